Context: an optimization exercise on an open-source flow, tuned for small area and a short achievable clock period. The choices shown serve that exercise and are no tape-out recipe.
At most, simulation tests tie the RTL to the original design; equivalence was not proved.
Order is by start time. A run may have started before the one above it ended, and the first run may already hold edits.
The series may have gaps, and a smaller design here may also do less where the tests do not look.
The RTL of runs 3 to 7, 11, 16 to 18, 28 and 29 was laid out without a check of its function.

File: design/flow/constraint.sdc
create_clock -name core_clock -period 120.0 [get_ports {clk}]
set_input_delay 24.0000 -clock core_clock [delete_from_list [all_inputs] [get_ports {clk}]]
set_output_delay 24.0000 -clock core_clock [all_outputs]
set_load 0.01 [all_outputs]
File: design/flow/design.v
`timescale 1ns / 1ps
module crc #(
	parameter DATA_WIDTH = 32,				 
	parameter CRC_WIDTH = 32				   
)
(
	input wire clk,							           
	input wire resetn,						         
	input wire clear,						           
	input wire [CRC_WIDTH-1:0]init_in,	   
	input wire [CRC_WIDTH:0]poly_in,		   
	input wire data_reverse,				       
	input wire crc_reverse,					       
	input wire [CRC_WIDTH-1:0]xorout_in,	 
	input wire [DATA_WIDTH-1:0]data_in,		 
	input wire data_in_valid,				       
	output wire [CRC_WIDTH-1:0]crc_out		 
);
reg [CRC_WIDTH-1:0]state;
reg [CRC_WIDTH-1:0]crc, crc_next;
wire [CRC_WIDTH-1:0]state_out;
reg [DATA_WIDTH-1:0]data;
integer i;
assign crc_out = crc;
always @(posedge clk or negedge resetn) begin
	if (resetn == 1'b0) begin
		state <= 'd0;
		crc <= 'd0;
	end else begin
		if (clear == 1'b1) begin
			state <= init_in;
			crc <= 'd0;
		end else begin
			if (data_in_valid) begin
				state <= state_out;
				crc <= crc_next;
			end
		end
	end
end
always @(*) begin
	data = data_in;
	if (data_reverse == 1'b1) begin
		for (i = 0; i < DATA_WIDTH; i = i + 1) begin
			data[i] = data_in[DATA_WIDTH-1-i];
		end
	end
end
always @(*) begin
	crc_next = state_out;
	if (crc_reverse == 1'b1) begin
		for (i = 0; i < CRC_WIDTH; i = i + 1) begin
			crc_next[i] = state_out[CRC_WIDTH-1-i];
		end
	end
	crc_next = crc_next ^ xorout_in;
end
crc_lfsr #(
	.DATA_WIDTH(DATA_WIDTH),
	.POLY_WIDTH(CRC_WIDTH)
) crc_lfsr_inst (
	.state_in(state),
	.data_in(data),
	.poly_in(poly_in),
	.state_out(state_out)
);
endmodule
module crc_lfsr #(
	parameter DATA_WIDTH = 4,		 
	parameter POLY_WIDTH = 4		 
)
(
	input wire [POLY_WIDTH-1:0]state_in,	 
	input wire [DATA_WIDTH-1:0]data_in,		 
	input wire [POLY_WIDTH  :0]poly_in,		 
	output wire [POLY_WIDTH-1:0]state_out	 
);
reg [POLY_WIDTH-1:0]c_state[DATA_WIDTH  :0];
reg [POLY_WIDTH-1:0]r_state[DATA_WIDTH-1:0];
reg [POLY_WIDTH  :0]t_state[DATA_WIDTH-1:0];
reg [$clog2(POLY_WIDTH+1)-1:0]deg_p;
reg [POLY_WIDTH-1:0]r_mask;
integer i, j;
assign state_out = c_state[DATA_WIDTH] & r_mask;
always @(*) begin
	deg_p = 'd0;
	for (i = 0; i < POLY_WIDTH+1; i = i + 1)begin
		if (poly_in[i] & 1'b1) begin
			deg_p = i;
		end	 
	end
	for (i = 0; i < POLY_WIDTH; i = i + 1) begin
		r_mask[i] = 1'b0;
		if (i < deg_p) begin
			r_mask[i] = 1'b1;
		end
	end
end
always @(*) begin
	c_state[0] = state_in;
	for (i = 0; i < DATA_WIDTH; i = i + 1) begin
		t_state[i][0] = 1'b0; 
		for (j = 1; j < POLY_WIDTH+1; j = j + 1) begin
			t_state[i][j] = c_state[i][j-1];
		end
		for (j = 0; j < POLY_WIDTH; j = j + 1) begin
			r_state[i][j] = t_state[i][j] ^ (poly_in[j] & (t_state[i][deg_p] ^ data_in[DATA_WIDTH-1-i]));
		end
		c_state[i+1] = r_state[i];
	end
end
endmodule
File: design/flow/run.sh
#!/bin/bash
# synth_recipe.tcl (not shown) runs the flow's synth.tcl, then flattens the netlist and writes it again
# the make line also repeats each setting of config.mk as NAME=value (left out here)
make -C /OpenROAD-flow-scripts/flow DESIGN_CONFIG=/design/flow/config.mk WORK_HOME=/design/flow/orfs CLKGATE_MAP_FILE= SYNTH_SCRIPT=/design/flow/synth_recipe.tcl finish
File: design/flow/config.mk
export PLATFORM = sky130hd
export DESIGN_NAME = crc
export DESIGN_NICKNAME = crc
export VERILOG_FILES = /design/flow/design.v
export SDC_FILE = /design/flow/constraint.sdc
export NUM_CORES = 4
export LEC_CHECK = 0
export CAP_MARGIN = 20
export CORE_MARGIN = 2
export CORE_UTILIZATION = 25
export GPL_ROUTABILITY_DRIVEN = 1
export PLACE_DENSITY = 0.35
export SLEW_MARGIN = 20
==> reports/metrics.yaml, run 1 <==
layout_commonest_cell: "nand2_1"
root_buffer: "clkbuf_16"
cp-end-kind: "register"
num_rows: 189
clkLatencyLatePin_ps: 350
rsz0062_at_grt: "no"
numClockSinks: 64
synth-main-ff-cell: "dfrtp_1"
hold_buffers: 0
wl_per_cell_um: 49.5
rr_worst_depth: 172
worst_path_most_repeated_cell: "buf_4"
first_pass_iters: 10
fill_cells: 29640
syn_to_final_growth_pct: 5.17
reg2reg_slack_ps: 45380
r2r_start: "state[25]"
drc: 0
grt_pass1_vias: 82534
synthArstFlopShare: 1.00
gp_congestion: 1.11
cts-htree-levels: 3
arrival_ps: 101040
syn_inst: 9447
grt_pass1_wl_mm: 820
hold_violations: 0
vias_per_cell: 7.42
cts_setup_buffers: 0
grt_usage: 0.444
final_cell_mix: "nand2_1 (1106), nor2_1 (737), xnor2_1 (560)"
grt_max_degree: 74
slew_headroom: 0.0709
io_pins: 167
drive_gt1_frac: 0.167
syn_area_mm2: 0.0663
yosysSeqAreaShare: 0.0241
die_height_um: 519
worstPathMaxFanout: 46
setup_viol: 0
worstSetupStartpoint: "poly_in[20]"
crit_required_ps: 120270
synth_edf_count: 0
io_buffers: 166
coreArea_mm2: 0.265
routed-via-count: 95361
criticalPathCategory: "input pin to register"
fin_tns_setup_ps: 0
antenna_left: 0
syn_avg_cell_area_um2: 7.02
slowest_stage: "a21oi_4"
min_path_cells: 2
fin_crit_sh: 0.840
grt_overflow: 0
synth_nets: 9582
fin_nets: 9298
hpwl_mm: 448
slowest_delay_ps: 1070
worst_slew_pin_slew_ps: 1390
slew_viol_final: 0
first_iter_violations: 18768
dieWidth_um: 519
fp.dieArea_mm2: 0.269
antenna_found_initial: 132
period_needed_ps: 100770
status: "no timing/DRC/antenna violations"
hp-class: "register to register"
cts_tree: "done"
fin_skew_ps: 10.5
routed_wirelength_mm: 636
synth_seq_cells: 64
cts_resized: 0
max_freq_ghz: 0.00992
ys_warn_count: 5
clk_pin_slew_ps: 60
initial_utilization: 0.251
critPathLaunchType: "input pin"
timing.rr.end: "state[23]"
clockBufferDepth: 2
ys_types: 189
maxCapViolCount: 0
cts_buffers: 9
critPathCapture: "state[23]"
-- through the flow --
step | worst slack, ps | instances | area (um^2) | hold WS [ps] | util
after CTS | 22340 | 12698 | 69300 | 535 | 0.262
after global placement | 22850 | 12681 | 68900 | 523 | 0.260
after global routing | 17470 | 12720 | 69400 | 551 | 0.262
after floorplan | 46970 | 9447 | 66300 | 539 | -
after detailed placement | 22240 | 12682 | 69000 | 527 | 0.261
final | 19230 | 12849 | 69800 | 529 | 0.264
-- cell families (layout without fill, tap and decap cells) --
kind of cell	Yosys count	in the layout	share of synthesized area
compound gates	3214	3214	0.368
xor+xnor	895	895	0.126
buf+inv	1063	784	0.129
flops	64	64	0.0241
mux	327	327	0.0520
other cells	0	148	0
simple gates	3884	3884	0.302
-- routing by layer --
layer / vias up / GRT usage / wire, um
met5: - / 0.00231 / 230
met4: 32 / 0.385 / 65100
met3: 2966 / 0.186 / 86800
met2: 9825 / 0.599 / 245000
met1: 46630 / 0.534 / 238000
li1: 35908 / - / -
-- synthesized netlist by cell type (all sizes together) (233+ instances only) --
cell type     n  area (um^2)
a21oi       547         3080
a31oi       233         1580
buf         570         4880
clkbuf      360         2730
mux2i       246         2500
nand2      1166         4530
nand3       414         2180
nor2        808         3170
nor3        413         2260
o21ai       534         2940
xnor2       619         5770
xor2        274         2520
-- sequential cells by signal, summed over array words and instances (netlist names) --
signal  count
crc        32
state      32
-- critical path, delay by kind of cell --
kind / cells / cell delay (ps)
xor+xnor: 15 / 8760
buf+inv: 14 / 4610
compound gates: 82 / 31130
simple gates: 58 / 28420
mux: 10 / 3480
-- final cells by class --
class,count,area [um^2],area share
timing repair buffer,697,5610,0.0804
sequential,64,1600,0.0230
clock inverter,7,71.3,0.00102
clock buffer,9,225,0.00323
antenna,148,370,0.00531
multi-input combinational,8320,57200,0.819
tap,3533,4420,0.0634
inverter,71,304,0.00436
-- how the worst min path moves through the flow --
stage	startpoint	to	slack [ps]
finish	crc[13]	crc[13]	530
detailed placement	crc[14]	crc[14]	530
global route	crc[19]	crc[19]	550
CTS	crc[7]	crc[7]	540
floorplan	state[31]	state[31]	540
global placement	crc[13]	crc[13]	520
Power of run 1 is not shown: default switching activity piles up to over one toggle a cycle in this logic, so the estimate is an artifact.
==> run 2, diff against run 1 <==
==> design/flow/design.v (replaced) <==
`timescale 1ns / 1ps
module crc #(
	parameter DATA_WIDTH = 32,
	parameter CRC_WIDTH = 32
)
(
	input wire clk,
	input wire resetn,
	input wire clear,
	input wire [CRC_WIDTH-1:0]init_in,
	input wire [CRC_WIDTH:0]poly_in,
	input wire data_reverse,
	input wire crc_reverse,
	input wire [CRC_WIDTH-1:0]xorout_in,
	input wire [DATA_WIDTH-1:0]data_in,
	input wire data_in_valid,
	output wire [CRC_WIDTH-1:0]crc_out
);
reg [31:0] state;
reg [31:0] crc;
assign crc_out = crc;
integer i;
wire s4 = ~|poly_in[32:17];
wire [32:0] p4 = s4 ? {poly_in[16:0], 16'd0} : poly_in;
wire s3 = ~|p4[32:25];
wire [32:0] p3 = s3 ? {p4[24:0], 8'd0} : p4;
wire s2 = ~|p3[32:29];
wire [32:0] p2 = s2 ? {p3[28:0], 4'd0} : p3;
wire s1 = ~|p2[32:31];
wire [32:0] p1 = s1 ? {p2[30:0], 2'd0} : p2;
wire s0 = ~p1[32];
wire [31:0] pn = s0 ? {p1[30:0], 1'b0} : p1[31:0];
wire [31:0] t4 = s4 ? {state[15:0], 16'd0} : state;
wire [31:0] t3 = s3 ? {t4[23:0], 8'd0} : t4;
wire [31:0] t2 = s2 ? {t3[27:0], 4'd0} : t3;
wire [31:0] t1 = s1 ? {t2[29:0], 2'd0} : t2;
wire [31:0] sl = s0 ? {t1[30:0], 1'b0} : t1;
reg [31:0] mask;
always @(*) begin
	for (i = 0; i < 32; i = i + 1)
		mask[i] = |(poly_in >> (i + 1));
end
reg [31:0] data;
always @(*) begin
	for (i = 0; i < 32; i = i + 1)
		data[i] = data_reverse ? data_in[31-i] : data_in[i];
end
reg [31:0] e;
reg [31:0] q;
always @(*) begin
	e = sl ^ data;
	for (i = 0; i < 32; i = i + 1) begin
		q[i] = e[31];
		e = {e[30:0], 1'b0} ^ (pn & {32{q[i]}});
	end
end
reg [31:0] prod;
always @(*) begin
	prod = 32'd0;
	for (i = 0; i < 32; i = i + 1)
		prod = prod ^ ((poly_in[31:0] << (31 - i)) & {32{q[i]}});
end
wire [31:0] n = prod & mask;
reg [31:0] nr;
always @(*) begin
	for (i = 0; i < 32; i = i + 1)
		nr[i] = crc_reverse ? n[31-i] : n[i];
end
always @(posedge clk) begin
	if (clear)
		state <= init_in;
	else if (data_in_valid)
		state <= n;
end
always @(posedge clk or negedge resetn) begin
	if (!resetn)
		crc <= 32'd0;
	else if (clear)
		crc <= 32'd0;
	else if (data_in_valid)
		crc <= nr ^ xorout_in;
end
endmodule
==> run 2 against run 1 <==
  * Still clean on timing, DRC and antenna
  * Critical path depth is 116 lower
  * Core utilization is 2.0 points higher
  * Worst hold slack worse by 43 ps
  * Cell area shrank 55%
  * Register-to-register slack improved by 55000 ps
  * Area after synthesis decreased by 58%
  * Setup slack gained 54000 ps
  * Clock-buffer cell count unchanged
  * Via count is 68% lower
  * Critical path type unchanged
==> reports/metrics.yaml, run 2 <==
syn_inst: 4305  # -54%
fp.dieArea_mm2: 0.114  # -58%
vias_per_cell: 5.34  # -28%
layout_commonest_cell: "nand2_1"
ys_warn_count: 1  # -4
cts_buffers: 9  # unchanged
grt_max_degree: 81  # +9.5%
worst_path_most_repeated_cell: "buf_4"
hold_buffers: 0  # unchanged
ys_top_cells_by_area: "xnor2_1 (25%), nand2_1 (14%), mux2i_1 (6.4%)"
reg2reg_slack_ps: 100010  # +54630 ps
syn_avg_cell_area_um2: 6.48  # -7.7%
routed-via-count: 30571  # -68%
synthArstFlopShare: 0.500  # -0.500
slew_headroom: 0.259  # +0.188
yosysTopAreaCell: "xnor2_1"
io_buffers: 166  # unchanged
cts_setup_buffers: 0  # unchanged
synth_nets: 4440  # -54%
rr_worst_depth: 55  # -68%
cts_tree: "done"
wl_per_cell_um: 25.2  # -49%
critPathLaunchType: "input pin"
period_needed_ps: 46730  # -54040 ps
slew_viol_final: 0  # unchanged
numClockSinks: 64  # unchanged
die_height_um: 338  # -35%
critPathCapture: "crc[30]"
fin_tns_setup_ps: 0  # unchanged
worstPathMaxFanout: 46  # unchanged
criticalPathCategory: "input pin to register"
ys_types: 125  # -34%
synth-main-ff-cell: "edfxtp_1"
grt_usage: 0.245  # -0.199
hold_violations: 0  # unchanged
antenna_found_initial: 2  # -98%
fin_nets: 4363  # -53%
slowest_stage: "or2_1"
yosysMostFrequentCell: "nand2_1"
cp-end-kind: "register"
hold_path_startpoint: "crc[0]"
syn_area_mm2: 0.0279  # -58%
io_pins: 167  # unchanged
grt_pass1_vias: 29187  # -65%
drc: 0  # unchanged
cts_resized: 0  # unchanged
clkLatencyLatePin_ps: 360  # about the same
setup_viol: 0  # unchanged
drive_gt1_frac: 0.0754  # -0.0916
root_buffer: "clkbuf_16"
fill_cells: 12212  # -59%
timing.rr.end: "crc[30]"
first_pass_iters: 5  # -5
routed_wirelength_mm: 144  # -77%
fin_skew_ps: 10.4  # -0.0567 ps
hp-class: "register to register"
r2r_start: "state[4]"
fin_crit_sh: 0.389  # -0.450
initial_utilization: 0.252  # +0.00132
dieWidth_um: 338  # -35%
cts-htree-levels: 3  # unchanged
rsz0062_at_grt: "no"
reg_top3: "crc x32, state x32"
coreArea_mm2: 0.111  # -58%
crit_required_ps: 120240  # -30 ps
yosys.area.top_type_share: 0.249  # +0.174
antenna_cells: 0  # -100%
maxCapViolCount: 0  # unchanged
worst_slew_pin_slew_ps: 1110  # -283 ps
antenna_left: 0  # unchanged
grt_overflow: 0  # unchanged
grt_pass1_wl_mm: 211  # -74%
yosys-top-cells-count: "nand2_1 (1056), xnor2_1 (793), a21oi_1 (256), clkbuf_1 (256), o21ai_0 (232)"
worstSetupStartpoint: "poly_in[29]"
max_freq_ghz: 0.0214  # +120%
final_cell_mix: "nand2_1 (1055), xnor2_1 (784), a21oi_1 (254)"
status: "no timing/DRC/antenna violations"
clk_pin_slew_ps: 60  # about the same
yosysSeqAreaShare: 0.0632  # +0.0390
clockBufferDepth: 2  # unchanged
arrival_ps: 46970  # -54070 ps
num_rows: 122  # -35%
syn_to_final_growth_pct: 12.5
hpwl_mm: 105  # -77%
synth_seq_cells: 64  # unchanged
first_iter_violations: 2629  # -86%
gp_congestion: 0.863  # -22%
synth_edf_count: 32  # +32
slowest_delay_ps: 830  # -240 ps
[run 2: cell types whose count changed after synthesis, moves of 191 or more]
cell     previous run  this run
a21oi_1           483       256
buf_6             197         6
nand3_1           397       118
nor2_1            774       210
nor3_1            381       103
xnor2_1           572       793
xor2_1            258        35
[run 2: worst min-delay path by stage]
stage,to,slack [ps],cells past startpoint
final,crc[0],490,2
after CTS,crc[0],500,2
after detailed placement,crc[0],470,2
after floorplan,crc[0],520,2
after global placement,crc[24],480,2
after global routing,crc[0],510,2
[run 2: stage by stage]
| stage | utilization | std cells | cell area (um^2) | setup WS, ps | hold WS [ps] |
|---|---|---|---|---|---|
| 2_1_floorplan | - | 4305 | 27900 | 81350 | 517 |
| 3_3_place_gp | 0.281 | 5705 | 31100 | 73030 | 481 |
| 3_5_place_dp | 0.281 | 5705 | 31100 | 73060 | 473 |
| 4_1_cts | 0.283 | 5721 | 31400 | 73390 | 496 |
| 5_1_grt | 0.283 | 5721 | 31400 | 71640 | 512 |
| 6_report | 0.283 | 5721 | 31400 | 73270 | 486 |
[run 2: cell type report]
cell class | count | area [um^2] | share of cell area
Clock buffer | 9 | 225 | 0.00718
Clock inverter | 7 | 46.3 | 0.00148
Inverter | 35 | 131 | 0.00419
Multi-Input combinational cell | 3809 | 24600 | 0.786
Sequential cell | 64 | 1760 | 0.0562
Tap cell | 1488 | 1860 | 0.0593
Timing Repair Buffer | 309 | 2700 | 0.0860
[run 2: logic make-up (layout without fill, tap and decap cells)]
group,count (synthesis),after routing,synth area share
xor gates and xnor gates,860,860,0.284
and+or+nand+nor,1762,1762,0.283
AOI/OAI and AO/OA,997,997,0.238
muxes,190,190,0.0691
buffers and inverters,432,360,0.0630
DFF,64,64,0.0632
[run 2: worst max-delay path: cells and delay by family]
family                 cells  cell delay [ps]
multiplexers               3             1180
AND/OR/NAND/NOR           21             8940
buffers and inverters     10             4390
AO/OA/AOI/OAI             20             5440
XOR/XNOR                   9             2850
[run 2: layer usage]
layer / routed length [um] / global-route usage / part of all wire / vias up
met5: 0 / 0 / 0 / -
met4: 4180 / 0.0651 / 0.029 / 0
met3: 5200 / 0.0161 / 0.036 / 146
met2: 68600 / 0.419 / 0.48 / 915
met1: 66100 / 0.331 / 0.46 / 14741
li1: - / - / - / 14769
Power of run 2 is left out for the same reason.
==> run 3, diff against run 2 <==
==> design/flow/design.v (replaced) <==
`timescale 1ns / 1ps
module crc #(
	parameter DATA_WIDTH = 32,
	parameter CRC_WIDTH = 32
)
(
	input wire clk,
	input wire resetn,
	input wire clear,
	input wire [CRC_WIDTH-1:0]init_in,
	input wire [CRC_WIDTH:0]poly_in,
	input wire data_reverse,
	input wire crc_reverse,
	input wire [CRC_WIDTH-1:0]xorout_in,
	input wire [DATA_WIDTH-1:0]data_in,
	input wire data_in_valid,
	output wire [CRC_WIDTH-1:0]crc_out
);
localparam M = 19;
reg [31:0] r;        
reg raw;             
reg [32:0] pl;       
reg [31:0] xo;
reg rv;
integer i;
wire a4 = ~|poly_in[32:17];
wire [32:0] b4 = a4 ? {poly_in[16:0], 16'd0} : poly_in;
wire a3 = ~|b4[32:25];
wire [32:0] b3 = a3 ? {b4[24:0], 8'd0} : b4;
wire a2 = ~|b3[32:29];
wire [32:0] b2 = a2 ? {b3[28:0], 4'd0} : b3;
wire a1 = ~|b2[32:31];
wire [32:0] b1 = a1 ? {b2[30:0], 2'd0} : b2;
wire a0 = ~b1[32];
wire [31:0] bn = a0 ? {b1[30:0], 1'b0} : b1[31:0];
reg s4, s3, s2, s1, s0;
reg [31:0] pn;
reg [31:0] mask;
always @(*) begin
	for (i = 0; i < 32; i = i + 1)
		mask[i] = |(pl >> (i + 1));
end
wire [31:0] q;
wire [31:0] e2 [M:32];
assign e2[M] = {r[31:M], {M{1'b0}}};
genvar gi, gj;
generate
	for (gi = 0; gi < M; gi = gi + 1) begin : g_qlo
		assign q[gi] = r[M-1-gi];
	end
	for (gi = M; gi < 32; gi = gi + 1) begin : g_q2
		assign q[gi] = e2[gi][31];
		for (gj = 0; gj <= gi; gj = gj + 1) begin : g_lo
			assign e2[gi+1][gj] = 1'b0;
		end
		for (gj = gi + 1; gj < 32; gj = gj + 1) begin : g_hi
			crc_axo u (.a(e2[gi][gj-1]), .b(pn[gj]), .c(q[gi]), .y(e2[gi+1][gj]));
		end
	end
	for (gj = 0; gj < 32; gj = gj + 1) begin : g_prod
		wire [31:0] acc;
		assign acc[31-gj] = q[31-gj] & pl[0];
		for (gi = 32 - gj; gi < 32; gi = gi + 1) begin : g_t
			crc_axo u (.a(acc[gi-1]), .b(pl[gj-31+gi]), .c(q[gi]), .y(acc[gi]));
		end
	end
endgenerate
wire [31:0] prod;
generate
	for (gj = 0; gj < 32; gj = gj + 1) begin : g_pb
		assign prod[gj] = g_prod[gj].acc[31];
	end
endgenerate
wire [31:0] n = prod & mask;
reg [31:0] nr;
always @(*) begin
	for (i = 0; i < 32; i = i + 1)
		nr[i] = rv ? n[31-i] : n[i];
end
assign crc_out = (nr ^ xo) & {32{~raw}};
wire [31:0] s = raw ? r : n;
wire [31:0] t4 = s4 ? {s[15:0], 16'd0} : s;
wire [31:0] t3 = s3 ? {t4[23:0], 8'd0} : t4;
wire [31:0] t2 = s2 ? {t3[27:0], 4'd0} : t3;
wire [31:0] t1 = s1 ? {t2[29:0], 2'd0} : t2;
wire [31:0] sl = s0 ? {t1[30:0], 1'b0} : t1;
reg [31:0] data;
always @(*) begin
	for (i = 0; i < 32; i = i + 1)
		data[i] = data_reverse ? data_in[31-i] : data_in[i];
end
wire [31:0] e1 [0:M];
assign e1[0] = sl ^ data;
wire [31:0] r_next;
generate
	for (gi = 0; gi < M; gi = gi + 1) begin : g_q1
		assign r_next[M-1-gi] = e1[gi][31];
		for (gj = 0; gj <= gi; gj = gj + 1) begin : g_lo
			assign e1[gi+1][gj] = 1'b0;
		end
		for (gj = gi + 1; gj < 32; gj = gj + 1) begin : g_hi
			crc_axo u (.a(e1[gi][gj-1]), .b(pn[gj]), .c(e1[gi][31]), .y(e1[gi+1][gj]));
		end
	end
endgenerate
assign r_next[31:M] = e1[M][31:M];
always @(posedge clk) begin
	pl <= poly_in;
	pn <= bn;
	{s4, s3, s2, s1, s0} <= {a4, a3, a2, a1, a0};
	xo <= xorout_in;
	rv <= crc_reverse;
	if (clear)
		r <= init_in;
	else if (data_in_valid)
		r <= r_next;
end
always @(posedge clk or negedge resetn) begin
	if (!resetn)
		raw <= 1'b1;
	else if (clear)
		raw <= 1'b1;
	else if (data_in_valid)
		raw <= 1'b0;
end
endmodule
module crc_axo (
	input wire a,
	input wire b,
	input wire c,
	output wire y
);
assign y = a ^ (b & c);
endmodule
--- a/design/flow/config.mk
+++ b/design/flow/config.mk
@@ -8,6 +8,7 @@
 export CAP_MARGIN = 20
 export CORE_MARGIN = 2
-export CORE_UTILIZATION = 25
+export CORE_UTILIZATION = 55
 export GPL_ROUTABILITY_DRIVEN = 1
-export PLACE_DENSITY = 0.35
+export PLACE_DENSITY = 0.65
 export SLEW_MARGIN = 20
+export SYNTH_HIERARCHICAL = 1
==> run 3 against run 2 <==
  * Still clean on timing, DRC and antenna
  * Clock skew up 1.7 ps
  * Non-clock buffer count down 69
  * Worst hold slack better by 520 ps
  * Register-to-register slack worse by 3100 ps
  * Critical path type unchanged
  * Critical endpoint is now r[29]
  * Largest cell class unchanged
==> reports/metrics.yaml, run 3 <==
hold_buffers: 0  # unchanged
path_buf_inv: 14  # +4
antenna_found_initial: 2  # unchanged
synth_mux_area_frac: 0.0885  # +0.0193
period_needed_ps: 36640  # -10090 ps
routed-via-count: 23021  # -25%
hold_violations: 0  # unchanged
criticalPathCategory: "input pin to register"
synth_seq_cells: 135  # +110%
timing.rr.end: "r[29]"
syn_to_final_growth_pct: 14.5
cp-end-kind: "register"
slew_headroom: 0.257  # -0.00212
final_cell_mix: "nand2_1 (1091), xnor2_1 (1009), clkdlybuf4s50_1 (165)"
critPathLaunchType: "input pin"
ys_top_cells_by_area: "xnor2_1 (40%), nand2_1 (18%), dfxtp_1 (9.1%)"
slew_viol_final: 0  # unchanged
maxCapViolCount: 0  # unchanged
routed_wirelength_mm: 83.5  # -42%
regMostFlops: "pl"
rsz0062_at_grt: "no"
arrival_ps: 36830  # -10140 ps
hp-class: "register to register"
wl_per_cell_um: 21.6  # -14%
grt_pass1_vias: 21558  # -26%
wl_met2_mm: 38.0  # -45%
rr_worst_depth: 98  # +78%
ys_warn_count: 7  # +6
worstPathMaxFanout: 32  # -30%
synth_nets: 3286  # -26%
io_pins: 167  # unchanged
fp.dieArea_mm2: 0.0426  # -63%
yosysMostFrequentCell: "nand2_1"
status: "no timing/DRC/antenna violations"
clkLatencyLatePin_ps: 440  # +80 ps
io_buffers: 166  # unchanged
synth-simple-area-share: 0.243  # -0.0400
drc: 0  # unchanged
drive_gt1_frac: 0.0674  # -0.00795
syn_inst: 3151  # -27%
largest_register_ffs: 33
cts-htree-levels: 4  # +1
max_freq_ghz: 0.0273  # +28%
yosysSeqAreaShare: 0.134  # +0.0712
yosys-top-cells-count: "nand2_1 (1091), xnor2_1 (1032), mux2i_1 (116), dfxtp_1 (102), nor2_1 (85)"
vias_per_cell: 5.95  # +11%
wirelength_met1_mm: 34.7  # -47%
yosys.area_share.xor_xnor: 0.410  # +0.126
synth_edf_count: 32  # unchanged
first_pass_iters: 5  # unchanged
root_buffer: "clkbuf_16"
cts_setup_buffers: 0  # unchanged
cts_buffers: 17  # +8
reg2reg_slack_ps: 96890  # -3120 ps
slowest_delay_ps: 880  # +50 ps
num_rows: 74  # -39%
grt_overflow: 0  # unchanged
syn_avg_cell_area_um2: 7.15  # +10%
min_path_cells: 4  # +2
worst_slew_pin_slew_ps: 1110  # +1.81 ps
cts_tree: "done"
grt_usage: 0.388  # +0.143
first_iter_violations: 2586  # -1.6%
cts_resized: 0  # unchanged
die_height_um: 206  # -39%
post_dp_cell_area_mm2: 0.0252  # -19%
clk_pin_slew_ps: 60  # about the same
synthAdderAreaFrac: 0  # unchanged
dr_wl_met3_mm: 6.82  # +31%
yosys.area.top_type_share: 0.401  # +0.152
yosysTopAreaCell: "xnor2_1"
fin_crit_sh: 0.305  # -0.0841
synthArstFlopShare: 0.00741  # -0.493
setup_viol: 0  # unchanged
utilization: 0.635  # +0.351
reg_top3: "pl x33, r x32, xo x32"
hpwl_mm: 62.0  # -41%
layout_setup_ws_ps: 83360  # +10090 ps
gp_congestion: 1.05  # +21%
ys_types: 82  # -34%
slowest_stage: "xnor2_1"
critPathTopFamily: "XOR/XNOR gates"
hold_path_startpoint: "pn[20]"
r2r_start: "r[31]"
numClockSinks: 135  # +110%
fin_nets: 3462  # -21%
crit_required_ps: 120190  # -50 ps
fin_tns_setup_ps: 0  # unchanged
synth-main-ff-cell: "dfxtp_1"
fin_area_mm2: 0.0258  # -18%
routed.top_layer: "met4"
dieWidth_um: 206  # -39%
place_ws_ps: 82490  # +9420 ps
fin_skew_ps: 12.1  # +1.72 ps
grt_pass1_wl_mm: 127  # -40%
syn_area_mm2: 0.0225  # -19%
antenna_left: 0  # unchanged
synth-compound-area-share: 0.105  # -0.133
worst_path_most_repeated_cell: "nand2_1"
grt_max_degree: 55  # -32%
coreArea_mm2: 0.0406  # -63%
clockBufferDepth: 2  # unchanged
initial_utilization: 0.555  # +0.303
synth_top_family_by_area: "XOR/XNOR gates"
layout_commonest_cell: "nand2_1"
hold_end: "r[20]"
[run 3: layout make-up]
cell class,instances,area [um^2]
clock buffer,17,425
fill,3677,14800
inverter,22,82.6
sequential,135,3030
clock inverter,13,121
timing repair buffer,240,2210
antenna,2,5.00
tap,532,666
multi-input combinational,2911,19300
[run 3: worst min-delay path: stages, from the launching register on]
cell and delay (ps):
dfxtp_1 290, buf_4 220, nand2_1 120, xnor2_1 110, mux2_2 130
[run 3: kinds of logic after synthesis]
| kind of cell | after synthesis |
|---|---|
| AND/OR/NAND/NOR | 1343 |
| XOR/XNOR | 1055 |
| AO/OA/AOI/OAI | 334 |
| multiplexers | 179 |
| flip-flops | 135 |
| buffers and inverters | 105 |
[run 3: Yosys stat by module (local to each module, per instance)]
| module | cells inside | times used | flip-flops and latches | area (um^2) |
|---|---|---|---|---|
| crc | 1167 | 1 | 135 | 10100 |
| crc_axo | 2 | 992 | 0 | 12.5 |
[run 3: metrics by stage]
stage / std cells / hold slack [ps]
CTS: 3870 / 990
global route: 3871 / 1030
floorplan: 3151 / 892
detailed placement: 3840 / 975
global placement: 3840 / 968
finish: 3872 / 1000
[run 3: metal layers]
layer	vias to the layer above	GRT usage
met2	1134	0.627
met1	10887	0.509
met5	-	0
met3	240	0.0591
met4	0	0.174
li1	10760	-
[run 3: worst max path at each step]
stage | slack, ps | from | to | cells past startpoint
3_5_place_dp | 82490 | data_reverse | r[22] | 56
5_1_grt | 82110 | data_reverse | r[29] | 55
4_1_cts | 82810 | data_reverse | r[29] | 56
6_report | 83360 | data_reverse | r[29] | 56
3_3_place_gp | 83050 | data_reverse | r[31] | 56
2_1_floorplan | 74760 | data_reverse | r[19] | 43
Power of run 3 is left out for the same reason.
==> run 4, diff against run 3 <==
--- a/design/flow/config.mk
+++ b/design/flow/config.mk
@@ -8,7 +8,7 @@
 export CAP_MARGIN = 20
 export CORE_MARGIN = 2
-export CORE_UTILIZATION = 55
+export CORE_UTILIZATION = 25
 export GPL_ROUTABILITY_DRIVEN = 1
-export PLACE_DENSITY = 0.65
+export PLACE_DENSITY = 0.35
 export SLEW_MARGIN = 20
 export SYNTH_HIERARCHICAL = 1
==> run 4 against run 3 <==
  * Clock-buffer cell count grew 1
  * Die area grew 120%
  * Clock skew rose by 1.7 ps
  * Flip-flop and latch count unchanged
  * Via count decreased by 4.4%
  * Non-clock buffer count is 3 higher
  * Area after synthesis unchanged
  * Synthesized cell count unchanged
  * Core utilization decreased by 34 points
  * Critical endpoint is now r[21]
==> reports/metrics.yaml, run 4 <==
clockBufferDepth: 2  # unchanged
fin_tns_setup_ps: 0  # unchanged
worst_slew_pin_slew_ps: 1100  # -8.87 ps
fp.dieArea_mm2: 0.0926  # +120%
hold_path_startpoint: "pn[20]"
worstPathMaxFanout: 32  # unchanged
gp_congestion: 0.894  # -14%
slew_headroom: 0.267  # +0.00955
synth_edf_count: 32  # unchanged
coreArea_mm2: 0.0897  # +120%
regMostFlops: "pl"
clk_pin_slew_ps: 70  # about the same
syn_inst: 3151  # unchanged
root_buffer: "clkbuf_16"
slew_viol_final: 0  # unchanged
first_iter_violations: 1676  # -35%
syn_to_final_growth_pct: 18.5
initial_utilization: 0.251  # -0.303
worstSetupStartpoint: "data_reverse"
fin_nets: 3465  # +0.087%
routed_wirelength_mm: 102  # +22%
grt_pass1_vias: 22067  # +2.4%
dieWidth_um: 304  # +47%
cts_buffers: 17  # unchanged
layout_commonest_cell: "nand2_1"
yosysSeqAreaShare: 0.134  # unchanged
vias_per_cell: 4.87  # -18%
antenna_left: 0  # unchanged
grt_overflow: 0  # unchanged
critPathLaunchType: "input pin"
ys_types: 82  # unchanged
wl_per_cell_um: 22.5  # +4.3%
critPathTopFamily: "XOR/XNOR gates"
arrival_ps: 37460  # +630 ps
worst_path_most_repeated_cell: "nand2_1"
die_height_um: 304  # +47%
fin_crit_sh: 0.310  # +0.00503
io_pins: 167  # unchanged
max_freq_ghz: 0.0268  # -1.6%
path_buf_inv: 13  # -1
dp_cells: 4486  # +17%
num_rows: 110  # +49%
grt_max_degree: 60  # +9.1%
status: "no timing/DRC/antenna violations"
cts_setup_buffers: 0  # unchanged
yosysMostFrequentCell: "nand2_1"
syn_area_mm2: 0.0225  # unchanged
fin_skew_ps: 13.8  # +1.68 ps
crit_required_ps: 120210  # +20 ps
drc: 0  # unchanged
cts-htree-levels: 4  # unchanged
ys_top_cells_by_area: "xnor2_1 (40%), nand2_1 (18%), dfxtp_1 (9.1%)"
hp-class: "register to register"
cp-end-kind: "register"
r2r_start: "r[31]"
numClockSinks: 135  # unchanged
io_buffers: 166  # unchanged
setup_viol: 0  # unchanged
slowest_delay_ps: 830  # -50 ps
cts_tree: "done"
criticalPathCategory: "input pin to register"
ys_warn_count: 7  # unchanged
slowest_stage: "xnor2_2"
drive_gt1_frac: 0.0697  # +0.00229
hold_violations: 0  # unchanged
reg_top3: "pl x33, r x32, xo x32"
largest_register_ffs: 33  # unchanged
yosysTopAreaCell: "xnor2_1"
first_pass_iters: 5  # unchanged
antenna_cells: 0  # -2
synth_seq_cells: 135  # unchanged
synth-main-ff-cell: "dfxtp_1"
stdcell_count: 4519  # +17%
hold_buffers: 0  # unchanged
antenna_found_initial: 1  # -1
rsz0062_at_grt: "no"
grt_pass1_wl_mm: 153  # +20%
final_cell_mix: "nand2_1 (1091), xnor2_1 (1006), clkdlybuf4s50_1 (165)"
routed-via-count: 22008  # -4.4%
clkLatencyLatePin_ps: 470  # +30 ps
synth_nets: 3286  # unchanged
yosys.area.top_type_share: 0.401  # unchanged
syn_avg_cell_area_um2: 7.15  # unchanged
period_needed_ps: 37250  # +603 ps
maxCapViolCount: 0  # unchanged
synthArstFlopShare: 0.00741  # unchanged
hpwl_mm: 75.9  # +22%
yosys-top-cells-count: "nand2_1 (1091), xnor2_1 (1032), mux2i_1 (116), dfxtp_1 (102), nor2_1 (85)"
cts_resized: 0  # unchanged
grt_usage: 0.216  # -0.172
-- run 4: cell counts after synthesis --
No cell type changed its count.
-- run 4: per-layer routing --
metal	vias to the layer above	wire length [um]	global-route usage
met2	552	48600	0.368
li1	10767	-	-
met3	110	3610	0.0172
met1	10579	46800	0.292
met5	-	0	0
met4	0	2580	0.0598
-- run 4: worst min-delay path, delay by kind of cell, from the launching register on --
kind	cells	cell delay [ps]
xor gates and xnor gates	1	110
buffers and inverters	1	230
DFF	1	300
muxes	1	130
and+or+nand+nor	1	130
-- run 4: layout make-up --
type | count | area, um^2
Multi-Input combinational cell | 2911 | 19300
Clock inverter | 14 | 153
Sequential cell | 135 | 3040
Clock buffer | 18 | 429
Timing Repair Buffer | 243 | 2240
Inverter | 22 | 82.6
Tap cell | 1176 | 1470
Fill cell | 9679 | 63000
-- run 4: stage by stage --
| stage | hold WS, ps | util | cell area, um^2 | worst slack (ps) |
|---|---|---|---|---|
| 3_5_place_dp | 1010 | 0.291 | 26100 | 81510 |
| 5_1_grt | 1070 | 0.298 | 26700 | 81350 |
| 3_3_place_gp | 1010 | 0.290 | 26100 | 80890 |
| 2_1_floorplan | 892 | - | 22500 | 74760 |
| 4_1_cts | 1030 | 0.297 | 26700 | 82010 |
| 6_report | 1030 | 0.298 | 26700 | 82750 |
-- run 4: path summary, 6_finish.rpt --
kind | to | slack [ps] | cells after the start
worst max register to register | r[21] | 95880 | 97
worst min register to register | r[20] | 1030 | 4
min in group asynchronous | raw | 23960 | 1
max in group asynchronous | raw | 96030 | 1
worst min-delay path | r[20] | 1030 | 4
worst max-delay path | r[21] | 82750 | 55
-- run 4: cells by family (layout without fill, tap and decap cells) --
family                 Yosys count  after routing  synth area share
multiplexers                   179            179            0.0885
XOR/XNOR                      1055           1055             0.410
buffers and inverters          105            297            0.0190
flip-flops                     135            135             0.134
AO/OA/AOI/OAI                  334            334             0.105
AND/OR/NAND/NOR               1343           1343             0.243
-- run 4: Yosys stat by module (local to each module, per instance) --
module   area [um^2]  cells  flip-flops and latches
crc            10100   1167                     135
crc_axo         12.5      2                       0
Power of run 4 is left out for the same reason.
## Run 5: large edit since run 4, in outline
design/flow/design.v: 134 -> 2833 lines; modules unchanged: 1
  crc: edited, 125 -> 2808 lines, shown in part
  crc_ax2: new, 9 lines
  crc_x2: new, 7 lines
==> module crc, changes in run 5, first 44 of 2807 lines <==
@@ -20,6 +20,8 @@
 reg raw;             
 reg [32:0] pl;       
+reg [31:0] pn;       
+reg s4, s3, s2, s1, s0;   
 reg [31:0] xo;
-reg rv;
+reg rv, dr;
 integer i;
 wire a4 = ~|poly_in[32:17];
@@ -33,6 +35,4 @@
 wire a0 = ~b1[32];
 wire [31:0] bn = a0 ? {b1[30:0], 1'b0} : b1[31:0];
-reg s4, s3, s2, s1, s0;
-reg [31:0] pn;
 reg [31:0] mask;
 always @(*) begin
@@ -40,35 +40,1686 @@
 		mask[i] = |(pl >> (i + 1));
 end
+wire [31:0] c0 = pn;
+wire [31:0] c1;
+assign c1[0] = c0[31] & pn[0];
+crc_axo u1 (.a(c0[0]), .b(c0[31]), .c(pn[1]), .y(c1[1]));
+crc_axo u2 (.a(c0[1]), .b(c0[31]), .c(pn[2]), .y(c1[2]));
+crc_axo u3 (.a(c0[2]), .b(c0[31]), .c(pn[3]), .y(c1[3]));
+crc_axo u4 (.a(c0[3]), .b(c0[31]), .c(pn[4]), .y(c1[4]));
+crc_axo u5 (.a(c0[4]), .b(c0[31]), .c(pn[5]), .y(c1[5]));
+crc_axo u6 (.a(c0[5]), .b(c0[31]), .c(pn[6]), .y(c1[6]));
+crc_axo u7 (.a(c0[6]), .b(c0[31]), .c(pn[7]), .y(c1[7]));
+crc_axo u8 (.a(c0[7]), .b(c0[31]), .c(pn[8]), .y(c1[8]));
+crc_axo u9 (.a(c0[8]), .b(c0[31]), .c(pn[9]), .y(c1[9]));
+crc_axo u10 (.a(c0[9]), .b(c0[31]), .c(pn[10]), .y(c1[10]));
+crc_axo u11 (.a(c0[10]), .b(c0[31]), .c(pn[11]), .y(c1[11]));
+crc_axo u12 (.a(c0[11]), .b(c0[31]), .c(pn[12]), .y(c1[12]));
+crc_axo u13 (.a(c0[12]), .b(c0[31]), .c(pn[13]), .y(c1[13]));
+crc_axo u14 (.a(c0[13]), .b(c0[31]), .c(pn[14]), .y(c1[14]));
+crc_axo u15 (.a(c0[14]), .b(c0[31]), .c(pn[15]), .y(c1[15]));
+crc_axo u16 (.a(c0[15]), .b(c0[31]), .c(pn[16]), .y(c1[16]));
+crc_axo u17 (.a(c0[16]), .b(c0[31]), .c(pn[17]), .y(c1[17]));
+crc_axo u18 (.a(c0[17]), .b(c0[31]), .c(pn[18]), .y(c1[18]));
+crc_axo u19 (.a(c0[18]), .b(c0[31]), .c(pn[19]), .y(c1[19]));
+crc_axo u20 (.a(c0[19]), .b(c0[31]), .c(pn[20]), .y(c1[20]));
+crc_axo u21 (.a(c0[20]), .b(c0[31]), .c(pn[21]), .y(c1[21]));
==> module crc_ax2 as of run 5 <==
module crc_ax2 (
	input wire a,
	input wire b,
	input wire c,
	input wire d,
	output wire y
);
assign y = (a & b) ^ (c & d);
endmodule
==> module crc_x2 as of run 5 <==
module crc_x2 (
	input wire a,
	input wire b,
	output wire y
);
assign y = a ^ b;
endmodule
--- a/design/flow/config.mk
+++ b/design/flow/config.mk
@@ -8,7 +8,7 @@
 export CAP_MARGIN = 20
 export CORE_MARGIN = 2
-export CORE_UTILIZATION = 25
+export CORE_UTILIZATION = 55
 export GPL_ROUTABILITY_DRIVEN = 1
-export PLACE_DENSITY = 0.35
+export PLACE_DENSITY = 0.65
 export SLEW_MARGIN = 20
 export SYNTH_HIERARCHICAL = 1
==> run 5 against run 4 <==
  * Die area fell by 53%
  * Sequential share of layout area rose by 0.13 points
  * Non-clock buffer count rose by 10
  * Global-route usage rose by 20 points
  * Cell count fell by 12%
  * Flip-flop and latch count rose by 1
  * Via count rose by 9.6%
  * Maximum frequency rose by 15%
  * Critical path type is now register to primary output
==> reports/metrics.yaml, run 5 <==
status: "no timing/DRC/antenna violations"
crit_required_ps: 96000  # -24210 ps
slowest_delay_ps: 850  # +20 ps
dp_cells: 3965  # -12%
syn_avg_cell_area_um2: 7.09  # -0.88%
rsz0062_at_grt: "no"
clk_pin_slew_ps: 70  # about the same
fin_area_mm2: 0.0266  # -0.54%
worstSetupStartpoint: "r[31]"
antenna_cells: 0  # unchanged
regMostFlops: "pl"
yosysMostFrequentCell: "nand2_1"
yosysTopAreaCell: "xor2_1"
dieWidth_um: 209  # -31%
vias_per_cell: 6.04  # +24%
slowest_stage: "xnor2_1"
hold_buffers: 0  # unchanged
regArea_mm2: 0.00305  # +0.58%
grt_overflow: 0  # unchanged
fin_tns_setup_ps: 0  # unchanged
critPathTopFamily: "XOR/XNOR gates"
fp.dieArea_mm2: 0.0436  # -53%
cts_buffers: 17  # unchanged
worstPathMaxFanout: 33  # +3.1%
multi_input_area_mm2: 0.0199  # +3.0%
cts_tree: "done"
slew_viol_final: 0  # unchanged
hold_path_startpoint: "pn[30]"
die_height_um: 209  # -31%
hpwl_mm: 65.9  # -13%
antenna_left: 0  # unchanged
root_buffer: "clkbuf_16"
grt_pass1_vias: 23050  # +4.5%
synth_seq_cells: 136  # +0.74%
clkLatencyLatePin_ps: 480  # about the same
cts_setup_buffers: 0  # unchanged
ys_types: 86  # +4.9%
r2r_start: "r[31]"
num_rows: 75  # -32%
routed_wirelength_mm: 91.5  # -9.9%
post_dp_cell_area_mm2: 0.0259  # -0.55%
syn_inst: 3255  # +3.3%
synth-main-ff-cell: "dfxtp_1"
worst_path_most_repeated_cell: "nand2_1"
coreArea_mm2: 0.0417  # -54%
layout_setup_ws_ps: 87620  # +4860 ps
reg_top3: "pl x33, r x32, xo x32"
routed-via-count: 24130  # +9.6%
clockBufferDepth: 2  # unchanged
cts_resized: 0  # unchanged
hold_end: "r[30]"
fin_crit_sh: 0.270  # -0.0405
first_pass_iters: 6  # +1
synth_nets: 3390  # +3.2%
fin_skew_ps: 19.6  # +5.74 ps
place_ws_ps: 87850  # +6340 ps
syn_to_final_growth_pct: 15.1
critPathLaunchType: "register"
synth_edf_count: 32  # unchanged
drc: 0  # unchanged
cts-htree-levels: 4  # unchanged
gp_congestion: 1.03  # +15%
fill_cells: 3789  # -61%
period_needed_ps: 32380  # -4860 ps
syn_area_mm2: 0.0231  # +2.4%
largest_register_ffs: 33  # unchanged
cp-end-kind: "primary output"
hp-class: "register to register"
io_pins: 167  # unchanged
layout_commonest_cell: "nand2_1"
fin_nets: 3580  # +3.3%
max_freq_ghz: 0.0309  # +15%
hold_violations: 0  # unchanged
stdcell_count: 3996  # -12%
initial_utilization: 0.554  # +0.303
min_path_cells: 4  # unchanged
grt_pass1_wl_mm: 139  # -9.2%
maxCapViolCount: 0  # unchanged
slew_headroom: 0.242  # -0.0244
yosys.area.top_type_share: 0.272  # -0.129
ys_top_cells_by_area: "xor2_1 (27%), nand2_1 (19%), xnor2_1 (15%)"
synthArstFlopShare: 0.00735  # -0.0000545
reg2reg_slack_ps: 104450  # +8570 ps
rr_worst_depth: 53  # -45%
antenna_found_initial: 1  # unchanged
first_iter_violations: 2991  # +78%
grt_usage: 0.414  # +0.198
drive_gt1_frac: 0.0836  # +0.0139
final_cell_mix: "nand2_1 (1167), xor2_1 (698), xnor2_1 (390)"
path_buf_inv: 4  # -9
grt_max_degree: 60  # unchanged
setup_viol: 0  # unchanged
timing.rr.end: "r[28]"
arrival_ps: 8380  # -29080 ps
yosysSeqAreaShare: 0.132  # -0.00227
criticalPathCategory: "register to primary output"
numClockSinks: 136  # +0.74%
worst_slew_pin_slew_ps: 1130  # +32.7 ps
wl_per_cell_um: 22.9  # +1.9%
yosys-top-cells-count: "nand2_1 (1167), xor2_1 (716), xnor2_1 (398), dfxtp_1 (103), mux2_2 (98)"
io_buffers: 166  # unchanged
ys_warn_count: 7  # unchanged
-- run 5: cell types whose count changed after synthesis, moves of 12 or more --
cell / delta
o311ai_0: -12
mux2i_1: -38
nand2_1: +76
mux2_2: +46
o211ai_1: -12
buf_2: -12
xnor2_1: -634
and2_1: -27
a21oi_1: +16
xor2_1: +693
-- run 5: cell families after synthesis --
kind of cell,count (synthesis),synth area share
and+or+nand+nor,1401,0.246
DFF,136,0.132
xor gates and xnor gates,1114,0.423
muxes,179,0.0846
buffers and inverters,98,0.0171
AOI/OAI and AO/OA,327,0.0979
-- run 5: final cells by class --
cell class	count	share of cell area
Sequential cell	136	0.115
Inverter	16	0.00226
Tap cell	539	0.0254
Timing Repair Buffer	253	0.0873
Clock buffer	17	0.0160
Multi-Input combinational cell	3021	0.748
Clock inverter	14	0.00617
-- run 5: per-stage QoR --
stage | util | hold slack (ps)
3_5_place_dp | 0.623 | 930
2_1_floorplan | - | 790
5_1_grt | 0.638 | 989
4_1_cts | 0.637 | 957
6_report | 0.638 | 965
3_3_place_gp | 0.622 | 913
-- run 5: tightest hold or removal path, delay by kind of cell (launching register included) --
kind	cells	cell delay [ps]
flip-flops	1	300
buffers and inverters	1	200
multiplexers	1	130
XOR/XNOR	1	110
AND/OR/NAND/NOR	1	100
-- run 5: worst max-delay path by stage --
stage	end	slack [ps]	depth (start not counted)
6_report	crc_out[11]	87620	25
5_1_grt	crc_out[11]	87180	25
4_1_cts	crc_out[11]	87750	25
3_5_place_dp	r[28]	87850	28
3_3_place_gp	r[31]	88030	28
2_1_floorplan	crc_out[27]	85260	22
-- run 5: routing by layer --
metal	routed length [um]	global-route usage	vias to the layer above
met2	41400	0.657	1407
met5	0	0	-
met1	36400	0.531	11354
met4	5250	0.229	0
met3	8440	0.0748	362
li1	-	-	11007
-- run 5: modules after synthesis, one instance, submodules excluded --
| module | flops+latches | cells inside |
|---|---|---|
| crc_ax2 | 0 | 3 |
| crc_x2 | 0 | 1 |
| crc_axo | 0 | 2 |
| crc | 136 | 1096 |
Power of run 5 is left out for the same reason.
==> run 6, diff against run 5 <==
--- a/design/flow/config.mk
+++ b/design/flow/config.mk
@@ -6,9 +6,9 @@
 export NUM_CORES = 4
 export LEC_CHECK = 0
-export CAP_MARGIN = 20
+export CAP_MARGIN = 75
 export CORE_MARGIN = 2
 export CORE_UTILIZATION = 55
 export GPL_ROUTABILITY_DRIVEN = 1
 export PLACE_DENSITY = 0.65
-export SLEW_MARGIN = 20
+export SLEW_MARGIN = 75
 export SYNTH_HIERARCHICAL = 1
==> run 6 against run 5 <==
  * First-iteration DRC count shrank 2.8%
  * Maximum frequency increased by 4.2%
  * Critical path depth rose by 3
  * Die area is the same
  * Non-clock buffer count rose by 112
  * Register-to-register slack improved by 2300 ps
  * Worst hold slack got worse by 100 ps
  * Flip-flop and latch count did not move
  * Cell area is 8.0% higher
  * Clock skew up 1.5 ps
  * Core utilization grew 5.1 points
==> reports/metrics.yaml, run 6 <==
fin_crit_sh: 0.259  # -0.0110
setup_viol: 0  # unchanged
io_buffers: 166  # unchanged
regArea_mm2: 0.00312  # +2.3%
fin_skew_ps: 21.0  # +1.49 ps
synthArstFlopShare: 0.00735  # unchanged
drc: 0  # unchanged
dieWidth_um: 209  # unchanged
yosysSeqAreaShare: 0.132  # unchanged
io_pins: 167  # unchanged
coreArea_mm2: 0.0417  # unchanged
fin_nets: 3692  # +3.1%
slew_viol_final: 0  # unchanged
antenna_found_initial: 1  # unchanged
routed_wirelength_mm: 93.3  # +2.0%
reg2reg_slack_ps: 106760  # +2310 ps
gp_congestion: 1.03  # unchanged
final_cell_mix: "nand2_1 (1164), xor2_1 (674), xnor2_1 (335)"
syn_avg_cell_area_um2: 7.09  # unchanged
numClockSinks: 136  # unchanged
layout_commonest_cell: "nand2_1"
fp.dieArea_mm2: 0.0436  # unchanged
slew_headroom: 0.721  # +0.479
synth_nets: 3390  # unchanged
cts_buffers: 17  # unchanged
die_height_um: 209  # unchanged
cts-htree-levels: 4  # unchanged
synth_seq_cells: 136  # unchanged
yosysMostFrequentCell: "nand2_1"
path_buf_inv: 6  # +2
yosysTopAreaCell: "xor2_1"
hpwl_mm: 68.8  # +4.4%
routed-via-count: 24784  # +2.7%
grt_pass1_wl_mm: 142  # +2.1%
multi_input_area_mm2: 0.0210  # +5.9%
fill_cells: 3565  # -5.9%
hold_violations: 0  # unchanged
grt_pass1_vias: 24195  # +5.0%
ys_types: 86  # unchanged
hold_buffers: 0  # unchanged
worst_slew_pin_slew_ps: 415  # -717 ps
ys_top_cells_by_area: "xor2_1 (27%), nand2_1 (19%), xnor2_1 (15%)"
first_iter_violations: 2907  # -2.8%
slowest_stage: "clkdlybuf4s50_1"
grt_max_degree: 52  # -13%
syn_to_final_growth_pct: 24.3
cts_setup_buffers: 0  # unchanged
clkLatencyLatePin_ps: 480  # about the same
largest_register_ffs: 33  # unchanged
syn_inst: 3255  # unchanged
cts_tree: "done"
period_needed_ps: 31060  # -1320 ps
yosys-top-cells-count: "nand2_1 (1167), xor2_1 (716), xnor2_1 (398), dfxtp_1 (103), mux2_2 (98)"
clockBufferDepth: 2  # unchanged
hp-class: "register to register"
num_rows: 75  # unchanged
yosys.area.top_type_share: 0.272  # unchanged
rsz0062_at_grt: "no"
synth_edf_count: 32  # unchanged
grt_usage: 0.422  # +0.00753
drive_gt1_frac: 0.160  # +0.0761
max_freq_ghz: 0.0322  # +4.2%
antenna_cells: 0  # unchanged
critPathTopFamily: "XOR/XNOR gates"
grt_overflow: 0  # unchanged
regMostFlops: "pl"
crit_required_ps: 96000  # about the same
worst_path_most_repeated_cell: "nand2_1"
clk_pin_slew_ps: 70  # about the same
arrival_ps: 7060  # -1320 ps
criticalPathCategory: "register to primary output"
maxCapViolCount: 0  # unchanged
cts_resized: 0  # unchanged
ys_warn_count: 7  # unchanged
reg_top3: "pl x33, r x32, xo x32"
first_pass_iters: 6  # unchanged
initial_utilization: 0.554  # unchanged
status: "no timing/DRC/antenna violations"
antenna_left: 0  # unchanged
syn_area_mm2: 0.0231  # unchanged
slowest_delay_ps: 580  # -270 ps
vias_per_cell: 6.03  # -0.11%
wl_per_cell_um: 22.7  # -0.84%
worstPathMaxFanout: 33  # unchanged
synth-main-ff-cell: "dfxtp_1"
root_buffer: "clkbuf_16"
critPathLaunchType: "register"
fin_tns_setup_ps: 0  # unchanged
cp-end-kind: "primary output"
## run 6: worst paths after layout
path | depth (start not counted) | startpoint | to
min in group asynchronous | 1 | resetn | raw
setup / recovery | 28 | r[31] | crc_out[11]
setup reg to reg | 59 | r[31] | r[19]
max in group asynchronous | 1 | resetn | raw
hold reg to reg | 3 | pn[20] | r[20]
hold / removal | 3 | pn[20] | r[20]
## run 6: logic make-up (layout without fill, tap and decap cells)
kind of cell,after synthesis,count (layout),share of synthesized area
xor gates and xnor gates,1114,1114,0.423
buffers and inverters,98,413,0.0171
AOI/OAI and AO/OA,327,327,0.0979
DFF,136,136,0.132
muxes,179,179,0.0846
and+or+nand+nor,1401,1401,0.246
## run 6: worst min-delay path, delay by kind of cell (launching register included)
| kind | cells | cell delay (ps) |
|---|---|---|
| muxes | 1 | 140 |
| and+or+nand+nor | 1 | 100 |
| DFF | 1 | 410 |
| xor gates and xnor gates | 1 | 110 |
## run 6: modules after synthesis (local to each module, per instance)
| module | cell area (um^2) | flip-flops and latches |
|---|---|---|
| crc | 9560 | 136 |
| crc_ax2 | 16.3 | 0 |
| crc_axo | 12.5 | 0 |
| crc_x2 | 8.76 | 0 |
## run 6: final cells by class
cell class / count / share of cell area
inverters: 16 / 0.00270
repair buffers: 365 / 0.111
clock buffers: 20 / 0.0167
clock inverters: 12 / 0.00358
flip-flops and latches: 136 / 0.109
well taps: 539 / 0.0235
multi-input cells: 3021 / 0.734
## run 6: stage by stage
step / cells / hold slack (ps) / area (um^2) / setup WS (ps) / util
floorplan: 3255 / 790 / 23100 / 85260 / -
global placement: 3964 / 913 / 25900 / 88030 / 0.622
detailed placement: 4067 / 854 / 27700 / 89000 / 0.664
CTS: 4099 / 868 / 28300 / 88840 / 0.678
global route: 4109 / 884 / 28700 / 88620 / 0.688
finish: 4109 / 862 / 28700 / 88940 / 0.688
## run 6: per-layer routing
metal  track usage  vias up  wire length, um  share of wire
met2         0.662     1487            42000           0.45
met4         0.256        0             5990          0.064
met5             0        -                0              0
li1              -    11222                -              -
met1         0.533    11678            36300           0.39
met3        0.0858      397             8990          0.096
Power of run 6 is left out for the same reason.
==> run 7, diff against run 6 <==
--- a/design/flow/config.mk
+++ b/design/flow/config.mk
@@ -6,9 +6,9 @@
 export NUM_CORES = 4
 export LEC_CHECK = 0
-export CAP_MARGIN = 75
+export CAP_MARGIN = 50
 export CORE_MARGIN = 2
 export CORE_UTILIZATION = 55
 export GPL_ROUTABILITY_DRIVEN = 1
 export PLACE_DENSITY = 0.65
-export SLEW_MARGIN = 75
+export SLEW_MARGIN = 50
 export SYNTH_HIERARCHICAL = 1
==> run 7 against run 6 <==
  * Via count is 2.1% lower
  * Highest routed layer unchanged
  * Still clean on timing, DRC and antenna
  * Register-to-register slack got worse by 1200 ps
  * Setup slack got worse by 640 ps
  * Sequential share of layout area rose by 0.51 points
  * Clock skew shrank 2.0 ps
  * Area after synthesis is the same
  * Cell count decreased by 2.5%
  * Die area is the same
  * Core utilization shrank 4.4 points
  * Synthesized cell count unchanged
  * First-iteration DRC count up 0.89%
==> reports/metrics.yaml, run 7 <==
crit_required_ps: 96000  # about the same
coreArea_mm2: 0.0417  # unchanged
rr_worst_depth: 55  # -6.8%
first_iter_violations: 2933  # +0.89%
yosys.area.top_type_share: 0.272  # unchanged
syn_area_mm2: 0.0231  # unchanged
worst_path_most_repeated_cell: "nand2_1"
hold_buffers: 0  # unchanged
fin_crit_sh: 0.264  # +0.00537
num_rows: 75  # unchanged
antenna_cells: 0  # unchanged
routed_wirelength_mm: 91.4  # -2.0%
slew_viol_final: 0  # unchanged
grt_pass1_wl_mm: 138  # -2.8%
place_ws_ps: 88590  # -408 ps
wl_per_cell_um: 22.8  # +0.47%
ys_warn_count: 7  # unchanged
critPathTopFamily: "XOR/XNOR gates"
antenna_left: 0  # unchanged
grt_overflow: 0  # unchanged
cts_resized: 0  # unchanged
syn_avg_cell_area_um2: 7.09  # unchanged
root_buffer: "clkbuf_16"
slew_headroom: 0.473  # -0.248
r2r_start: "r[31]"
regMostFlops: "pl"
layout_setup_ws_ps: 88290  # -644 ps
die_height_um: 209  # unchanged
numClockSinks: 136  # unchanged
routed-via-count: 24275  # -2.1%
grt_pass1_vias: 23146  # -4.3%
min_path_cells: 3  # unchanged
path_buf_inv: 5  # -1
hold_path_startpoint: "pn[27]"
reg2reg_slack_ps: 105550  # -1210 ps
setup_viol: 0  # unchanged
cts-htree-levels: 4  # unchanged
synth_nets: 3390  # unchanged
initial_utilization: 0.554  # unchanged
worstPathMaxFanout: 33  # unchanged
grt_max_degree: 60  # +15%
dieWidth_um: 209  # unchanged
synth_seq_cells: 136  # unchanged
hp-class: "register to register"
yosysSeqAreaShare: 0.132  # unchanged
yosysTopAreaCell: "xor2_1"
final_cell_mix: "nand2_1 (1167), xor2_1 (695), xnor2_1 (378)"
timing.rr.end: "r[24]"
antenna_found_initial: 1  # unchanged
status: "no timing/DRC/antenna violations"
first_pass_iters: 8  # +2
grt_usage: 0.410  # -0.0112
clk_pin_slew_ps: 60  # about the same
syn_inst: 3255  # unchanged
synth_edf_count: 32  # unchanged
cp-end-kind: "primary output"
cts_setup_buffers: 0  # unchanged
drive_gt1_frac: 0.0940  # -0.0657
fill_cells: 3821  # +7.2%
clkLatencyLatePin_ps: 480  # about the same
reg_top3: "pl x33, r x32, xo x32"
period_needed_ps: 31710  # +644 ps
hold_end: "r[27]"
largest_register_ffs: 33  # unchanged
ys_types: 86  # unchanged
hpwl_mm: 66.3  # -3.7%
fin_nets: 3591  # -2.7%
synthArstFlopShare: 0.00735  # unchanged
vias_per_cell: 6.06  # +0.41%
layout_commonest_cell: "nand2_1"
gp_congestion: 1.03  # unchanged
yosys-top-cells-count: "nand2_1 (1167), xor2_1 (716), xnor2_1 (398), dfxtp_1 (103), mux2_2 (98)"
syn_to_final_growth_pct: 16.3
fin_tns_setup_ps: 0  # unchanged
io_pins: 167  # unchanged
drc: 0  # unchanged
maxCapViolCount: 0  # unchanged
cts_buffers: 17  # unchanged
criticalPathCategory: "register to primary output"
slowest_delay_ps: 580  # about the same
fp.dieArea_mm2: 0.0436  # unchanged
worst_slew_pin_slew_ps: 782  # +366 ps
cts_tree: "done"
io_buffers: 166  # unchanged
arrival_ps: 7710  # +650 ps
max_freq_ghz: 0.0315  # -2.0%
rsz0062_at_grt: "no"
slowest_stage: "clkdlybuf4s50_1"
yosysMostFrequentCell: "nand2_1"
ys_top_cells_by_area: "xor2_1 (27%), nand2_1 (19%), xnor2_1 (15%)"
hold_violations: 0  # unchanged
synth-main-ff-cell: "dfxtp_1"
fin_skew_ps: 19.1  # -1.97 ps
critPathLaunchType: "register"
clockBufferDepth: 2  # unchanged
run 7: cell counts after synthesis:
Identical to the previous run, type by type.
run 7: area by class of cell:
type / instances / area (um^2) / area share
repair buffers: 264 / 2450 / 0.0913
flip-flops and latches: 136 / 3060 / 0.114
well taps: 539 / 674 / 0.0251
clock inverters: 13 / 111 / 0.00415
inverters: 16 / 61.3 / 0.00228
clock buffers: 19 / 443 / 0.0165
multi-input cells: 3021 / 20000 / 0.747
run 7: worst reg2reg max path, delay by kind of cell, from the launching register on:
family                    cells  cell delay [ps]
buffers and inverters         9             2750
xor gates and xnor gates     26             7240
and+or+nand+nor              14             1990
muxes                         3              900
DFF                           1              330
AOI/OAI and AO/OA             3             1010
run 7: cell families after synthesis:
kind of cell           count (synthesis)  share of synthesized area
buffers and inverters                 98                     0.0171
AO/OA/AOI/OAI                        327                     0.0979
AND/OR/NAND/NOR                     1401                      0.246
flip-flops                           136                      0.132
multiplexers                         179                     0.0846
XOR/XNOR                            1114                      0.423
run 7: Yosys stat by module (local to each module, per instance):
module | cells | area, um^2 | times used | flip-flops and latches
crc | 1096 | 9560 | 1 | 136
crc_ax2 | 3 | 16.3 | 352 | 0
crc_axo | 2 | 12.5 | 372 | 0
crc_x2 | 1 | 8.76 | 359 | 0
run 7: per-stage QoR:
stage               area (um^2)  std cells  hold WS [ps]   util
floorplan                 23100       3255           790      -
global placement          25900       3964           913  0.622
detailed placement        26200       3971           936  0.628
CTS                       26700       4003           962  0.641
global route              26800       4008           974  0.644
finish                    26800       4008           950  0.644
run 7: how the worst max path moves through the flow:
stage / start / end / slack [ps] / cells after the start
5_1_grt: r[31] / crc_out[11] / 87900 / 26
2_1_floorplan: pn[31] / crc_out[27] / 85260 / 22
3_5_place_dp: data_in[30] / r[24] / 88590 / 28
3_3_place_gp: data_in[1] / r[31] / 88030 / 28
6_report: r[31] / crc_out[11] / 88290 / 27
4_1_cts: r[31] / crc_out[11] / 88240 / 27
run 7: metal layers:
metal | vias to the layer above | wire length [um] | global-route usage
li1 | 11024 | - | -
met2 | 1381 | 41100 | 0.651
met4 | 0 | 5660 | 0.245
met3 | 379 | 8760 | 0.0736
met5 | - | 0 | 0
met1 | 11491 | 35900 | 0.520
Power of run 7 is left out for the same reason.
==> run 8, diff against run 7 <==
--- a/design/flow/design.v
+++ b/design/flow/design.v
@@ -1723,12 +1723,134 @@
 assign pa31_6 = pa31_6_t_0;
 assign prod[31] = pa31_6;
-wire [31:0] n = prod & mask;
-reg [31:0] nr;
-always @(*) begin
-	for (i = 0; i < 32; i = i + 1)
-		nr[i] = rv ? n[31-i] : n[i];
-end
-assign crc_out = (nr ^ xo) & {32{~raw}};
-wire [31:0] s = raw ? r : n;
+wire [31:0] ma, mb, xz;
+assign ma[0] = ~rv & mask[0] & ~raw;
+assign mb[0] = rv & mask[31] & ~raw;
+assign xz[0] = xo[0] & ~raw;
+crc_ob uo0 (.a(prod[0]), .b(ma[0]), .c(prod[31]), .d(mb[0]), .e(xz[0]), .y(crc_out[0]));
+assign ma[1] = ~rv & mask[1] & ~raw;
+assign mb[1] = rv & mask[30] & ~raw;
+assign xz[1] = xo[1] & ~raw;
+crc_ob uo1 (.a(prod[1]), .b(ma[1]), .c(prod[30]), .d(mb[1]), .e(xz[1]), .y(crc_out[1]));
+assign ma[2] = ~rv & mask[2] & ~raw;
+assign mb[2] = rv & mask[29] & ~raw;
+assign xz[2] = xo[2] & ~raw;
+crc_ob uo2 (.a(prod[2]), .b(ma[2]), .c(prod[29]), .d(mb[2]), .e(xz[2]), .y(crc_out[2]));
+assign ma[3] = ~rv & mask[3] & ~raw;
+assign mb[3] = rv & mask[28] & ~raw;
+assign xz[3] = xo[3] & ~raw;
+crc_ob uo3 (.a(prod[3]), .b(ma[3]), .c(prod[28]), .d(mb[3]), .e(xz[3]), .y(crc_out[3]));
+assign ma[4] = ~rv & mask[4] & ~raw;
+assign mb[4] = rv & mask[27] & ~raw;
+assign xz[4] = xo[4] & ~raw;
+crc_ob uo4 (.a(prod[4]), .b(ma[4]), .c(prod[27]), .d(mb[4]), .e(xz[4]), .y(crc_out[4]));
+assign ma[5] = ~rv & mask[5] & ~raw;
+assign mb[5] = rv & mask[26] & ~raw;
+assign xz[5] = xo[5] & ~raw;
+crc_ob uo5 (.a(prod[5]), .b(ma[5]), .c(prod[26]), .d(mb[5]), .e(xz[5]), .y(crc_out[5]));
+assign ma[6] = ~rv & mask[6] & ~raw;
+assign mb[6] = rv & mask[25] & ~raw;
+assign xz[6] = xo[6] & ~raw;
+crc_ob uo6 (.a(prod[6]), .b(ma[6]), .c(prod[25]), .d(mb[6]), .e(xz[6]), .y(crc_out[6]));
+assign ma[7] = ~rv & mask[7] & ~raw;
+assign mb[7] = rv & mask[24] & ~raw;
+assign xz[7] = xo[7] & ~raw;
+crc_ob uo7 (.a(prod[7]), .b(ma[7]), .c(prod[24]), .d(mb[7]), .e(xz[7]), .y(crc_out[7]));
+assign ma[8] = ~rv & mask[8] & ~raw;
+assign mb[8] = rv & mask[23] & ~raw;
+assign xz[8] = xo[8] & ~raw;
+crc_ob uo8 (.a(prod[8]), .b(ma[8]), .c(prod[23]), .d(mb[8]), .e(xz[8]), .y(crc_out[8]));
+assign ma[9] = ~rv & mask[9] & ~raw;
+assign mb[9] = rv & mask[22] & ~raw;
+assign xz[9] = xo[9] & ~raw;
+crc_ob uo9 (.a(prod[9]), .b(ma[9]), .c(prod[22]), .d(mb[9]), .e(xz[9]), .y(crc_out[9]));
+assign ma[10] = ~rv & mask[10] & ~raw;
+assign mb[10] = rv & mask[21] & ~raw;
+assign xz[10] = xo[10] & ~raw;
+crc_ob uo10 (.a(prod[10]), .b(ma[10]), .c(prod[21]), .d(mb[10]), .e(xz[10]), .y(crc_out[10]));
+assign ma[11] = ~rv & mask[11] & ~raw;
+assign mb[11] = rv & mask[20] & ~raw;
+assign xz[11] = xo[11] & ~raw;
+crc_ob uo11 (.a(prod[11]), .b(ma[11]), .c(prod[20]), .d(mb[11]), .e(xz[11]), .y(crc_out[11]));
+assign ma[12] = ~rv & mask[12] & ~raw;
+assign mb[12] = rv & mask[19] & ~raw;
+assign xz[12] = xo[12] & ~raw;
+crc_ob uo12 (.a(prod[12]), .b(ma[12]), .c(prod[19]), .d(mb[12]), .e(xz[12]), .y(crc_out[12]));
+assign ma[13] = ~rv & mask[13] & ~raw;
+assign mb[13] = rv & mask[18] & ~raw;
+assign xz[13] = xo[13] & ~raw;
+crc_ob uo13 (.a(prod[13]), .b(ma[13]), .c(prod[18]), .d(mb[13]), .e(xz[13]), .y(crc_out[13]));
+assign ma[14] = ~rv & mask[14] & ~raw;
+assign mb[14] = rv & mask[17] & ~raw;
+assign xz[14] = xo[14] & ~raw;
+crc_ob uo14 (.a(prod[14]), .b(ma[14]), .c(prod[17]), .d(mb[14]), .e(xz[14]), .y(crc_out[14]));
+assign ma[15] = ~rv & mask[15] & ~raw;
+assign mb[15] = rv & mask[16] & ~raw;
+assign xz[15] = xo[15] & ~raw;
+crc_ob uo15 (.a(prod[15]), .b(ma[15]), .c(prod[16]), .d(mb[15]), .e(xz[15]), .y(crc_out[15]));
+assign ma[16] = ~rv & mask[16] & ~raw;
+assign mb[16] = rv & mask[15] & ~raw;
+assign xz[16] = xo[16] & ~raw;
+crc_ob uo16 (.a(prod[16]), .b(ma[16]), .c(prod[15]), .d(mb[16]), .e(xz[16]), .y(crc_out[16]));
+assign ma[17] = ~rv & mask[17] & ~raw;
+assign mb[17] = rv & mask[14] & ~raw;
+assign xz[17] = xo[17] & ~raw;
+crc_ob uo17 (.a(prod[17]), .b(ma[17]), .c(prod[14]), .d(mb[17]), .e(xz[17]), .y(crc_out[17]));
+assign ma[18] = ~rv & mask[18] & ~raw;
+assign mb[18] = rv & mask[13] & ~raw;
+assign xz[18] = xo[18] & ~raw;
+crc_ob uo18 (.a(prod[18]), .b(ma[18]), .c(prod[13]), .d(mb[18]), .e(xz[18]), .y(crc_out[18]));
+assign ma[19] = ~rv & mask[19] & ~raw;
+assign mb[19] = rv & mask[12] & ~raw;
+assign xz[19] = xo[19] & ~raw;
+crc_ob uo19 (.a(prod[19]), .b(ma[19]), .c(prod[12]), .d(mb[19]), .e(xz[19]), .y(crc_out[19]));
+assign ma[20] = ~rv & mask[20] & ~raw;
+assign mb[20] = rv & mask[11] & ~raw;
+assign xz[20] = xo[20] & ~raw;
+crc_ob uo20 (.a(prod[20]), .b(ma[20]), .c(prod[11]), .d(mb[20]), .e(xz[20]), .y(crc_out[20]));
+assign ma[21] = ~rv & mask[21] & ~raw;
+assign mb[21] = rv & mask[10] & ~raw;
+assign xz[21] = xo[21] & ~raw;
+crc_ob uo21 (.a(prod[21]), .b(ma[21]), .c(prod[10]), .d(mb[21]), .e(xz[21]), .y(crc_out[21]));
+assign ma[22] = ~rv & mask[22] & ~raw;
+assign mb[22] = rv & mask[9] & ~raw;
+assign xz[22] = xo[22] & ~raw;
+crc_ob uo22 (.a(prod[22]), .b(ma[22]), .c(prod[9]), .d(mb[22]), .e(xz[22]), .y(crc_out[22]));
+assign ma[23] = ~rv & mask[23] & ~raw;
+assign mb[23] = rv & mask[8] & ~raw;
+assign xz[23] = xo[23] & ~raw;
+crc_ob uo23 (.a(prod[23]), .b(ma[23]), .c(prod[8]), .d(mb[23]), .e(xz[23]), .y(crc_out[23]));
+assign ma[24] = ~rv & mask[24] & ~raw;
+assign mb[24] = rv & mask[7] & ~raw;
+assign xz[24] = xo[24] & ~raw;
+crc_ob uo24 (.a(prod[24]), .b(ma[24]), .c(prod[7]), .d(mb[24]), .e(xz[24]), .y(crc_out[24]));
+assign ma[25] = ~rv & mask[25] & ~raw;
+assign mb[25] = rv & mask[6] & ~raw;
+assign xz[25] = xo[25] & ~raw;
+crc_ob uo25 (.a(prod[25]), .b(ma[25]), .c(prod[6]), .d(mb[25]), .e(xz[25]), .y(crc_out[25]));
+assign ma[26] = ~rv & mask[26] & ~raw;
+assign mb[26] = rv & mask[5] & ~raw;
+assign xz[26] = xo[26] & ~raw;
+crc_ob uo26 (.a(prod[26]), .b(ma[26]), .c(prod[5]), .d(mb[26]), .e(xz[26]), .y(crc_out[26]));
+assign ma[27] = ~rv & mask[27] & ~raw;
+assign mb[27] = rv & mask[4] & ~raw;
+assign xz[27] = xo[27] & ~raw;
+crc_ob uo27 (.a(prod[27]), .b(ma[27]), .c(prod[4]), .d(mb[27]), .e(xz[27]), .y(crc_out[27]));
+assign ma[28] = ~rv & mask[28] & ~raw;
+assign mb[28] = rv & mask[3] & ~raw;
+assign xz[28] = xo[28] & ~raw;
+crc_ob uo28 (.a(prod[28]), .b(ma[28]), .c(prod[3]), .d(mb[28]), .e(xz[28]), .y(crc_out[28]));
+assign ma[29] = ~rv & mask[29] & ~raw;
+assign mb[29] = rv & mask[2] & ~raw;
+assign xz[29] = xo[29] & ~raw;
+crc_ob uo29 (.a(prod[29]), .b(ma[29]), .c(prod[2]), .d(mb[29]), .e(xz[29]), .y(crc_out[29]));
+assign ma[30] = ~rv & mask[30] & ~raw;
+assign mb[30] = rv & mask[1] & ~raw;
+assign xz[30] = xo[30] & ~raw;
+crc_ob uo30 (.a(prod[30]), .b(ma[30]), .c(prod[1]), .d(mb[30]), .e(xz[30]), .y(crc_out[30]));
+assign ma[31] = ~rv & mask[31] & ~raw;
+assign mb[31] = rv & mask[0] & ~raw;
+assign xz[31] = xo[31] & ~raw;
+crc_ob uo31 (.a(prod[31]), .b(ma[31]), .c(prod[0]), .d(mb[31]), .e(xz[31]), .y(crc_out[31]));
+wire [31:0] s = raw ? r : prod;
 wire [31:0] t4 = s4 ? {s[15:0], 16'd0} : s;
 wire [31:0] t3 = s3 ? {t4[23:0], 8'd0} : t4;
@@ -2825,4 +2947,14 @@
 assign y = (a & b) ^ (c & d);
 endmodule
+module crc_ob (
+	input wire a,
+	input wire b,
+	input wire c,
+	input wire d,
+	input wire e,
+	output wire y
+);
+assign y = ((a & b) | (c & d)) ^ e;
+endmodule
 module crc_x2 (
 	input wire a,
==> run 8 against run 7 <==
  * Via count is 6.2% lower
  * Clock skew is 1.1 ps lower
  * Setup slack worse by 390 ps
  * Clock-buffer cell count is 2 lower
==> reports/metrics.yaml, run 8 <==
status: "no timing/DRC/antenna violations"
critPathCapture: "crc_out[26]"
cts_setup_buffers: 0  # unchanged
cts-htree-levels: 4  # unchanged
max_freq_ghz: 0.0312  # -1.2%
setup_viol: 0  # unchanged
num_rows: 74  # -1.3%
hpwl_mm: 61.6  # -7.0%
synth-main-ff-cell: "dfxtp_1"
final_cell_mix: "nand2_1 (1116), xor2_1 (691), xnor2_1 (383)"
worstSetupStartpoint: "pn[31]"
slowest_stage: "xnor2_1"
arrival_ps: 8100  # +390 ps
io_pins: 167  # unchanged
grt_usage: 0.384  # -0.0259
syn_avg_cell_area_um2: 7.21  # +1.7%
hp-class: "register to register"
hold_violations: 0  # unchanged
largest_register_ffs: 33  # unchanged
antenna_found_initial: 4  # +3
vias_per_cell: 5.84  # -3.6%
ys_warn_count: 7  # unchanged
numClockSinks: 136  # unchanged
regMostFlops: "pl"
synth_seq_cells: 136  # unchanged
dieWidth_um: 207  # -0.85%
gp_congestion: 0.956  # -6.8%
fp.dieArea_mm2: 0.0429  # -1.7%
first_pass_iters: 9  # +1
reg2reg_slack_ps: 105100  # -450 ps
cts_resized: 0  # unchanged
routed_wirelength_mm: 85.0  # -7.1%
layout_commonest_cell: "nand2_1"
cp-end-kind: "primary output"
routed-via-count: 22766  # -6.2%
r2r_start: "pn[31]"
rr_worst_depth: 60  # +9.1%
slowest_delay_ps: 590  # about the same
initial_utilization: 0.557  # +0.00285
cts_buffers: 17  # unchanged
grt_pass1_vias: 21797  # -5.8%
cts_tree: "done"
yosysMostFrequentCell: "nand2_1"
hold_buffers: 0  # unchanged
timing.rr.end: "r[21]"
clkLatencyLatePin_ps: 460  # -20 ps
synth_edf_count: 32  # unchanged
grt_max_degree: 75  # +25%
yosys.area.top_type_share: 0.275  # +0.00282
grt_overflow: 0  # unchanged
worst_slew_pin_slew_ps: 763  # -18.3 ps
reg_top3: "pl x33, r x32, xo x32"
syn_to_final_growth_pct: 16.5
clk_pin_slew_ps: 70  # about the same
drive_gt1_frac: 0.0991  # +0.00516
criticalPathCategory: "register to primary output"
ys_types: 75  # -13%
antenna_left: 0  # unchanged
antenna_cells: 0  # unchanged
maxCapViolCount: 0  # unchanged
wl_per_cell_um: 21.8  # -4.5%
coreArea_mm2: 0.0407  # -2.2%
ys_top_cells_by_area: "xor2_1 (27%), nand2_1 (18%), xnor2_1 (16%)"
clockBufferDepth: 2  # unchanged
syn_area_mm2: 0.0227  # -1.7%
worstPathMaxFanout: 43  # +30%
grt_pass1_wl_mm: 129  # -6.4%
yosysSeqAreaShare: 0.134  # +0.00231
fin_nets: 3491  # -2.8%
syn_inst: 3145  # -3.4%
rsz0062_at_grt: "no"
root_buffer: "clkbuf_16"
drc: 0  # unchanged
die_height_um: 207  # -0.85%
io_buffers: 166  # unchanged
fin_crit_sh: 0.267  # +0.00325
fin_tns_setup_ps: 0  # unchanged
synthArstFlopShare: 0.00735  # unchanged
slew_viol_final: 0  # unchanged
crit_required_ps: 96000  # about the same
fin_skew_ps: 18.0  # -1.08 ps
critPathLaunchType: "register"
yosys-top-cells-count: "nand2_1 (1116), xor2_1 (711), xnor2_1 (404), nor2_1 (139), mux2i_1 (115)"
utilization: 0.649  # +0.00462
period_needed_ps: 32100  # +390 ps
first_iter_violations: 2795  # -4.7%
worst_path_most_repeated_cell: "buf_4"
slew_headroom: 0.491  # +0.0179
synth_nets: 3280  # -3.2%
yosysTopAreaCell: "xor2_1"
[run 8: cell count changes in the layout (fill, tap and decap cells not counted), sizes merged, moves of 7 or more]
cell	before	now
nand2	1167	1118
nor2	96	141
mux2i	78	115
nor2b	2	37
a22oi	8	38
o21ai	71	45
nand3	34	10
a31oi	15	2
o31ai	13	1
o22ai	17	7
a211oi	19	10
and3	9	2
o211ai	13	6
[run 8: worst min path at each step]
| stage | start | end | slack (ps) | depth (start not counted) |
|---|---|---|---|---|
| 6_report | raw | raw | 930 | 2 |
| 5_1_grt | pn[19] | r[19] | 940 | 3 |
| 4_1_cts | pn[19] | r[19] | 920 | 3 |
| 3_5_place_dp | pn[19] | r[19] | 910 | 3 |
| 3_3_place_gp | pn[27] | r[27] | 920 | 4 |
| 2_1_floorplan | pn[19] | r[19] | 790 | 3 |
[run 8: layout make-up]
class                      count  area, um^2
tap                          532         666
timing repair buffer         257        2370
inverter                      14        58.8
sequential                   136        3060
clock buffer                  17         425
clock inverter                15         199
multi-input combinational   2930       19700
fill                        3676       14300
[run 8: cell families after synthesis]
family          share of synthesized area
mux                                 0.103
xor+xnor                            0.431
buf+inv                            0.0153
flops                               0.134
compound gates                     0.0712
simple gates                        0.246
[run 8: modules after synthesis (local to each module, per instance)]
module	cells inside	cell area [um^2]	times used	flip-flops and latches
crc_x2	1	8.76	359	0
crc	922	8480	1	136
crc_axo	2	12.5	372	0
crc_ob	2	21.3	32	0
crc_ax2	3	16.3	352	0
[run 8: per-layer routing]
layer  GRT usage  vias up  wire [um]
met4       0.188        0       4230
met3      0.0579      252       7440
met5           0        -          0
met2       0.603     1216      38100
li1            -    10494          -
met1       0.515    10804      35100
[run 8: critical path: cells and delay by family, from the launching register on]
kind            cells  cell delay [ps]
buf+inv             8             3180
xor+xnor           13             3110
simple gates        6              770
flops               1              310
compound gates      1              210
[run 8: per-stage QoR]
step	hold WS [ps]	cells	instance area [um^2]	setup slack, ps
2_1_floorplan	790	3145	22700	85420
3_3_place_gp	920	3860	25500	88070
3_5_place_dp	908	3866	25700	88480
4_1_cts	920	3898	26300	87940
5_1_grt	939	3901	26400	87380
6_report	927	3901	26400	87900
Power of run 8 is left out for the same reason.
==> run 9, diff against run 8 <==
==> design/flow/flow/run.sh (new file) <==
#!/bin/bash
# The standard layout, with two changes: timing repair aims for a larger
# setup slack than the 120 ns clock needs (so that it shortens the paths
# that set the achieved period), and the port buffers are buf_2 cells.
set -euo pipefail
bash standard.sh synth > synth.log 2>&1
bash standard.sh SETUP_SLACK_MARGIN=90 \
  BUFFER_PORTS_ARGS="-buffer_cell sky130_fd_sc_hd__buf_2" finish > layout.log 2>&1
==> design/flow/standard.sh (new file) <==
#!/bin/bash
# synth_recipe.tcl (not shown) runs the flow's synth.tcl, then flattens the netlist and writes it again
# the make line also repeats each setting of config.mk as NAME=value (left out here)
make -C /OpenROAD-flow-scripts/flow DESIGN_CONFIG=/design/flow/config.mk WORK_HOME=/design/flow/orfs CLKGATE_MAP_FILE= SYNTH_SCRIPT=/design/flow/synth_recipe.tcl "${@:-finish}"
removed: design/flow/run.sh
==> run 9 against run 8 <==
  * Setup slack better by 2300 ps
  * Sequential share of layout area shrank 0.47 points
  * Synthesized cell count did not move
  * Flip-flop and latch count is the same
  * Clock-buffer cell count unchanged
  * Via count rose by 3.5%
  * Critical endpoint is now crc_out[11]
==> reports/metrics.yaml, run 9 <==
status: "no timing/DRC/antenna violations"
clockBufferDepth: 2  # unchanged
antenna_left: 0  # unchanged
routed-via-count: 23556  # +3.5%
wl_per_cell_um: 22.5  # +3.4%
ys_types: 75  # unchanged
worst_slew_pin_slew_ps: 768  # +4.15 ps
synth_edf_count: 32  # unchanged
yosysTopAreaCell: "xor2_1"
rsz0062_at_grt: "no"
fp.dieArea_mm2: 0.0429  # unchanged
num_rows: 74  # unchanged
cts_buffers: 17  # unchanged
clk_pin_slew_ps: 80  # about the same
initial_utilization: 0.557  # unchanged
grt_overflow: 0  # unchanged
hp-class: "register to register"
regMostFlops: "pl"
cp-end-kind: "primary output"
ys_warn_count: 7  # unchanged
cts-htree-levels: 4  # unchanged
numClockSinks: 136  # unchanged
grt_max_degree: 45  # -40%
slew_headroom: 0.488  # -0.00277
syn_to_final_growth_pct: 21.5
grt_pass1_wl_mm: 135  # +4.8%
io_buffers: 166  # unchanged
ys_top_cells_by_area: "xor2_1 (27%), nand2_1 (18%), xnor2_1 (16%)"
fin_tns_setup_ps: 0  # unchanged
yosysMostFrequentCell: "nand2_1"
crit_required_ps: 96000  # about the same
arrival_ps: 5850  # -2250 ps
syn_inst: 3145  # unchanged
synth_seq_cells: 136  # unchanged
io_pins: 167  # unchanged
clkLatencyLatePin_ps: 470  # about the same
max_freq_ghz: 0.0335  # +7.5%
worstPathMaxFanout: 31  # -28%
hpwl_mm: 63.9  # +3.7%
place_ws_ps: 88330  # -154 ps
criticalPathCategory: "register to primary output"
synth-main-ff-cell: "dfxtp_1"
die_height_um: 207  # unchanged
antenna_found_initial: 1  # -3
coreArea_mm2: 0.0407  # unchanged
dieWidth_um: 207  # unchanged
routed_wirelength_mm: 89.4  # +5.2%
yosys-top-cells-count: "nand2_1 (1116), xor2_1 (711), xnor2_1 (404), nor2_1 (139), mux2i_1 (115)"
fin_skew_ps: 15.0  # -3.01 ps
period_needed_ps: 29850  # -2250 ps
cts_tree: "done"
drc: 0  # unchanged
setup_viol: 0  # unchanged
vias_per_cell: 5.93  # +1.7%
syn_avg_cell_area_um2: 7.21  # unchanged
gp_congestion: 1.03  # +7.6%
synth_nets: 3280  # unchanged
largest_register_ffs: 33  # unchanged
first_iter_violations: 3075  # +10%
first_pass_iters: 8  # -1
maxCapViolCount: 0  # unchanged
hold_violations: 0  # unchanged
layout_setup_ws_ps: 90150  # +2250 ps
layout_commonest_cell: "nand2_1"
fin_nets: 3557  # +1.9%
critPathLaunchType: "register"
reg_top3: "pl x33, r x32, xo x32"
final_cell_mix: "nand2_1 (1090), xor2_1 (651), xnor2_1 (347)"
fin_crit_sh: 0.249  # -0.0188
grt_pass1_vias: 22333  # +2.5%
drive_gt1_frac: 0.195  # +0.0956
grt_usage: 0.405  # +0.0207
yosys.area.top_type_share: 0.275  # unchanged
root_buffer: "clkbuf_16"
syn_area_mm2: 0.0227  # unchanged
slew_viol_final: 0  # unchanged
yosysSeqAreaShare: 0.134  # unchanged
synthArstFlopShare: 0.00735  # unchanged
## run 9: cell counts after synthesis
Identical to the previous run, type by type.
## run 9: stage by stage
stage                     hold WS [ps]  utilization  cells  instance area (um^2)
after floorplan                    797            -   3145                 23600
after global placement             902        0.623   3840                 25400
after detailed placement           910        0.634   3861                 25800
after CTS                          922        0.667   3942                 27200
after global routing               968        0.676   3967                 27600
final                              926        0.677   3969                 27600
## run 9: per-layer routing
layer / share of wire / GRT usage / wire (um) / up-vias
li1: - / - / - / 10611
met1: 0.40 / 0.547 / 35900 / 11168
met2: 0.43 / 0.615 / 38800 / 1482
met3: 0.11 / 0.0907 / 10200 / 295
met4: 0.049 / 0.183 / 4410 / 0
met5: 0 / 0 / 0 / -
## run 9: cell families (layout without fill, tap and decap cells)
family	count (synthesis)	count (layout)	synth area share
AO/OA/AOI/OAI	222	222	0.0712
XOR/XNOR	1115	1119	0.431
buffers and inverters	79	365	0.0153
flip-flops	136	136	0.134
multiplexers	213	213	0.103
other	0	2	0
AND/OR/NAND/NOR	1380	1380	0.246
## run 9: Yosys stat by module, one instance, submodules excluded
module / flip-flops and latches / cells inside / times used
crc: 136 / 922 / 1
crc_ob: 0 / 2 / 32
crc_x2: 0 / 1 / 359
crc_ax2: 0 / 3 / 352
crc_axo: 0 / 2 / 372
## run 9: area by class of cell
type | count | area (um^2)
Sequential cell | 136 | 3060
Clock inverter | 15 | 196
Clock buffer | 17 | 425
Inverter | 14 | 58.8
Timing Repair Buffer | 319 | 2230
Tap cell | 532 | 666
Multi-Input combinational cell | 2934 | 20900
Antenna cell | 2 | 5.00
Fill cell | 3476 | 13200
## run 9: timing repair
item                       4_1_cts  5_1_grt
pin swaps                       26        9
cloned                           4        1
resized for setup               42       19
buffers inserted                45       16
hold buffers                     0        0
setup endpoints to repair       48       46
## run 9: critical path: stages, from the launching register on
cell	delay, ps
dfxtp_4	400
buf_12	210
nand2_2	120
xnor2_4	190
buf_8	230
nand2_1	130
xor2_2	270
xor2_4	220
buf_4	160
nand2_1	80
xor2_2	180
xor2_2	220
buf_4	150
buf_4	140
nand2_1	90
xor2_2	200
xor2_2	210
buf_12	200
nand2_1	80
xnor2_1	240
xor2_1	430
xnor2_1	190
xor2_1	260
xnor2_2	180
a22oi_2	270
xnor2_1	140
buf_2	150
## run 9: worst paths after layout
path | cells past startpoint | start | slack (ps) | to
max | 26 | pn[31] | 90150 | crc_out[11]
min | 4 | pn[23] | 930 | r[23]
max reg2reg | 56 | pn[31] | 107670 | r[23]
min reg2reg | 4 | pn[23] | 930 | r[23]
max in group asynchronous | 1 | resetn | 96530 | raw
min in group asynchronous | 1 | resetn | 23450 | raw
Power of run 9 is left out for the same reason.
==> run 10, diff against run 9 <==
==> design/flow/flow/run.sh (replaced) <==
#!/bin/bash
# The standard layout, with two changes: timing repair aims for a larger
# setup slack than the 120 ns clock needs (so that it shortens the paths
# that set the achieved period), and the port buffers are buf_1 cells.
set -euo pipefail
bash standard.sh synth > synth.log 2>&1
bash standard.sh SETUP_SLACK_MARGIN=94 \
  BUFFER_PORTS_ARGS="-buffer_cell sky130_fd_sc_hd__buf_1" finish > layout.log 2>&1
==> run 10 against run 9 <==
  * Sequential share of layout area decreased by 1.9 points
  * Cell area increased by 20%
  * Cell count increased by 7.1%
  * Critical path depth increased by 4
  * Still clean on timing, DRC and antenna
  * First-iteration DRC count increased by 46%
  * Area after synthesis unchanged
  * Non-clock buffer count increased by 269
  * Highest routed layer is now met5
  * Global-route usage increased by 5.4 points
==> reports/metrics.yaml, run 10 <==
status: "no timing/DRC/antenna violations"
synth-main-ff-cell: "dfxtp_1"
drive_gt1_frac: 0.304  # +0.109
hp-class: "register to register"
antenna_found_initial: 4  # +3
worst_path_most_repeated_cell: "xor2_4"
fin_skew_ps: 18.8  # +3.81 ps
yosysTopAreaCell: "xor2_1"
crit_required_ps: 120250  # +24250 ps
syn_area_mm2: 0.0227  # unchanged
drc: 0  # unchanged
ys_top_cells_by_area: "xor2_1 (27%), nand2_1 (18%), xnor2_1 (16%)"
worstSetupStartpoint: "data_in[29]"
grt_pass1_vias: 24789  # +11%
critPathCapture: "r[31]"
grt_overflow: 0  # unchanged
synth_edf_count: 32  # unchanged
dieWidth_um: 207  # unchanged
r2r_start: "pn[31]"
regMostFlops: "pl"
worstPathMaxFanout: 7  # -77%
fin_crit_sh: 0.254  # +0.00569
syn_to_final_growth_pct: 46.2
syn_avg_cell_area_um2: 7.21  # unchanged
yosysSeqAreaShare: 0.134  # unchanged
vias_per_cell: 6.41  # +8.0%
cts_tree: "done"
io_pins: 167  # unchanged
grt_pass1_wl_mm: 152  # +13%
final_cell_mix: "nand2_1 (1012), xor2_1 (592), xnor2_1 (282)"
yosys.area.top_type_share: 0.275  # unchanged
worst_slew_pin_slew_ps: 1050  # +278 ps
root_buffer: "clkbuf_16"
cp-end-kind: "register"
synth_seq_cells: 136  # unchanged
hpwl_mm: 62.9  # -1.6%
criticalPathCategory: "input pin to register"
numClockSinks: 136  # unchanged
synthArstFlopShare: 0.00735  # unchanged
slowest_delay_ps: 850  # +420 ps
synth_nets: 3280  # unchanged
wl_per_cell_um: 27.3  # +21%
slew_headroom: 0.302  # -0.186
arrival_ps: 30780  # +24930 ps
reg2reg_slack_ps: 106340  # -1330 ps
io_buffers: 166  # unchanged
routed_wirelength_mm: 116  # +30%
syn_inst: 3145  # unchanged
slowest_stage: "xor2_2"
fin_nets: 3835  # +7.8%
layout_commonest_cell: "nand2_1"
die_height_um: 207  # unchanged
layout_setup_ws_ps: 89470  # -683 ps
grt_usage: 0.459  # +0.0543
reg_top3: "pl x33, r x32, xo x32"
yosysMostFrequentCell: "nand2_1"
timing.rr.end: "r[31]"
cts_buffers: 17  # unchanged
initial_utilization: 0.557  # unchanged
rr_worst_depth: 62  # +11%
largest_register_ffs: 33  # unchanged
maxCapViolCount: 0  # unchanged
first_pass_iters: 9  # +1
coreArea_mm2: 0.0407  # unchanged
period_needed_ps: 30530  # +683 ps
setup_viol: 0  # unchanged
place_ws_ps: 88290  # -44.4 ps
clockBufferDepth: 2  # unchanged
cts-htree-levels: 4  # unchanged
num_rows: 74  # unchanged
first_iter_violations: 4490  # +46%
ys_warn_count: 7  # unchanged
grt_max_degree: 45  # unchanged
ys_types: 75  # unchanged
antenna_left: 0  # unchanged
clk_pin_slew_ps: 80  # about the same
rsz0062_at_grt: "yes"
gp_congestion: 0.979  # -4.8%
routed-via-count: 27230  # +16%
critPathLaunchType: "input pin"
slew_viol_final: 0  # unchanged
fin_tns_setup_ps: 0  # unchanged
hold_violations: 0  # unchanged
fp.dieArea_mm2: 0.0429  # unchanged
max_freq_ghz: 0.0328  # -2.2%
clkLatencyLatePin_ps: 490  # +20 ps
yosys-top-cells-count: "nand2_1 (1116), xor2_1 (711), xnor2_1 (404), nor2_1 (139), mux2i_1 (115)"
## run 10: kinds of logic (layout without fill, tap and decap cells)
| logic type | count (synthesis) | count (layout) | share of synthesized area |
|---|---|---|---|
| simple gates | 1380 | 1381 | 0.246 |
| xor+xnor | 1115 | 1119 | 0.431 |
| compound gates | 222 | 225 | 0.0712 |
| mux | 213 | 213 | 0.103 |
| flops | 136 | 136 | 0.134 |
| buf+inv | 79 | 639 | 0.0153 |
| other cells | 0 | 5 | 0 |
## run 10: worst min path at each step
stage	cells after the start	slack, ps	startpoint	endpoint
6_report	3	960	pn[19]	r[19]
3_5_place_dp	3	900	pn[31]	r[31]
3_3_place_gp	3	900	pn[31]	r[31]
4_1_cts	3	930	pn[26]	r[26]
5_1_grt	3	970	pn[19]	r[19]
2_1_floorplan	3	800	pn[19]	r[19]
## run 10: final cells by class
cell class,instances,area (um^2)
clock inverters,14,149
repair inverters,5,56.3
fillers,2454,7570
flip-flops and latches,136,3070
inverters,14,124
well taps,532,666
repair buffers,588,5280
clock buffers,18,439
multi-input cells,2938,23400
diodes,5,12.5
## run 10: metrics by stage
step / util / instances / area (um^2) / hold WS, ps
6_report: 0.814 / 4250 / 33200 / 964
5_1_grt: 0.814 / 4245 / 33200 / 975
4_1_cts: 0.759 / 4160 / 30900 / 929
3_5_place_dp: 0.629 / 3860 / 25600 / 898
3_3_place_gp: 0.618 / 3836 / 25200 / 899
2_1_floorplan: - / 3145 / 23800 / 797
## run 10: metal layers
metal	track usage	wire length [um]	vias up
li1	-	-	11144
met1	0.591	39600	12654
met2	0.692	47800	2545
met3	0.134	18200	885
met4	0.250	10400	2
met5	0	97	-
## run 10: worst max-delay path: cells and delay by family
kind	cells	cell delay, ps
buffers and inverters	7	970
XOR/XNOR	14	4350
AND/OR/NAND/NOR	7	830
multiplexers	2	580
## run 10: repair_timing
| item | CTS | global route |
|---|---|---|
| setup buffers | 241 | 82 |
| cloned | 27 | 1 |
| hold endpoints to repair | 0 | 0 |
| resized for setup | 457 | 292 |
| hold buffers | 0 | 0 |
| endpoints found under the setup margin | 94 | 91 |
| pin swaps | 194 | 194 |
## run 10: Yosys stat by module (local to each module, per instance)
module   copies in the design  cells inside
crc_axo                   372             2
crc                         1           922
crc_ax2                   352             3
crc_x2                    359             1
crc_ob                     32             2
Power of run 10 is left out for the same reason.
## Run 11: large edit since run 10, in outline
design/flow/design.v: 2965 -> 2891 lines; modules unchanged: 4
  crc: edited, 2930 -> 2856 lines, shown in part
==> module crc, changes in run 11, first 30 of 4421 lines <==
@@ -107,4 +107,37 @@
 crc_axo u61 (.a(c1[29]), .b(c1[31]), .c(pn[30]), .y(c2[30]));
 crc_axo u62 (.a(c1[30]), .b(c1[31]), .c(pn[31]), .y(c2[31]));
+wire [31:0] c3;
+assign c3[0] = c2[31] & pn[0];
+crc_axo u63 (.a(c2[0]), .b(c2[31]), .c(pn[1]), .y(c3[1]));
+crc_axo u64 (.a(c2[1]), .b(c2[31]), .c(pn[2]), .y(c3[2]));
+crc_axo u65 (.a(c2[2]), .b(c2[31]), .c(pn[3]), .y(c3[3]));
+crc_axo u66 (.a(c2[3]), .b(c2[31]), .c(pn[4]), .y(c3[4]));
+crc_axo u67 (.a(c2[4]), .b(c2[31]), .c(pn[5]), .y(c3[5]));
+crc_axo u68 (.a(c2[5]), .b(c2[31]), .c(pn[6]), .y(c3[6]));
+crc_axo u69 (.a(c2[6]), .b(c2[31]), .c(pn[7]), .y(c3[7]));
+crc_axo u70 (.a(c2[7]), .b(c2[31]), .c(pn[8]), .y(c3[8]));
+crc_axo u71 (.a(c2[8]), .b(c2[31]), .c(pn[9]), .y(c3[9]));
+crc_axo u72 (.a(c2[9]), .b(c2[31]), .c(pn[10]), .y(c3[10]));
+crc_axo u73 (.a(c2[10]), .b(c2[31]), .c(pn[11]), .y(c3[11]));
+crc_axo u74 (.a(c2[11]), .b(c2[31]), .c(pn[12]), .y(c3[12]));
+crc_axo u75 (.a(c2[12]), .b(c2[31]), .c(pn[13]), .y(c3[13]));
+crc_axo u76 (.a(c2[13]), .b(c2[31]), .c(pn[14]), .y(c3[14]));
+crc_axo u77 (.a(c2[14]), .b(c2[31]), .c(pn[15]), .y(c3[15]));
+crc_axo u78 (.a(c2[15]), .b(c2[31]), .c(pn[16]), .y(c3[16]));
+crc_axo u79 (.a(c2[16]), .b(c2[31]), .c(pn[17]), .y(c3[17]));
+crc_axo u80 (.a(c2[17]), .b(c2[31]), .c(pn[18]), .y(c3[18]));
+crc_axo u81 (.a(c2[18]), .b(c2[31]), .c(pn[19]), .y(c3[19]));
+crc_axo u82 (.a(c2[19]), .b(c2[31]), .c(pn[20]), .y(c3[20]));
+crc_axo u83 (.a(c2[20]), .b(c2[31]), .c(pn[21]), .y(c3[21]));
+crc_axo u84 (.a(c2[21]), .b(c2[31]), .c(pn[22]), .y(c3[22]));
+crc_axo u85 (.a(c2[22]), .b(c2[31]), .c(pn[23]), .y(c3[23]));
+crc_axo u86 (.a(c2[23]), .b(c2[31]), .c(pn[24]), .y(c3[24]));
+crc_axo u87 (.a(c2[24]), .b(c2[31]), .c(pn[25]), .y(c3[25]));
--- a/design/flow/flow/run.sh
+++ b/design/flow/flow/run.sh
@@ -5,4 +5,4 @@
 set -euo pipefail
 bash standard.sh synth > synth.log 2>&1
-bash standard.sh SETUP_SLACK_MARGIN=94 \
+bash standard.sh SETUP_SLACK_MARGIN=88 \
   BUFFER_PORTS_ARGS="-buffer_cell sky130_fd_sc_hd__buf_1" finish > layout.log 2>&1
==> run 11 against run 10 <==
  * Synthesized cell count grew 1.8%
  * Largest cell class unchanged
  * Flip-flop and latch count did not move
  * Wire length shrank 25%
  * Register-to-register slack worse by 280 ps
  * Area after synthesis is 1.7% higher
  * Critical path depth down 4
  * Cell count down 6.7%
  * Clock-buffer cell count fell by 1
  * Sequential share of layout area rose by 2.6 points
  * Worst hold slack gained 34 ps
  * Setup slack got worse by 760 ps
  * Core utilization fell by 20 points
==> reports/metrics.yaml, run 11 <==
yosysTopAreaCell: "xor2_1"
status: "no timing/DRC/antenna violations"
ys_types: 75  # unchanged
synth_nets: 3336  # +1.7%
maxCapViolCount: 0  # unchanged
num_rows: 75  # +1.4%
wl_per_cell_um: 22.0  # -20%
slowest_delay_ps: 590  # -260 ps
cp-end-kind: "primary output"
reg_top3: "pl x33, r x32, xo x32"
root_buffer: "clkbuf_16"
vias_per_cell: 5.83  # -9.0%
grt_max_degree: 75  # +67%
path_buf_inv: 6  # -1
yosysSeqAreaShare: 0.132  # -0.00229
gp_congestion: 0.999  # +2.1%
yosys.area.top_type_share: 0.362  # +0.0876
antenna_cells: 0  # -5
critPathLaunchType: "register"
fin_skew_ps: 23.0  # +4.26 ps
fin_nets: 3547  # -7.5%
max_freq_ghz: 0.0320  # -2.4%
slowest_stage: "buf_4"
final_cell_mix: "nand2_1 (1156), xor2_1 (931), xnor2_1 (177)"
dp_cells: 3931  # +1.8%
layout_setup_ws_ps: 88710  # -755 ps
fp.dieArea_mm2: 0.0436  # +1.7%
dieWidth_um: 209  # +0.85%
cts_setup_buffers: 0  # -100%
antenna_left: 0  # unchanged
syn_avg_cell_area_um2: 7.21  # about the same
criticalPathCategory: "register to primary output"
clockBufferDepth: 2  # unchanged
place_ws_ps: 89330  # +1040 ps
ys_warn_count: 7  # unchanged
hold_violations: 0  # unchanged
die_height_um: 209  # +0.85%
stdcell_count: 3964  # -6.7%
hold_path_startpoint: "raw"
yosysMostFrequentCell: "nand2_1"
hold_buffers: 0  # unchanged
rsz0062_at_grt: "no"
clkLatencyLatePin_ps: 470  # -20 ps
syn_area_mm2: 0.0231  # +1.7%
period_needed_ps: 31290  # +755 ps
io_buffers: 166  # unchanged
routed-via-count: 23100  # -15%
r2r_start: "pn[31]"
routed_wirelength_mm: 87.1  # -25%
worstSetupStartpoint: "pn[31]"
slew_viol_final: 0  # unchanged
hp-class: "register to register"
grt_pass1_wl_mm: 132  # -14%
synth-main-ff-cell: "dfxtp_1"
utilization: 0.619  # -0.196
coreArea_mm2: 0.0417  # +2.3%
ys_top_cells_by_area: "xor2_1 (36%), nand2_1 (19%), dfxtp_1 (8.9%)"
numClockSinks: 136  # unchanged
regMostFlops: "pl"
hpwl_mm: 64.2  # +2.0%
worstPathMaxFanout: 49  # +42
io_pins: 167  # unchanged
syn_to_final_growth_pct: 11.7
yosys-top-cells-count: "nand2_1 (1156), xor2_1 (954), xnor2_1 (189), nor2_1 (137), dfxtp_1 (103)"
clk_pin_slew_ps: 80  # about the same
first_iter_violations: 2626  # -42%
initial_utilization: 0.554  # -0.00294
drc: 0  # unchanged
grt_pass1_vias: 21641  # -13%
drive_gt1_frac: 0.0984  # -0.205
largest_register_ffs: 33  # unchanged
arrival_ps: 7290  # -23490 ps
synth_edf_count: 32  # unchanged
synth_seq_cells: 136  # unchanged
fin_crit_sh: 0.261  # +0.00630
critPathTopFamily: "XOR/XNOR gates"
cts_resized: 0  # -100%
fin_tns_setup_ps: 0  # unchanged
setup_viol: 0  # unchanged
grt_usage: 0.392  # -0.0674
worst_path_most_repeated_cell: "xor2_1"
antenna_found_initial: 0  # -4
syn_inst: 3201  # +1.8%
worst_slew_pin_slew_ps: 779  # -267 ps
cts_buffers: 17  # unchanged
first_pass_iters: 6  # -3
grt_overflow: 0  # unchanged
layout_commonest_cell: "nand2_1"
cts-htree-levels: 4  # unchanged
cts_tree: "done"
fill_cells: 3919  # +60%
slew_headroom: 0.481  # +0.178
crit_required_ps: 96000  # -24250 ps
synthArstFlopShare: 0.00735  # unchanged
[run 11: path summary, 6_finish.rpt]
| path | end | slack, ps | cells past startpoint |
|---|---|---|---|
| max | crc_out[29] | 88710 | 26 |
| min | raw | 1000 | 2 |
| max reg2reg | r[0] | 106060 | 55 |
| min reg2reg | raw | 1000 | 2 |
| max in group asynchronous | raw | 96510 | 1 |
| min in group asynchronous | raw | 23470 | 1 |
[run 11: through the flow]
step                      hold slack (ps)  cell area (um^2)
after CTS                             958             25700
after detailed placement              949             25100
after global routing                 1020             25800
after floorplan                       887             23100
after global placement               1020             24900
final                                 998             25800
[run 11: kinds of logic after synthesis]
| logic type | share of synthesized area |
|---|---|
| xor+xnor | 0.434 |
| compound gates | 0.0731 |
| flops | 0.132 |
| buf+inv | 0.0158 |
| simple gates | 0.245 |
| mux | 0.100 |
[run 11: layout make-up]
type,instances,area (um^2),area share
Sequential cell,136,3060,0.119
Timing Repair Buffer,257,1340,0.0519
Clock buffer,17,425,0.0165
Multi-Input combinational cell,2987,20000,0.777
Inverter,13,53.8,0.00209
Clock inverter,15,191,0.00743
Tap cell,539,674,0.0262
[run 11: metal layers]
metal / vias up / track usage / wire length [um]
met2: 1233 / 0.607 / 38200
met3: 235 / 0.0515 / 7610
met5: - / 0 / 0
met1: 10946 / 0.533 / 36500
met4: 0 / 0.205 / 4790
li1: 10686 / - / -
[run 11: worst reg2reg max path, delay by kind of cell (launching register included)]
family	cells	cell delay, ps
xor+xnor	27	6690
buf+inv	9	3240
simple gates	12	1430
mux	4	1240
compound gates	3	570
flops	1	500
[run 11: per-module statistics from Yosys (local to each module, per instance)]
module	times used	cells inside	flip-flops and latches	area, um^2
crc	1	921	136	8520
crc_ax2	474	3	0	16.3
crc_axo	157	2	0	12.5
crc_ob	32	2	0	21.3
crc_x2	480	1	0	8.76
Power of run 11 is left out for the same reason.
==> run 12, diff against run 11 <==
==> design/flow/design.v: back to that of run 8 <==
--- a/design/flow/config.mk
+++ b/design/flow/config.mk
@@ -10,4 +10,5 @@
 export CORE_UTILIZATION = 55
 export GPL_ROUTABILITY_DRIVEN = 1
+export GPL_TIMING_DRIVEN = 1
 export PLACE_DENSITY = 0.65
 export SLEW_MARGIN = 50
==> run 12 against run 11 <==
  * Cell count decreased by 1.3%
  * First-iteration DRC count up 7.0%
  * Setup slack got worse by 51 ps
  * Sequential share of layout area grew 0.092 points
  * Maximum frequency shrank 0.16%
  * Non-clock buffer count grew 11
  * Clock-buffer cell count stayed put
  * Cell area shrank 0.77%
==> reports/metrics.yaml, run 12 <==
status: "no timing/DRC/antenna violations"
numClockSinks: 136  # unchanged
cts_buffers: 17  # unchanged
fill_cells: 3731  # -4.8%
clk_pin_slew_ps: 80  # about the same
layout_commonest_cell: "nand2_1"
cts-htree-levels: 4  # unchanged
synth_nets: 3280  # -1.7%
io_buffers: 166  # unchanged
yosysSeqAreaShare: 0.134  # +0.00229
clockBufferDepth: 2  # unchanged
maxCapViolCount: 0  # unchanged
first_iter_violations: 2809  # +7.0%
synth-main-ff-cell: "dfxtp_1"
largest_register_ffs: 33  # unchanged
clkLatencyLatePin_ps: 460  # about the same
ys_top_cells_by_area: "xor2_1 (27%), nand2_1 (18%), xnor2_1 (16%)"
grt_usage: 0.382  # -0.0103
synth_seq_cells: 136  # unchanged
criticalPathCategory: "register to primary output"
yosys-top-cells-count: "nand2_1 (1116), xor2_1 (711), xnor2_1 (404), nor2_1 (139), mux2i_1 (115)"
final_cell_mix: "nand2_1 (1116), xor2_1 (688), xnor2_1 (381)"
syn_inst: 3145  # -1.7%
syn_to_final_growth_pct: 12.8
syn_avg_cell_area_um2: 7.21  # about the same
rsz0062_at_grt: "no"
ys_types: 75  # unchanged
period_needed_ps: 31340  # +50.8 ps
worst_slew_pin_slew_ps: 817  # +37.9 ps
fp.dieArea_mm2: 0.0429  # -1.7%
grt_max_degree: 76  # +1.3%
hpwl_mm: 61.8  # -3.7%
fin_tns_setup_ps: 0  # unchanged
synth_edf_count: 32  # unchanged
worst_path_most_repeated_cell: "nand2_1"
gp_congestion: 0.934  # -6.6%
setup_viol: 0  # unchanged
hold_violations: 0  # unchanged
fin_skew_ps: 18.5  # -4.53 ps
syn_area_mm2: 0.0227  # -1.7%
yosysMostFrequentCell: "nand2_1"
max_freq_ghz: 0.0319  # -0.16%
slowest_delay_ps: 630  # +40 ps
fin_crit_sh: 0.261  # +0.000423
fin_nets: 3502  # -1.3%
grt_overflow: 0  # unchanged
worstPathMaxFanout: 41  # -16%
antenna_left: 0  # unchanged
initial_utilization: 0.557  # +0.00294
hp-class: "register to register"
dieWidth_um: 207  # -0.84%
drc: 0  # unchanged
routed-via-count: 22705  # -1.7%
hold_buffers: 0  # unchanged
first_pass_iters: 8  # +2
die_height_um: 207  # -0.84%
slew_viol_final: 0  # unchanged
wl_per_cell_um: 21.5  # -2.0%
grt_pass1_vias: 21370  # -1.3%
synthArstFlopShare: 0.00735  # unchanged
regMostFlops: "pl"
multi_input_area_mm2: 0.0198  # -1.4%
vias_per_cell: 5.80  # -0.40%
slowest_stage: "xnor2_1"
regArea_mm2: 0.00306  # unchanged
yosys.area.top_type_share: 0.275  # -0.0876
cp-end-kind: "primary output"
crit_required_ps: 96000  # about the same
critPathLaunchType: "register"
io_pins: 167  # unchanged
grt_pass1_wl_mm: 128  # -2.5%
cts_setup_buffers: 0  # unchanged
ys_warn_count: 7  # unchanged
root_buffer: "clkbuf_16"
coreArea_mm2: 0.0407  # -2.2%
yosysTopAreaCell: "xor2_1"
arrival_ps: 7340  # +50 ps
antenna_found_initial: 0  # unchanged
cts_tree: "done"
cts_resized: 0  # unchanged
drive_gt1_frac: 0.103  # +0.00456
slew_headroom: 0.451  # -0.0292
routed_wirelength_mm: 84.3  # -3.3%
reg_top3: "pl x33, r x32, xo x32"
num_rows: 74  # -1.3%
antenna_cells: 0  # unchanged
[run 12: layout make-up]
| cell class | count | area share |
|---|---|---|
| inverters | 14 | 0.00230 |
| flip-flops and latches | 136 | 0.120 |
| clock buffers | 17 | 0.0166 |
| multi-input cells | 2930 | 0.772 |
| repair buffers | 268 | 0.0555 |
| well taps | 532 | 0.0260 |
| clock inverters | 15 | 0.00778 |
[run 12: worst paths after layout]
check | cells after the start | slack [ps] | end | from
min in group asynchronous | 1 | 23470 | raw | resetn
worst min-delay path | 2 | 900 | raw | raw
worst max register to register | 57 | 105260 | r[30] | pn[31]
worst max-delay path | 26 | 88660 | crc_out[26] | pn[31]
max in group asynchronous | 1 | 96510 | raw | resetn
worst min register to register | 2 | 900 | raw | raw
[run 12: modules after synthesis, one instance, submodules excluded]
module / area (um^2) / copies in the design / flip-flops and latches / cells inside
crc: 8480 / 1 / 136 / 922
crc_ax2: 16.3 / 352 / 0 / 3
crc_axo: 12.5 / 372 / 0 / 2
crc_ob: 21.3 / 32 / 0 / 2
crc_x2: 8.76 / 359 / 0 / 1
[run 12: metrics by stage]
step	worst slack [ps]	instances	hold WS, ps	instance area, um^2	utilization
CTS	88770	3908	901	25400	0.625
global placement	87810	3867	919	24600	0.603
floorplan	88050	3145	790	22800	-
detailed placement	88410	3876	891	24800	0.609
finish	88660	3912	901	25600	0.628
global route	88400	3912	957	25600	0.628
[run 12: kinds of logic (layout without fill, tap and decap cells)]
family / after synthesis / in the layout / share of synthesized area
XOR/XNOR: 1115 / 1115 / 0.431
AND/OR/NAND/NOR: 1380 / 1380 / 0.246
buffers and inverters: 79 / 314 / 0.0153
flip-flops: 136 / 136 / 0.134
multiplexers: 213 / 213 / 0.103
AO/OA/AOI/OAI: 222 / 222 / 0.0712
[run 12: critical path, delay by kind of cell, from the launching register on]
| kind | cells | cell delay [ps] |
|---|---|---|
| flops | 1 | 330 |
| compound gates | 1 | 200 |
| xor+xnor | 12 | 3200 |
| simple gates | 6 | 810 |
| buf+inv | 7 | 2260 |
[run 12: layer usage]
| metal | GRT usage | vias to the layer above | share of wire |
|---|---|---|---|
| li1 | - | 10515 | - |
| met5 | 0 | - | 0 |
| met1 | 0.534 | 10739 | 0.42 |
| met4 | 0.153 | 0 | 0.041 |
| met3 | 0.0487 | 226 | 0.090 |
| met2 | 0.595 | 1225 | 0.44 |
Power of run 12 is left out for the same reason.
==> run 13, diff against run 12 <==
--- a/design/flow/config.mk
+++ b/design/flow/config.mk
@@ -8,8 +8,7 @@
 export CAP_MARGIN = 50
 export CORE_MARGIN = 2
-export CORE_UTILIZATION = 55
+export CORE_UTILIZATION = 70
 export GPL_ROUTABILITY_DRIVEN = 1
-export GPL_TIMING_DRIVEN = 1
-export PLACE_DENSITY = 0.65
+export PLACE_DENSITY = 0.8
 export SLEW_MARGIN = 50
 export SYNTH_HIERARCHICAL = 1
==> run 13 against run 12 <==
  * Still clean on timing, DRC and antenna
  * Worst hold slack better by 40 ps
  * Highest routed layer is now met5
  * Synthesized cell count did not move
  * Sequential share of layout area increased by 0.16 points
==> reports/metrics.yaml, run 13 <==
io_pins: 167  # unchanged
ys_top_cells_by_area: "xor2_1 (27%), nand2_1 (18%), xnor2_1 (16%)"
fin_crit_sh: 0.265  # +0.00354
hold_buffers: 0  # unchanged
clkLatencyLatePin_ps: 460  # about the same
yosysMostFrequentCell: "nand2_1"
fp.dieArea_mm2: 0.0339  # -21%
routed-via-count: 24301  # +7.0%
clockBufferDepth: 2  # unchanged
cp-end-kind: "primary output"
critPathLaunchType: "register"
slew_viol_final: 0  # unchanged
grt_pass1_vias: 22850  # +6.9%
initial_utilization: 0.715  # +0.158
worst_path_most_repeated_cell: "nand2_1"
final_cell_mix: "nand2_1 (1116), xor2_1 (686), xnor2_1 (381)"
grt_usage: 0.494  # +0.113
maxCapViolCount: 0  # unchanged
yosysSeqAreaShare: 0.134  # unchanged
routed_wirelength_mm: 85.9  # +2.0%
grt_max_degree: 75  # -1.3%
ys_warn_count: 7  # unchanged
num_rows: 65  # -12%
fin_tns_setup_ps: 0  # unchanged
wl_per_cell_um: 22.8  # +5.6%
dp_cells: 3742  # -3.5%
antenna_found_initial: 3  # +3
grt_pass1_wl_mm: 129  # +0.27%
hp-class: "register to register"
synth_seq_cells: 136  # unchanged
coreArea_mm2: 0.0317  # -22%
arrival_ps: 7760  # +420 ps
slowest_stage: "xnor2_1"
cts-htree-levels: 4  # unchanged
criticalPathCategory: "register to primary output"
die_height_um: 184  # -11%
yosysTopAreaCell: "xor2_1"
largest_register_ffs: 33  # unchanged
hpwl_mm: 60.8  # -1.6%
cts_tree: "done"
stdcell_count: 3777  # -3.5%
io_buffers: 166  # unchanged
synth_edf_count: 32  # unchanged
drive_gt1_frac: 0.102  # -0.000676
first_iter_violations: 4386  # +56%
fill_cells: 2115  # -43%
reg_top3: "pl x33, r x32, xo x32"
syn_inst: 3145  # unchanged
hold_violations: 0  # unchanged
syn_to_final_growth_pct: 11.5
cts_setup_buffers: 0  # unchanged
regMostFlops: "pl"
gp_congestion: 0.992  # +6.2%
antenna_left: 0  # unchanged
vias_per_cell: 6.43  # +11%
ys_types: 75  # unchanged
grt_overflow: 0  # unchanged
fin_area_mm2: 0.0253  # -1.2%
worstPathMaxFanout: 36  # -12%
synth_nets: 3280  # unchanged
crit_required_ps: 96000  # about the same
cts_buffers: 17  # unchanged
layout_commonest_cell: "nand2_1"
fin_nets: 3495  # -0.20%
setup_viol: 0  # unchanged
worst_slew_pin_slew_ps: 823  # +5.52 ps
drc: 0  # unchanged
cts_resized: 0  # unchanged
clk_pin_slew_ps: 70  # about the same
period_needed_ps: 31760  # +425 ps
fin_skew_ps: 27.9  # +9.36 ps
rsz0062_at_grt: "no"
slew_headroom: 0.448  # -0.00371
status: "no timing/DRC/antenna violations"
numClockSinks: 136  # unchanged
root_buffer: "clkbuf_16"
post_dp_cell_area_mm2: 0.0246  # -1.1%
dieWidth_um: 184  # -11%
critPathTopFamily: "XOR/XNOR gates"
slowest_delay_ps: 680  # +50 ps
path_buf_inv: 5  # -2
max_freq_ghz: 0.0315  # -1.3%
yosys-top-cells-count: "nand2_1 (1116), xor2_1 (711), xnor2_1 (404), nor2_1 (139), mux2i_1 (115)"
first_pass_iters: 7  # -1
synth-main-ff-cell: "dfxtp_1"
syn_avg_cell_area_um2: 7.21  # unchanged
syn_area_mm2: 0.0227  # unchanged
yosys.area.top_type_share: 0.275  # unchanged
synthArstFlopShare: 0.00735  # unchanged
-- run 13: cell types whose count changed in the layout (fill, tap and decap cells not counted), sizes merged --
cell	previous run	this run
bufinv	2	1
inv	21	19
diode	0	2
clkinv	6	8
clkinvlp	0	1
buf	267	260
-- run 13: Yosys stat by module (local to each module, per instance) --
module,cells,times used,flops+latches,area [um^2]
crc,922,1,136,8480
crc_axo,2,372,0,12.5
crc_x2,1,359,0,8.76
crc_ob,2,32,0,21.3
crc_ax2,3,352,0,16.3
-- run 13: per-layer routing --
metal / track usage / part of all wire / routed length [um]
met1: 0.644 / 0.36 / 31000
met2: 0.736 / 0.41 / 35100
met3: 0.150 / 0.16 / 13900
met4: 0.254 / 0.069 / 5940
met5: 0.00444 / 0.00033 / 28
-- run 13: layout make-up --
cell class | count | area, um^2 | share of cell area
Clock buffer | 17 | 425 | 0.0168
Inverter | 14 | 58.8 | 0.00233
Timing Repair Buffer | 261 | 1350 | 0.0532
Clock inverter | 15 | 160 | 0.00633
Tap cell | 402 | 503 | 0.0199
Multi-Input combinational cell | 2930 | 19700 | 0.780
Antenna cell | 2 | 5.00 | 0.000198
Sequential cell | 136 | 3070 | 0.121
-- run 13: path summary, 6_finish.rpt --
check                        from          to  slack [ps]  cells past startpoint
max reg2reg                pn[31]       r[30]      104410                     56
max in group asynchronous  resetn         raw       96450                      1
max                        pn[31]  crc_out[4]       88240                     25
min reg2reg                pn[25]       r[25]         940                      3
min                        pn[25]       r[25]         940                      3
min in group asynchronous  resetn         raw       23530                      1
-- run 13: stage by stage --
stage	util	hold slack [ps]	setup WS (ps)
global route	0.797	965	88070
detailed placement	0.774	924	88450
CTS	0.793	939	88340
floorplan	-	790	88050
global placement	0.769	900	87820
finish	0.797	941	88240
-- run 13: cells by family (layout without fill, tap and decap cells) --
| group | after synthesis | after routing | share of synthesized area |
|---|---|---|---|
| simple gates | 1380 | 1380 | 0.246 |
| xor+xnor | 1115 | 1115 | 0.431 |
| compound gates | 222 | 222 | 0.0712 |
| mux | 213 | 213 | 0.103 |
| flops | 136 | 136 | 0.134 |
| buf+inv | 79 | 307 | 0.0153 |
| other cells | 0 | 2 | 0 |
-- run 13: worst min-delay path, cell delays in order (launching register included) --
cell and delay (ps):
dfxtp_2 460, nand2_1 130, xnor2_1 120, mux2_2 130
Power of run 13 is left out for the same reason.
==> run 14, diff against run 13 <==
--- a/design/flow/config.mk
+++ b/design/flow/config.mk
@@ -8,7 +8,7 @@
 export CAP_MARGIN = 50
 export CORE_MARGIN = 2
-export CORE_UTILIZATION = 70
+export CORE_UTILIZATION = 55
 export GPL_ROUTABILITY_DRIVEN = 1
-export PLACE_DENSITY = 0.8
+export PLACE_DENSITY = 0.65
 export SLEW_MARGIN = 50
 export SYNTH_HIERARCHICAL = 1
==> run 14 against run 13 <==
  * Still clean
  * Area after synthesis unchanged
  * Maximum frequency is 1.4% higher
  * Cell count grew 3.6%
  * Critical endpoint is now crc_out[26]
  * Largest cell class unchanged
==> reports/metrics.yaml, run 14 <==
status: "no timing/DRC/antenna violations"
criticalPathCategory: "register to primary output"
layout_commonest_cell: "nand2_1"
vias_per_cell: 5.80  # -9.8%
max_freq_ghz: 0.0319  # +1.4%
syn_to_final_growth_pct: 12.8
stdcell_count: 3912  # +3.6%
fin_area_mm2: 0.0256  # +1.2%
worst_slew_pin_slew_ps: 817  # -5.52 ps
utilization: 0.628  # -0.169
yosysMostFrequentCell: "nand2_1"
worstPathMaxFanout: 41  # +14%
synth_nets: 3280  # unchanged
largest_register_ffs: 33  # unchanged
hold_end: "raw"
hp-class: "register to register"
regMostFlops: "pl"
grt_pass1_vias: 21370  # -6.5%
cp-end-kind: "primary output"
clk_pin_slew_ps: 80  # about the same
grt_overflow: 0  # unchanged
gp_congestion: 0.934  # -5.9%
slew_viol_final: 0  # unchanged
num_rows: 74  # +14%
syn_inst: 3145  # unchanged
slew_headroom: 0.451  # +0.00371
fin_crit_sh: 0.261  # -0.00354
dp_cells: 3876  # +3.6%
hpwl_mm: 61.8  # +1.7%
reg2reg_slack_ps: 105260  # +850 ps
routed-via-count: 22705  # -6.6%
cts_tree: "done"
grt_pass1_wl_mm: 128  # -0.27%
syn_avg_cell_area_um2: 7.21  # unchanged
initial_utilization: 0.557  # -0.158
r2r_start: "pn[31]"
post_dp_cell_area_mm2: 0.0248  # +1.1%
final_cell_mix: "nand2_1 (1116), xor2_1 (688), xnor2_1 (381)"
crit_required_ps: 96000  # about the same
drive_gt1_frac: 0.103  # +0.000676
fin_tns_setup_ps: 0  # unchanged
antenna_left: 0  # unchanged
setup_viol: 0  # unchanged
hold_path_startpoint: "raw"
yosys-top-cells-count: "nand2_1 (1116), xor2_1 (711), xnor2_1 (404), nor2_1 (139), mux2i_1 (115)"
routed_wirelength_mm: 84.3  # -2.0%
grt_usage: 0.382  # -0.113
cts_buffers: 17  # unchanged
first_pass_iters: 8  # +1
first_iter_violations: 2809  # -36%
cts_setup_buffers: 0  # unchanged
timing.rr.end: "r[30]"
hold_buffers: 0  # unchanged
critPathLaunchType: "register"
wl_per_cell_um: 21.5  # -5.3%
min_path_cells: 2  # -1
worstSetupStartpoint: "pn[31]"
reg_top3: "pl x33, r x32, xo x32"
coreArea_mm2: 0.0407  # +28%
ys_warn_count: 7  # unchanged
root_buffer: "clkbuf_16"
multi_input_area_mm2: 0.0198  # +0.15%
period_needed_ps: 31340  # -425 ps
synth-main-ff-cell: "dfxtp_1"
yosys.area.top_type_share: 0.275  # unchanged
io_buffers: 166  # unchanged
syn_area_mm2: 0.0227  # unchanged
numClockSinks: 136  # unchanged
fp.dieArea_mm2: 0.0429  # +27%
fin_skew_ps: 18.5  # -9.36 ps
rr_worst_depth: 57  # +1.8%
io_pins: 167  # unchanged
dieWidth_um: 207  # +13%
clockBufferDepth: 2  # unchanged
regArea_mm2: 0.00306  # -0.16%
synth_seq_cells: 136  # unchanged
fin_nets: 3502  # +0.20%
maxCapViolCount: 0  # unchanged
drc: 0  # unchanged
antenna_found_initial: 0  # -3
hold_violations: 0  # unchanged
synth_edf_count: 32  # unchanged
antenna_cells: 0  # -2
ys_top_cells_by_area: "xor2_1 (27%), nand2_1 (18%), xnor2_1 (16%)"
synthArstFlopShare: 0.00735  # unchanged
fill_cells: 3731  # +76%
rsz0062_at_grt: "no"
cts-htree-levels: 4  # unchanged
arrival_ps: 7340  # -420 ps
ys_types: 75  # unchanged
cts_resized: 0  # unchanged
clkLatencyLatePin_ps: 460  # about the same
yosysTopAreaCell: "xor2_1"
yosysSeqAreaShare: 0.134  # unchanged
grt_max_degree: 76  # +1.3%
die_height_um: 207  # +13%
run 14: Yosys stat by module, one instance, submodules excluded:
module   flops+latches  cell area (um^2)  copies in the design
crc_ob               0              21.3                    32
crc                136              8480                     1
crc_x2               0              8.76                   359
crc_ax2              0              16.3                   352
crc_axo              0              12.5                   372
run 14: worst max-delay path: stages, from the launching register on:
cell and delay, ps:
dfxtp_2 330, buf_4 360, nand2_1 220, xnor2_4 290
buf_4 540, nand2_1 140, xnor2_1 450, nand2_1 120
xor2_1 240, xor2_2 150, buf_4 390, nand2_1 120
xor2_1 230, xor2_2 140, buf_4 370, nand2_1 120
xor2_1 330, xor2_4 170, buf_6 200, buf_6 220
nand2_1 90, xnor2_1 150, xor2_1 180, xnor2_1 630
a22oi_2 200, xnor2_1 240, buf_1 180
run 14: cells by family after synthesis:
logic type,after synthesis,synth area share
flip-flops,136,0.134
buffers and inverters,79,0.0153
AO/OA/AOI/OAI,222,0.0712
XOR/XNOR,1115,0.431
AND/OR/NAND/NOR,1380,0.246
multiplexers,213,0.103
run 14: stage by stage:
stage / setup slack, ps / hold slack, ps
after floorplan: 88050 / 790
after global placement: 87810 / 919
after detailed placement: 88410 / 891
after CTS: 88770 / 901
after global routing: 88400 / 957
final: 88660 / 901
run 14: worst max-delay path by stage:
stage                       end  slack (ps)  cells past startpoint
floorplan            crc_out[4]       88050                     20
global placement          r[25]       87810                     27
detailed placement        r[19]       88410                     27
CTS                 crc_out[30]       88770                     26
global route        crc_out[26]       88400                     26
finish              crc_out[26]       88660                     26
run 14: routing by layer:
layer	up-vias	share of wire	routed length, um	GRT usage
li1	10515	-	-	-
met1	10739	0.42	35800	0.534
met2	1225	0.44	37500	0.595
met3	226	0.090	7570	0.0487
met4	0	0.041	3440	0.153
met5	-	0	0	0
run 14: cell type report:
class	count	share of cell area
clock buffers	17	0.0166
clock inverters	15	0.00778
flip-flops and latches	136	0.120
well taps	532	0.0260
inverters	14	0.00230
multi-input cells	2930	0.772
repair buffers	268	0.0555
Power of run 14 is left out for the same reason.
==> run 15, diff against run 14 <==
--- a/design/flow/config.mk
+++ b/design/flow/config.mk
@@ -6,9 +6,9 @@
 export NUM_CORES = 4
 export LEC_CHECK = 0
-export CAP_MARGIN = 50
+export CAP_MARGIN = 20
 export CORE_MARGIN = 2
 export CORE_UTILIZATION = 55
 export GPL_ROUTABILITY_DRIVEN = 1
 export PLACE_DENSITY = 0.65
-export SLEW_MARGIN = 50
+export SLEW_MARGIN = 20
 export SYNTH_HIERARCHICAL = 1
==> run 15 against run 14 <==
  * Cell area is 1.0% lower
  * Flip-flop and latch count stayed put
  * Core utilization is 0.64 points lower
  * Critical path type unchanged
==> reports/metrics.yaml, run 15 <==
multi_input_area_mm2: 0.0196  # -0.66%
crit_required_ps: 96000  # about the same
hold_buffers: 0  # unchanged
worst_path_most_repeated_cell: "nand2_1"
yosysTopAreaCell: "xor2_1"
routed_wirelength_mm: 84.4  # +0.17%
first_pass_iters: 6  # -2
final_cell_mix: "nand2_1 (1116), xor2_1 (687), xnor2_1 (395)"
grt_pass1_wl_mm: 128  # -0.43%
critPathTopFamily: "XOR/XNOR gates"
hp-class: "register to register"
synth-compound-area-share: 0.0712  # unchanged
synth_seq_cells: 136  # unchanged
antenna_left: 0  # unchanged
yosys-top-cells-count: "nand2_1 (1116), xor2_1 (711), xnor2_1 (404), nor2_1 (139), mux2i_1 (115)"
fp.dieArea_mm2: 0.0429  # unchanged
clk_pin_slew_ps: 90  # about the same
period_needed_ps: 31780  # +442 ps
numClockSinks: 136  # unchanged
worstPathMaxFanout: 41  # unchanged
grt_overflow: 0  # unchanged
coreArea_mm2: 0.0407  # unchanged
grt_max_degree: 76  # unchanged
critPathLaunchType: "register"
cts_resized: 0  # unchanged
first_iter_violations: 2611  # -7.0%
initial_utilization: 0.557  # unchanged
fin_skew_ps: 23.6  # +5.11 ps
layout_commonest_cell: "nand2_1"
status: "no timing/DRC/antenna violations"
gp_congestion: 0.934  # unchanged
max_freq_ghz: 0.0315  # -1.4%
clkLatencyLatePin_ps: 460  # about the same
slowest_delay_ps: 710  # +80 ps
yosys.area_share.xor_xnor: 0.431  # unchanged
ys_top_cells_by_area: "xor2_1 (27%), nand2_1 (18%), xnor2_1 (16%)"
cp-end-kind: "primary output"
synthAdderAreaFrac: 0  # unchanged
wl_per_cell_um: 21.6  # +0.43%
antenna_found_initial: 2  # +2
dieWidth_um: 207  # unchanged
ys_types: 75  # unchanged
synthArstFlopShare: 0.00735  # unchanged
drive_gt1_frac: 0.0938  # -0.00913
num_rows: 74  # unchanged
fin_tns_setup_ps: 0  # unchanged
cts-htree-levels: 4  # unchanged
cts_setup_buffers: 0  # unchanged
clockBufferDepth: 2  # unchanged
synth-main-ff-cell: "dfxtp_1"
synth_mux_area_frac: 0.103  # unchanged
cts_tree: "done"
syn_avg_cell_area_um2: 7.21  # unchanged
syn_inst: 3145  # unchanged
cts_buffers: 17  # unchanged
setup_viol: 0  # unchanged
rsz0062_at_grt: "no"
regArea_mm2: 0.00305  # -0.29%
vias_per_cell: 5.81  # +0.14%
hold_violations: 0  # unchanged
ys_warn_count: 7  # unchanged
synth_top_family_by_area: "XOR/XNOR gates"
largest_register_ffs: 33  # unchanged
syn_area_mm2: 0.0227  # unchanged
die_height_um: 207  # unchanged
hpwl_mm: 61.2  # -0.85%
path_buf_inv: 4  # -3
io_buffers: 166  # unchanged
fill_cells: 3731  # unchanged
reg_top3: "pl x33, r x32, xo x32"
fin_crit_sh: 0.265  # +0.00369
slew_headroom: 0.242  # -0.209
arrival_ps: 7780  # +440 ps
root_buffer: "clkbuf_16"
worst_slew_pin_slew_ps: 1130  # +316 ps
io_pins: 167  # unchanged
slew_viol_final: 0  # unchanged
synth_nets: 3280  # unchanged
yosysSeqAreaShare: 0.134  # unchanged
yosysMostFrequentCell: "nand2_1"
regMostFlops: "pl"
maxCapViolCount: 0  # unchanged
routed-via-count: 22678  # -0.12%
criticalPathCategory: "register to primary output"
grt_pass1_vias: 21152  # -1.0%
slowest_stage: "xnor2_1"
drc: 0  # unchanged
fin_nets: 3490  # -0.34%
synth-simple-area-share: 0.246  # unchanged
grt_usage: 0.380  # -0.00160
synth_edf_count: 32  # unchanged
syn_to_final_growth_pct: 11.6
yosys.area.top_type_share: 0.275  # unchanged
crit_chain: "buf_4 -> nand2_1 -> xnor2_4 -> buf_4 -> nand2_1 -> xnor2_1 -> nand2_1 -> xor2_1 -> xor2_2 -> buf_4 -> nand2_1 -> xor2_1 -> xor2_1 -> nand2_1 -> xor2_2 -> xor2_4 -> nand2_1 -> xnor2_1 -> xor2_1 -> xnor2_1 -> a22oi_2 -> xnor2_1 -> buf_1"
==> run 15: cell count changes in the layout (fill, tap and decap cells not counted), moves of 4 or more <==
cell / delta
dfxtp_2: -4
buf_6: -8
xnor2_2: -14
buf_4: -5
dfxtp_1: +5
xor2_2: +4
xnor2_1: +14
==> run 15: final timing paths <==
path / startpoint / end / slack [ps] / cells past startpoint
max in group asynchronous: resetn / raw / 96510 / 1
min in group asynchronous: resetn / raw / 23470 / 1
hold reg to reg: pn[22] / r[22] / 960 / 4
setup / recovery: pn[31] / crc_out[22] / 88220 / 23
hold / removal: pn[22] / r[22] / 960 / 4
setup reg to reg: pn[31] / r[19] / 104320 / 52
==> run 15: kinds of logic after synthesis <==
kind of cell    Yosys count
simple gates           1380
xor+xnor               1115
compound gates          222
mux                     213
flops                   136
buf+inv                  79
==> run 15: area by class of cell <==
type / count / area share
tap: 532 / 0.0263
timing repair buffer: 255 / 0.0510
sequential: 136 / 0.121
clock buffer: 17 / 0.0168
clock inverter: 15 / 0.00796
inverter: 14 / 0.00232
multi-input combinational: 2931 / 0.775
antenna: 2 / 0.000198
==> run 15: layer usage <==
layer / routed length [um] / share of wire / track usage
met5: 11 / 0.00013 / 0
met1: 35600 / 0.42 / 0.532
met3: 8070 / 0.096 / 0.0593
met2: 37200 / 0.44 / 0.585
met4: 3440 / 0.041 / 0.147
==> run 15: per-stage QoR <==
| stage | utilization | worst slack, ps | area [um^2] | std cells | hold slack (ps) |
|---|---|---|---|---|---|
| 2_1_floorplan | - | 88050 | 22800 | 3145 | 790 |
| 3_3_place_gp | 0.603 | 87810 | 24600 | 3867 | 919 |
| 3_5_place_dp | 0.603 | 87570 | 24600 | 3867 | 938 |
| 4_1_cts | 0.619 | 88040 | 25200 | 3899 | 944 |
| 5_1_grt | 0.621 | 87990 | 25300 | 3900 | 977 |
| 6_report | 0.622 | 88220 | 25300 | 3902 | 957 |
==> run 15: Yosys stat by module (local to each module, per instance) <==
module,cells inside,times used,cell area (um^2)
crc_ob,2,32,21.3
crc,922,1,8480
crc_ax2,3,352,16.3
crc_axo,2,372,12.5
crc_x2,1,359,8.76
==> run 15: worst reg2reg max path: cells and delay by family (launching register included) <==
family                 cells  cell delay (ps)
XOR/XNOR                  25             9130
buffers and inverters      6             2220
AND/OR/NAND/NOR           15             2180
AO/OA/AOI/OAI              3              800
multiplexers               3              780
flip-flops                 1              330
Power of run 15 is left out for the same reason.
## Run 16: large edit since run 15, in outline
design/flow/design.v: 2965 -> 2958 lines; modules unchanged: 4
  crc: edited, 2930 -> 2923 lines, shown in part
==> module crc, changes in run 16, first 46 of 1766 lines <==
@@ -167,400 +167,393 @@
 assign g20[31] = g20_b31_0;
 assign q[19] = g19[31];
-wire [31:0] g22;
-assign g22[21:0] = 22'd0;
-wire g22_b22_0;
-crc_ax2 u75 (.a(g20[31]), .b(c1[22]), .c(g20[30]), .d(c0[22]), .y(g22_b22_0));
-wire g22_b22_1;
-crc_x2 u76 (.a(g22_b22_0), .b(g20[20]), .y(g22_b22_1));
-assign g22[22] = g22_b22_1;
-wire g22_b23_0;
-crc_ax2 u77 (.a(g20[31]), .b(c1[23]), .c(g20[30]), .d(c0[23]), .y(g22_b23_0));
-wire g22_b23_1;
-crc_x2 u78 (.a(g22_b23_0), .b(g20[21]), .y(g22_b23_1));
-assign g22[23] = g22_b23_1;
-wire g22_b24_0;
-crc_ax2 u79 (.a(g20[31]), .b(c1[24]), .c(g20[30]), .d(c0[24]), .y(g22_b24_0));
-wire g22_b24_1;
-crc_x2 u80 (.a(g22_b24_0), .b(g20[22]), .y(g22_b24_1));
-assign g22[24] = g22_b24_1;
-wire g22_b25_0;
-crc_ax2 u81 (.a(g20[31]), .b(c1[25]), .c(g20[30]), .d(c0[25]), .y(g22_b25_0));
-wire g22_b25_1;
-crc_x2 u82 (.a(g22_b25_0), .b(g20[23]), .y(g22_b25_1));
-assign g22[25] = g22_b25_1;
-wire g22_b26_0;
-crc_ax2 u83 (.a(g20[31]), .b(c1[26]), .c(g20[30]), .d(c0[26]), .y(g22_b26_0));
-wire g22_b26_1;
-crc_x2 u84 (.a(g22_b26_0), .b(g20[24]), .y(g22_b26_1));
-assign g22[26] = g22_b26_1;
-wire g22_b27_0;
-crc_ax2 u85 (.a(g20[31]), .b(c1[27]), .c(g20[30]), .d(c0[27]), .y(g22_b27_0));
-wire g22_b27_1;
-crc_x2 u86 (.a(g22_b27_0), .b(g20[25]), .y(g22_b27_1));
-assign g22[27] = g22_b27_1;
-wire g22_b28_0;
-crc_ax2 u87 (.a(g20[31]), .b(c1[28]), .c(g20[30]), .d(c0[28]), .y(g22_b28_0));
-wire g22_b28_1;
-crc_x2 u88 (.a(g22_b28_0), .b(g20[26]), .y(g22_b28_1));
-assign g22[28] = g22_b28_1;
-wire g22_b29_0;
-crc_ax2 u89 (.a(g20[31]), .b(c1[29]), .c(g20[30]), .d(c0[29]), .y(g22_b29_0));
-wire g22_b29_1;
-crc_x2 u90 (.a(g22_b29_0), .b(g20[27]), .y(g22_b29_1));
-assign g22[29] = g22_b29_1;
-wire g22_b30_0;
--- a/design/flow/config.mk
+++ b/design/flow/config.mk
@@ -6,9 +6,9 @@
 export NUM_CORES = 4
 export LEC_CHECK = 0
-export CAP_MARGIN = 20
+export CAP_MARGIN = 50
 export CORE_MARGIN = 2
 export CORE_UTILIZATION = 55
 export GPL_ROUTABILITY_DRIVEN = 1
 export PLACE_DENSITY = 0.65
-export SLEW_MARGIN = 20
+export SLEW_MARGIN = 50
 export SYNTH_HIERARCHICAL = 1
==> run 16 against run 15 <==
  * Global-route usage grew 1.2 points
  * Cell count is essentially flat
  * Via count is 0.17% higher
  * Maximum frequency grew 1.1%
  * Sequential share of layout area barely moved
  * Area after synthesis unchanged
  * Core utilization up 0.12 points
  * First-iteration DRC count up 8.3%
  * Non-clock buffer count grew 6
  * Critical endpoint is now crc_out[30]
  * Worst hold slack lost 25 ps
  * Clock skew down 7.4 ps
==> reports/metrics.yaml, run 16 <==
synth_seq_cells: 136  # unchanged
grt_usage: 0.392  # +0.0116
cts_buffers: 17  # unchanged
clk_pin_slew_ps: 70  # -20 ps
ys_warn_count: 7  # unchanged
routed_wirelength_mm: 86.6  # +2.6%
dieWidth_um: 207  # unchanged
arrival_ps: 7440  # -340 ps
largest_register_ffs: 33  # unchanged
max_freq_ghz: 0.0318  # +1.1%
syn_to_final_growth_pct: 11.8
critPathLaunchType: "register"
hold_violations: 0  # unchanged
drive_gt1_frac: 0.0976  # +0.00374
criticalPathCategory: "register to primary output"
hold_buffers: 0  # unchanged
place_ws_ps: 88650  # +1080 ps
fin_crit_sh: 0.262  # -0.00283
slew_viol_final: 0  # unchanged
yosysSeqAreaShare: 0.134  # unchanged
layout_commonest_cell: "nand2_1"
slew_headroom: 0.514  # +0.272
syn_inst: 3145  # unchanged
yosys-top-cells-count: "nand2_1 (1116), xor2_1 (711), xnor2_1 (404), nor2_1 (139), mux2i_1 (115)"
fin_nets: 3495  # +0.14%
final_cell_mix: "nand2_1 (1116), xor2_1 (692), xnor2_1 (394)"
coreArea_mm2: 0.0407  # unchanged
regMostFlops: "pl"
period_needed_ps: 31440  # -340 ps
layout_setup_ws_ps: 88560  # +340 ps
ys_types: 75  # unchanged
cp-end-kind: "primary output"
initial_utilization: 0.557  # unchanged
hpwl_mm: 63.1  # +3.0%
worstPathMaxFanout: 32  # -22%
hp-class: "register to register"
die_height_um: 207  # unchanged
setup_viol: 0  # unchanged
num_rows: 74  # unchanged
synthArstFlopShare: 0.00735  # unchanged
io_buffers: 166  # unchanged
first_pass_iters: 7  # +1
syn_avg_cell_area_um2: 7.21  # unchanged
first_iter_violations: 2829  # +8.3%
maxCapViolCount: 0  # unchanged
grt_max_degree: 46  # -39%
crit_required_ps: 96000  # about the same
vias_per_cell: 5.82  # +0.12%
antenna_found_initial: 2  # unchanged
routed-via-count: 22716  # +0.17%
root_buffer: "clkbuf_16"
io_pins: 167  # unchanged
cts_setup_buffers: 0  # unchanged
yosysTopAreaCell: "xor2_1"
antenna_left: 0  # unchanged
synth_nets: 3280  # unchanged
clockBufferDepth: 2  # unchanged
antenna_cells: 0  # -2
fin_tns_setup_ps: 0  # unchanged
grt_pass1_vias: 21787  # +3.0%
drc: 0  # unchanged
slowest_delay_ps: 580  # -130 ps
grt_overflow: 0  # unchanged
yosysMostFrequentCell: "nand2_1"
ys_top_cells_by_area: "xor2_1 (27%), nand2_1 (18%), xnor2_1 (16%)"
fp.dieArea_mm2: 0.0429  # unchanged
worst_slew_pin_slew_ps: 709  # -424 ps
status: "no timing/DRC/antenna violations"
slowest_stage: "xor2_1"
cts-htree-levels: 4  # unchanged
reg_top3: "pl x33, r x32, xo x32"
fin_skew_ps: 16.2  # -7.43 ps
rsz0062_at_grt: "no"
synth_edf_count: 32  # unchanged
grt_pass1_wl_mm: 131  # +2.7%
fill_cells: 3763  # +0.86%
wl_per_cell_um: 22.2  # +2.6%
clkLatencyLatePin_ps: 470  # about the same
synth-main-ff-cell: "dfxtp_1"
cts_tree: "done"
numClockSinks: 136  # unchanged
cts_resized: 0  # unchanged
gp_congestion: 0.976  # +4.5%
syn_area_mm2: 0.0227  # unchanged
yosys.area.top_type_share: 0.275  # unchanged
==> run 16: cell count changes in the layout (fill, tap and decap cells not counted), sizes merged <==
cell	previous run	this run
diode	2	0
buf	254	260
inv	23	21
bufinv	2	3
xor2	712	711
==> run 16: metrics by stage <==
stage	util	std cells	instance area [um^2]	hold WS [ps]
final	0.623	3904	25400	932
after global routing	0.623	3904	25400	990
after CTS	0.622	3902	25300	950
after detailed placement	0.606	3871	24700	931
after global placement	0.603	3863	24600	944
after floorplan	-	3145	22900	790
==> run 16: layer usage <==
layer,share of wire,track usage,vias to the layer above
met3,0.091,0.0622,256
met2,0.45,0.619,1190
met1,0.41,0.521,10760
met4,0.051,0.188,4
met5,0.00029,0,-
li1,-,-,10506
==> run 16: area by class of cell <==
class                           count  area (um^2)  area share
Timing Repair Buffer              261         1360      0.0535
Multi-Input combinational cell   2930        19600       0.773
Sequential cell                   136         3060       0.121
Inverter                           14         58.8     0.00232
Tap cell                          532          666      0.0262
Clock buffer                       17          425      0.0168
Clock inverter                     14          201     0.00794
==> run 16: worst max-delay path: cells and delay by family, from the launching register on <==
family | cells | cell delay [ps]
AO/OA/AOI/OAI | 1 | 190
flip-flops | 1 | 310
AND/OR/NAND/NOR | 7 | 970
buffers and inverters | 5 | 1370
XOR/XNOR | 13 | 4080
==> run 16: path summary, 6_finish.rpt <==
| check | startpoint | to | slack, ps | cells past startpoint |
|---|---|---|---|---|
| setup / recovery | pn[31] | crc_out[30] | 88560 | 26 |
| hold / removal | pn[25] | r[25] | 930 | 3 |
| setup reg to reg | pn[31] | r[20] | 105090 | 58 |
| hold reg to reg | pn[25] | r[25] | 930 | 3 |
| max in group asynchronous | resetn | raw | 96520 | 1 |
| min in group asynchronous | resetn | raw | 23460 | 1 |
==> run 16: cell families after synthesis <==
family,count (synthesis),synth area share
AND/OR/NAND/NOR,1380,0.246
buffers and inverters,79,0.0153
XOR/XNOR,1115,0.431
AO/OA/AOI/OAI,222,0.0712
multiplexers,213,0.103
flip-flops,136,0.134
==> run 16: per-module statistics from Yosys (local to each module, per instance) <==
| module | flops+latches | cells | copies in the design | area, um^2 |
|---|---|---|---|---|
| crc_x2 | 0 | 1 | 359 | 8.76 |
| crc_ax2 | 0 | 3 | 352 | 16.3 |
| crc_axo | 0 | 2 | 372 | 12.5 |
| crc_ob | 0 | 2 | 32 | 21.3 |
| crc | 136 | 922 | 1 | 8480 |
Power of run 16 is left out for the same reason.
## Run 17: large edit since run 16, in outline
design/flow/design.v: 2958 -> 2942 lines; modules unchanged: 4
  crc: edited, 2923 -> 2907 lines, shown in part
==> module crc as of run 17, first 56 of 2907 lines <==
module crc #(
	parameter DATA_WIDTH = 32,
	parameter CRC_WIDTH = 32
)
(
	input wire clk,
	input wire resetn,
	input wire clear,
	input wire [CRC_WIDTH-1:0]init_in,
	input wire [CRC_WIDTH:0]poly_in,
	input wire data_reverse,
	input wire crc_reverse,
	input wire [CRC_WIDTH-1:0]xorout_in,
	input wire [DATA_WIDTH-1:0]data_in,
	input wire data_in_valid,
	output wire [CRC_WIDTH-1:0]crc_out
);
localparam M = 18;
reg [31:0] r;        
reg raw;             
reg [32:0] pl;       
reg [31:0] pn;       
reg s4, s3, s2, s1, s0;   
reg [31:0] xo;
reg rv, dr;
integer i;
wire a4 = ~|poly_in[32:17];
wire [32:0] b4 = a4 ? {poly_in[16:0], 16'd0} : poly_in;
wire a3 = ~|b4[32:25];
wire [32:0] b3 = a3 ? {b4[24:0], 8'd0} : b4;
wire a2 = ~|b3[32:29];
wire [32:0] b2 = a2 ? {b3[28:0], 4'd0} : b3;
wire a1 = ~|b2[32:31];
wire [32:0] b1 = a1 ? {b2[30:0], 2'd0} : b2;
wire a0 = ~b1[32];
wire [31:0] bn = a0 ? {b1[30:0], 1'b0} : b1[31:0];
reg [31:0] mask;
always @(*) begin
	for (i = 0; i < 32; i = i + 1)
		mask[i] = |(pl >> (i + 1));
end
wire [31:0] c0 = pn;
wire [31:0] c1;
assign c1[0] = c0[31] & pn[0];
crc_axo u1 (.a(c0[0]), .b(c0[31]), .c(pn[1]), .y(c1[1]));
crc_axo u2 (.a(c0[1]), .b(c0[31]), .c(pn[2]), .y(c1[2]));
crc_axo u3 (.a(c0[2]), .b(c0[31]), .c(pn[3]), .y(c1[3]));
crc_axo u4 (.a(c0[3]), .b(c0[31]), .c(pn[4]), .y(c1[4]));
crc_axo u5 (.a(c0[4]), .b(c0[31]), .c(pn[5]), .y(c1[5]));
crc_axo u6 (.a(c0[5]), .b(c0[31]), .c(pn[6]), .y(c1[6]));
crc_axo u7 (.a(c0[6]), .b(c0[31]), .c(pn[7]), .y(c1[7]));
crc_axo u8 (.a(c0[7]), .b(c0[31]), .c(pn[8]), .y(c1[8]));
crc_axo u9 (.a(c0[8]), .b(c0[31]), .c(pn[9]), .y(c1[9]));
crc_axo u10 (.a(c0[9]), .b(c0[31]), .c(pn[10]), .y(c1[10]));
crc_axo u11 (.a(c0[10]), .b(c0[31]), .c(pn[11]), .y(c1[11]));
crc_axo u12 (.a(c0[11]), .b(c0[31]), .c(pn[12]), .y(c1[12]));
==> run 17 against run 16 <==
  * Still clean on timing, DRC and antenna
  * Clock-buffer cell count grew 1
  * Non-clock buffer count is 4 lower
  * Via count decreased by 0.36%
  * Die area stayed put
  * Clock skew shrank 4.6 ps
  * Flip-flop and latch count is the same
  * Critical path depth grew 2
  * Critical endpoint is now crc_out[5]
==> reports/metrics.yaml, run 17 <==
io_pins: 167  # unchanged
r2r_start: "pn[31]"
cts-htree-levels: 4  # unchanged
routed-via-count: 22634  # -0.36%
syn_avg_cell_area_um2: 7.21  # unchanged
critPathTopFamily: "XOR/XNOR gates"
hold_violations: 0  # unchanged
die_height_um: 207  # unchanged
hpwl_mm: 61.4  # -2.7%
regArea_mm2: 0.00306  # -0.12%
critPathLaunchType: "register"
drc: 0  # unchanged
reg_top3: "pl x33, r x32, xo x32"
antenna_left: 0  # unchanged
num_rows: 74  # unchanged
cts_buffers: 17  # unchanged
rsz0062_at_grt: "no"
clk_pin_slew_ps: 70  # about the same
slowest_delay_ps: 520  # -60 ps
max_freq_ghz: 0.0318  # about the same
coreArea_mm2: 0.0407  # unchanged
yosysSeqAreaShare: 0.134  # unchanged
criticalPathCategory: "register to primary output"
syn_to_final_growth_pct: 12.3
multi_input_area_mm2: 0.0197  # +0.54%
period_needed_ps: 31430  # -5.50 ps
root_buffer: "clkbuf_16"
status: "no timing/DRC/antenna violations"
syn_inst: 3145  # unchanged
grt_overflow: 0  # unchanged
grt_pass1_vias: 21120  # -3.1%
dieWidth_um: 207  # unchanged
first_iter_violations: 2283  # -19%
hold_path_startpoint: "pn[30]"
layout_setup_ws_ps: 88570  # +5.50 ps
wl_per_cell_um: 21.9  # -1.1%
grt_max_degree: 64  # +39%
fin_tns_setup_ps: 0  # unchanged
layout_commonest_cell: "nand2_1"
cts_setup_buffers: 0  # unchanged
routed_wirelength_mm: 85.6  # -1.2%
ys_top_cells_by_area: "xor2_1 (29%), nand2_1 (18%), xnor2_1 (14%)"
synthArstFlopShare: 0.00735  # unchanged
place_ws_ps: 88830  # +185 ps
clockBufferDepth: 2  # unchanged
slowest_stage: "xor2_1"
slew_viol_final: 0  # unchanged
synth_nets: 3280  # unchanged
grt_pass1_wl_mm: 130  # -1.2%
reg2reg_slack_ps: 105230  # +140 ps
cp-end-kind: "primary output"
setup_viol: 0  # unchanged
vias_per_cell: 5.80  # -0.28%
fill_cells: 3793  # +0.80%
ys_types: 75  # unchanged
worst_slew_pin_slew_ps: 827  # +118 ps
whs_ps: 1040  # +109 ps
cts_tree: "done"
worstSetupStartpoint: "pn[31]"
gp_congestion: 0.986  # +1.0%
syn_area_mm2: 0.0227  # unchanged
yosysTopAreaCell: "xor2_1"
grt_usage: 0.387  # -0.00457
path_buf_inv: 7  # +2
ys_warn_count: 7  # unchanged
fin_skew_ps: 11.6  # -4.58 ps
yosys-top-cells-count: "nand2_1 (1116), xor2_1 (755), xnor2_1 (360), nor2_1 (139), mux2i_1 (115)"
synth-main-ff-cell: "dfxtp_1"
fp.dieArea_mm2: 0.0429  # unchanged
largest_register_ffs: 33  # unchanged
final_cell_mix: "nand2_1 (1116), xor2_1 (732), xnor2_1 (347)"
hp-class: "register to register"
synth_seq_cells: 136  # unchanged
drive_gt1_frac: 0.0980  # +0.000384
fin_crit_sh: 0.262  # about the same
yosysMostFrequentCell: "nand2_1"
antenna_cells: 0  # unchanged
crit_required_ps: 96000  # about the same
fin_nets: 3491  # -0.11%
maxCapViolCount: 0  # unchanged
clkLatencyLatePin_ps: 470  # about the same
first_pass_iters: 5  # -2
slew_headroom: 0.448  # -0.0659
worstPathMaxFanout: 44  # +38%
worst_path_most_repeated_cell: "nand2_1"
io_buffers: 166  # unchanged
numClockSinks: 136  # unchanged
yosys.area.top_type_share: 0.292  # +0.0170
antenna_found_initial: 6  # +4
utilization: 0.625  # +0.00276
arrival_ps: 7430  # about the same
synth_edf_count: 32  # unchanged
regMostFlops: "pl"
initial_utilization: 0.557  # unchanged
==> run 17: changes by cell type after synthesis, sizes merged <==
cell   delta
xor2     +44
xnor2    -44
==> run 17: per-module statistics from Yosys (local to each module, per instance) <==
| module | flops+latches | area (um^2) | times used |
|---|---|---|---|
| crc_ob | 0 | 21.3 | 32 |
| crc_axo | 0 | 12.5 | 328 |
| crc_ax2 | 0 | 16.3 | 374 |
| crc_x2 | 0 | 8.76 | 381 |
| crc | 136 | 8480 | 1 |
==> run 17: cells by family (layout without fill, tap and decap cells) <==
family          after synthesis  in the layout  share of synthesized area
simple gates               1380           1380                      0.246
xor+xnor                   1115           1115                      0.431
mux                         213            213                      0.103
compound gates              222            222                     0.0712
flops                       136            136                      0.134
buf+inv                      79            303                     0.0153
==> run 17: path summary, 6_finish.rpt <==
path	end	cells past startpoint
worst max-delay path	crc_out[5]	28
worst min-delay path	r[30]	4
worst max register to register	r[29]	57
worst min register to register	r[30]	4
max in group asynchronous	raw	1
min in group asynchronous	raw	1
==> run 17: layout make-up <==
class,count,share of cell area
Inverter,14,0.00231
Multi-Input combinational cell,2930,0.773
Clock buffer,18,0.0177
Timing Repair Buffer,257,0.0547
Clock inverter,14,0.00589
Tap cell,532,0.0261
Sequential cell,136,0.120
==> run 17: worst reg2reg max path: cells and delay by family (launching register included) <==
family | cells | cell delay (ps)
xor gates and xnor gates | 25 | 6930
buffers and inverters | 11 | 3500
AOI/OAI and AO/OA | 3 | 660
muxes | 4 | 1150
and+or+nand+nor | 14 | 1760
DFF | 1 | 510
==> run 17: timing repair <==
item | CTS | global route
setup endpoints to repair | 0 | 28
endpoints found under the hold margin | 0 | 0
hold buffers | 0 | 0
resized for setup | 0 | 4
==> run 17: routing by layer <==
layer  share of wire  GRT usage  vias up
met3           0.093     0.0572      220
met5         0.00060          0        -
li1                -          -    10500
met2            0.45      0.611     1209
met4           0.043      0.167        8
met1            0.41      0.526    10697
==> run 17: metrics by stage <==
stage / instances / area, um^2
after detailed placement: 3865 / 24800
after CTS: 3897 / 25400
after floorplan: 3145 / 22800
after global routing: 3901 / 25500
after global placement: 3848 / 24500
final: 3901 / 25500
Power of run 17 is left out for the same reason.
## Run 18: large edit since run 17, in outline
design/flow/design.v: 2942 -> 2975 lines; modules unchanged: 4
  crc: edited, 2907 -> 2940 lines, shown in part
==> module crc, changes in run 18, first 35 of 4097 lines <==
@@ -16,5 +16,5 @@
 	output wire [CRC_WIDTH-1:0]crc_out
 );
-localparam M = 18;
+localparam M = 19;
 reg [31:0] r;        
 reg raw;             
@@ -107,271 +107,280 @@
 crc_axo u61 (.a(c1[29]), .b(c1[31]), .c(pn[30]), .y(c2[30]));
 crc_axo u62 (.a(c1[30]), .b(c1[31]), .c(pn[31]), .y(c2[31]));
+wire [31:0] c3;
+assign c3[0] = c2[31] & pn[0];
+crc_axo u63 (.a(c2[0]), .b(c2[31]), .c(pn[1]), .y(c3[1]));
+crc_axo u64 (.a(c2[1]), .b(c2[31]), .c(pn[2]), .y(c3[2]));
+crc_axo u65 (.a(c2[2]), .b(c2[31]), .c(pn[3]), .y(c3[3]));
+crc_axo u66 (.a(c2[3]), .b(c2[31]), .c(pn[4]), .y(c3[4]));
+crc_axo u67 (.a(c2[4]), .b(c2[31]), .c(pn[5]), .y(c3[5]));
+crc_axo u68 (.a(c2[5]), .b(c2[31]), .c(pn[6]), .y(c3[6]));
+crc_axo u69 (.a(c2[6]), .b(c2[31]), .c(pn[7]), .y(c3[7]));
+crc_axo u70 (.a(c2[7]), .b(c2[31]), .c(pn[8]), .y(c3[8]));
+crc_axo u71 (.a(c2[8]), .b(c2[31]), .c(pn[9]), .y(c3[9]));
+crc_axo u72 (.a(c2[9]), .b(c2[31]), .c(pn[10]), .y(c3[10]));
+crc_axo u73 (.a(c2[10]), .b(c2[31]), .c(pn[11]), .y(c3[11]));
+crc_axo u74 (.a(c2[11]), .b(c2[31]), .c(pn[12]), .y(c3[12]));
+crc_axo u75 (.a(c2[12]), .b(c2[31]), .c(pn[13]), .y(c3[13]));
+crc_axo u76 (.a(c2[13]), .b(c2[31]), .c(pn[14]), .y(c3[14]));
+crc_axo u77 (.a(c2[14]), .b(c2[31]), .c(pn[15]), .y(c3[15]));
+crc_axo u78 (.a(c2[15]), .b(c2[31]), .c(pn[16]), .y(c3[16]));
+crc_axo u79 (.a(c2[16]), .b(c2[31]), .c(pn[17]), .y(c3[17]));
+crc_axo u80 (.a(c2[17]), .b(c2[31]), .c(pn[18]), .y(c3[18]));
+crc_axo u81 (.a(c2[18]), .b(c2[31]), .c(pn[19]), .y(c3[19]));
+crc_axo u82 (.a(c2[19]), .b(c2[31]), .c(pn[20]), .y(c3[20]));
+crc_axo u83 (.a(c2[20]), .b(c2[31]), .c(pn[21]), .y(c3[21]));
+crc_axo u84 (.a(c2[21]), .b(c2[31]), .c(pn[22]), .y(c3[22]));
+crc_axo u85 (.a(c2[22]), .b(c2[31]), .c(pn[23]), .y(c3[23]));
==> run 18 against run 17 <==
  * Still clean
  * First-iteration DRC count shrank 5.5%
  * Die area grew 0.70%
  * Cell count increased by 0.74%
  * Register-to-register slack better by 240 ps
  * Flip-flop and latch count unchanged
  * Area after synthesis up 0.72%
  * Via count is 0.22% higher
  * Maximum frequency fell by 0.28%
  * Setup slack got worse by 88 ps
  * Worst hold slack worse by 130 ps
  * Largest cell class unchanged
  * Highest routed layer is now met4
==> reports/metrics.yaml, run 18 <==
synthAdderAreaFrac: 0  # unchanged
synth_top_family_by_area: "XOR/XNOR gates"
routed-via-count: 22684  # +0.22%
synth_seq_cells: 136  # unchanged
routed_wirelength_mm: 83.4  # -2.6%
die_height_um: 208  # +0.35%
multi_input_area_mm2: 0.0198  # +0.48%
final_cell_mix: "nand2_1 (1129), xor2_1 (719), xnor2_1 (379)"
ys_types: 75  # unchanged
fin_tns_setup_ps: 0  # unchanged
fin_nets: 3518  # +0.77%
grt_usage: 0.377  # -0.0100
vias_per_cell: 5.77  # -0.52%
grt_overflow: 0  # unchanged
initial_utilization: 0.558  # +0.00146
period_needed_ps: 31520  # +87.7 ps
worstPathMaxFanout: 33  # -25%
ys_warn_count: 7  # unchanged
yosysTopAreaCell: "xor2_1"
synth_mux_area_frac: 0.102  # -0.000732
syn_to_final_growth_pct: 11.5
drc: 0  # unchanged
worst_slew_pin_slew_ps: 783  # -44.0 ps
syn_area_mm2: 0.0228  # +0.72%
antenna_found_initial: 2  # -4
critPathLaunchType: "register"
hold_violations: 0  # unchanged
yosys.area.top_type_share: 0.283  # -0.00898
yosysMostFrequentCell: "nand2_1"
grt_pass1_vias: 21577  # +2.2%
whs_ps: 915  # -126 ps
cts_buffers: 17  # unchanged
fin_area_mm2: 0.0255  # about the same
fill_cells: 3780  # -0.34%
worstSetupStartpoint: "r[31]"
slew_headroom: 0.478  # +0.0301
clockBufferDepth: 2  # unchanged
fp.dieArea_mm2: 0.0432  # +0.70%
reg_top3: "pl x33, r x32, xo x32"
dieWidth_um: 208  # +0.35%
regMostFlops: "pl"
numClockSinks: 136  # unchanged
max_freq_ghz: 0.0317  # -0.28%
crit_required_ps: 96000  # about the same
num_rows: 74  # unchanged
ys_top_cells_by_area: "xor2_1 (28%), nand2_1 (19%), xnor2_1 (15%)"
io_buffers: 166  # unchanged
cts_tree: "done"
hp-class: "register to register"
hpwl_mm: 60.9  # -0.90%
fin_crit_sh: 0.263  # +0.000731
setup_viol: 0  # unchanged
drive_gt1_frac: 0.0957  # -0.00225
criticalPathCategory: "register to primary output"
hold_path_startpoint: "raw"
fin_skew_ps: 18.5  # +6.88 ps
synthArstFlopShare: 0.00735  # unchanged
regArea_mm2: 0.00306  # about the same
yosysSeqAreaShare: 0.133  # -0.000957
largest_register_ffs: 33  # unchanged
yosys-top-cells-count: "nand2_1 (1129), xor2_1 (737), xnor2_1 (391), nor2_1 (139), mux2i_1 (115)"
clkLatencyLatePin_ps: 470  # about the same
layout_commonest_cell: "nand2_1"
coreArea_mm2: 0.0409  # +0.45%
r2r_start: "r[31]"
status: "no timing/DRC/antenna violations"
cts-htree-levels: 4  # unchanged
synth-simple-area-share: 0.246  # +0.000387
root_buffer: "clkbuf_16"
slew_viol_final: 0  # unchanged
gp_congestion: 0.982  # -0.47%
post_dp_cell_area_mm2: 0.0248  # +0.22%
syn_inst: 3171  # +0.83%
maxCapViolCount: 0  # unchanged
antenna_left: 0  # unchanged
grt_pass1_wl_mm: 128  # -1.6%
synth_edf_count: 32  # unchanged
first_iter_violations: 2157  # -5.5%
arrival_ps: 7520  # +90 ps
clk_pin_slew_ps: 60  # about the same
grt_max_degree: 75  # +17%
synth-main-ff-cell: "dfxtp_1"
yosys.area_share.xor_xnor: 0.432  # +0.00192
rsz0062_at_grt: "no"
syn_avg_cell_area_um2: 7.20  # -0.11%
io_pins: 167  # unchanged
synth_nets: 3306  # +0.79%
synth-compound-area-share: 0.0707  # -0.000507
first_pass_iters: 8  # +3
cp-end-kind: "primary output"
wl_per_cell_um: 21.2  # -3.3%
-- run 18: cell types whose count changed after synthesis, sizes merged --
cell and change:
xnor2 +31, xor2 -18, nand2 +13
-- run 18: timing repair --
item	CTS	global route
gates resized for setup	0	1
setup endpoints to repair	0	1
buffers inserted	0	0
hold buffers	0	0
-- run 18: cell families (layout without fill, tap and decap cells) --
logic type,after synthesis,in the layout
mux,213,213
compound gates,222,222
xor+xnor,1128,1128
buf+inv,79,304
flops,136,136
simple gates,1393,1393
other cells,0,2
-- run 18: through the flow --
| stage | util | worst slack (ps) | std cells |
|---|---|---|---|
| finish | 0.623 | 88480 | 3930 |
| global route | 0.622 | 88010 | 3928 |
| CTS | 0.621 | 88500 | 3927 |
| detailed placement | 0.607 | 89050 | 3895 |
| global placement | 0.602 | 87880 | 3882 |
| floorplan | - | 88040 | 3171 |
-- run 18: path summary, 6_finish.rpt --
check | endpoint | slack [ps] | cells past startpoint
max | crc_out[31] | 88480 | 27
min | raw | 910 | 2
max reg2reg | r[31] | 105470 | 57
min reg2reg | raw | 910 | 2
max in group asynchronous | raw | 96510 | 1
min in group asynchronous | raw | 23470 | 1
-- run 18: layer usage --
layer / global-route usage / share of wire / vias to the layer above
met1: 0.478 / 0.40 / 10719
met4: 0.203 / 0.054 / 0
met2: 0.616 / 0.46 / 1147
met3: 0.0587 / 0.080 / 235
met5: 0 / 0 / -
li1: - / - / 10583
-- run 18: cell type report --
| cell class | count | area share |
|---|---|---|
| Tap cell | 532 | 0.0261 |
| Sequential cell | 136 | 0.120 |
| Clock buffer | 19 | 0.0174 |
| Multi-Input combinational cell | 2956 | 0.777 |
| Clock inverter | 13 | 0.00417 |
| Inverter | 14 | 0.00231 |
| Antenna cell | 2 | 0.000196 |
| Timing Repair Buffer | 258 | 0.0526 |
-- run 18: Yosys stat by module, one instance, submodules excluded --
| module | flops+latches | area (um^2) | times used | cells inside |
|---|---|---|---|---|
| crc | 136 | 8480 | 1 | 922 |
| crc_ob | 0 | 21.3 | 32 | 2 |
| crc_ax2 | 0 | 16.3 | 365 | 3 |
| crc_axo | 0 | 12.5 | 359 | 2 |
| crc_x2 | 0 | 8.76 | 372 | 1 |
-- run 18: critical path, cell delays in order, from the launching register on --
cell and delay (ps):
edfxtp_1 320, buf_4 360, nand2_1 210, xnor2_4 380, buf_6 210, nand2_1 90, xnor2_2 550, nand2_1 150
xor2_1 200, xor2_1 550, nand2_1 140, xor2_1 290, xor2_2 160, buf_4 340, nand2_1 110, xor2_1 220
xor2_2 140, buf_4 350, nand2_1 110, xor2_1 240, xor2_2 140, buf_4 360, nand2_1 120, xnor2_1 180
xor2_1 560, a22oi_2 180, xnor2_1 180, buf_1 170
Power of run 18 is left out for the same reason.
--- run 19: outline of the changes from run 18 ---
design/flow/design.v: 2975 -> 2982 lines; modules unchanged: 4
  crc: edited, 2940 -> 2947 lines, shown in part
==> module crc, changes in run 19, first 48 of 1766 lines <==
@@ -200,393 +200,400 @@
 assign g20[31] = g20_b31_0;
 assign q[19] = g19[31];
-wire [31:0] g21;
-assign g21[20:0] = 21'd0;
-wire g21_b21_0;
-crc_axo u106 (.a(g20[20]), .b(g20[31]), .c(c0[21]), .y(g21_b21_0));
-assign g21[21] = g21_b21_0;
-wire g21_b22_0;
-crc_axo u107 (.a(g20[21]), .b(g20[31]), .c(c0[22]), .y(g21_b22_0));
-assign g21[22] = g21_b22_0;
-wire g21_b23_0;
-crc_axo u108 (.a(g20[22]), .b(g20[31]), .c(c0[23]), .y(g21_b23_0));
-assign g21[23] = g21_b23_0;
-wire g21_b24_0;
-crc_axo u109 (.a(g20[23]), .b(g20[31]), .c(c0[24]), .y(g21_b24_0));
-assign g21[24] = g21_b24_0;
-wire g21_b25_0;
-crc_axo u110 (.a(g20[24]), .b(g20[31]), .c(c0[25]), .y(g21_b25_0));
-assign g21[25] = g21_b25_0;
-wire g21_b26_0;
-crc_axo u111 (.a(g20[25]), .b(g20[31]), .c(c0[26]), .y(g21_b26_0));
-assign g21[26] = g21_b26_0;
-wire g21_b27_0;
-crc_axo u112 (.a(g20[26]), .b(g20[31]), .c(c0[27]), .y(g21_b27_0));
-assign g21[27] = g21_b27_0;
-wire g21_b28_0;
-crc_axo u113 (.a(g20[27]), .b(g20[31]), .c(c0[28]), .y(g21_b28_0));
-assign g21[28] = g21_b28_0;
-wire g21_b29_0;
-crc_axo u114 (.a(g20[28]), .b(g20[31]), .c(c0[29]), .y(g21_b29_0));
-assign g21[29] = g21_b29_0;
-wire g21_b30_0;
-crc_axo u115 (.a(g20[29]), .b(g20[31]), .c(c0[30]), .y(g21_b30_0));
-assign g21[30] = g21_b30_0;
-wire g21_b31_0;
-crc_axo u116 (.a(g20[30]), .b(g20[31]), .c(c0[31]), .y(g21_b31_0));
-assign g21[31] = g21_b31_0;
+wire [31:0] g22;
+assign g22[21:0] = 22'd0;
+wire g22_b22_0;
+crc_ax2 u106 (.a(g20[31]), .b(c1[22]), .c(g20[30]), .d(c0[22]), .y(g22_b22_0));
+wire g22_b22_1;
+crc_x2 u107 (.a(g22_b22_0), .b(g20[20]), .y(g22_b22_1));
+assign g22[22] = g22_b22_1;
+wire g22_b23_0;
+crc_ax2 u108 (.a(g20[31]), .b(c1[23]), .c(g20[30]), .d(c0[23]), .y(g22_b23_0));
+wire g22_b23_1;
--- a/design/flow/config.mk
+++ b/design/flow/config.mk
@@ -9,4 +9,6 @@
 export CORE_MARGIN = 2
 export CORE_UTILIZATION = 55
+export CTS_BUF_LIST = sky130_fd_sc_hd__clkbuf_8
+export CTS_CLUSTER_SIZE = 30
 export GPL_ROUTABILITY_DRIVEN = 1
 export PLACE_DENSITY = 0.65
==> run 19 against run 18 <==
  * Global-route usage increased by 0.12 points
  * Clock-buffer cell count down 1
  * Synthesized cell count unchanged
  * Critical path depth fell by 1
  * Still clean
  * Wire length rose by 0.94%
  * Cell count about the same
  * Via count up 0.63%
  * Worst hold slack gained 170 ps
  * Clock skew increased by 15 ps
  * Core utilization shrank 0.47 points
  * Cell area is 0.76% lower
  * Register-to-register slack improved by 440 ps
==> reports/metrics.yaml, run 19 <==
cts_setup_buffers: 0  # unchanged
maxCapViolCount: 0  # unchanged
yosysTopAreaCell: "xor2_1"
hp-class: "register to register"
synthArstFlopShare: 0.00735  # unchanged
fin_nets: 3519  # +0.028%
clk_pin_slew_ps: 110  # +50 ps
yosysSeqAreaShare: 0.133  # unchanged
yosys.area.top_type_share: 0.283  # unchanged
vias_per_cell: 5.81  # +0.60%
rr_worst_depth: 57  # unchanged
regMostFlops: "pl"
hold_end: "r[2]"
routed-via-count: 22827  # +0.63%
first_iter_violations: 2153  # -0.19%
syn_avg_cell_area_um2: 7.20  # unchanged
clockBufferDepth: 2  # unchanged
synth_seq_cells: 136  # unchanged
grt_max_degree: 49  # -35%
ys_warn_count: 7  # unchanged
syn_to_final_growth_pct: 10.7
slowest_stage: "xnor2_1"
io_buffers: 166  # unchanged
io_pins: 167  # unchanged
grt_pass1_wl_mm: 128  # +0.20%
reg2reg_slack_ps: 105910  # +440 ps
routed_wirelength_mm: 84.1  # +0.94%
yosysMostFrequentCell: "nand2_1"
cts_resized: 0  # unchanged
syn_area_mm2: 0.0228  # unchanged
worstPathMaxFanout: 33  # unchanged
hold_violations: 0  # unchanged
synth-main-ff-cell: "dfxtp_1"
hpwl_mm: 60.8  # -0.11%
critPathLaunchType: "register"
root_buffer: "clkbuf_8"
cp-end-kind: "primary output"
cts_tree: "done"
largest_register_ffs: 33  # unchanged
reg_top3: "pl x33, r x32, xo x32"
antenna_found_initial: 3  # +1
fill_cells: 3890  # +2.9%
fin_tns_setup_ps: 0  # unchanged
setup_viol: 0  # unchanged
hold_path_startpoint: "pn[31]"
period_needed_ps: 31160  # -363 ps
rsz0062_at_grt: "no"
final_cell_mix: "nand2_1 (1129), xor2_1 (716), xnor2_1 (375)"
dieWidth_um: 208  # unchanged
ys_top_cells_by_area: "xor2_1 (28%), nand2_1 (19%), xnor2_1 (15%)"
hold_buffers: 0  # unchanged
min_path_cells: 4  # +2
clkLatencyLatePin_ps: 530  # +60 ps
synth_nets: 3306  # unchanged
path_buf_inv: 6  # unchanged
drive_gt1_frac: 0.0980  # +0.00233
synth_edf_count: 32  # unchanged
fp.dieArea_mm2: 0.0432  # unchanged
slowest_delay_ps: 670  # +110 ps
status: "no timing/DRC/antenna violations"
worst_slew_pin_slew_ps: 817  # +34.1 ps
drc: 0  # unchanged
regArea_mm2: 0.00306  # +0.16%
cts_buffers: 17  # unchanged
fin_skew_ps: 33.5  # +15.0 ps
critPathTopFamily: "XOR/XNOR gates"
arrival_ps: 7160  # -360 ps
timing.rr.end: "r[19]"
slew_viol_final: 0  # unchanged
syn_inst: 3171  # unchanged
num_rows: 74  # unchanged
wl_per_cell_um: 21.4  # +0.91%
slew_headroom: 0.451  # -0.0266
fin_crit_sh: 0.260  # -0.00303
grt_usage: 0.378  # +0.00116
coreArea_mm2: 0.0409  # unchanged
ys_types: 75  # unchanged
r2r_start: "r[31]"
crit_required_ps: 96000  # about the same
multi_input_area_mm2: 0.0198  # about the same
first_pass_iters: 5  # -3
antenna_left: 0  # unchanged
yosys-top-cells-count: "nand2_1 (1129), xor2_1 (737), xnor2_1 (391), nor2_1 (139), mux2i_1 (115)"
max_freq_ghz: 0.0321  # +1.2%
gp_congestion: 0.941  # -4.1%
die_height_um: 208  # unchanged
initial_utilization: 0.558  # unchanged
worst_path_most_repeated_cell: "nand2_1"
grt_pass1_vias: 21672  # +0.44%
grt_overflow: 0  # unchanged
numClockSinks: 136  # unchanged
cts-htree-levels: 4  # unchanged
criticalPathCategory: "register to primary output"
layout_commonest_cell: "nand2_1"
run 19: cell count changes in the layout (fill, tap and decap cells not counted), moves of 2 or more:
cell       previous run  this run
clkbuf_8              1        19
clkbuf_16            17         0
xnor2_2               8        15
buf_4                85        90
buf_6                 7         2
xor2_2               15        20
xnor2_1             379       375
inv_8                 0         3
xnor2_4               4         1
xor2_1              719       716
dfxtp_1              96        94
xor2_4                3         1
run 19: tightest hold or removal path, delay by kind of cell (launching register included):
kind / cells / cell delay (ps)
flip-flops: 1 / 330
buffers and inverters: 1 / 230
multiplexers: 1 / 150
XOR/XNOR: 1 / 130
AND/OR/NAND/NOR: 1 / 120
run 19: cells by family after synthesis:
family / after synthesis / synth area share
flops: 136 / 0.133
simple gates: 1393 / 0.246
xor+xnor: 1128 / 0.432
mux: 213 / 0.102
compound gates: 222 / 0.0707
buf+inv: 79 / 0.0152
run 19: area by class of cell:
type / instances / share of cell area
Antenna cell: 2 / 0.000198
Sequential cell: 136 / 0.121
Clock buffer: 18 / 0.00980
Tap cell: 532 / 0.0263
Clock inverter: 14 / 0.00490
Inverter: 14 / 0.00233
Multi-Input combinational cell: 2956 / 0.782
Timing Repair Buffer: 259 / 0.0529
run 19: metrics by stage:
stage | hold WS [ps] | instances | setup slack [ps] | cell area, um^2 | utilization
6_report | 1090 | 3931 | 88840 | 25300 | 0.618
2_1_floorplan | 1000 | 3171 | 88100 | 23000 | -
3_3_place_gp | 1020 | 3888 | 88900 | 24700 | 0.603
3_5_place_dp | 1030 | 3893 | 89260 | 24800 | 0.606
4_1_cts | 1080 | 3925 | 88790 | 25200 | 0.615
5_1_grt | 1130 | 3929 | 88460 | 25300 | 0.618
run 19: per-layer routing:
layer	GRT usage	part of all wire
met4	0.165	0.042
met2	0.605	0.46
met5	0	0
met1	0.510	0.42
met3	0.0498	0.078
run 19: worst max path at each step:
stage / cells past startpoint / endpoint / from
final: 26 / crc_out[28] / r[31]
after global routing: 25 / crc_out[30] / r[31]
after CTS: 26 / crc_out[10] / r[31]
after detailed placement: 28 / r[19] / data_in[30]
after global placement: 28 / r[31] / data_in[1]
after floorplan: 22 / r[31] / data_in[1]
run 19: modules after synthesis, one instance, submodules excluded:
module / flops+latches / cells inside
crc: 136 / 922
crc_x2: 0 / 1
crc_ob: 0 / 2
crc_ax2: 0 / 3
crc_axo: 0 / 2
Power of run 19 is left out for the same reason.
==> run 20, diff against run 19 <==
--- a/design/flow/flow/run.sh
+++ b/design/flow/flow/run.sh
@@ -5,4 +5,4 @@
 set -euo pipefail
 bash standard.sh synth > synth.log 2>&1
-bash standard.sh SETUP_SLACK_MARGIN=88 \
+bash standard.sh SETUP_SLACK_MARGIN=89 \
   BUFFER_PORTS_ARGS="-buffer_cell sky130_fd_sc_hd__buf_1" finish > layout.log 2>&1
==> run 20 against run 19 <==
  * First-iteration DRC count up 27%
  * Setup slack better by 510 ps
  * Register-to-register slack better by 290 ps
  * Via count about the same
  * Clock-buffer cell count down 1
  * Cell count up 0.20%
  * Clock skew up 0.68 ps
  * Non-clock buffer count up 7
  * Largest cell class unchanged
==> reports/metrics.yaml, run 20 <==
clkLatencyLatePin_ps: 540  # about the same
num_rows: 74  # unchanged
fill_cells: 3718  # -4.4%
crit_required_ps: 96000  # about the same
io_buffers: 166  # unchanged
synth_seq_cells: 136  # unchanged
numClockSinks: 136  # unchanged
worst_path_most_repeated_cell: "nand2_1"
worst_slew_pin_slew_ps: 745  # -72.6 ps
critPathTopFamily: "XOR/XNOR gates"
yosys-top-cells-count: "nand2_1 (1129), xor2_1 (737), xnor2_1 (391), nor2_1 (139), mux2i_1 (115)"
grt_max_degree: 75  # +53%
slew_headroom: 0.500  # +0.0488
arrival_ps: 6650  # -510 ps
grt_pass1_vias: 21462  # -0.97%
dieWidth_um: 208  # unchanged
synth_edf_count: 32  # unchanged
initial_utilization: 0.558  # unchanged
synthArstFlopShare: 0.00735  # unchanged
routed-via-count: 22842  # +0.066%
routed_wirelength_mm: 85.0  # +1.1%
fin_skew_ps: 34.2  # +0.677 ps
largest_register_ffs: 33  # unchanged
fin_crit_sh: 0.255  # -0.00423
setup_viol: 0  # unchanged
ys_types: 75  # unchanged
regMostFlops: "pl"
grt_overflow: 0  # unchanged
syn_to_final_growth_pct: 13.0
clockBufferDepth: 2  # unchanged
yosysSeqAreaShare: 0.133  # unchanged
gp_congestion: 0.932  # -1.0%
slowest_stage: "xnor2_1"
drive_gt1_frac: 0.107  # +0.00940
die_height_um: 208  # unchanged
io_pins: 167  # unchanged
grt_pass1_wl_mm: 128  # about the same
hold_violations: 0  # unchanged
yosysMostFrequentCell: "nand2_1"
yosysTopAreaCell: "xor2_1"
antenna_found_initial: 1  # -2
syn_area_mm2: 0.0228  # unchanged
ys_warn_count: 7  # unchanged
path_buf_inv: 4  # -2
syn_inst: 3171  # unchanged
maxCapViolCount: 0  # unchanged
multi_input_area_mm2: 0.0202  # +2.4%
reg_top3: "pl x33, r x32, xo x32"
final_cell_mix: "nand2_1 (1129), xor2_1 (706), xnor2_1 (356)"
fin_tns_setup_ps: 0  # unchanged
critPathLaunchType: "register"
fin_nets: 3529  # +0.28%
grt_usage: 0.379  # +0.000981
coreArea_mm2: 0.0409  # unchanged
slew_viol_final: 0  # unchanged
cp-end-kind: "primary output"
synth-main-ff-cell: "dfxtp_1"
hp-class: "register to register"
antenna_left: 0  # unchanged
fp.dieArea_mm2: 0.0432  # unchanged
ys_top_cells_by_area: "xor2_1 (28%), nand2_1 (19%), xnor2_1 (15%)"
status: "no timing/DRC/antenna violations"
layout_commonest_cell: "nand2_1"
wl_per_cell_um: 21.6  # +0.85%
crit_chain: "buf_4 -> nand2_1 -> xnor2_4 -> nand2_1 -> xor2_1 -> xor2_4 -> nand2_1 -> xor2_1 -> xor2_2 -> nand2_1 -> xnor2_1 -> xor2_4 -> buf_6 -> nand2_1 -> xor2_1 -> xor2_2 -> buf_4 -> nand2_1 -> xnor2_1 -> xor2_1 -> xnor2_1 -> a22oi_2 -> xnor2_1 -> buf_1"
first_iter_violations: 2725  # +27%
drc: 0  # unchanged
max_freq_ghz: 0.0326  # +1.7%
regArea_mm2: 0.00306  # -0.12%
worstPathMaxFanout: 33  # unchanged
syn_avg_cell_area_um2: 7.20  # unchanged
cts_tree: "done"
rsz0062_at_grt: "no"
cts_buffers: 17  # unchanged
period_needed_ps: 30650  # -507 ps
hpwl_mm: 61.9  # +1.9%
first_pass_iters: 8  # +3
slowest_delay_ps: 540  # -130 ps
cts-htree-levels: 4  # unchanged
criticalPathCategory: "register to primary output"
clk_pin_slew_ps: 90  # -20 ps
synth_nets: 3306  # unchanged
vias_per_cell: 5.80  # -0.14%
yosys.area.top_type_share: 0.283  # unchanged
root_buffer: "clkbuf_8"
antenna_cells: 0  # -2
-- run 20: area by class of cell --
cell class,instances,share of cell area
Clock buffer,17,0.00906
Clock inverter,15,0.00465
Inverter,14,0.00228
Multi-Input combinational cell,2959,0.784
Sequential cell,136,0.118
Tap cell,532,0.0258
Timing Repair Buffer,266,0.0554
-- run 20: cells by family (layout without fill, tap and decap cells) --
family | after synthesis | in the layout | synth area share
compound gates | 222 | 222 | 0.0707
xor+xnor | 1128 | 1131 | 0.432
buf+inv | 79 | 312 | 0.0152
flops | 136 | 136 | 0.133
mux | 213 | 213 | 0.102
simple gates | 1393 | 1393 | 0.246
-- run 20: per-module statistics from Yosys (local to each module, per instance) --
module   cell area (um^2)  cells
crc                  8480    922
crc_x2               8.76      1
crc_axo              12.5      2
crc_ob               21.3      2
crc_ax2              16.3      3
-- run 20: final timing paths --
kind	from	to	slack, ps	depth (start not counted)
worst max-delay path	r[31]	crc_out[25]	89350	24
min in group asynchronous	resetn	raw	23400	1
worst min-delay path	raw	raw	890	2
max in group asynchronous	resetn	raw	96580	1
worst min register to register	raw	raw	890	2
worst max register to register	r[31]	r[24]	106200	50
-- run 20: layer usage --
layer / vias to the layer above / global-route usage / wire, um
met3: 234 / 0.0635 / 7490
met5: - / 0 / 0
met1: 10863 / 0.513 / 35700
li1: 10601 / - / -
met2: 1144 / 0.594 / 38100
met4: 0 / 0.163 / 3800
-- run 20: stage by stage --
step                      hold slack (ps)  instances   util  worst slack [ps]  instance area [um^2]
final                                 888       3939  0.631             89350                 25800
after floorplan                      1000       3171      -             89020                 23100
after global routing                  937       3939  0.631             89000                 25800
after global placement               1030       3877  0.603             87890                 24700
after CTS                             924       3919  0.621             89030                 25400
after detailed placement              907       3887  0.611             88710                 25000
-- run 20: worst min-delay path, stage by stage (launching register included) --
cell,delay [ps]
dfstp_2,380
buf_6,270
a21o_1,240
-- run 20: what timing repair did --
item	CTS	global route
pin swaps	0	5
hold buffers	0	0
gates cloned	0	3
setup endpoints to repair	32	46
resized for setup	8	18
setup buffers	0	13
hold endpoints to repair	0	0
Power of run 20 is left out for the same reason.
==> run 21, diff against run 20 <==
--- a/design/flow/flow/run.sh
+++ b/design/flow/flow/run.sh
@@ -5,4 +5,4 @@
 set -euo pipefail
 bash standard.sh synth > synth.log 2>&1
-bash standard.sh SETUP_SLACK_MARGIN=89 \
+bash standard.sh SETUP_SLACK_MARGIN=88 \
   BUFFER_PORTS_ARGS="-buffer_cell sky130_fd_sc_hd__buf_1" finish > layout.log 2>&1
--- a/design/flow/config.mk
+++ b/design/flow/config.mk
@@ -9,6 +9,4 @@
 export CORE_MARGIN = 2
 export CORE_UTILIZATION = 55
-export CTS_BUF_LIST = sky130_fd_sc_hd__clkbuf_8
-export CTS_CLUSTER_SIZE = 30
 export GPL_ROUTABILITY_DRIVEN = 1
 export PLACE_DENSITY = 0.65
==> run 21 against run 20 <==
  * Non-clock buffer count down 7
  * Wire length down 0.91%
  * Die area unchanged
  * Still clean on timing, DRC and antenna
  * First-iteration DRC count down 21%
  * Core utilization down 0.87 points
  * Critical path depth up 2
  * Clock skew down 14 ps
  * Largest cell class unchanged
  * Setup slack worse by 460 ps
==> reports/metrics.yaml, run 21 <==
status: "no timing/DRC/antenna violations"
hold_path_startpoint: "pn[31]"
yosys-top-cells-count: "nand2_1 (1129), xor2_1 (737), xnor2_1 (391), nor2_1 (139), mux2i_1 (115)"
syn_inst: 3171  # unchanged
period_needed_ps: 31110  # +463 ps
reg_top3: "pl x33, r x32, xo x32"
hold_buffers: 0  # unchanged
synth_nets: 3306  # unchanged
clk_pin_slew_ps: 70  # -20 ps
grt_usage: 0.380  # about the same
yosysMostFrequentCell: "nand2_1"
ys_top_cells_by_area: "xor2_1 (28%), nand2_1 (19%), xnor2_1 (15%)"
max_freq_ghz: 0.0321  # -1.5%
criticalPathCategory: "register to primary output"
routed_wirelength_mm: 84.3  # -0.91%
io_pins: 167  # unchanged
drive_gt1_frac: 0.0980  # -0.00940
setup_viol: 0  # unchanged
grt_pass1_vias: 21684  # +1.0%
arrival_ps: 7110  # +460 ps
root_buffer: "clkbuf_16"
routed-via-count: 22716  # -0.55%
cts-htree-levels: 4  # unchanged
synthArstFlopShare: 0.00735  # unchanged
vias_per_cell: 5.78  # -0.30%
yosys.area.top_type_share: 0.283  # unchanged
synth_seq_cells: 136  # unchanged
hpwl_mm: 60.8  # -1.8%
maxCapViolCount: 0  # unchanged
regArea_mm2: 0.00306  # +0.12%
hold_end: "r[2]"
numClockSinks: 136  # unchanged
ys_types: 75  # unchanged
final_cell_mix: "nand2_1 (1129), xor2_1 (716), xnor2_1 (375)"
crit_required_ps: 96000  # about the same
worst_slew_pin_slew_ps: 792  # +47.0 ps
regMostFlops: "pl"
die_height_um: 208  # unchanged
coreArea_mm2: 0.0409  # unchanged
clockBufferDepth: 2  # unchanged
ys_warn_count: 7  # unchanged
r2r_start: "r[31]"
antenna_found_initial: 2  # +1
initial_utilization: 0.558  # unchanged
grt_max_degree: 49  # -35%
fin_nets: 3519  # -0.28%
fin_tns_setup_ps: 0  # unchanged
grt_overflow: 0  # unchanged
drc: 0  # unchanged
fin_skew_ps: 20.0  # -14.2 ps
io_buffers: 166  # unchanged
syn_avg_cell_area_um2: 7.20  # unchanged
timing.rr.end: "r[19]"
grt_pass1_wl_mm: 128  # +0.20%
slew_headroom: 0.468  # -0.0316
multi_input_area_mm2: 0.0198  # -2.3%
cts_buffers: 17  # unchanged
first_iter_violations: 2151  # -21%
rr_worst_depth: 57  # +14%
synth_edf_count: 32  # unchanged
fp.dieArea_mm2: 0.0432  # unchanged
reg2reg_slack_ps: 105910  # -290 ps
worstPathMaxFanout: 33  # unchanged
antenna_left: 0  # unchanged
wl_per_cell_um: 21.4  # -0.66%
layout_commonest_cell: "nand2_1"
synth-main-ff-cell: "dfxtp_1"
yosysTopAreaCell: "xor2_1"
syn_area_mm2: 0.0228  # unchanged
gp_congestion: 0.941  # +1.0%
cts_setup_buffers: 0  # unchanged
first_pass_iters: 6  # -2
largest_register_ffs: 33  # unchanged
yosysSeqAreaShare: 0.133  # unchanged
rsz0062_at_grt: "no"
antenna_cells: 0  # unchanged
cts_resized: 0  # -8
hp-class: "register to register"
min_path_cells: 4  # +2
num_rows: 74  # unchanged
clkLatencyLatePin_ps: 470  # -70 ps
critPathLaunchType: "register"
hold_violations: 0  # unchanged
slew_viol_final: 0  # unchanged
fill_cells: 3866  # +4.0%
cp-end-kind: "primary output"
fin_crit_sh: 0.259  # +0.00386
cts_tree: "done"
syn_to_final_growth_pct: 11.4
dieWidth_um: 208  # unchanged
run 21: cell types whose count changed in the layout (fill, tap and decap cells not counted), sizes merged:
cell / delta
inv: +3
clkbuf: +2
clkinvlp: -3
buf: -8
clkinv: -1
xor2: -3
run 21: critical path, cell delays in order, from the launching register on:
cell,delay (ps)
edfxtp_1,320
buf_4,370
nand2_1,170
xnor2_2,530
nand2_1,170
xor2_1,250
xor2_2,150
buf_4,360
nand2_1,120
xor2_1,220
xor2_2,140
buf_4,350
nand2_1,120
xor2_1,230
xor2_2,150
buf_4,360
nand2_1,120
xor2_1,250
xor2_2,150
buf_4,380
nand2_1,130
xnor2_1,240
xor2_1,140
xnor2_1,640
a22oi_2,180
xnor2_1,190
buf_1,170
run 21: cell type report:
| class | count | share of cell area |
|---|---|---|
| Inverter | 14 | 0.00231 |
| Timing Repair Buffer | 259 | 0.0525 |
| Sequential cell | 136 | 0.120 |
| Clock inverter | 14 | 0.00487 |
| Multi-Input combinational cell | 2956 | 0.777 |
| Tap cell | 532 | 0.0261 |
| Clock buffer | 18 | 0.0172 |
run 21: kinds of logic after synthesis:
group / after synthesis / synth area share
flops: 136 / 0.133
compound gates: 222 / 0.0707
mux: 213 / 0.102
xor+xnor: 1128 / 0.432
buf+inv: 79 / 0.0152
simple gates: 1393 / 0.246
run 21: per-module statistics from Yosys (local to each module, per instance):
module	copies in the design	cell area, um^2	flops+latches	cells inside
crc_axo	359	12.5	0	2
crc	1	8480	136	922
crc_ax2	365	16.3	0	3
crc_ob	32	21.3	0	2
crc_x2	372	8.76	0	1
run 21: per-stage QoR:
stage                     setup WS, ps  cell area (um^2)  hold slack (ps)  utilization  instances
after floorplan                  88100             23000             1000            -       3171
after global placement           88900             24700             1020        0.603       3888
after detailed placement         89260             24800             1030        0.606       3893
after CTS                        88860             25400             1070        0.620       3925
after global routing             88520             25500             1120        0.622       3929
final                            88890             25500             1080        0.622       3929
run 21: worst max path at each step:
stage / from / to / slack [ps] / depth (start not counted)
after floorplan: data_in[1] / r[31] / 88100 / 22
after global placement: data_in[1] / r[31] / 88900 / 28
after detailed placement: data_in[30] / r[19] / 89260 / 28
after CTS: r[31] / crc_out[10] / 88860 / 26
after global routing: r[31] / crc_out[30] / 88520 / 25
final: r[31] / crc_out[8] / 88890 / 26
run 21: layer usage:
metal  wire (um)  vias to the layer above  track usage
met3        6490                      225       0.0533
li1            -                    10573            -
met2       38500                     1047        0.609
met5           0                        -            0
met1       35600                    10871        0.508
met4        3700                        0        0.165
Power of run 21 is left out for the same reason.
==> run 22, diff against run 21 <==
--- a/design/flow/config.mk
+++ b/design/flow/config.mk
@@ -10,5 +10,5 @@
 export CORE_UTILIZATION = 55
 export GPL_ROUTABILITY_DRIVEN = 1
-export PLACE_DENSITY = 0.65
+export PLACE_DENSITY = 0.75
 export SLEW_MARGIN = 50
 export SYNTH_HIERARCHICAL = 1
==> run 22 against run 21 <==
  * First-iteration DRC count is 23% higher
  * Setup slack lost 310 ps
  * Cell area up 0.36%
  * Clock skew increased by 0.99 ps
  * Non-clock buffer count increased by 3
  * Via count down 0.15%
  * Critical path depth up 1
  * Cell count grew 0.10%
==> reports/metrics.yaml, run 22 <==
grt_pass1_wl_mm: 121  # -5.3%
cts_buffers: 17  # unchanged
routed-via-count: 22682  # -0.15%
yosys.area.top_type_share: 0.283  # unchanged
post_dp_cell_area_mm2: 0.0249  # +0.18%
hp-class: "register to register"
rsz0062_at_grt: "no"
grt_overflow: 0  # unchanged
synth_seq_cells: 136  # unchanged
antenna_left: 0  # unchanged
routed_wirelength_mm: 78.2  # -7.2%
hold_violations: 0  # unchanged
worst_slew_pin_slew_ps: 801  # +9.43 ps
largest_register_ffs: 33  # unchanged
slew_headroom: 0.462  # -0.00633
drive_gt1_frac: 0.0965  # -0.00156
yosysMostFrequentCell: "nand2_1"
slew_viol_final: 0  # unchanged
io_pins: 167  # unchanged
critPathLaunchType: "register"
first_iter_violations: 2647  # +23%
arrival_ps: 7420  # +310 ps
final_cell_mix: "nand2_1 (1129), xor2_1 (716), xnor2_1 (377)"
cts-htree-levels: 4  # unchanged
cts_resized: 0  # unchanged
yosysTopAreaCell: "xor2_1"
numClockSinks: 136  # unchanged
root_buffer: "clkbuf_16"
crit_required_ps: 96000  # about the same
grt_usage: 0.353  # -0.0270
reg2reg_slack_ps: 105590  # -320 ps
fin_nets: 3522  # +0.085%
wl_per_cell_um: 19.9  # -7.3%
synth_edf_count: 32  # unchanged
fp.dieArea_mm2: 0.0432  # unchanged
clkLatencyLatePin_ps: 450  # -20 ps
syn_area_mm2: 0.0228  # unchanged
status: "no timing/DRC/antenna violations"
grt_max_degree: 75  # +53%
cp-end-kind: "primary output"
max_freq_ghz: 0.0318  # -0.99%
num_rows: 74  # unchanged
cts_setup_buffers: 0  # unchanged
die_height_um: 208  # unchanged
hpwl_mm: 56.0  # -7.9%
dieWidth_um: 208  # unchanged
fin_skew_ps: 21.0  # +0.988 ps
worstPathMaxFanout: 40  # +21%
syn_inst: 3171  # unchanged
fin_area_mm2: 0.0256  # +0.36%
fin_crit_sh: 0.262  # +0.00259
setup_viol: 0  # unchanged
cts_tree: "done"
drc: 0  # unchanged
ys_top_cells_by_area: "xor2_1 (28%), nand2_1 (19%), xnor2_1 (15%)"
antenna_found_initial: 3  # +1
synth-main-ff-cell: "dfxtp_1"
initial_utilization: 0.558  # unchanged
synthArstFlopShare: 0.00735  # unchanged
dp_cells: 3899  # +0.15%
clk_pin_slew_ps: 70  # about the same
synth_nets: 3306  # unchanged
yosys-top-cells-count: "nand2_1 (1129), xor2_1 (737), xnor2_1 (391), nor2_1 (139), mux2i_1 (115)"
vias_per_cell: 5.77  # -0.25%
ys_warn_count: 7  # unchanged
layout_commonest_cell: "nand2_1"
reg_top3: "pl x33, r x32, xo x32"
hold_buffers: 0  # unchanged
coreArea_mm2: 0.0409  # unchanged
slowest_delay_ps: 660  # +20 ps
utilization: 0.624  # +0.00226
regMostFlops: "pl"
maxCapViolCount: 0  # unchanged
io_buffers: 166  # unchanged
first_pass_iters: 6  # unchanged
critPathTopFamily: "XOR/XNOR gates"
syn_avg_cell_area_um2: 7.20  # unchanged
criticalPathCategory: "register to primary output"
clockBufferDepth: 2  # unchanged
path_buf_inv: 7  # +1
grt_pass1_vias: 21221  # -2.1%
stdcell_count: 3933  # +0.10%
syn_to_final_growth_pct: 11.9
period_needed_ps: 31420  # +311 ps
ys_types: 75  # unchanged
slowest_stage: "xnor2_1"
yosysSeqAreaShare: 0.133  # unchanged
gp_congestion: 0.997  # +5.9%
fin_tns_setup_ps: 0  # unchanged
run 22: cell counts after synthesis:
No cell type changed its count.
run 22: worst paths after layout:
check | start | end | cells past startpoint
min | raw | raw | 2
max in group asynchronous | resetn | raw | 1
max | pn[31] | crc_out[11] | 27
max reg2reg | pn[31] | r[25] | 57
min in group asynchronous | resetn | raw | 1
min reg2reg | raw | raw | 2
run 22: cells by family (layout without fill, tap and decap cells):
kind of cell | after synthesis | after routing | share of synthesized area
flops | 136 | 136 | 0.133
simple gates | 1393 | 1393 | 0.246
compound gates | 222 | 222 | 0.0707
buf+inv | 79 | 308 | 0.0152
xor+xnor | 1128 | 1128 | 0.432
mux | 213 | 213 | 0.102
other cells | 0 | 1 | 0
run 22: worst reg2reg max path: cells and delay by family (launching register included):
family,cells,cell delay (ps)
muxes,4,1240
AOI/OAI and AO/OA,3,400
buffers and inverters,10,3500
xor gates and xnor gates,26,6880
and+or+nand+nor,14,1800
DFF,1,310
run 22: per-module statistics from Yosys, one instance, submodules excluded:
module | cell area [um^2] | cells inside
crc | 8480 | 922
crc_ax2 | 16.3 | 3
crc_axo | 12.5 | 2
crc_ob | 21.3 | 2
crc_x2 | 8.76 | 1
run 22: stage by stage:
stage | setup slack, ps | hold WS (ps)
detailed placement | 89150 | 941
floorplan | 88100 | 1000
global route | 88170 | 1080
global placement | 88790 | 1000
finish | 88580 | 1050
CTS | 88640 | 958
run 22: metal layers:
layer,vias to the layer above,part of all wire,GRT usage
met5,-,0,0
met4,0,0.054,0.182
met3,270,0.10,0.0728
met2,1318,0.45,0.561
met1,10514,0.39,0.450
li1,10580,-,-
run 22: final cells by class:
class / instances / area (um^2)
antenna: 1 / 2.50
clock buffer: 20 / 468
clock inverter: 12 / 150
fill: 3734 / 15400
inverter: 14 / 58.8
multi-input combinational: 2956 / 19800
sequential: 136 / 3060
tap: 532 / 666
timing repair buffer: 262 / 1370
Power of run 22 is left out for the same reason.
==> run 23, diff against run 22 <==
--- a/design/flow/config.mk
+++ b/design/flow/config.mk
@@ -10,5 +10,5 @@
 export CORE_UTILIZATION = 55
 export GPL_ROUTABILITY_DRIVEN = 1
-export PLACE_DENSITY = 0.75
+export PLACE_DENSITY = 0.55
 export SLEW_MARGIN = 50
 export SYNTH_HIERARCHICAL = 1
==> run 23 against run 22 <==
  * Still clean on timing, DRC and antenna
  * Maximum frequency is 0.21% higher
  * Clock-buffer cell count is 3 lower
  * Wire length is 7.7% higher
  * Clock skew is 3.6 ps higher
  * Non-clock buffer count is 5 lower
  * Highest routed layer unchanged
==> reports/metrics.yaml, run 23 <==
worst_slew_pin_slew_ps: 760  # -41.1 ps
fin_crit_sh: 0.261  # -0.000541
setup_viol: 0  # unchanged
syn_avg_cell_area_um2: 7.20  # unchanged
cp-end-kind: "primary output"
slowest_delay_ps: 750  # +90 ps
worstSetupStartpoint: "pn[31]"
routed-via-count: 22665  # -0.075%
wl_met2_mm: 38.5  # +9.3%
maxCapViolCount: 0  # unchanged
yosys-top-cells-count: "nand2_1 (1129), xor2_1 (737), xnor2_1 (391), nor2_1 (139), mux2i_1 (115)"
critPathLaunchType: "register"
grt_pass1_vias: 21728  # +2.4%
reg_top3: "pl x33, r x32, xo x32"
regMostFlops: "pl"
num_rows: 74  # unchanged
vias_per_cell: 5.77  # about the same
syn_inst: 3171  # unchanged
largest_register_ffs: 33  # unchanged
grt_max_degree: 76  # +1.3%
cts_resized: 0  # unchanged
grt_overflow: 0  # unchanged
hold_path_startpoint: "pn[31]"
yosysSeqAreaShare: 0.133  # unchanged
fp.dieArea_mm2: 0.0432  # unchanged
dr_wl_met3_mm: 6.69  # -18%
ys_warn_count: 7  # unchanged
hold_violations: 0  # unchanged
cts_buffers: 17  # unchanged
place_ws_ps: 89180  # +26.8 ps
drc: 0  # unchanged
antenna_left: 0  # unchanged
root_buffer: "clkbuf_16"
slew_headroom: 0.489  # +0.0266
slowest_stage: "dfxtp_2"
wl_per_cell_um: 21.5  # +7.9%
crit_required_ps: 96000  # about the same
fill_cells: 3835  # +2.7%
yosysTopAreaCell: "xor2_1"
synth_seq_cells: 136  # unchanged
die_height_um: 208  # unchanged
max_freq_ghz: 0.0319  # +0.21%
slew_viol_final: 0  # unchanged
multi_input_area_mm2: 0.0198  # about the same
criticalPathCategory: "register to primary output"
hpwl_mm: 61.0  # +8.9%
fin_tns_setup_ps: 0  # unchanged
grt_pass1_wl_mm: 129  # +6.3%
layout_setup_ws_ps: 88640  # +64.9 ps
clk_pin_slew_ps: 80  # about the same
drive_gt1_frac: 0.0969  # +0.000437
period_needed_ps: 31360  # -64.9 ps
io_pins: 167  # unchanged
grt_usage: 0.381  # +0.0281
syn_to_final_growth_pct: 11.6
coreArea_mm2: 0.0409  # unchanged
first_pass_iters: 6  # unchanged
routed_wirelength_mm: 84.3  # +7.7%
synthArstFlopShare: 0.00735  # unchanged
ys_types: 75  # unchanged
numClockSinks: 136  # unchanged
syn_area_mm2: 0.0228  # unchanged
synth_edf_count: 32  # unchanged
clkLatencyLatePin_ps: 480  # +30 ps
antenna_found_initial: 1  # -2
clockBufferDepth: 2  # unchanged
hold_buffers: 0  # unchanged
r2r_start: "pn[31]"
yosys.area.top_type_share: 0.283  # unchanged
arrival_ps: 7360  # -60 ps
fin_skew_ps: 24.5  # +3.56 ps
wirelength_met1_mm: 35.5  # +16%
final_cell_mix: "nand2_1 (1129), xor2_1 (716), xnor2_1 (376)"
synth_nets: 3306  # unchanged
gp_congestion: 0.973  # -2.4%
initial_utilization: 0.558  # unchanged
worstPathMaxFanout: 37  # -7.5%
synth-main-ff-cell: "dfxtp_1"
status: "no timing/DRC/antenna violations"
regArea_mm2: 0.00306  # about the same
hp-class: "register to register"
yosysMostFrequentCell: "nand2_1"
worst_path_most_repeated_cell: "nand2_1"
layout_commonest_cell: "nand2_1"
cts_setup_buffers: 0  # unchanged
cts-htree-levels: 4  # unchanged
routed.top_layer: "met4"
first_iter_violations: 2363  # -11%
ys_top_cells_by_area: "xor2_1 (28%), nand2_1 (19%), xnor2_1 (15%)"
dieWidth_um: 208  # unchanged
io_buffers: 166  # unchanged
fin_nets: 3517  # -0.14%
rsz0062_at_grt: "no"
cts_tree: "done"
run 23: stage by stage:
step           std cells  cell area (um^2)  hold slack (ps)  utilization
3_3_place_gp        3889             24700             1080        0.603
5_1_grt             3927             25500             1140        0.623
6_report            3928             25500             1110        0.623
4_1_cts             3923             25400             1010        0.620
3_5_place_dp        3891             24800             1010        0.606
2_1_floorplan       3171             23000             1000            -
run 23: critical path, delay by kind of cell (launching register included):
kind / cells / cell delay, ps
flops: 1 / 750
compound gates: 1 / 180
buf+inv: 6 / 1990
xor+xnor: 13 / 3200
simple gates: 6 / 690
run 23: worst paths after layout:
path,endpoint,slack [ps],cells past startpoint
worst max-delay path,crc_out[10],88640,26
worst min-delay path,r[2],1110,3
worst max register to register,r[25],105600,57
worst min register to register,r[2],1110,3
max in group asynchronous,raw,96510,1
min in group asynchronous,raw,23470,1
run 23: kinds of logic after synthesis:
family | after synthesis | share of synthesized area
buffers and inverters | 79 | 0.0152
xor gates and xnor gates | 1128 | 0.432
muxes | 213 | 0.102
AOI/OAI and AO/OA | 222 | 0.0707
and+or+nand+nor | 1393 | 0.246
DFF | 136 | 0.133
run 23: area by class of cell:
class,instances,share of cell area
Antenna cell,1,0.0000981
Sequential cell,136,0.120
Multi-Input combinational cell,2956,0.776
Clock inverter,15,0.00613
Timing Repair Buffer,257,0.0521
Inverter,14,0.00231
Clock buffer,17,0.0167
Tap cell,532,0.0261
run 23: layer usage:
metal / GRT usage / vias to the layer above
met1: 0.509 / 10778
met3: 0.0545 / 207
met5: 0 / -
met4: 0.164 / 0
li1: - / 10583
met2: 0.611 / 1097
run 23: modules after synthesis, one instance, submodules excluded:
module	cells inside	times used	flops+latches
crc_axo	2	359	0
crc_x2	1	372	0
crc_ax2	3	365	0
crc_ob	2	32	0
crc	922	1	136
Power of run 23 is left out for the same reason.
==> run 24, diff against run 23 <==
--- a/design/flow/config.mk
+++ b/design/flow/config.mk
@@ -9,6 +9,6 @@
 export CORE_MARGIN = 2
 export CORE_UTILIZATION = 55
-export GPL_ROUTABILITY_DRIVEN = 1
-export PLACE_DENSITY = 0.55
+export GPL_ROUTABILITY_DRIVEN = 0
+export PLACE_DENSITY = 0.65
 export SLEW_MARGIN = 50
 export SYNTH_HIERARCHICAL = 1
==> run 24 against run 23 <==
  * Maximum frequency grew 0.13%
  * Clock skew is 18 ps lower
  * Still clean on timing, DRC and antenna
  * Non-clock buffer count down 3
  * Highest routed layer unchanged
  * Sequential share of layout area is essentially flat
  * Via count rose by 0.31%
  * Wire length shrank 4.6%
  * Clock-buffer cell count is the same
  * Critical path type unchanged
  * Die area did not move
  * Flip-flop and latch count unchanged
==> reports/metrics.yaml, run 24 <==
regMostFlops: "pl"
synth_seq_cells: 136  # unchanged
hold_buffers: 0  # unchanged
post_dp_cell_area_mm2: 0.0249  # +0.24%
hpwl_mm: 58.1  # -4.7%
cp-end-kind: "primary output"
rsz0062_at_grt: "no"
cts_resized: 0  # unchanged
clockBufferDepth: 2  # unchanged
antenna_left: 0  # unchanged
cts_setup_buffers: 0  # unchanged
yosysMostFrequentCell: "nand2_1"
ys_warn_count: 7  # unchanged
max_freq_ghz: 0.0319  # +0.13%
cts-htree-levels: 4  # unchanged
hold_violations: 0  # unchanged
numClockSinks: 136  # unchanged
arrival_ps: 7320  # -40 ps
first_iter_violations: 2532  # +7.2%
synth_nets: 3306  # unchanged
crit_required_ps: 96000  # about the same
multi_input_area_mm2: 0.0199  # +0.42%
grt_pass1_wl_mm: 124  # -3.9%
criticalPathCategory: "register to primary output"
maxCapViolCount: 0  # unchanged
io_buffers: 166  # unchanged
yosysTopAreaCell: "xor2_1"
r2r_start: "r[31]"
ys_types: 75  # unchanged
fp.dieArea_mm2: 0.0432  # unchanged
cts_buffers: 17  # unchanged
wl_per_cell_um: 20.5  # -4.5%
syn_area_mm2: 0.0228  # unchanged
fin_nets: 3514  # -0.085%
routed_wirelength_mm: 80.4  # -4.6%
dieWidth_um: 208  # unchanged
ys_top_cells_by_area: "xor2_1 (28%), nand2_1 (19%), xnor2_1 (15%)"
num_rows: 74  # unchanged
status: "no timing/DRC/antenna violations"
root_buffer: "clkbuf_16"
syn_to_final_growth_pct: 12.0
cts_tree: "done"
hold_path_startpoint: "pn[31]"
critPathLaunchType: "register"
worstSetupStartpoint: "r[31]"
grt_max_degree: 49  # -36%
yosys-top-cells-count: "nand2_1 (1129), xor2_1 (737), xnor2_1 (391), nor2_1 (139), mux2i_1 (115)"
yosysSeqAreaShare: 0.133  # unchanged
synthArstFlopShare: 0.00735  # unchanged
yosys.area.top_type_share: 0.283  # unchanged
grt_pass1_vias: 21638  # -0.41%
first_pass_iters: 7  # +1
largest_register_ffs: 33  # unchanged
grt_overflow: 0  # unchanged
initial_utilization: 0.558  # unchanged
fin_area_mm2: 0.0256  # +0.34%
slew_headroom: 0.481  # -0.00737
synth_edf_count: 32  # unchanged
slew_viol_final: 0  # unchanged
routed-via-count: 22736  # +0.31%
drive_gt1_frac: 0.0994  # +0.00244
fin_crit_sh: 0.261  # -0.000348
regArea_mm2: 0.00306  # about the same
grt_usage: 0.361  # -0.0196
period_needed_ps: 31320  # -41.7 ps
whs_ps: 1040  # -70.9 ps
worstPathMaxFanout: 33  # -11%
syn_avg_cell_area_um2: 7.20  # unchanged
worst_slew_pin_slew_ps: 777  # +17.0 ps
fin_skew_ps: 6.19  # -18.3 ps
hp-class: "register to register"
drc: 0  # unchanged
die_height_um: 208  # unchanged
final_cell_mix: "nand2_1 (1129), xor2_1 (716), xnor2_1 (368)"
coreArea_mm2: 0.0409  # unchanged
syn_inst: 3171  # unchanged
antenna_found_initial: 3  # +2
synth-main-ff-cell: "dfxtp_1"
clk_pin_slew_ps: 70  # about the same
reg_top3: "pl x33, r x32, xo x32"
clkLatencyLatePin_ps: 450  # -30 ps
fill_cells: 3775  # -1.6%
fin_tns_setup_ps: 0  # unchanged
vias_per_cell: 5.79  # +0.39%
setup_viol: 0  # unchanged
io_pins: 167  # unchanged
layout_commonest_cell: "nand2_1"
run 24: routing by layer:
metal / vias up / track usage / routed length, um
met3: 258 / 0.0670 / 7240
met1: 10782 / 0.462 / 32300
li1: 10571 / - / -
met5: - / 0 / 0
met2: 1125 / 0.584 / 36900
met4: 0 / 0.178 / 3910
run 24: area by class of cell:
cell class,count,share of cell area
clock buffer,17,0.0166
antenna,1,0.0000978
multi-input combinational,2956,0.777
sequential,136,0.120
inverter,14,0.00230
tap,532,0.0260
clock inverter,15,0.00709
timing repair buffer,254,0.0511
run 24: cell families after synthesis:
| logic type | share of synthesized area |
|---|---|
| compound gates | 0.0707 |
| flops | 0.133 |
| buf+inv | 0.0152 |
| xor+xnor | 0.432 |
| simple gates | 0.246 |
| mux | 0.102 |
run 24: per-stage QoR:
step | setup slack (ps) | cells | utilization
floorplan | 88100 | 3171 | -
global placement | 88730 | 3885 | 0.602
detailed placement | 88950 | 3891 | 0.607
CTS | 88720 | 3923 | 0.622
global route | 88310 | 3924 | 0.625
finish | 88680 | 3925 | 0.625
run 24: critical path, stage by stage (launching register included):
cell      delay, ps
edfxtp_1        320
buf_4           400
nand2_1         170
xnor2_2         310
buf_4           400
nand2_1         120
xor2_1          230
xor2_2          150
buf_4           380
nand2_1         120
xor2_1          240
xor2_2          150
buf_4           370
nand2_1         120
xor2_1          240
xor2_2          160
buf_4           380
nand2_1         120
xor2_1          250
xor2_2          150
buf_4           380
nand2_1         120
xnor2_1         190
xor2_1          190
xnor2_1         610
a22oi_2         180
xnor2_1         180
buf_1           180
run 24: path summary, 6_finish.rpt:
kind | endpoint | slack [ps] | cells after the start
max | crc_out[20] | 88680 | 27
min | r[14] | 1040 | 4
max reg2reg | r[23] | 105450 | 58
min reg2reg | r[14] | 1040 | 4
max in group asynchronous | raw | 96500 | 1
min in group asynchronous | raw | 23480 | 1
run 24: per-module statistics from Yosys (local to each module, per instance):
module	copies in the design	cell area (um^2)	cells	flops+latches
crc_ax2	365	16.3	3	0
crc_axo	359	12.5	2	0
crc_ob	32	21.3	2	0
crc_x2	372	8.76	1	0
crc	1	8480	922	136
Power of run 24 is left out for the same reason.
==> run 25, diff against run 24 <==
--- a/design/flow/config.mk
+++ b/design/flow/config.mk
@@ -7,7 +7,9 @@
 export LEC_CHECK = 0
 export CAP_MARGIN = 50
+export CELL_PAD_IN_SITES_DETAIL_PLACEMENT = 0
+export CELL_PAD_IN_SITES_GLOBAL_PLACEMENT = 0
 export CORE_MARGIN = 2
 export CORE_UTILIZATION = 55
-export GPL_ROUTABILITY_DRIVEN = 0
+export GPL_ROUTABILITY_DRIVEN = 1
 export PLACE_DENSITY = 0.65
 export SLEW_MARGIN = 50
==> run 25 against run 24 <==
  * Die area did not move
  * Clock skew rose by 14 ps
  * Worst hold slack improved by 39 ps
  * Global-route usage rose by 1.8 points
  * Critical path depth fell by 1
  * Non-clock buffer count rose by 5
  * Flip-flop and latch count did not move
  * Clock-buffer cell count rose by 1
  * Via count barely moved
  * Synthesized cell count did not move
  * Highest routed layer unchanged
  * Wire length rose by 4.8%
==> reports/metrics.yaml, run 25 <==
status: "no timing/DRC/antenna violations"
first_pass_iters: 6  # -1
cts_setup_buffers: 0  # unchanged
yosysSeqAreaShare: 0.133  # unchanged
synth-main-ff-cell: "dfxtp_1"
synth_nets: 3306  # unchanged
dieWidth_um: 208  # unchanged
regMostFlops: "pl"
grt_max_degree: 49  # unchanged
gp_congestion: 0.941
drive_gt1_frac: 0.0980  # -0.00132
cts_buffers: 17  # unchanged
clockBufferDepth: 2  # unchanged
fin_crit_sh: 0.259  # -0.00170
routed-via-count: 22716  # -0.088%
antenna_cells: 0  # -1
hp-class: "register to register"
max_freq_ghz: 0.0321  # +0.66%
ys_top_cells_by_area: "xor2_1 (28%), nand2_1 (19%), xnor2_1 (15%)"
slowest_delay_ps: 640  # +30 ps
antenna_found_initial: 2  # -1
yosys.area.top_type_share: 0.283  # unchanged
die_height_um: 208  # unchanged
rsz0062_at_grt: "no"
cp-end-kind: "primary output"
yosys-top-cells-count: "nand2_1 (1129), xor2_1 (737), xnor2_1 (391), nor2_1 (139), mux2i_1 (115)"
grt_pass1_wl_mm: 128  # +3.4%
syn_avg_cell_area_um2: 7.20  # unchanged
coreArea_mm2: 0.0409  # unchanged
clk_pin_slew_ps: 70  # about the same
num_rows: 74  # unchanged
hold_violations: 0  # unchanged
arrival_ps: 7110  # -210 ps
ys_warn_count: 7  # unchanged
io_buffers: 166  # unchanged
synthArstFlopShare: 0.00735  # unchanged
routed_wirelength_mm: 84.3  # +4.8%
largest_register_ffs: 33  # unchanged
final_cell_mix: "nand2_1 (1129), xor2_1 (716), xnor2_1 (375)"
slew_viol_final: 0  # unchanged
fp.dieArea_mm2: 0.0432  # unchanged
syn_area_mm2: 0.0228  # unchanged
syn_to_final_growth_pct: 11.4
initial_utilization: 0.558  # unchanged
vias_per_cell: 5.78  # -0.19%
grt_usage: 0.380  # +0.0185
worstPathMaxFanout: 33  # unchanged
synth_edf_count: 32  # unchanged
io_pins: 167  # unchanged
synth_seq_cells: 136  # unchanged
slowest_stage: "xnor2_1"
layout_setup_ws_ps: 88890  # +204 ps
numClockSinks: 136  # unchanged
cts_resized: 0  # unchanged
grt_pass1_vias: 21684  # +0.21%
hpwl_mm: 60.8  # +4.7%
hold_buffers: 0  # unchanged
worst_path_most_repeated_cell: "nand2_1"
cts_tree: "done"
antenna_left: 0  # unchanged
maxCapViolCount: 0  # unchanged
syn_inst: 3171  # unchanged
wl_per_cell_um: 21.4  # +4.7%
crit_required_ps: 96000  # about the same
reg_top3: "pl x33, r x32, xo x32"
first_iter_violations: 2151  # -15%
drc: 0  # unchanged
ys_types: 75  # unchanged
slew_headroom: 0.468  # -0.0129
period_needed_ps: 31110  # -204 ps
yosysMostFrequentCell: "nand2_1"
setup_viol: 0  # unchanged
fin_nets: 3519  # +0.14%
criticalPathCategory: "register to primary output"
layout_commonest_cell: "nand2_1"
fin_skew_ps: 20.0  # +13.8 ps
clkLatencyLatePin_ps: 470  # +20 ps
cts-htree-levels: 4  # unchanged
critPathLaunchType: "register"
grt_overflow: 0  # unchanged
worst_slew_pin_slew_ps: 792  # +14.7 ps
place_ws_ps: 89260  # +303 ps
yosysTopAreaCell: "xor2_1"
root_buffer: "clkbuf_16"
fin_tns_setup_ps: 0  # unchanged
-- run 25: cell types whose count changed in the layout (fill, tap and decap cells not counted), sizes merged --
cell	change
inv	+3
clkbuf	+2
diode	-1
bufinv	-1
buf	+4
clkinvlp	-1
clkinv	-2
-- run 25: final timing paths --
check	cells after the start	startpoint	endpoint	slack, ps
max reg2reg	57	r[31]	r[19]	105910
min reg2reg	4	pn[31]	r[2]	1080
max in group asynchronous	1	resetn	raw	96530
min	4	pn[31]	r[2]	1080
min in group asynchronous	1	resetn	raw	23450
max	26	r[31]	crc_out[8]	88890
-- run 25: cell families after synthesis --
group / after synthesis / synth area share
simple gates: 1393 / 0.246
xor+xnor: 1128 / 0.432
compound gates: 222 / 0.0707
mux: 213 / 0.102
flops: 136 / 0.133
buf+inv: 79 / 0.0152
-- run 25: worst max-delay path: cells and delay by family, from the launching register on --
family          cells  cell delay [ps]
xor+xnor           13             3280
buf+inv             6             1990
simple gates        6              830
flops               1              320
compound gates      1              180
-- run 25: per-layer routing --
| metal | track usage | up-vias | share of wire |
|---|---|---|---|
| li1 | - | 10573 | - |
| met1 | 0.508 | 10871 | 0.42 |
| met2 | 0.609 | 1047 | 0.46 |
| met3 | 0.0533 | 225 | 0.077 |
| met4 | 0.165 | 0 | 0.044 |
| met5 | 0 | - | 0 |
-- run 25: Yosys stat by module, one instance, submodules excluded --
| module | flip-flops and latches | cell area [um^2] |
|---|---|---|
| crc | 136 | 8480 |
| crc_x2 | 0 | 8.76 |
| crc_ax2 | 0 | 16.3 |
| crc_axo | 0 | 12.5 |
| crc_ob | 0 | 21.3 |
-- run 25: cell type report --
type                            count  area (um^2)
Multi-Input combinational cell   2956        19800
Timing Repair Buffer              259         1340
Sequential cell                   136         3060
Fill cell                        3866        15500
Inverter                           14         58.8
Clock buffer                       18          439
Tap cell                          532          666
Clock inverter                     14          124
-- run 25: stage by stage --
step | hold slack, ps | util | cells | instance area (um^2)
2_1_floorplan | 1000 | - | 3171 | 23000
3_3_place_gp | 1020 | 0.603 | 3888 | 24700
3_5_place_dp | 1030 | 0.606 | 3893 | 24800
4_1_cts | 1070 | 0.620 | 3925 | 25400
5_1_grt | 1120 | 0.622 | 3929 | 25500
6_report | 1080 | 0.622 | 3929 | 25500
Power of run 25 is left out for the same reason.
==> run 26, diff against run 25 <==
--- a/design/flow/config.mk
+++ b/design/flow/config.mk
@@ -7,8 +7,8 @@
 export LEC_CHECK = 0
 export CAP_MARGIN = 50
-export CELL_PAD_IN_SITES_DETAIL_PLACEMENT = 0
-export CELL_PAD_IN_SITES_GLOBAL_PLACEMENT = 0
 export CORE_MARGIN = 2
 export CORE_UTILIZATION = 55
+export CTS_CLUSTER_DIAMETER = 400
+export CTS_CLUSTER_SIZE = 70
 export GPL_ROUTABILITY_DRIVEN = 1
 export PLACE_DENSITY = 0.65
==> run 26 against run 25 <==
  * Register-to-register slack hardly changed
  * Cell area stayed put
  * Core utilization stayed put
  * Critical path depth stayed put
  * Maximum frequency stayed put
  * Clock-buffer cell count stayed put
  * Synthesized cell count stayed put
  * Area after synthesis stayed put
  * Die area stayed put
  * Global-route usage stayed put
  * Setup slack stayed put
  * Largest cell class unchanged
==> reports/metrics.yaml, run 26 <==
fin_crit_sh: 0.259  # unchanged
hold_violations: 0  # unchanged
first_iter_violations: 2151  # unchanged
clockBufferDepth: 2  # unchanged
place_ws_ps: 89260  # unchanged
antenna_cells: 0  # unchanged
drc: 0  # unchanged
synth_seq_cells: 136  # unchanged
hold_buffers: 0  # unchanged
grt_max_degree: 49  # unchanged
cts_tree: "done"
slew_viol_final: 0  # unchanged
slew_headroom: 0.468  # unchanged
largest_register_ffs: 33  # unchanged
critPathLaunchType: "register"
io_buffers: 166  # unchanged
grt_overflow: 0  # unchanged
coreArea_mm2: 0.0409  # unchanged
rsz0062_at_grt: "no"
yosysTopAreaCell: "xor2_1"
period_needed_ps: 31110  # unchanged
antenna_left: 0  # unchanged
max_freq_ghz: 0.0321  # unchanged
antenna_found_initial: 2  # unchanged
syn_avg_cell_area_um2: 7.20  # unchanged
syn_to_final_growth_pct: 11.4  # unchanged
regMostFlops: "pl"
crit_required_ps: 96000  # about the same
fin_skew_ps: 20.0  # unchanged
yosys.area.top_type_share: 0.283  # unchanged
grt_pass1_wl_mm: 128  # unchanged
ys_warn_count: 7  # unchanged
cp-end-kind: "primary output"
ys_top_cells_by_area: "xor2_1 (28%), nand2_1 (19%), xnor2_1 (15%)"
reg_top3: "pl x33, r x32, xo x32"
hold_end: "r[2]"
r2r_start: "r[31]"
cts_buffers: 17  # unchanged
fill_cells: 3866  # unchanged
dieWidth_um: 208  # unchanged
die_height_um: 208  # unchanged
ys_types: 75  # unchanged
syn_inst: 3171  # unchanged
routed-via-count: 22716  # unchanged
yosysMostFrequentCell: "nand2_1"
cts-htree-levels: 4  # unchanged
post_dp_cell_area_mm2: 0.0248  # unchanged
wl_per_cell_um: 21.4  # unchanged
final_cell_mix: "nand2_1 (1129), xor2_1 (716), xnor2_1 (375)"
synthArstFlopShare: 0.00735  # unchanged
numClockSinks: 136  # unchanged
fp.dieArea_mm2: 0.0432  # unchanged
routed_wirelength_mm: 84.3  # unchanged
grt_usage: 0.380  # unchanged
grt_pass1_vias: 21684  # unchanged
syn_area_mm2: 0.0228  # unchanged
fin_area_mm2: 0.0255  # unchanged
num_rows: 74  # unchanged
fin_nets: 3519  # unchanged
hpwl_mm: 60.8  # unchanged
arrival_ps: 7110  # about the same
status: "no timing/DRC/antenna violations"
io_pins: 167  # unchanged
layout_setup_ws_ps: 88890  # unchanged
min_path_cells: 4  # unchanged
gp_congestion: 0.941  # unchanged
root_buffer: "clkbuf_16"
timing.rr.end: "r[19]"
synth_nets: 3306  # unchanged
first_pass_iters: 6  # unchanged
yosysSeqAreaShare: 0.133  # unchanged
cts_resized: 0  # unchanged
synth-main-ff-cell: "dfxtp_1"
vias_per_cell: 5.78  # unchanged
rr_worst_depth: 57  # unchanged
setup_viol: 0  # unchanged
clkLatencyLatePin_ps: 470  # about the same
worst_slew_pin_slew_ps: 792  # unchanged
synth_edf_count: 32  # unchanged
clk_pin_slew_ps: 70  # about the same
initial_utilization: 0.558  # unchanged
hp-class: "register to register"
maxCapViolCount: 0  # unchanged
reg2reg_slack_ps: 105910  # about the same
worstPathMaxFanout: 33  # unchanged
fin_tns_setup_ps: 0  # unchanged
cts_setup_buffers: 0  # unchanged
hold_path_startpoint: "pn[31]"
drive_gt1_frac: 0.0980  # unchanged
yosys-top-cells-count: "nand2_1 (1129), xor2_1 (737), xnor2_1 (391), nor2_1 (139), mux2i_1 (115)"
criticalPathCategory: "register to primary output"
layout_commonest_cell: "nand2_1"
[run 26: how the worst max path moves through the flow]
stage | startpoint | end | slack (ps) | cells past startpoint
after floorplan | data_in[1] | r[31] | 88100 | 22
after global placement | data_in[1] | r[31] | 88900 | 28
after detailed placement | data_in[30] | r[19] | 89260 | 28
after CTS | r[31] | crc_out[10] | 88860 | 26
after global routing | r[31] | crc_out[30] | 88520 | 25
final | r[31] | crc_out[8] | 88890 | 26
[run 26: metal layers]
layer  part of all wire  vias up  global-route usage
met5                  0        -                   0
met1               0.42    10871               0.508
met3              0.077      225              0.0533
li1                   -    10573                   -
met2               0.46     1047               0.609
met4              0.044        0               0.165
[run 26: kinds of logic after synthesis]
group,after synthesis,share of synthesized area
buffers and inverters,79,0.0152
and+or+nand+nor,1393,0.246
xor gates and xnor gates,1128,0.432
AOI/OAI and AO/OA,222,0.0707
muxes,213,0.102
DFF,136,0.133
[run 26: area by class of cell]
| type | instances | area [um^2] | share of cell area |
|---|---|---|---|
| Multi-Input combinational cell | 2956 | 19800 | 0.777 |
| Sequential cell | 136 | 3060 | 0.120 |
| Timing Repair Buffer | 259 | 1340 | 0.0525 |
| Tap cell | 532 | 666 | 0.0261 |
| Clock buffer | 18 | 439 | 0.0172 |
| Clock inverter | 14 | 124 | 0.00487 |
| Inverter | 14 | 58.8 | 0.00231 |
[run 26: modules after synthesis (local to each module, per instance)]
module,area [um^2],cells
crc_x2,8.76,1
crc_axo,12.5,2
crc_ax2,16.3,3
crc,8480,922
crc_ob,21.3,2
[run 26: per-stage QoR]
step | instances | hold WS [ps] | util
after floorplan | 3171 | 1000 | -
after global placement | 3888 | 1020 | 0.603
after detailed placement | 3893 | 1030 | 0.606
after CTS | 3925 | 1070 | 0.620
after global routing | 3929 | 1120 | 0.622
final | 3929 | 1080 | 0.622
[run 26: critical path: stages, from the launching register on]
cell	delay, ps
edfxtp_1	320
buf_4	370
nand2_1	170
xnor2_2	530
nand2_1	170
xor2_1	250
xor2_2	150
buf_4	360
nand2_1	120
xor2_1	220
xor2_2	140
buf_4	350
nand2_1	120
xor2_1	230
xor2_2	150
buf_4	360
nand2_1	120
xor2_1	250
xor2_2	150
buf_4	380
nand2_1	130
xnor2_1	240
xor2_1	140
xnor2_1	640
a22oi_2	180
xnor2_1	190
buf_1	170
Power of run 26 is left out for the same reason.
==> run 27, diff against run 26 <==
--- a/design/flow/config.mk
+++ b/design/flow/config.mk
@@ -9,6 +9,6 @@
 export CORE_MARGIN = 2
 export CORE_UTILIZATION = 55
-export CTS_CLUSTER_DIAMETER = 400
-export CTS_CLUSTER_SIZE = 70
+export CTS_CLUSTER_DIAMETER = 200
+export CTS_CLUSTER_SIZE = 40
 export GPL_ROUTABILITY_DRIVEN = 1
 export PLACE_DENSITY = 0.65
==> run 27 against run 26 <==
  * Via count unchanged
  * Setup slack is the same
  * Worst hold slack unchanged
  * Flip-flop and latch count stayed put
  * Maximum frequency unchanged
==> reports/metrics.yaml, run 27 <==
synthAdderAreaFrac: 0  # unchanged
coreArea_mm2: 0.0409  # unchanged
place_ws_ps: 89260  # unchanged
regMostFlops: "pl"
busiest_layer: "met2"
grt_usage: 0.380  # unchanged
initial_utilization: 0.558  # unchanged
grt_overflow: 0  # unchanged
synth_seq_cells: 136  # unchanged
first_iter_violations: 2151  # unchanged
reg_top3: "pl x33, r x32, xo x32"
grt_max_degree: 49  # unchanged
worst_path_most_repeated_cell: "nand2_1"
fin_area_mm2: 0.0255  # unchanged
criticalPathCategory: "register to primary output"
arrival_ps: 7110  # about the same
r2r_start: "r[31]"
cts-htree-levels: 4  # unchanged
slowest_stage: "xnor2_1"
worstPathMaxFanout: 33  # unchanged
yosys-top-cells-count: "nand2_1 (1129), xor2_1 (737), xnor2_1 (391), nor2_1 (139), mux2i_1 (115)"
clkLatencyLatePin_ps: 470  # about the same
drive_gt1_frac: 0.0980  # unchanged
hold_violations: 0  # unchanged
yosys.area.top_type_share: 0.283  # unchanged
worst_slew_pin_slew_ps: 792  # unchanged
cts_setup_buffers: 0  # unchanged
grt_util_met1: 0.508  # unchanged
slew_headroom: 0.468  # unchanged
critPathTopFamily: "XOR/XNOR gates"
first_pass_iters: 6  # unchanged
fp.dieArea_mm2: 0.0432  # unchanged
status: "no timing/DRC/antenna violations"
cp-end-kind: "primary output"
fin_tns_setup_ps: 0  # unchanged
cts_resized: 0  # unchanged
cts_tree: "done"
io_buffers: 166  # unchanged
root_buffer: "clkbuf_16"
routed-via-count: 22716  # unchanged
wl_per_cell_um: 21.4  # unchanged
syn_area_mm2: 0.0228  # unchanged
critPathLaunchType: "register"
maxCapViolCount: 0  # unchanged
grtUsageMet2: 0.609  # unchanged
met3_usage: 0.0533  # unchanged
cts_buffers: 17  # unchanged
grt_pass1_vias: 21684  # unchanged
rsz0062_at_grt: "no"
synth_top_family_by_area: "XOR/XNOR gates"
largest_register_ffs: 33  # unchanged
max_freq_ghz: 0.0321  # unchanged
period_needed_ps: 31110  # unchanged
yosysTopAreaCell: "xor2_1"
ys_warn_count: 7  # unchanged
hold_buffers: 0  # unchanged
hp-class: "register to register"
gp_congestion: 0.941  # unchanged
die_height_um: 208  # unchanged
io_pins: 167  # unchanged
yosys.area_share.xor_xnor: 0.432  # unchanged
final_cell_mix: "nand2_1 (1129), xor2_1 (716), xnor2_1 (375)"
antenna_cells: 0  # unchanged
synth_nets: 3306  # unchanged
vias_per_cell: 5.78  # unchanged
grt_pass1_wl_mm: 128  # unchanged
clk_pin_slew_ps: 70  # about the same
synth_mux_area_frac: 0.102  # unchanged
num_rows: 74  # unchanged
slew_viol_final: 0  # unchanged
ys_top_cells_by_area: "xor2_1 (28%), nand2_1 (19%), xnor2_1 (15%)"
synth-main-ff-cell: "dfxtp_1"
dieWidth_um: 208  # unchanged
fin_skew_ps: 20.0  # unchanged
slowest_delay_ps: 640  # about the same
clockBufferDepth: 2  # unchanged
drc: 0  # unchanged
layout_commonest_cell: "nand2_1"
crit_required_ps: 96000  # about the same
syn_to_final_growth_pct: 11.4  # unchanged
syn_inst: 3171  # unchanged
post_dp_cell_area_mm2: 0.0248  # unchanged
synth-compound-area-share: 0.0707  # unchanged
antenna_left: 0  # unchanged
antenna_found_initial: 2  # unchanged
ys_types: 75  # unchanged
synth-simple-area-share: 0.246  # unchanged
layout_setup_ws_ps: 88890  # unchanged
fin_crit_sh: 0.259  # unchanged
yosysMostFrequentCell: "nand2_1"
fin_nets: 3519  # unchanged
hpwl_mm: 60.8  # unchanged
synth_edf_count: 32  # unchanged
synthArstFlopShare: 0.00735  # unchanged
path_buf_inv: 6  # unchanged
hold_path_startpoint: "pn[31]"
setup_viol: 0  # unchanged
routed_wirelength_mm: 84.3  # unchanged
numClockSinks: 136  # unchanged
syn_avg_cell_area_um2: 7.20  # unchanged
worstSetupStartpoint: "r[31]"
yosysSeqAreaShare: 0.133  # unchanged
run 27: cell counts in the layout (fill, tap and decap cells not counted):
No cell type changed its count.
run 27: modules after synthesis, one instance, submodules excluded:
module	flops+latches	cells inside	cell area (um^2)
crc_ob	0	2	21.3
crc_x2	0	1	8.76
crc_ax2	0	3	16.3
crc_axo	0	2	12.5
crc	136	922	8480
run 27: layout make-up:
class / instances / area (um^2)
Inverter: 14 / 58.8
Multi-Input combinational cell: 2956 / 19800
Sequential cell: 136 / 3060
Timing Repair Buffer: 259 / 1340
Fill cell: 3866 / 15500
Clock buffer: 18 / 439
Tap cell: 532 / 666
Clock inverter: 14 / 124
run 27: final timing paths:
path / depth (start not counted) / slack [ps] / end
max in group asynchronous: 1 / 96530 / raw
min in group asynchronous: 1 / 23450 / raw
worst min register to register: 4 / 1080 / r[2]
worst max register to register: 57 / 105910 / r[19]
worst max-delay path: 26 / 88890 / crc_out[8]
worst min-delay path: 4 / 1080 / r[2]
run 27: through the flow:
step	hold WS, ps	util	cells
floorplan	1000	-	3171
global placement	1020	0.603	3888
detailed placement	1030	0.606	3893
CTS	1070	0.620	3925
global route	1120	0.622	3929
finish	1080	0.622	3929
run 27: worst reg2reg max path, delay by kind of cell (launching register included):
kind	cells	cell delay, ps
XOR/XNOR	26	6630
buffers and inverters	10	3370
AO/OA/AOI/OAI	3	570
multiplexers	4	1120
flip-flops	1	320
AND/OR/NAND/NOR	14	1820
run 27: logic make-up after synthesis:
family	Yosys count
xor+xnor	1128
flops	136
mux	213
buf+inv	79
simple gates	1393
compound gates	222
run 27: per-layer routing:
metal / vias up / share of wire
met1: 10871 / 0.42
met2: 1047 / 0.46
met4: 0 / 0.044
met3: 225 / 0.077
li1: 10573 / -
met5: - / 0
Power of run 27 is left out for the same reason.
## Run 28: large edit since run 27, in outline
design/flow/design.v: 2982 -> 2922 lines; modules unchanged: 4
  crc: edited, 2947 -> 2887 lines, shown in part
==> module crc as of run 28, first 56 of 2887 lines <==
module crc #(
	parameter DATA_WIDTH = 32,
	parameter CRC_WIDTH = 32
)
(
	input wire clk,
	input wire resetn,
	input wire clear,
	input wire [CRC_WIDTH-1:0]init_in,
	input wire [CRC_WIDTH:0]poly_in,
	input wire data_reverse,
	input wire crc_reverse,
	input wire [CRC_WIDTH-1:0]xorout_in,
	input wire [DATA_WIDTH-1:0]data_in,
	input wire data_in_valid,
	output wire [CRC_WIDTH-1:0]crc_out
);
localparam M = 20;
reg [31:0] r;        
reg raw;             
reg [32:0] pl;       
reg [31:0] pn;       
reg s4, s3, s2, s1, s0;   
reg [31:0] xo;
reg rv, dr;
integer i;
wire a4 = ~|poly_in[32:17];
wire [32:0] b4 = a4 ? {poly_in[16:0], 16'd0} : poly_in;
wire a3 = ~|b4[32:25];
wire [32:0] b3 = a3 ? {b4[24:0], 8'd0} : b4;
wire a2 = ~|b3[32:29];
wire [32:0] b2 = a2 ? {b3[28:0], 4'd0} : b3;
wire a1 = ~|b2[32:31];
wire [32:0] b1 = a1 ? {b2[30:0], 2'd0} : b2;
wire a0 = ~b1[32];
wire [31:0] bn = a0 ? {b1[30:0], 1'b0} : b1[31:0];
reg [31:0] mask;
always @(*) begin
	for (i = 0; i < 32; i = i + 1)
		mask[i] = |(pl >> (i + 1));
end
wire [31:0] c0 = pn;
wire [31:0] c1;
assign c1[0] = c0[31] & pn[0];
crc_axo u1 (.a(c0[0]), .b(c0[31]), .c(pn[1]), .y(c1[1]));
crc_axo u2 (.a(c0[1]), .b(c0[31]), .c(pn[2]), .y(c1[2]));
crc_axo u3 (.a(c0[2]), .b(c0[31]), .c(pn[3]), .y(c1[3]));
crc_axo u4 (.a(c0[3]), .b(c0[31]), .c(pn[4]), .y(c1[4]));
crc_axo u5 (.a(c0[4]), .b(c0[31]), .c(pn[5]), .y(c1[5]));
crc_axo u6 (.a(c0[5]), .b(c0[31]), .c(pn[6]), .y(c1[6]));
crc_axo u7 (.a(c0[6]), .b(c0[31]), .c(pn[7]), .y(c1[7]));
crc_axo u8 (.a(c0[7]), .b(c0[31]), .c(pn[8]), .y(c1[8]));
crc_axo u9 (.a(c0[8]), .b(c0[31]), .c(pn[9]), .y(c1[9]));
crc_axo u10 (.a(c0[9]), .b(c0[31]), .c(pn[10]), .y(c1[10]));
crc_axo u11 (.a(c0[10]), .b(c0[31]), .c(pn[11]), .y(c1[11]));
crc_axo u12 (.a(c0[11]), .b(c0[31]), .c(pn[12]), .y(c1[12]));
--- a/design/flow/config.mk
+++ b/design/flow/config.mk
@@ -9,6 +9,4 @@
 export CORE_MARGIN = 2
 export CORE_UTILIZATION = 55
-export CTS_CLUSTER_DIAMETER = 200
-export CTS_CLUSTER_SIZE = 40
 export GPL_ROUTABILITY_DRIVEN = 1
 export PLACE_DENSITY = 0.65
==> run 28 against run 27 <==
  * First-iteration DRC count rose by 1.7%
  * Area after synthesis up 0.35%
  * Wire length rose by 0.40%
  * Non-clock buffer count unchanged
  * Setup slack worse by 190 ps
==> reports/metrics.yaml, run 28 <==
syn_to_final_growth_pct: 11.6
max_freq_ghz: 0.0319  # -0.62%
hold_buffers: 0  # unchanged
coreArea_mm2: 0.0410  # +0.23%
grt_pass1_vias: 21564  # -0.55%
fin_skew_ps: 13.0  # -7.01 ps
io_buffers: 166  # unchanged
regMostFlops: "pl"
synth_edf_count: 32  # unchanged
status: "no timing/DRC/antenna violations"
r2r_start: "pn[31]"
root_buffer: "clkbuf_16"
gp_congestion: 0.968  # +2.8%
arrival_ps: 7310  # +200 ps
slew_headroom: 0.501  # +0.0326
synth_seq_cells: 136  # unchanged
synthArstFlopShare: 0.00735  # unchanged
grt_max_degree: 73  # +49%
cp-end-kind: "primary output"
yosys.area.top_type_share: 0.300  # +0.0170
maxCapViolCount: 0  # unchanged
hold_path_startpoint: "raw"
num_rows: 74  # unchanged
antenna_found_initial: 5  # +3
yosysMostFrequentCell: "nand2_1"
dieWidth_um: 208  # +0.17%
ys_types: 75  # unchanged
fin_nets: 3525  # +0.17%
vias_per_cell: 5.81  # +0.50%
clk_pin_slew_ps: 60  # about the same
rr_worst_depth: 55  # -3.5%
io_pins: 167  # unchanged
syn_avg_cell_area_um2: 7.22  # +0.16%
fin_tns_setup_ps: 0  # unchanged
first_pass_iters: 6  # unchanged
cts-htree-levels: 4  # unchanged
ys_warn_count: 7  # unchanged
initial_utilization: 0.559  # +0.000692
worst_slew_pin_slew_ps: 747  # -44.3 ps
antenna_left: 0  # unchanged
yosysSeqAreaShare: 0.133  # -0.000466
die_height_um: 208  # +0.17%
hp-class: "register to register"
final_cell_mix: "nand2_1 (1144), xor2_1 (756), xnor2_1 (333)"
clockBufferDepth: 2  # unchanged
hold_violations: 0  # unchanged
cts_tree: "done"
numClockSinks: 136  # unchanged
layout_commonest_cell: "nand2_1"
stdcell_count: 3937  # +0.20%
wl_per_cell_um: 21.5  # +0.19%
first_iter_violations: 2188  # +1.7%
whs_ps: 930  # -146 ps
reg2reg_slack_ps: 105500  # -410 ps
worstPathMaxFanout: 49  # +48%
grt_pass1_wl_mm: 129  # +0.71%
critPathLaunchType: "register"
crit_required_ps: 96000  # about the same
grt_usage: 0.383  # +0.00347
cts_buffers: 17  # unchanged
dp_cells: 3902  # +0.23%
clkLatencyLatePin_ps: 460  # about the same
slew_viol_final: 0  # unchanged
fin_crit_sh: 0.261  # +0.00161
yosysTopAreaCell: "xor2_1"
drive_gt1_frac: 0.101  # +0.00277
hpwl_mm: 61.3  # +0.89%
period_needed_ps: 31310  # +193 ps
cts_resized: 0  # unchanged
ys_top_cells_by_area: "xor2_1 (30%), nand2_1 (19%), xnor2_1 (13%)"
setup_viol: 0  # unchanged
cts_setup_buffers: 0  # unchanged
timing.rr.end: "r[31]"
criticalPathCategory: "register to primary output"
reg_top3: "pl x33, r x32, xo x32"
hold_end: "raw"
synth_nets: 3312  # +0.18%
synth-main-ff-cell: "dfxtp_1"
fp.dieArea_mm2: 0.0433  # +0.35%
rsz0062_at_grt: "no"
grt_overflow: 0  # unchanged
routed_wirelength_mm: 84.6  # +0.40%
routed-via-count: 22877  # +0.71%
min_path_cells: 2  # -2
syn_area_mm2: 0.0229  # +0.35%
syn_inst: 3177  # +0.19%
yosys-top-cells-count: "nand2_1 (1144), xor2_1 (784), xnor2_1 (347), nor2_1 (137), dfxtp_1 (103)"
drc: 0  # unchanged
largest_register_ffs: 33  # unchanged
## run 28: per-stage QoR
stage / setup slack [ps] / instance area (um^2) / utilization
final: 88690 / 25600 / 0.624
after global placement: 88350 / 24700 / 0.603
after floorplan: 88150 / 23100 / -
after CTS: 88670 / 25500 / 0.621
after global routing: 88210 / 25600 / 0.624
after detailed placement: 88870 / 24900 / 0.607
## run 28: how the worst max path moves through the flow
stage                     slack (ps)       start          end
final                          88690      pn[31]  crc_out[21]
after detailed placement       88870  data_in[1]        r[31]
after floorplan                88150      pn[31]  crc_out[11]
after global placement         88350  data_in[1]        r[26]
after CTS                      88670      pn[31]  crc_out[15]
after global routing           88210      pn[31]   crc_out[9]
## run 28: critical path, cell delays in order, from the launching register on
cell and delay, ps:
dfxtp_2 730, nand2_1 260, xnor2_4 180, buf_4 560
nand2_1 140, xor2_1 240, xor2_2 140, buf_4 370
nand2_1 130, xor2_1 220, xor2_2 150, buf_4 370
nand2_1 120, xor2_1 240, xor2_2 150, buf_4 370
nand2_1 120, xor2_1 250, xor2_2 150, buf_4 370
nand2_1 120, xnor2_1 230, xor2_1 600, a22oi_2 180
xnor2_1 190, buf_1 180
## run 28: cells by family after synthesis
| group | share of synthesized area |
|---|---|
| and+or+nand+nor | 0.245 |
| xor gates and xnor gates | 0.432 |
| AOI/OAI and AO/OA | 0.0736 |
| muxes | 0.101 |
| DFF | 0.133 |
| buffers and inverters | 0.0159 |
## run 28: layout make-up
class,instances,area [um^2]
Antenna cell,2,5.00
Clock inverter,7,56.3
Inverter,13,53.8
Sequential cell,136,3060
Timing Repair Buffer,259,1340
Fill cell,3842,15400
Multi-Input combinational cell,2963,19900
Tap cell,532,666
Clock buffer,25,527
## run 28: modules after synthesis, one instance, submodules excluded
module	area, um^2	flip-flops and latches	copies in the design
crc	8520	136	1
crc_ob	21.3	0	32
crc_x2	8.76	0	395
crc_ax2	16.3	0	389
crc_axo	12.5	0	315
## run 28: routing by layer
metal  GRT usage  share of wire  wire, um  vias to the layer above
met4       0.173          0.044      3730                        2
met3      0.0666          0.082      6970                      259
met5           0        0.00015        13                        -
li1            -              -         -                    10608
met1       0.502           0.42     35200                    10885
met2       0.615           0.46     38700                     1123
Power of run 28 is left out for the same reason.
--- run 29: outline of the changes from run 28 ---
design/flow/design.v: 2922 -> 2924 lines; modules unchanged: 4
  crc: edited, 2887 -> 2889 lines, shown in part
==> module crc, changes in run 29, first 66 of 4068 lines <==
@@ -16,5 +16,5 @@
 	output wire [CRC_WIDTH-1:0]crc_out
 );
-localparam M = 20;
+localparam M = 19;
 reg [31:0] r;        
 reg raw;             
@@ -141,208 +141,229 @@
 crc_axo u93 (.a(c2[30]), .b(c2[31]), .c(pn[31]), .y(c3[31]));
 wire [31:0] q;
-assign q[0] = r[19];
-assign q[1] = r[18];
-assign q[2] = r[17];
-assign q[3] = r[16];
-assign q[4] = r[15];
-assign q[5] = r[14];
-assign q[6] = r[13];
-assign q[7] = r[12];
-assign q[8] = r[11];
-assign q[9] = r[10];
-assign q[10] = r[9];
-assign q[11] = r[8];
-assign q[12] = r[7];
-assign q[13] = r[6];
-assign q[14] = r[5];
-assign q[15] = r[4];
-assign q[16] = r[3];
-assign q[17] = r[2];
-assign q[18] = r[1];
-assign q[19] = r[0];
-wire [31:0] g20 = {r[31:M], {M{1'b0}}};
+assign q[0] = r[18];
+assign q[1] = r[17];
+assign q[2] = r[16];
+assign q[3] = r[15];
+assign q[4] = r[14];
+assign q[5] = r[13];
+assign q[6] = r[12];
+assign q[7] = r[11];
+assign q[8] = r[10];
+assign q[9] = r[9];
+assign q[10] = r[8];
+assign q[11] = r[7];
+assign q[12] = r[6];
+assign q[13] = r[5];
+assign q[14] = r[4];
+assign q[15] = r[3];
+assign q[16] = r[2];
+assign q[17] = r[1];
+assign q[18] = r[0];
+wire [31:0] g19 = {r[31:M], {M{1'b0}}};
 wire [31:0] g21;
 assign g21[20:0] = 21'd0;
 wire g21_b21_0;
-crc_axo u94 (.a(g20[20]), .b(g20[31]), .c(c0[21]), .y(g21_b21_0));
-assign g21[21] = g21_b21_0;
+crc_ax2 u94 (.a(g19[31]), .b(c1[21]), .c(g19[30]), .d(c0[21]), .y(g21_b21_0));
+wire g21_b21_1;
+crc_x2 u95 (.a(g21_b21_0), .b(g19[19]), .y(g21_b21_1));
+assign g21[21] = g21_b21_1;
 wire g21_b22_0;
-crc_axo u95 (.a(g20[21]), .b(g20[31]), .c(c0[22]), .y(g21_b22_0));
-assign g21[22] = g21_b22_0;
+crc_ax2 u96 (.a(g19[31]), .b(c1[22]), .c(g19[30]), .d(c0[22]), .y(g21_b22_0));
+wire g21_b22_1;
+crc_x2 u97 (.a(g21_b22_0), .b(g19[20]), .y(g21_b22_1));
==> run 29 against run 28 <==
  * Still clean on timing, DRC and antenna
  * Via count is 1.0% lower
  * Clock-buffer cell count is 8 lower
  * First-iteration DRC count is 14% higher
  * Global-route usage is 0.67 points lower
  * Maximum frequency is 0.35% lower
  * Worst hold slack worse by 170 ps
  * Critical endpoint is now crc_out[29]
==> reports/metrics.yaml, run 29 <==
regMostFlops: "pl"
hold_buffers: 0  # unchanged
yosysTopAreaCell: "xor2_1"
ys_types: 66  # -12%
fin_tns_setup_ps: 0  # unchanged
worst_path_most_repeated_cell: "nand2_1"
yosysMostFrequentCell: "nand2_1"
synth-simple-area-share: 0.248  # +0.00300
synth_edf_count: 32  # unchanged
cts-htree-levels: 4  # unchanged
hp-class: "register to register"
synth_mux_area_frac: 0.102  # +0.00174
fin_crit_sh: 0.262  # +0.000906
synth-compound-area-share: 0.0673  # -0.00634
first_iter_violations: 2485  # +14%
fin_skew_ps: 11.5  # -1.41 ps
fin_area_mm2: 0.0255  # -0.45%
period_needed_ps: 31420  # +109 ps
largest_register_ffs: 33  # unchanged
vias_per_cell: 5.74  # -1.2%
fin_nets: 3534  # +0.26%
clk_pin_slew_ps: 70  # about the same
criticalPathCategory: "register to primary output"
final_cell_mix: "nand2_1 (1145), xor2_1 (774), xnor2_1 (318)"
slew_headroom: 0.500  # -0.000856
hold_violations: 0  # unchanged
clkLatencyLatePin_ps: 460  # about the same
ys_warn_count: 7  # unchanged
grt_max_degree: 74  # +1.4%
syn_inst: 3183  # +0.19%
reg_top3: "pl x33, r x32, xo x32"
yosys.area.top_type_share: 0.307  # +0.00778
rsz0062_at_grt: "no"
synthArstFlopShare: 0.00735  # unchanged
slowest_delay_ps: 480  # -250 ps
antenna_left: 0  # unchanged
ys_top_cells_by_area: "xor2_1 (31%), nand2_1 (19%), xnor2_1 (13%)"
slew_viol_final: 0  # unchanged
worst_slew_pin_slew_ps: 750  # +2.31 ps
grt_overflow: 0  # unchanged
rr_worst_depth: 58  # +5.5%
routed_wirelength_mm: 82.7  # -2.3%
yosysSeqAreaShare: 0.134  # +0.00106
io_buffers: 166  # unchanged
fp.dieArea_mm2: 0.0430  # -0.78%
timing.rr.end: "r[21]"
syn_to_final_growth_pct: 12.0
io_pins: 167  # unchanged
hpwl_mm: 61.2  # -0.20%
syn_area_mm2: 0.0227  # -0.79%
r2r_start: "pn[31]"
coreArea_mm2: 0.0408  # -0.45%
setup_viol: 0  # unchanged
critPathLaunchType: "register"
yosys.area_share.xor_xnor: 0.434  # +0.00229
synth_seq_cells: 136  # unchanged
cts_tree: "done"
synthAdderAreaFrac: 0  # unchanged
cp-end-kind: "primary output"
arrival_ps: 7410  # +100 ps
die_height_um: 207  # -0.39%
layout_commonest_cell: "nand2_1"
grt_pass1_wl_mm: 129  # -0.41%
syn_avg_cell_area_um2: 7.15  # -0.98%
hold_end: "raw"
antenna_found_initial: 0  # -5
synth-main-ff-cell: "dfxtp_1"
first_pass_iters: 5  # -1
min_path_cells: 2  # unchanged
maxCapViolCount: 0  # unchanged
max_freq_ghz: 0.0318  # -0.35%
wl_per_cell_um: 21.0  # -2.5%
synth_nets: 3318  # +0.18%
crit_required_ps: 96000  # about the same
worstPathMaxFanout: 49  # unchanged
root_buffer: "clkbuf_16"
grt_usage: 0.376  # -0.00668
dieWidth_um: 207  # -0.39%
slowest_stage: "xor2_1"
drc: 0  # unchanged
yosys-top-cells-count: "nand2_1 (1145), xor2_1 (798), xnor2_1 (330), nor2_1 (149), mux2i_1 (117)"
numClockSinks: 136  # unchanged
initial_utilization: 0.557  # -0.00191
status: "no timing/DRC/antenna violations"
post_dp_cell_area_mm2: 0.0248  # -0.48%
synth_top_family_by_area: "XOR/XNOR gates"
hold_path_startpoint: "raw"
grt_pass1_vias: 21798  # +1.1%
routed-via-count: 22642  # -1.0%
drive_gt1_frac: 0.0967  # -0.00405
cts_buffers: 17  # unchanged
reg2reg_slack_ps: 105840  # +340 ps
clockBufferDepth: 2  # unchanged
fill_cells: 3761  # -2.1%
num_rows: 74  # unchanged
gp_congestion: 0.987  # +1.9%
[run 29: worst max-delay path, delay by kind of cell, from the launching register on]
family                    cells  cell delay [ps]
xor gates and xnor gates     13             3120
buffers and inverters         8             2380
and+or+nand+nor               7              900
DFF                           1              310
AOI/OAI and AO/OA             1              190
[run 29: final cells by class]
cell class / count / area [um^2] / area share
multi-input cells: 2968 / 19700 / 0.775
flip-flops and latches: 136 / 3060 / 0.120
repair buffers: 262 / 1390 / 0.0545
well taps: 532 / 666 / 0.0261
clock buffers: 17 / 425 / 0.0167
clock inverters: 14 / 129 / 0.00506
inverters: 14 / 55.1 / 0.00216
diodes: 1 / 2.50 / 0.0000982
[run 29: worst max-delay path by stage]
stage	from	endpoint	depth (start not counted)
after floorplan	pn[31]	crc_out[2]	21
after global placement	data_in[2]	r[20]	26
after detailed placement	pn[31]	crc_out[14]	28
after CTS	pn[31]	crc_out[14]	28
after global routing	pn[31]	crc_out[6]	29
final	pn[31]	crc_out[29]	29
[run 29: through the flow]
step	hold slack [ps]	instances	setup slack [ps]	util
floorplan	1000	3183	88010	-
global placement	1060	3893	88030	0.601
detailed placement	937	3906	88710	0.607
CTS	949	3937	88190	0.620
global route	774	3943	88150	0.624
finish	757	3944	88590	0.624
[run 29: logic make-up (layout without fill, tap and decap cells)]
| family | Yosys count | after routing |
|---|---|---|
| other | 0 | 1 |
| buffers and inverters | 79 | 307 |
| multiplexers | 214 | 214 |
| flip-flops | 136 | 136 |
| AO/OA/AOI/OAI | 214 | 214 |
| AND/OR/NAND/NOR | 1412 | 1412 |
| XOR/XNOR | 1128 | 1128 |
[run 29: what timing repair did]
item	4_1_cts	5_1_grt
gates resized for setup	0	5
buffers inserted	0	3
setup endpoints to repair	0	31
[run 29: routing by layer]
metal	vias to the layer above	GRT usage	part of all wire
met2	1151	0.598	0.45
met4	0	0.175	0.048
met1	10662	0.505	0.42
li1	10606	-	-
met5	-	0	0
met3	223	0.0526	0.083
[run 29: Yosys stat by module (local to each module, per instance)]
module | cells | flops+latches
crc | 933 | 136
crc_x2 | 1 | 0
crc_ob | 2 | 0
crc_axo | 2 | 0
crc_ax2 | 3 | 0
Power of run 29 is left out for the same reason.

-- static timing again, ports no longer ideal --
The flow's constraints put no driver on any port. The routed layouts listed below were extracted and timed again, unchanged, in two steps.
Step 1, drivers: a clkbuf_16 drives clk and a buf_2 each remaining input, both assumed.
Step 2 adds t to the input delays and takes it off the output delays; t is the mean of the earliest and latest rising clock arrival at the registers after step 1. Input paths then give back, and output paths get back, about the clock's delay inside the block.
a / b / c = ideal / step 1 / step 2; a / b = the first two.
| run | t, ns | slack for setup (ns) | hold WS [ns] | latest minus earliest clock arrival (ns) | pins driven straight from the clock port |
|---|---|---|---|---|---|
| run 1 | 0.391 | 19.232 / 19.248 / 18.858 | 0.529 / 0.529 / 0.529 | 0.010 / 0.011 | 1 |
| run 2 | 0.398 | 73.271 / 73.248 / 72.851 | 0.486 / 0.486 / 0.486 | 0.011 / 0.011 | 1 |
| run 3 | 0.496 | 83.358 / 83.391 / 82.895 | 1.005 / 1.005 / 1.005 | 0.016 / 0.016 | 1 |
| run 4 | 0.527 | 82.754 / 82.796 / 82.269 | 1.035 / 1.035 / 1.035 | 0.016 / 0.016 | 1 |
| run 5 | 0.533 | 87.619 / 87.556 / 88.019 | 0.965 / 0.965 / 0.965 | 0.019 / 0.020 | 1 |
| run 6 | 0.532 | 88.935 / 88.874 / 88.883 | 0.862 / 0.862 / 0.862 | 0.021 / 0.021 | 1 |
| run 7 | 0.534 | 88.291 / 88.231 / 88.569 | 0.950 / 0.950 / 0.950 | 0.019 / 0.019 | 1 |
| run 8 | 0.508 | 87.901 / 87.841 / 88.349 | 0.927 / 0.927 / 0.927 | 0.018 / 0.018 | 1 |
| run 9 | 0.522 | 90.154 / 90.101 / 89.671 | 0.926 / 0.926 / 0.926 | 0.019 / 0.018 | 1 |
| run 10 | 0.542 | 89.470 / 89.495 / 88.953 | 0.964 / 0.964 / 0.964 | 0.018 / 0.019 | 1 |
| run 11 | 0.514 | 88.715 / 88.660 / 89.174 | 0.998 / 0.998 / 0.998 | 0.023 / 0.023 | 1 |
| run 12 | 0.506 | 88.664 / 88.609 / 88.713 | 0.901 / 0.901 / 0.901 | 0.019 / 0.019 | 1 |
| run 13 | 0.504 | 88.238 / 88.181 / 88.344 | 0.941 / 0.941 / 0.941 | 0.030 / 0.030 | 1 |
| run 14 | 0.506 | 88.664 / 88.609 / 88.713 | 0.901 / 0.901 / 0.901 | 0.019 / 0.019 | 1 |
| run 15 | 0.508 | 88.221 / 88.165 / 88.161 | 0.957 / 0.957 / 0.957 | 0.024 / 0.023 | 1 |
| run 16 | 0.515 | 88.561 / 88.506 / 88.543 | 0.932 / 0.932 / 0.932 | 0.016 / 0.016 | 1 |
| run 17 | 0.516 | 88.567 / 88.512 / 88.777 | 1.041 / 1.041 / 1.041 | 0.013 / 0.013 | 1 |
| run 18 | 0.522 | 88.479 / 88.421 / 88.942 | 0.915 / 0.915 / 0.915 | 0.019 / 0.019 | 1 |
| run 19 | 0.564 | 88.842 / 88.790 / 89.192 | 1.086 / 1.086 / 1.086 | 0.035 / 0.035 | 1 |
| run 20 | 0.570 | 89.350 / 89.295 / 88.976 | 0.888 / 0.888 / 0.888 | 0.045 / 0.044 | 1 |
| run 21 | 0.521 | 88.887 / 88.828 / 89.184 | 1.076 / 1.076 / 1.076 | 0.020 / 0.020 | 1 |
| run 22 | 0.491 | 88.576 / 88.525 / 89.016 | 1.049 / 1.049 / 1.049 | 0.021 / 0.021 | 1 |
| run 23 | 0.524 | 88.640 / 88.579 / 89.103 | 1.108 / 1.108 / 1.108 | 0.025 / 0.025 | 1 |
| run 24 | 0.499 | 88.682 / 88.626 / 88.905 | 1.037 / 1.037 / 1.037 | 0.008 / 0.008 | 1 |
| run 25 | 0.521 | 88.887 / 88.828 / 89.184 | 1.076 / 1.076 / 1.076 | 0.020 / 0.020 | 1 |
| run 26 | 0.521 | 88.887 / 88.828 / 89.184 | 1.076 / 1.076 / 1.076 | 0.020 / 0.020 | 1 |
| run 27 | 0.521 | 88.887 / 88.828 / 89.184 | 1.076 / 1.076 / 1.076 | 0.020 / 0.020 | 1 |
| run 28 | 0.516 | 88.694 / 88.633 / 88.881 | 0.930 / 0.930 / 0.930 | 0.013 / 0.013 | 1 |
| run 29 | 0.508 | 88.585 / 88.530 / 89.038 | 0.757 / 0.757 / 0.757 | 0.012 / 0.012 | 1 |
After both steps setup and hold are still met in every run listed. The setup slack of run 10, which loses most, moves by +0.025 ns with the drivers and by -0.517 ns with both steps.
